This is an optimization exercise on Yosys and OpenROAD, whose aim is small area, not a production implementation.
At most, simulation tests tie the RTL to the original design; equivalence was not proved.
Runs are listed by start time; runs that overlapped did not see each other's results, and the first one shown may already differ from the original design.
Not every run is shown, and edits may drop behaviour that the tests do not exercise.
Only the layout flow was run in runs 8 and 9; the RTL was not checked for function there.
Power figures rest on the tool's default switching activity, not on a simulated workload.

## constraint.sdc

```tcl
create_clock -name core_clock -period 20.0 [get_ports {clock}]
set_input_delay 4.0000 -clock core_clock [delete_from_list [all_inputs] [get_ports {clock}]]
set_output_delay 4.0000 -clock core_clock [all_outputs]
set_load 0.01 [all_outputs]
```

## config.mk

```make
export PLATFORM = sky130hd
export DESIGN_NAME = FreqMod
export DESIGN_NICKNAME = FreqMod
export VERILOG_FILES = /design/flow/design.v
export SDC_FILE = /design/flow/constraint.sdc
export NUM_CORES = 4
export LEC_CHECK = 0
export ABC_AREA = 1
export CAP_MARGIN = 20
export CORE_MARGIN = 2
export CORE_UTILIZATION = 40
export SLEW_MARGIN = 20
```

## design.v

```verilog
`timescale 1ns / 1ps
module FreqMod(
    input signed [17:0] audio_in,
    input ready,
    input clock,
    input reset,
    input [9:0] controls,
    output wire signed [17:0] audio_out,
    output reg [7:0] freq1,
    output reg [7:0] freq2,
    output reg [7:0] freq3,
    output reg [7:0] freq4,
    output reg [7:0] freq5,
    output reg [7:0] freq6,
    output reg [7:0] freq7,
    output reg [4:0] weight1,
    output reg [4:0] weight2,
    output reg [4:0] weight3,
    output reg [4:0] weight4,
    output reg [4:0] weight5,
    output reg [4:0] weight6,
    output reg [4:0] weight7
    );
    wire [7:0] switches = controls[7:0];
    wire fup = controls[8];
    wire fdown = controls[9];
    reg old_fup, old_fdown, increment, decrement;
    always @(posedge clock) begin
        old_fup <= fup;
        old_fdown <= fdown;
        increment <= fup & ~old_fup;
        decrement <= fdown & ~old_fdown;
        if (reset) begin
            weight1 <= 5'd0; weight2 <= 5'd0; weight3 <= 5'd0; weight4 <= 5'd0;
            weight5 <= 5'd0; weight6 <= 5'd0; weight7 <= 5'd0;
        end else begin
            if (switches[0]) begin
                if (increment & weight1 != 5'd31) weight1 <= weight1 + 1;
                if (decrement & weight1 != 5'd0) weight1 <= weight1 - 1;
            end
            if (switches[1]) begin
                if (increment & weight2 != 5'd31) weight2 <= weight2 + 1;
                if (decrement & weight2 != 5'd0) weight2 <= weight2 - 1;
            end
            if (switches[2]) begin
                if (increment & weight3 != 5'd31) weight3 <= weight3 + 1;
                if (decrement & weight3 != 5'd0) weight3 <= weight3 - 1;
            end
            if (switches[3]) begin
                if (increment & weight4 != 5'd31) weight4 <= weight4 + 1;
                if (decrement & weight4 != 5'd0) weight4 <= weight4 - 1;
            end
            if (switches[4]) begin
                if (increment & weight5 != 5'd31) weight5 <= weight5 + 1;
                if (decrement & weight5 != 5'd0) weight5 <= weight5 - 1;
            end
            if (switches[5]) begin
                if (increment & weight6 != 5'd31) weight6 <= weight6 + 1;
                if (decrement & weight6 != 5'd0) weight6 <= weight6 - 1;
            end
            if (switches[6]) begin
                if (increment & weight7 != 5'd31) weight7 <= weight7 + 1;
                if (decrement & weight7 != 5'd0) weight7 <= weight7 - 1;
            end
        end
    end
    reg [575:0] ring;
    reg [4:0] m1;        
    reg pending;         
    reg [17:0] q;        
    reg [17:0] o;        
    reg [27:0] acc;
    reg [8:0] t;
    wire ins = pending & (m1 == 5'd0);
    wire [17:0] tap1 = ins ? q : ring[575:558];
    wire [17:0] tap2 = ring[287:270];
    always @(posedge clock) begin
        ring <= {ring[557:0], tap1};
        if (reset) m1 <= 5'd0;
        else if (!ready) m1 <= m1 - 5'd1;
        if (reset) pending <= 1'b0;
        else if (ready) pending <= 1'b1;
        else if (m1 == 5'd0) pending <= 1'b0;
        if (reset) t <= 9'd511;
        else if (ready) t <= 9'd1;
        else if (t != 9'd511) t <= t + 9'd1;
    end
    localparam A_HOLD = 2'd0, A_ZERO = 2'd1, A_X4 = 2'd2;
    localparam S_TAP = 2'd0, S_O = 2'd1, S_Q = 2'd2;
    localparam D_NONE = 2'd0, D_ROM = 2'd1, D_CONST = 2'd2, D_BOOTH = 2'd3;
    reg [1:0] amode;
    reg p1_on;
    reg [1:0] p2_dsrc;
    reg [1:0] p2_src;
    reg [2:0] p2_const;
    reg [3:0] pass;
    reg [2:0] wsel;         
    reg [1:0] bstep;        
    reg ld_o_y, ld_o_w, ld_q_y;
    reg [2:0] ld_f;         
    reg [2:0] o_band;       
    wire eqm = !(switches == 8'h01 || switches == 8'h02 || switches == 8'h04 ||
                 switches == 8'h08 || switches == 8'h10 || switches == 8'h20 ||
                 switches == 8'h40);
    task weigh;
        input [8:0] s;
        input [2:0] k;
        input [1:0] src;
        begin
            if (t >= s && t <= s + 9'd2) begin
                amode = (t == s) ? A_ZERO : A_X4;
                p2_dsrc = D_BOOTH; p2_src = src; wsel = k;
                bstep = (t == s) ? 2'd2 : (t == s + 9'd1) ? 2'd1 : 2'd0;
            end
            if (t == s + 9'd3) begin
                ld_f = k;
                if (k == 3'd7) begin
                    ld_o_w = 1'b1; o_band = k;
                end else begin
                    amode = A_HOLD; p2_dsrc = eqm ? D_CONST : D_NONE; p2_src = S_O; p2_const = 3'b001;
                end
            end
            if (t == s + 9'd4 && k != 3'd7) begin
                ld_o_w = 1'b1; o_band = k;
            end
        end
    endtask
    task passes;
        input [8:0] s;
        input [3:0] p0;
        input [3:0] n;
        begin
            if (t >= s && t - s < {n, 4'd0}) begin
                p1_on = 1'b1; p2_dsrc = D_ROM; p2_src = S_TAP;
                pass = p0 + ((t - s) >> 4);
                amode = (t == s) ? A_ZERO : ((t - s) & 9'd15) == 9'd0 ? A_X4 : A_HOLD;
            end
        end
    endtask
    always @(*) begin
        amode = A_HOLD; p1_on = 1'b0; p2_dsrc = D_NONE; p2_src = S_TAP; p2_const = 3'b000;
        pass = 4'd0; wsel = 3'd1; bstep = 2'd0;
        ld_o_y = 1'b0; ld_o_w = 1'b0; ld_q_y = 1'b0; ld_f = 3'd0; o_band = 3'd0;
        if (t == 9'd33) begin amode = A_ZERO; p2_dsrc = D_CONST; p2_src = S_Q; p2_const = 3'b010; end
        if (t >= 9'd34 && t <= 9'd37) amode = A_X4;
        if (t == 9'd38) begin p2_dsrc = D_CONST; p2_src = S_Q; p2_const = 3'b101; end
        if (t == 9'd39) ld_o_y = 1'b1;
        passes(9'd39, 4'd0, 4'd4);
        if (t == 9'd103) ld_q_y = 1'b1;
        weigh(9'd301, 3'd7, S_O);
        weigh(9'd304, 3'd5, S_Q);
        weigh(9'd308, 3'd6, S_Q);
        if (t >= 9'd312 && t < 9'd328) begin passes(9'd312, 4'd4, 4'd1); end
        if (t == 9'd328) amode = A_X4;
        if (t >= 9'd329 && t < 9'd345) begin passes(9'd329, 4'd5, 4'd1); amode = (t == 9'd329) ? A_X4 : A_HOLD; end
        if (t == 9'd345) ld_q_y = 1'b1;
        weigh(9'd346, 3'd1, S_Q);
        passes(9'd350, 4'd6, 4'd3);
        if (t == 9'd398) ld_q_y = 1'b1;
        weigh(9'd399, 3'd2, S_Q);
        passes(9'd403, 4'd9, 4'd2);
        if (t == 9'd435) ld_q_y = 1'b1;
        weigh(9'd436, 3'd3, S_Q);
        passes(9'd440, 4'd11, 4'd1);
        if (t == 9'd456) ld_q_y = 1'b1;
        weigh(9'd457, 3'd4, S_Q);
    end
    wire [5:0] dig;
    eq_digits digits (.pass(pass), .j(m1[3:0]), .dig(dig));
    wire [2:0] d1 = m1[4] ? dig[5:3] : dig[2:0];
    wire [2:0] d2rom = m1[4] ? dig[2:0] : dig[5:3];
    reg [4:0] wt;
    always @(*) begin
        case (wsel)
            3'd1: wt = weight1;
            3'd2: wt = weight2;
            3'd3: wt = weight3;
            3'd4: wt = weight4;
            3'd5: wt = weight5;
            3'd6: wt = weight6;
            default: wt = weight7;
        endcase
    end
    reg [2:0] dbooth;
    always @(*) begin
        case (bstep)
            2'd2: dbooth = {1'b0, wt[4] & wt[3], wt[4] ^ wt[3]};
            2'd1: dbooth = {wt[3] & ~(wt[2] & wt[1]), (wt[3] & ~wt[2] & ~wt[1]) | (~wt[3] & wt[2] & wt[1]), wt[2] ^ wt[1]};
            default: dbooth = {wt[1], wt[1] & ~wt[0], wt[0]};
        endcase
    end
    reg [2:0] d2;
    always @(*) begin
        case (p2_dsrc)
            D_ROM: d2 = d2rom;
            D_CONST: d2 = p2_const;
            D_BOOTH: d2 = dbooth;
            default: d2 = 3'b000;
        endcase
    end
    wire [2:0] d1g = p1_on ? d1 : 3'b000;
    reg [17:0] v2;
    always @(*) begin
        case (p2_src)
            S_O: v2 = o;
            S_Q: v2 = q;
            default: v2 = tap2;
        endcase
    end
    function [27:0] term;
        input [17:0] v;
        input [2:0] d;
        reg [27:0] m;
        begin
            m = d[0] ? {{10{v[17]}}, v} : d[1] ? {{9{v[17]}}, v, 1'b0} : 28'd0;
            term = d[2] ? ~m : m;
        end
    endfunction
    wire [27:0] abase = (amode == A_ZERO) ? 28'd0 : (amode == A_X4) ? {acc[25:0], 2'b00} : acc;
    wire [27:0] acc_next = abase + term(tap1, d1g) + term(v2, d2) + d1g[2] + d2[2];
    always @(posedge clock) begin
        acc <= acc_next;
        if (ready) q <= audio_in;
        else if (ld_q_y) q <= acc[27:10];
        if (ld_o_y) o <= acc[27:10];
        else if (ld_o_w && (o_band == 3'd7 ? switches == 8'h40 :
                            (eqm || switches == (8'd1 << (o_band - 3'd1))))) o <= acc[17:0];
        if (ld_f == 3'd1) freq1 <= acc[17:10];
        if (ld_f == 3'd2) freq2 <= acc[17:10];
        if (ld_f == 3'd3) freq3 <= acc[17:10];
        if (ld_f == 3'd4) freq4 <= acc[17:10];
        if (ld_f == 3'd5) freq5 <= acc[17:10];
        if (ld_f == 3'd6) freq6 <= acc[17:10];
        if (ld_f == 3'd7) freq7 <= acc[17:10];
    end
    assign audio_out = o;
endmodule
module eq_digits(input wire [3:0] pass, input wire [3:0] j, output reg [5:0] dig);
  always @(*)
    case ({pass, j})
      8'd0: dig = 6'b000000;
      8'd1: dig = 6'b000000;
      8'd2: dig = 6'b000000;
      8'd3: dig = 6'b000101;
      8'd4: dig = 6'b000101;
      8'd5: dig = 6'b000110;
      8'd6: dig = 6'b000110;
      8'd7: dig = 6'b000110;
      8'd8: dig = 6'b000110;
      8'd9: dig = 6'b000110;
      8'd10: dig = 6'b000110;
      8'd11: dig = 6'b000110;
      8'd12: dig = 6'b000101;
      8'd13: dig = 6'b000101;
      8'd14: dig = 6'b000000;
      8'd15: dig = 6'b000000;
      8'd16: dig = 6'b010010;
      8'd17: dig = 6'b010001;
      8'd18: dig = 6'b010000;
      8'd19: dig = 6'b010001;
      8'd20: dig = 6'b001101;
      8'd21: dig = 6'b000001;
      8'd22: dig = 6'b101000;
      8'd23: dig = 6'b110101;
      8'd24: dig = 6'b110110;
      8'd25: dig = 6'b110101;
      8'd26: dig = 6'b101000;
      8'd27: dig = 6'b000001;
      8'd28: dig = 6'b001101;
      8'd29: dig = 6'b010001;
      8'd30: dig = 6'b010000;
      8'd31: dig = 6'b010001;
      8'd32: dig = 6'b000000;
      8'd33: dig = 6'b010000;
      8'd34: dig = 6'b001110;
      8'd35: dig = 6'b101001;
      8'd36: dig = 6'b000000;
      8'd37: dig = 6'b101001;
      8'd38: dig = 6'b101110;
      8'd39: dig = 6'b001110;
      8'd40: dig = 6'b000000;
      8'd41: dig = 6'b001110;
      8'd42: dig = 6'b101110;
      8'd43: dig = 6'b101001;
      8'd44: dig = 6'b000000;
      8'd45: dig = 6'b101001;
      8'd46: dig = 6'b001110;
      8'd47: dig = 6'b010000;
      8'd48: dig = 6'b001001;
      8'd49: dig = 6'b101000;
      8'd50: dig = 6'b010110;
      8'd51: dig = 6'b001001;
      8'd52: dig = 6'b110010;
      8'd53: dig = 6'b000101;
      8'd54: dig = 6'b001101;
      8'd55: dig = 6'b000110;
      8'd56: dig = 6'b010000;
      8'd57: dig = 6'b000110;
      8'd58: dig = 6'b001101;
      8'd59: dig = 6'b000101;
      8'd60: dig = 6'b110010;
      8'd61: dig = 6'b001001;
      8'd62: dig = 6'b010110;
      8'd63: dig = 6'b101000;
      8'd64: dig = 6'b010010;
      8'd65: dig = 6'b010010;
      8'd66: dig = 6'b010010;
      8'd67: dig = 6'b010010;
      8'd68: dig = 6'b010010;
      8'd69: dig = 6'b010010;
      8'd70: dig = 6'b010010;
      8'd71: dig = 6'b010010;
      8'd72: dig = 6'b010010;
      8'd73: dig = 6'b010010;
      8'd74: dig = 6'b010010;
      8'd75: dig = 6'b010010;
      8'd76: dig = 6'b010010;
      8'd77: dig = 6'b010010;
      8'd78: dig = 6'b010010;
      8'd79: dig = 6'b010010;
      8'd80: dig = 6'b101101;
      8'd81: dig = 6'b001101;
      8'd82: dig = 6'b001101;
      8'd83: dig = 6'b001101;
      8'd84: dig = 6'b001101;
      8'd85: dig = 6'b000101;
      8'd86: dig = 6'b000000;
      8'd87: dig = 6'b000101;
      8'd88: dig = 6'b000000;
      8'd89: dig = 6'b000101;
      8'd90: dig = 6'b000000;
      8'd91: dig = 6'b000101;
      8'd92: dig = 6'b001101;
      8'd93: dig = 6'b001101;
      8'd94: dig = 6'b001101;
      8'd95: dig = 6'b001101;
      8'd96: dig = 6'b001001;
      8'd97: dig = 6'b001001;
      8'd98: dig = 6'b001001;
      8'd99: dig = 6'b001001;
      8'd100: dig = 6'b001001;
      8'd101: dig = 6'b001001;
      8'd102: dig = 6'b001001;
      8'd103: dig = 6'b001001;
      8'd104: dig = 6'b001001;
      8'd105: dig = 6'b001001;
      8'd106: dig = 6'b001001;
      8'd107: dig = 6'b001001;
      8'd108: dig = 6'b001001;
      8'd109: dig = 6'b001001;
      8'd110: dig = 6'b001001;
      8'd111: dig = 6'b001001;
      8'd112: dig = 6'b010010;
      8'd113: dig = 6'b010010;
      8'd114: dig = 6'b010010;
      8'd115: dig = 6'b010010;
      8'd116: dig = 6'b010010;
      8'd117: dig = 6'b010010;
      8'd118: dig = 6'b010010;
      8'd119: dig = 6'b010010;
      8'd120: dig = 6'b010010;
      8'd121: dig = 6'b010010;
      8'd122: dig = 6'b010010;
      8'd123: dig = 6'b010010;
      8'd124: dig = 6'b010010;
      8'd125: dig = 6'b010010;
      8'd126: dig = 6'b010010;
      8'd127: dig = 6'b010010;
      8'd128: dig = 6'b101101;
      8'd129: dig = 6'b000000;
      8'd130: dig = 6'b101000;
      8'd131: dig = 6'b101000;
      8'd132: dig = 6'b000000;
      8'd133: dig = 6'b001101;
      8'd134: dig = 6'b000101;
      8'd135: dig = 6'b000000;
      8'd136: dig = 6'b010000;
      8'd137: dig = 6'b000000;
      8'd138: dig = 6'b000101;
      8'd139: dig = 6'b001101;
      8'd140: dig = 6'b000000;
      8'd141: dig = 6'b101000;
      8'd142: dig = 6'b101000;
      8'd143: dig = 6'b000000;
      8'd144: dig = 6'b000000;
      8'd145: dig = 6'b000000;
      8'd146: dig = 6'b000000;
      8'd147: dig = 6'b000000;
      8'd148: dig = 6'b000000;
      8'd149: dig = 6'b000000;
      8'd150: dig = 6'b001000;
      8'd151: dig = 6'b000000;
      8'd152: dig = 6'b000000;
      8'd153: dig = 6'b000000;
      8'd154: dig = 6'b001000;
      8'd155: dig = 6'b000000;
      8'd156: dig = 6'b000000;
      8'd157: dig = 6'b000000;
      8'd158: dig = 6'b000000;
      8'd159: dig = 6'b000000;
      8'd160: dig = 6'b001001;
      8'd161: dig = 6'b001000;
      8'd162: dig = 6'b000001;
      8'd163: dig = 6'b001001;
      8'd164: dig = 6'b010000;
      8'd165: dig = 6'b010001;
      8'd166: dig = 6'b101000;
      8'd167: dig = 6'b000000;
      8'd168: dig = 6'b000010;
      8'd169: dig = 6'b000000;
      8'd170: dig = 6'b101000;
      8'd171: dig = 6'b010001;
      8'd172: dig = 6'b010000;
      8'd173: dig = 6'b001001;
      8'd174: dig = 6'b000001;
      8'd175: dig = 6'b001000;
      8'd176: dig = 6'b101101;
      8'd177: dig = 6'b101110;
      8'd178: dig = 6'b000101;
      8'd179: dig = 6'b101101;
      8'd180: dig = 6'b101101;
      8'd181: dig = 6'b000101;
      8'd182: dig = 6'b101101;
      8'd183: dig = 6'b110010;
      8'd184: dig = 6'b000000;
      8'd185: dig = 6'b110010;
      8'd186: dig = 6'b101101;
      8'd187: dig = 6'b000101;
      8'd188: dig = 6'b101101;
      8'd189: dig = 6'b101101;
      8'd190: dig = 6'b000101;
      8'd191: dig = 6'b101110;
      default: dig = 6'b000000;
    endcase
endmodule
```

## run.sh

```bash
#!/bin/bash
# synth_recipe.tcl (not shown) runs the flow's synth.tcl, then flattens the netlist and writes it again
# the make line also repeats each setting of config.mk as NAME=value (left out here)
make -C /OpenROAD-flow-scripts/flow DESIGN_CONFIG=/design/flow/config.mk WORK_HOME=/design/flow/orfs CLKGATE_MAP_FILE= SYNTH_SCRIPT=/design/flow/synth_recipe.tcl finish
```

==> results of run 1 <==
state kept, by name, summed over array words and instances, names as in the netlist, 8 cells and up:
| signal | flops |
|---|---|
| ring | 576 |
| acc | 28 |
| o | 18 |
| q | 18 |
| t | 9 |
| freq1 | 8 |
| freq2 | 8 |
| freq3 | 8 |
| freq4 | 8 |
| freq5 | 8 |
| freq6 | 8 |
| freq7 | 8 |
cells in the mapped netlist, drive strengths merged, types with 2 or more instances:
cell type and count:
a211oi 2, buf 28, o21bai 7, nor4 5, nand3b 2, fa 35
o221ai 3, ha 82, nor3 18, clkbuf 37, clkinv 2, o211ai 10
xnor2 21, nand3 118, inv 311, a21oi 153, xor2 71, a221o 22
a2111oi 2, nand2 526, o22ai 6, dfxtp 658, o21ai 268, nor2 167
a21boi 7, o31ai 7, nand4 40, edfxtp 92, a31oi 5, o2111ai 4
where the power goes:
part / internal (mW) / switching (mW) / total [mW] / leakage [nW]
clock: 0.818 / 0.582 / 1.40 / 1.25
combinational: 0.742 / 1.24 / 1.98 / 6.28
sequential: 1.73 / 0.101 / 1.83 / 6.24
worst paths after layout:
kind | from | to | cells past startpoint
setup reg to reg | t[4]$_SDFFE_PP1P_ | acc[26]$_DFF_P_ | 41
setup / recovery | controls[0] | acc[26]$_DFF_P_ | 41
hold / removal | ring[413]$_DFF_P_ | ring[431]$_DFF_P_ | 0
hold reg to reg | ring[413]$_DFF_P_ | ring[431]$_DFF_P_ | 0
layout make-up:
cell class	count	area share [%]
clock inverter	27	0.981
inverter	313	3.75
timing repair buffer	160	4.92
clock buffer	109	7.07
sequential	750	50.8
tap	864	3.45
multi-input combinational	1589	29.0
worst max-delay path, delay by kind of cell:
family	cells	cell delay, ns
simple gates	14	1.70
fa+ha+maj	2	0.96
xor+xnor	2	0.24
buf+inv	6	1.04
compound gates	17	3.51
per-layer routing:
metal	track usage [%]	share of wire [%]
met1	29.3	47
met2	32.5	44
met3	3.65	6.4
met4	6.80	2.4
met5	0	0
kinds of logic (layout without fill, tap and decap cells):
family / count (synthesis) / after routing / share of synthesized area (%)
xor+xnor: 92 / 92 / 3.10
simple gates: 878 / 878 / 14.2
fa+ha+maj: 117 / 117 / 6.51
compound gates: 501 / 501 / 10.5
buf+inv: 378 / 609 / 5.61
flops: 750 / 750 / 60.1
mux: 1 / 1 / 0.0378
per-stage QoR:
step / std cells / util (%)
floorplan: 2717 / -
global placement: 3676 / 43.9
detailed placement: 3676 / 43.9
CTS: 3812 / 47.8
global route: 3812 / 47.8
finish: 3812 / 47.8
==> run summary, run 1 <==
run status=timing/DRC/antenna clean; total via count after detailed routing=19100; netlist area before placement=26500 um2; TritonCTS clock tree=done; diode insertion count for antenna repair=0; footprint of the flip-flops and latches=15900 um2; data arrival time of the critical path=11.49 ns; total cell area at the placement stage=28800 um2; Tightest Hold Check Type=flip-flop to flip-flop; horizontal die dimension=261 um; Port Buffer Count=139; unrepaired setup endpoints after global routing=false; via count of the first global-routing pass=18600; setup TNS=0 ns; sort of element at the end of the critical path=flip-flop; leading post-synthesis cells by cell area=dfxtp_1, edfxtp_1, nand2_1; count of TritonRoute iterations in the first routing pass=6; Lkg Pwr=13.8 nW; most frequent cell on the critical path=nand2_1; RD Place Congestion=0.977; flops & latches, synth=750; number of cell rows=94; worst-case headroom to the max-slew limit=27.2%; floorplan die height=261 um; post-CTS setup-driven buffer insertion count=0; sequential cell area fraction in the yosys report=60.1%; time the worst path needs with I/O delays and setup=10.95 ns; highest achievable clock rate=91.3 MHz; setup slack on the worst flop-to-flop path=10.03 ns; Post-synth EDFFs=92; share of post-route cells with drive strength above 1=6.92%; CTS max path bufs=3; Clk Latency, worst-skew pair=0.64 ns; Final Cycle Share=54.8%; Crit Path Class=input port to flip-flop; global route overflow=0; Setup crit start kind=input port; Final Hold Violating Endpoints=0; cell count after synthesis=2717; area of the die=68300 um2; worst voltage drop across the vdd grid=0.000137 V; min setup slack post-route=9.05 ns; Slowest cell on crit path=clkdlybuf4s50_1; Core ar.=65600 um2; first-pass GRT wire length=109000 um; biggest fanout along the worst timing path=36; number of buffers added by the clock tree synthesis step=74; number of setup violations in the final report=0; final design instance area without fill=31400 um2; most frequent cells in the layout=dfxtp_1, nand2_1, inv_1; number of different library cells in the post-synthesis netlist=55; mean cell area of the mapped netlist=9.76 um2; WL/cell=18.7 um; worst slew pin tran=1.09 ns; count of antenna-violating nets left after detailed routing=0; prevailing post-synth register cell=dfxtp_1; largest stage delay on the critical path=0.62 ns; routed wire length=71100 um; number of fill cells in the layout=6140; area share of the largest cell type after synthesis=49.7%; leading cell type in the layout, fill and taps excluded=dfxtp_1; Worst Path Required=20.53 ns; power density normalized to cell area=166 nW/um2; number of antenna violations at the first check in global routing=2; area used by multi-input combinational logic=9100 um2; MaxCap Viol Count=0; dpl hpwl=52000 um; CTS-repair resized insts=0; net count after synthesis=2865; detailed router's first-iteration violation count=1533; Worst Hold Slack=0.309 ns; initial core utilization=40.4%; final net count=3036; overall power consumption=5.21 mW; largest area contributor in the netlist=dfxtp_1; asr flop ratio synth=0%; # clock sinks=750; YS warnings=2; number of remaining DRC errors=0; vias per std cell=5.01; max-slew violation count=0; clock slew at the register clock pins of the worst setup and hold paths=0.07 ns; pin count of the biggest net entering global routing=48; Post-CTS Hold Fix Bufs=0; setup slack after placement=8.47 ns; post-route clock skew=0.0400 ns; Area growth, synth to finish=18.3%; total I/O pin count=140; count of H-tree levels built during CTS=3; buffer type at the clock tree root=clkbuf_16; All-Layer GR Usage=20.8%
==> run 2: changes to the inputs <==
--- a/config.mk
+++ b/config.mk
@@ -9,4 +9,5 @@
 export CAP_MARGIN = 20
 export CORE_MARGIN = 2
 export CORE_UTILIZATION = 40
+export CTS_BUF_LIST = sky130_fd_sc_hd__clkbuf_4
 export SLEW_MARGIN = 20
==> run 2 against run 1 <==
Count of clock-buffer cells in the layout up 148. Final cell count up 4.7%. Worst hold slack worse by 0.025 ns. Critical endpoint unchanged. Critical path type unchanged. Highest routed layer unchanged.
==> run summary, run 2 <==
worst-case headroom to the max-slew limit=44.6%; number of cell rows=94; total via count after detailed routing=19700; floorplan die height=261 um; net count after synthesis=2865; Comb power frac=39.2%; CTS max path bufs=3; Internal Pwr Total=3.11 mW; number of setup violations in the final report=0; initial core utilization=40.4%; run status=timing/DRC/antenna clean; YS warnings=2; power density normalized to cell area=162 nW/um2; most common cell in the synthesized netlist=dfxtp_1; count of antenna-violating nets left after detailed routing=0; Lkg Pwr=13.9 nW; first-pass GRT wire length=111000 um; leading cell type in the layout, fill and taps excluded=dfxtp_1; Area growth, synth to finish=17.6%; CTS-repair resized insts=0; largest register by flop count=ring; worst voltage drop across the vdd grid=0.000135 V; MaxCap Viol Count=0; Post-CTS Hold Fix Bufs=0; unrepaired setup endpoints after global routing=false; mean cell area of the mapped netlist=9.76 um2; count of TritonRoute iterations in the first routing pass=6; sequential fraction of design power=36.2%; routed wire length=72000 um; buffer type at the clock tree root=clkbuf_4; max-slew violation count=0; switch share=38.4%; top flop regs=ring (576), acc (28); Post-synth EDFFs=92; pin count of the biggest net entering global routing=48; dpl hpwl=52000 um; asr flop ratio synth=0%; Tightest Hold Check Type=flip-flop to flip-flop; highest achievable clock rate=94.1 MHz; number of remaining DRC errors=0; prevailing post-synth register cell=dfxtp_1; top cells by count, synth=dfxtp_1, nand2_1, inv_1, o21ai_0, nor2_1; worst slew pin tran=0.830 ns; Final Cycle Share=53.1%; Port Buffer Count=139; cell count after synthesis=2717; Core ar.=65600 um2; share of total power in the clock network=24.6%; vias per std cell=4.94; Worst Path Required=20.91 ns; netlist area before placement=26500 um2; area of the die=68300 um2; clock slew at the register clock pins of the worst setup and hold paths=0.07 ns; leading post-synthesis cells by cell area=dfxtp_1, edfxtp_1, nand2_1; post-CTS setup-driven buffer insertion count=0; flops & latches, synth=750; WL/cell=18.0 um; Slowest cell on crit path=clkdlybuf4s50_1; horizontal die dimension=261 um; Crit path max-delay family=compound AO/OA/AOI/OAI gates; count of buffering cells on the critical path with inverters included=6; overall power consumption=5.05 mW; Final Util=47.5%; Crit Path Class=input port to flip-flop; detailed router's first-iteration violation count=1393; number of different library cells in the post-synthesis netlist=55; sort of element at the end of the critical path=flip-flop; largest stage delay on the critical path=0.62 ns; setup TNS=0 ns; # clock sinks=750; global route overflow=0; post-route clock skew=0.115 ns; largest area contributor in the netlist=dfxtp_1; most frequent cells in the layout=dfxtp_1, nand2_1, inv_1; Switch Pwr=1.94 mW; data arrival time of the critical path=11.54 ns; RD Place Congestion=0.977; Final Hold Violating Endpoints=0; time the worst path needs with I/O delays and setup=10.63 ns; sequential cell area fraction in the yosys report=60.1%; All-Layer GR Usage=21.4%; final net count=3145; share of post-route cells with drive strength above 1=11.6%; number of antenna violations at the first check in global routing=4; number of buffers added by the clock tree synthesis step=182; total I/O pin count=140; max reg flops=576; biggest fanout along the worst timing path=36; most frequent cell on the critical path=nand2_1; Setup crit start kind=input port; TritonCTS clock tree=done; area share of the largest cell type after synthesis=49.7%; count of H-tree levels built during CTS=4; via count of the first global-routing pass=19700; Clk Latency, worst-skew pair=1.09 ns
-- run 2: cell families after synthesis --
kind of cell / after synthesis / synth area share, %
simple gates: 878 / 14.2
flops: 750 / 60.1
compound gates: 501 / 10.5
buf+inv: 378 / 5.61
fa+ha+maj: 117 / 6.51
xor+xnor: 92 / 3.10
mux: 1 / 0.0378
-- run 2: power by group through the flow --
stage	Combinational (mW)	Sequential (mW)	Clock (mW)
finish	1.98	1.83	1.24
global route	2.24	1.84	1.37
CTS	1.97	1.83	1.29
detailed placement	1.95	1.86	0
global placement	1.93	1.86	0
floorplan	1.51	1.81	0
-- run 2: metrics by stage --
stage          instances  hold slack, ns  setup slack [ns]  cell area (um2)
3_5_place_dp        3676           0.312              8.47            28800
6_report            3992           0.284              9.37            31200
2_1_floorplan       2717           0.310             10.52            26500
4_1_cts             3988           0.278              9.59            31200
5_1_grt             3991           0.292              8.74            31200
3_3_place_gp        3676           0.310              8.61            28800
-- run 2: worst register-to-register path, delay by kind of cell, from the launching register on --
family                     cells  cell delay [ns]
AOI/OAI and AO/OA             18             4.22
and+or+nand+nor               15             2.33
adders and majority gates      4             1.70
DFF                            1             0.81
buffers and inverters          2             0.62
xor gates and xnor gates       2             0.24
-- run 2: final timing paths --
| check | start | to | slack (ns) | cells past startpoint |
|---|---|---|---|---|
| min | ring[519]$_DFF_P_ | ring[537]$_DFF_P_ | 0.28 | 0 |
| max reg2reg | t[4]$_SDFFE_PP1P_ | acc[26]$_DFF_P_ | 9.92 | 41 |
| min reg2reg | ring[519]$_DFF_P_ | ring[537]$_DFF_P_ | 0.28 | 0 |
| max | controls[0] | acc[26]$_DFF_P_ | 9.37 | 41 |
-- run 2: layout make-up --
cell class,instances,area [um2]
well taps,864,1080
flip-flops and latches,750,15900
diodes,3,7.51
fillers,6227,34400
repair buffers,161,1560
clock buffers,257,1930
multi-input cells,1589,9100
clock inverters,55,395
inverters,313,1180
-- run 2: per-layer routing --
layer | GRT usage, % | wire length, um
met5 | 0 | 0
met1 | 29.1 | 33600
met2 | 33.1 | 32400
met3 | 4.65 | 4090
met4 | 8.30 | 1880
==> run 3: changes to the inputs <==
--- a/config.mk
+++ b/config.mk
@@ -8,6 +8,6 @@
 export ABC_AREA = 1
 export CAP_MARGIN = 20
 export CORE_MARGIN = 2
-export CORE_UTILIZATION = 40
-export CTS_BUF_LIST = sky130_fd_sc_hd__clkbuf_4
+export CORE_UTILIZATION = 60
+export CTS_BUF_LIST = sky130_fd_sc_hd__clkbuf_8
 export SLEW_MARGIN = 20
==> run 3 against run 2 <==
Cell area fell by 1.1%. Routed wire length fell by 2.1%. Worst setup slack worse by 0.12 ns. Synthesized area is the same. Sequential power about the same. Critical path type unchanged. Register-to-register slack hardly changed. Synthesized cell count unchanged. Highest routed layer unchanged. Critical endpoint unchanged. Still clean on timing, DRC and antenna. Via count barely moved. Final cell count shrank 9.8%.
==> run summary, run 3 <==
largest area contributor in the netlist=dfxtp_1; via count of the first global-routing pass=19400; setup TNS=0 ns; area share of the largest cell type after synthesis=49.7%; sort of element at the end of the critical path=flip-flop; most frequent cells in the layout=dfxtp_1, nand2_1, inv_1; worst-case headroom to the max-slew limit=32.0%; All-Layer GR Usage=30.6%; CTS-repair resized insts=0; WL/cell=19.6 um; Tightest Hold Check Type=flip-flop to flip-flop; net count after synthesis=2865; area of the die=45900 um2; worst hold stages=0; biggest fanout along the worst timing path=36; YS warnings=2; max-slew violation count=0; endpoint of the worst-slack reg-to-reg timing path=acc[26]$_DFF_P_; count of antenna-violating nets left after detailed routing=0; top cells by count, synth=dfxtp_1, nand2_1, inv_1, o21ai_0, nor2_1; Port Buffer Count=139; Post-CTS Hold Fix Bufs=0; area used by multi-input combinational logic=9100 um2; RD Place Congestion=0.998; power density normalized to cell area=165 nW/um2; leading cell type in the layout, fill and taps excluded=dfxtp_1; number of fill cells in the layout=3270; TritonCTS clock tree=done; largest register by flop count=ring; footprint of the flip-flops and latches=15900 um2; count of buffering cells on the critical path with inverters included=4; Crit path max-delay family=compound AO/OA/AOI/OAI gates; Slowest cell on crit path=nor2_4; highest achievable clock rate=93.1 MHz; post-CTS setup-driven buffer insertion count=0; Clk Latency, worst-skew pair=0.70 ns; time the worst path needs with I/O delays and setup=10.74 ns; largest stage delay on the critical path=0.58 ns; Lkg Pwr=13.8 nW; sequential cell area fraction in the yosys report=60.1%; most frequent cell on the critical path=nand2_1; max reg flops=576; setup slack after placement=8.69 ns; count of TritonRoute iterations in the first routing pass=7; floorplan die height=214 um; mean cell area of the mapped netlist=9.76 um2; worst slew pin tran=1.01 ns; number of antenna violations at the first check in global routing=1; cell count after synthesis=2717; initial core utilization=60.3%; number of cell rows=77; first-pass GRT wire length=109000 um; Post-synth EDFFs=92; Worst Hold Slack=0.305 ns; most common cell in the synthesized netlist=dfxtp_1; post-route clock skew=0.0409 ns; # clock sinks=750; CTS max path bufs=3; number of different library cells in the post-synthesis netlist=55; final net count=3061; leading post-synthesis cells by cell area=dfxtp_1, edfxtp_1, nand2_1; unrepaired setup endpoints after global routing=false; Final Cycle Share=53.7%; number of buffers added by the clock tree synthesis step=105; global route overflow=0; top flop regs=ring (576), acc (28); worst voltage drop across the vdd grid=0.000136 V; total cell area at the placement stage=28500 um2; final design instance area without fill=30800 um2; horizontal die dimension=214 um; prevailing post-synth register cell=dfxtp_1; capture endpoint of the worst hold path=ring[149]$_DFF_P_; pin count of the biggest net entering global routing=48; MaxCap Viol Count=0; netlist area before placement=26500 um2; data arrival time of the critical path=11.36 ns; number of remaining DRC errors=0; asr flop ratio synth=0%; r2r startpoint=t[6]$_SDFFE_PP1P_; Worst Path Required=20.61 ns; total via count after detailed routing=19700; overall power consumption=5.10 mW; detailed router's first-iteration violation count=1796; clock slew at the register clock pins of the worst setup and hold paths=0.07 ns; min setup slack post-route=9.26 ns; vias per std cell=5.47; routed wire length=70500 um; flops & latches, synth=750; Crit Path Class=input port to flip-flop; Final Hold Violating Endpoints=0; Core ar.=43900 um2; Setup crit start kind=input port; startpoint of the lowest-slack hold path=ring[131]$_DFF_P_; depth of the worst register-to-register path=35; share of post-route cells with drive strength above 1=8.32%; total I/O pin count=140; number of setup violations in the final report=0; buffer type at the clock tree root=clkbuf_8; count of H-tree levels built during CTS=3; setup slack on the worst flop-to-flop path=9.92 ns; dpl hpwl=49700 um; Area growth, synth to finish=16.4%; run status=timing/DRC/antenna clean
-- run 3: cell count changes in the layout (fill, tap and decap cells not counted), moves of 6 or more --
cell / previous run / this run
clkinv_1: 35 / 2
buf_4: 21 / 15
clkinv_2: 4 / 15
clkbuf_4: 257 / 0
inv_1: 297 / 325
clkbuf_8: 0 / 142
-- run 3: where the power goes --
part | total, mW | switching [mW] | internal, mW
sequential | 1.83 | 0.106 | 1.73
clock | 1.28 | 0.569 | 0.706
combinational | 1.99 | 1.25 | 0.742
-- run 3: layer usage --
layer / up-vias / wire length (um) / global-route usage (%)
met1: 9264 / 29900 / 41.9
met3: 157 / 6280 / 6.17
li1: 9311 / - / -
met5: - / 0 / 0
met2: 962 / 32200 / 48.9
met4: 0 / 2120 / 10.5
-- run 3: worst max-delay path by stage --
stage,from,endpoint,slack (ns),depth (start not counted)
after floorplan,controls[0],acc[26]$_DFF_P_,10.52,41
after CTS,controls[0],acc[26]$_DFF_P_,9.40,40
after global placement,controls[0],acc[26]$_DFF_P_,8.96,41
after detailed placement,controls[0],acc[26]$_DFF_P_,8.69,40
after global routing,controls[0],acc[26]$_DFF_P_,8.66,40
final,controls[0],acc[26]$_DFF_P_,9.26,42
-- run 3: logic make-up (layout without fill, tap and decap cells) --
logic type | Yosys count | after routing | share of synthesized area [%]
muxes | 1 | 1 | 0.0378
adders and majority gates | 117 | 117 | 6.51
DFF | 750 | 750 | 60.1
buffers and inverters | 378 | 667 | 5.61
and+or+nand+nor | 878 | 878 | 14.2
other | 0 | 1 | 0
AOI/OAI and AO/OA | 501 | 501 | 10.5
xor gates and xnor gates | 92 | 92 | 3.10
-- run 3: area by class of cell --
type / count / area share [%]
Sequential cell: 750 / 51.7
Multi-Input combinational cell: 1589 / 29.5
Clock buffer: 142 / 6.34
Timing Repair Buffer: 154 / 4.86
Inverter: 313 / 3.82
Tap cell: 592 / 2.40
Clock inverter: 58 / 1.42
Antenna cell: 1 / 0.00811
-- run 3: per-stage QoR --
| stage | utilization [%] | std cells |
|---|---|---|
| after global placement | 64.8 | 3398 |
| after detailed placement | 64.8 | 3398 |
| after floorplan | - | 2717 |
| after CTS | 70.2 | 3598 |
| final | 70.2 | 3599 |
| after global routing | 70.2 | 3598 |
==> run 4: changes to the inputs <==
--- a/design.v
+++ b/design.v
@@ -30,40 +30,27 @@
         old_fdown <= fdown;
         increment <= fup & ~old_fup;
         decrement <= fdown & ~old_fdown;
-        if (reset) begin
-            weight1 <= 5'd0; weight2 <= 5'd0; weight3 <= 5'd0; weight4 <= 5'd0;
-            weight5 <= 5'd0; weight6 <= 5'd0; weight7 <= 5'd0;
-        end else begin
-            if (switches[0]) begin
-                if (increment & weight1 != 5'd31) weight1 <= weight1 + 1;
-                if (decrement & weight1 != 5'd0) weight1 <= weight1 - 1;
-            end
-            if (switches[1]) begin
-                if (increment & weight2 != 5'd31) weight2 <= weight2 + 1;
-                if (decrement & weight2 != 5'd0) weight2 <= weight2 - 1;
-            end
-            if (switches[2]) begin
-                if (increment & weight3 != 5'd31) weight3 <= weight3 + 1;
-                if (decrement & weight3 != 5'd0) weight3 <= weight3 - 1;
-            end
-            if (switches[3]) begin
-                if (increment & weight4 != 5'd31) weight4 <= weight4 + 1;
-                if (decrement & weight4 != 5'd0) weight4 <= weight4 - 1;
-            end
-            if (switches[4]) begin
-                if (increment & weight5 != 5'd31) weight5 <= weight5 + 1;
-                if (decrement & weight5 != 5'd0) weight5 <= weight5 - 1;
-            end
-            if (switches[5]) begin
-                if (increment & weight6 != 5'd31) weight6 <= weight6 + 1;
-                if (decrement & weight6 != 5'd0) weight6 <= weight6 - 1;
-            end
-            if (switches[6]) begin
-                if (increment & weight7 != 5'd31) weight7 <= weight7 + 1;
-                if (decrement & weight7 != 5'd0) weight7 <= weight7 - 1;
-            end
+    end
+    wire [34:0] wts = {weight7, weight6, weight5, weight4, weight3, weight2, weight1};
+    reg [34:0] wts_next;
+    integer k;
+    reg [4:0] w, tg;
+    reg dn, up;
+    always @(*) begin
+        for (k = 0; k < 7; k = k + 1) begin
+            w = wts[5*k +: 5];
+            dn = switches[k] & decrement & (w != 5'd0);
+            up = switches[k] & increment & (w != 5'd31) & ~dn;
+            tg[0] = up | dn;
+            tg[1] = (up & w[0]) | (dn & ~w[0]);
+            tg[2] = (up & (&w[1:0])) | (dn & ~(|w[1:0]));
+            tg[3] = (up & (&w[2:0])) | (dn & ~(|w[2:0]));
+            tg[4] = (up & (&w[3:0])) | (dn & ~(|w[3:0]));
+            wts_next[5*k +: 5] = reset ? 5'd0 : (w ^ tg);
         end
     end
+    always @(posedge clock)
+        {weight7, weight6, weight5, weight4, weight3, weight2, weight1} <= wts_next;
     reg [575:0] ring;
     reg [4:0] m1;        
     reg pending;         
@@ -85,9 +72,11 @@
         else if (ready) t <= 9'd1;
         else if (t != 9'd511) t <= t + 9'd1;
     end
-    localparam A_HOLD = 2'd0, A_ZERO = 2'd1, A_X4 = 2'd2;
+    localparam A_HOLD = 2'd0, A_ZERO = 2'd1, A_X4 = 2'd2, A_X16 = 2'd3;
     localparam S_TAP = 2'd0, S_O = 2'd1, S_Q = 2'd2;
     localparam D_NONE = 2'd0, D_ROM = 2'd1, D_CONST = 2'd2, D_BOOTH = 2'd3;
+    wire [4:0] blk = t[8:4];
+    wire [3:0] c = t[3:0];
     reg [1:0] amode;
     reg p1_on;
     reg [1:0] p2_dsrc;
@@ -102,68 +91,75 @@
     wire eqm = !(switches == 8'h01 || switches == 8'h02 || switches == 8'h04 ||
                  switches == 8'h08 || switches == 8'h10 || switches == 8'h20 ||
                  switches == 8'h40);
-    task weigh;
-        input [8:0] s;
-        input [2:0] k;
-        input [1:0] src;
-        begin
-            if (t >= s && t <= s + 9'd2) begin
-                amode = (t == s) ? A_ZERO : A_X4;
-                p2_dsrc = D_BOOTH; p2_src = src; wsel = k;
-                bstep = (t == s) ? 2'd2 : (t == s + 9'd1) ? 2'd1 : 2'd0;
-            end
-            if (t == s + 9'd3) begin
-                ld_f = k;
-                if (k == 3'd7) begin
-                    ld_o_w = 1'b1; o_band = k;
-                end else begin
-                    amode = A_HOLD; p2_dsrc = eqm ? D_CONST : D_NONE; p2_src = S_O; p2_const = 3'b001;
-                end
+    reg is_pass, first_zero, first_x16, is_w;
+    reg [2:0] wk;
+    always @(*) begin
+        is_pass = 1'b0; first_zero = 1'b0; first_x16 = 1'b0; is_w = 1'b0; wk = 3'd1; pass = 4'd0;
+        case (blk)
+            5'd3:  begin is_pass = 1'b1; pass = 4'd0; first_zero = 1'b1; end    
+            5'd4:  begin is_pass = 1'b1; pass = 4'd1; end
+            5'd5:  begin is_pass = 1'b1; pass = 4'd2; end
+            5'd6:  begin is_pass = 1'b1; pass = 4'd3; end
+            5'd20: begin is_pass = 1'b1; pass = 4'd4; first_zero = 1'b1; end   
+            5'd21: begin is_pass = 1'b1; pass = 4'd5; first_x16 = 1'b1; end
+            5'd22: begin is_w = 1'b1; wk = 3'd1; end
+            5'd23: begin is_pass = 1'b1; pass = 4'd6; first_zero = 1'b1; end   
+            5'd24: begin is_pass = 1'b1; pass = 4'd7; end
+            5'd25: begin is_pass = 1'b1; pass = 4'd8; end
+            5'd26: begin is_w = 1'b1; wk = 3'd2; end
+            5'd27: begin is_pass = 1'b1; pass = 4'd9; first_zero = 1'b1; end   
+            5'd28: begin is_pass = 1'b1; pass = 4'd10; end
+            5'd29: begin is_w = 1'b1; wk = 3'd3; end
+            5'd30: begin is_pass = 1'b1; pass = 4'd11; first_zero = 1'b1; end  
+            5'd31: begin is_w = 1'b1; wk = 3'd4; end
+            default: ;
+        endcase
+    end
+    always @(*) begin
+        amode = A_HOLD; p1_on = 1'b0; p2_dsrc = D_NONE; p2_src = S_TAP; p2_const = 3'b000;
+        wsel = wk; bstep = 2'd0;
+        ld_o_y = 1'b0; ld_o_w = 1'b0; ld_q_y = 1'b0; ld_f = 3'd0; o_band = wk;
+        if (is_pass) begin
+            p1_on = 1'b1; p2_dsrc = D_ROM;
+            if (c == 4'd0) amode = first_zero ? A_ZERO : first_x16 ? A_X16 : A_X4;
+        end
+        if (blk == 5'd2) begin
+            if (c == 4'd1) begin amode = A_ZERO; p2_dsrc = D_CONST; p2_src = S_Q; p2_const = 3'b010; end
+            if (c == 4'd2 || c == 4'd3) amode = A_X16;
+            if (c == 4'd4) begin p2_dsrc = D_CONST; p2_src = S_Q; p2_const = 3'b101; end
+        end
+        if (blk == 5'd3 && c == 4'd0) ld_o_y = 1'b1;
+        if (blk == 5'd7 && c == 4'd0) ld_q_y = 1'b1;
+        if (is_w) begin
+            if (c == 4'd0) ld_q_y = 1'b1;
+            if (c >= 4'd1 && c <= 4'd3) begin
+                amode = (c == 4'd1) ? A_ZERO : A_X4;
+                p2_dsrc = D_BOOTH; p2_src = S_Q;
+                bstep = (c == 4'd1) ? 2'd2 : (c == 4'd2) ? 2'd1 : 2'd0;
             end
-            if (t == s + 9'd4 && k != 3'd7) begin
-                ld_o_w = 1'b1; o_band = k;
+            if (c == 4'd4) begin
+                ld_f = wk; p2_dsrc = eqm ? D_CONST : D_NONE; p2_src = S_O; p2_const = 3'b001;
             end
+            if (c == 4'd5) ld_o_w = 1'b1;
         end
-    endtask
-    task passes;
-        input [8:0] s;
-        input [3:0] p0;
-        input [3:0] n;
-        begin
-            if (t >= s && t - s < {n, 4'd0}) begin
-                p1_on = 1'b1; p2_dsrc = D_ROM; p2_src = S_TAP;
-                pass = p0 + ((t - s) >> 4);
-                amode = (t == s) ? A_ZERO : ((t - s) & 9'd15) == 9'd0 ? A_X4 : A_HOLD;
+        if (blk == 5'd19) begin
+            if (c <= 4'd2) begin
+                amode = (c == 4'd0) ? A_ZERO : A_X4;
+                p2_dsrc = D_BOOTH; p2_src = S_O; wsel = 3'd7;
+                bstep = (c == 4'd0) ? 2'd2 : (c == 4'd1) ? 2'd1 : 2'd0;
+            end
+            if (c == 4'd3) begin ld_f = 3'd7; ld_o_w = 1'b1; o_band = 3'd7; end
+            if ((c >= 4'd3 && c <= 4'd5) || (c >= 4'd7 && c <= 4'd9)) begin
+                amode = (c == 4'd3 || c == 4'd7) ? A_ZERO : A_X4;
+                p2_dsrc = D_BOOTH; p2_src = S_Q; wsel = (c <= 4'd5) ? 3'd5 : 3'd6;
+                bstep = (c == 4'd3 || c == 4'd7) ? 2'd2 : (c == 4'd4 || c == 4'd8) ? 2'd1 : 2'd0;
+            end
+            if (c == 4'd6 || c == 4'd10) begin
+                ld_f = (c == 4'd6) ? 3'd5 : 3'd6;
+                p2_dsrc = eqm ? D_CONST : D_NONE; p2_src = S_O; p2_const = 3'b001;
             end
+            if (c == 4'd7 || c == 4'd11) begin ld_o_w = 1'b1; o_band = (c == 4'd7) ? 3'd5 : 3'd6; end
         end
-    endtask
-    always @(*) begin
-        amode = A_HOLD; p1_on = 1'b0; p2_dsrc = D_NONE; p2_src = S_TAP; p2_const = 3'b000;
-        pass = 4'd0; wsel = 3'd1; bstep = 2'd0;
-        ld_o_y = 1'b0; ld_o_w = 1'b0; ld_q_y = 1'b0; ld_f = 3'd0; o_band = 3'd0;
-        if (t == 9'd33) begin amode = A_ZERO; p2_dsrc = D_CONST; p2_src = S_Q; p2_const = 3'b010; end
-        if (t >= 9'd34 && t <= 9'd37) amode = A_X4;
-        if (t == 9'd38) begin p2_dsrc = D_CONST; p2_src = S_Q; p2_const = 3'b101; end
-        if (t == 9'd39) ld_o_y = 1'b1;
-        passes(9'd39, 4'd0, 4'd4);
-        if (t == 9'd103) ld_q_y = 1'b1;
-        weigh(9'd301, 3'd7, S_O);
-        weigh(9'd304, 3'd5, S_Q);
-        weigh(9'd308, 3'd6, S_Q);
-        if (t >= 9'd312 && t < 9'd328) begin passes(9'd312, 4'd4, 4'd1); end
-        if (t == 9'd328) amode = A_X4;
-        if (t >= 9'd329 && t < 9'd345) begin passes(9'd329, 4'd5, 4'd1); amode = (t == 9'd329) ? A_X4 : A_HOLD; end
-        if (t == 9'd345) ld_q_y = 1'b1;
-        weigh(9'd346, 3'd1, S_Q);
-        passes(9'd350, 4'd6, 4'd3);
-        if (t == 9'd398) ld_q_y = 1'b1;
-        weigh(9'd399, 3'd2, S_Q);
-        passes(9'd403, 4'd9, 4'd2);
-        if (t == 9'd435) ld_q_y = 1'b1;
-        weigh(9'd436, 3'd3, S_Q);
-        passes(9'd440, 4'd11, 4'd1);
-        if (t == 9'd456) ld_q_y = 1'b1;
-        weigh(9'd457, 3'd4, S_Q);
     end
     wire [5:0] dig;
     eq_digits digits (.pass(pass), .j(m1[3:0]), .dig(dig));
@@ -216,8 +212,20 @@
             term = d[2] ? ~m : m;
         end
     endfunction
-    wire [27:0] abase = (amode == A_ZERO) ? 28'd0 : (amode == A_X4) ? {acc[25:0], 2'b00} : acc;
-    wire [27:0] acc_next = abase + term(tap1, d1g) + term(v2, d2) + d1g[2] + d2[2];
+    wire [27:0] abase = (amode == A_ZERO) ? 28'd0 : (amode == A_X4) ? {acc[25:0], 2'b00} :
+                        (amode == A_X16) ? {acc[23:0], 4'b0000} : acc;
+    wire [27:0] t1 = term(tap1, d1g);
+    wire [27:0] t2 = term(v2, d2);
+    wire [27:0] cs_s = abase ^ t1 ^ t2;
+    wire [27:0] cs_c = {(abase[26:0] & t1[26:0]) | (abase[26:0] & t2[26:0]) | (t1[26:0] & t2[26:0]), d1g[2]};
+    wire [28:0] rc;
+    wire [27:0] acc_next;
+    assign rc[0] = d2[2];
+    genvar gi;
+    generate for (gi = 0; gi < 28; gi = gi + 1) begin : ripple
+        assign acc_next[gi] = cs_s[gi] ^ cs_c[gi] ^ rc[gi];
+        assign rc[gi+1] = (cs_s[gi] & cs_c[gi]) | (cs_s[gi] & rc[gi]) | (cs_c[gi] & rc[gi]);
+    end endgenerate
     always @(posedge clock) begin
         acc <= acc_next;
         if (ready) q <= audio_in;
--- a/config.mk
+++ b/config.mk
@@ -8,6 +8,7 @@
 export ABC_AREA = 1
 export CAP_MARGIN = 20
 export CORE_MARGIN = 2
-export CORE_UTILIZATION = 60
-export CTS_BUF_LIST = sky130_fd_sc_hd__clkbuf_8
+export CORE_UTILIZATION = 40
+export CTS_CLUSTER_DIAMETER = 150
+export CTS_CLUSTER_SIZE = 24
 export SLEW_MARGIN = 20
==> run 4 against run 3 <==
Clock power decreased by 37%. Sequential power increased by 2%. Worst hold slack improved by 0.0070 ns. Sequential share of layout area increased by 6.9 points. Fmax decreased by 41%. Synthesized area decreased by 8.2%. Die area increased by 37%. Critical path type unchanged. Critical endpoint is now acc[27]$_DFF_P_. Largest power group is now sequential cells. Highest routed layer unchanged.
==> run summary, run 4 <==
count of H-tree levels built during CTS=2; power density normalized to cell area=119 nW/um2; Crit Path Class=input port to flip-flop; first-pass GRT wire length=85800 um; Port Buffer Count=139; count of TritonRoute iterations in the first routing pass=5; leading post-synthesis cells by cell area=dfxtp_1, edfxtp_1, nand2_1; number of remaining DRC errors=0; highest achievable clock rate=54.8 MHz; horizontal die dimension=251 um; Post-CTS Hold Fix Bufs=0; number of setup violations in the final report=0; # clock sinks=761; data arrival time of the critical path=18.76 ns; r2r startpoint=t[1]$_SDFFE_PP1N_; number of different library cells in the post-synthesis netlist=57; floorplan die height=251 um; global route overflow=0; final design instance area without fill=27600 um2; total I/O pin count=140; All-Layer GR Usage=17.5%; setup slack on the worst flop-to-flop path=4.00 ns; area share of the largest cell type after synthesis=55.0%; biggest fanout along the worst timing path=18; buffer type at the clock tree root=clkbuf_16; largest family of logic cells by synthesized area=simple AND/OR/NAND/NOR gates; post-CTS setup-driven buffer insertion count=0; asr flop ratio synth=0%; run status=timing/DRC/antenna clean; diode insertion count for antenna repair=0; vias per std cell=4.96; Slowest cell on crit path=fa_1; TritonCTS clock tree=done; YS warnings=2; capture endpoint of the worst hold path=ring[23]$_DFF_P_; most common cell in the synthesized netlist=dfxtp_1; max-slew violation count=0; Core ar.=60200 um2; sort of element at the end of the critical path=flip-flop; clock slew at the register clock pins of the worst setup and hold paths=0.10 ns; post-synthesis share of cell area spent on full adders, half adders and majority gates=5.73%; total cell area at the placement stage=26500 um2; Lkg Pwr=11.7 nW; worst voltage drop across the vdd grid=0.0000654 V; MaxCap Viol Count=0; prevailing post-synth register cell=dfxtp_1; most frequent cells in the layout=dfxtp_1, nand2_1, inv_1; Clk Latency, worst-skew pair=0.60 ns; net count after synthesis=2361; share of post-route cells with drive strength above 1=5.32%; routed wire length=55600 um; WL/cell=17.4 um; most frequent cell on the critical path=fa_1; total via count after detailed routing=15800; dpl hpwl=40400 um; count of antenna-violating nets left after detailed routing=0; Worst Path Required=20.50 ns; mean cell area of the mapped netlist=10.8 um2; largest stage delay on the critical path=0.60 ns; overall power consumption=3.27 mW; cell count after synthesis=2251; largest register by flop count=ring; worst hold stages=0; Final Hold Violating Endpoints=0; top cells by count, synth=dfxtp_1, nand2_1, inv_1, o21ai_0, nor2_1; Tightest Hold Check Type=flip-flop to flip-flop; endpoint of the worst-slack reg-to-reg timing path=acc[27]$_DFF_P_; final cell count without fillers=3188; number of antenna violations at the first check in global routing=0; CTS max path bufs=3; number of buffers added by the clock tree synthesis step=37; Setup crit start kind=input port; time the worst path needs with I/O delays and setup=18.26 ns; Inst Count DP=3134; final net count=2501; unrepaired setup endpoints after global routing=false; worst-case headroom to the max-slew limit=26.0%; multiplexer share of the synthesized area=0.0411%; flops & latches, synth=761; post-route clock skew=0.0423 ns; max reg flops=576; Synth Area in XOR/XNOR=0.936%; via count of the first global-routing pass=15000; CTS-repair resized insts=0; Final Cycle Share=91.3%; startpoint of the lowest-slack hold path=ring[5]$_DFF_P_; pin count of the biggest net entering global routing=41; area of the die=62800 um2; top flop regs=ring (576), acc (28); Compound-Gate Fraction of Synth Area=9.39%; Post-synth EDFFs=92; depth of the worst register-to-register path=59; Area growth, synth to finish=13.4%; RD Place Congestion=0.921; sequential cell area fraction in the yosys report=66.4%; worst slew pin tran=1.11 ns; Post-Synth Simple-Gate Area=12.6%; detailed router's first-iteration violation count=1234; leading cell type in the layout, fill and taps excluded=dfxtp_1; number of cell rows=90; initial core utilization=40.4%; netlist area before placement=24300 um2; setup TNS=0 ns; largest area contributor in the netlist=dfxtp_1
## run 4: final cells by class
type,instances,area [um2]
tap,782,978
clock buffer,51,1000
timing repair buffer,154,1500
inverter,245,920
fill,5511,32600
multi-input combinational,1192,6990
sequential,761,16200
clock inverter,3,45.0
## run 4: per-layer routing
| layer | up-vias | routed length, um | GRT usage [%] |
|---|---|---|---|
| met4 | 0 | 917 | 4.35 |
| li1 | 7622 | - | - |
| met5 | - | 0 | 0 |
| met1 | 7589 | 26100 | 25.6 |
| met2 | 534 | 24800 | 26.9 |
| met3 | 69 | 3780 | 2.81 |
## run 4: kinds of logic after synthesis
kind of cell    count (synthesis)
simple gates                  702
fa+ha+maj                      79
mux                             1
buf+inv                       298
compound gates                384
xor+xnor                       26
flops                         761
## run 4: report_power, final
group,switching (mW),internal [mW],total (mW),leakage (nW)
combinational,0.368,0.226,0.594,4.84
clock,0.450,0.356,0.806,0.505
sequential,0.120,1.75,1.87,6.34
## run 4: critical path: cells and delay by family
family	cells	cell delay (ns)
simple gates	14	1.30
xor+xnor	2	0.37
compound gates	4	0.80
fa+ha+maj	28	11.13
buf+inv	7	1.12
## run 4: worst max-delay path by stage
stage,startpoint,end,slack [ns],cells after the start
6_report,controls[3],acc[27]$_DFF_P_,1.74,55
5_1_grt,controls[3],acc[27]$_DFF_P_,1.12,54
4_1_cts,controls[3],acc[27]$_DFF_P_,1.78,55
3_5_place_dp,controls[3],acc[27]$_DFF_P_,1.14,55
3_3_place_gp,controls[3],acc[27]$_DFF_P_,1.29,52
2_1_floorplan,controls[1],acc[27]$_DFF_P_,2.77,56
## run 4: metrics by stage
stage | hold slack (ns) | util (%) | setup WS, ns
final | 0.312 | 45.8 | 1.74
after global routing | 0.310 | 45.8 | 1.12
after CTS | 0.312 | 45.8 | 1.78
after detailed placement | 0.312 | 44.1 | 1.14
after global placement | 0.310 | 44.1 | 1.29
after floorplan | 0.310 | - | 2.77
==> run 5: changes to the inputs <==
--- a/config.mk
+++ b/config.mk
@@ -9,6 +9,6 @@
 export CAP_MARGIN = 20
 export CORE_MARGIN = 2
 export CORE_UTILIZATION = 40
-export CTS_CLUSTER_DIAMETER = 150
-export CTS_CLUSTER_SIZE = 24
+export CTS_CLUSTER_DIAMETER = 100
+export CTS_CLUSTER_SIZE = 30
 export SLEW_MARGIN = 20
==> run 5 against run 4 <==
Register-to-register slack about the same. Synthesized area unchanged. Sequential power is essentially flat. Synthesized cell count did not move. Combinational power about the same. Count of clock-buffer cells in the layout fell by 12. Largest power group unchanged. Die area is the same. Sequential share of layout area rose by 0.36 points. Highest routed layer unchanged. Still clean. Non-clock buffer count stayed put.
==> run summary, run 5 <==
post-route clock skew=0.0331 ns; max-slew violation count=0; largest register by flop count=ring; overall power consumption=3.20 mW; number of cell rows=90; Final Cycle Share=91.0%; setup TNS=0 ns; worst-case headroom to the max-slew limit=26.6%; diode insertion count for antenna repair=0; setup slack on the worst flop-to-flop path=3.99 ns; unrepaired setup endpoints after global routing=false; Worst setup startpoint=controls[3]; TritonCTS clock tree=done; WL/cell=17.4 um; All-Layer GR Usage=17.3%; sequential cell area fraction in the yosys report=66.4%; Crit Path Class=input port to flip-flop; biggest fanout along the worst timing path=18; MaxCap Viol Count=0; floorplan die height=251 um; dpl hpwl=40400 um; clock slew at the register clock pins of the worst setup and hold paths=0.12 ns; count of TritonRoute iterations in the first routing pass=6; top cells by count, synth=dfxtp_1, nand2_1, inv_1, o21ai_0, nor2_1; vias per std cell=4.93; Lkg Pwr=11.6 nW; Setup crit start kind=input port; worst slew pin tran=1.10 ns; number of setup violations in the final report=0; flops & latches, synth=761; highest achievable clock rate=55.0 MHz; worst voltage drop across the vdd grid=0.0000801 V; via count of the first global-routing pass=15000; Slowest cell on crit path=fa_1; startpoint of the lowest-slack hold path=ring[65]$_DFF_P_; largest stage delay on the critical path=0.60 ns; top flop regs=ring (576), acc (28); cell count after synthesis=2251; max reg flops=576; leading cell type in the layout, fill and taps excluded=dfxtp_1; most frequent cells in the layout=dfxtp_1, nand2_1, inv_1; pin count of the biggest net entering global routing=41; count of H-tree levels built during CTS=1; netlist area before placement=24300 um2; count of antenna-violating nets left after detailed routing=0; run status=timing/DRC/antenna clean; time the worst path needs with I/O delays and setup=18.19 ns; number of buffers added by the clock tree synthesis step=30; horizontal die dimension=251 um; Area growth, synth to finish=12.7%; Worst Path Required=20.53 ns; most common cell in the synthesized netlist=dfxtp_1; area of the die=62800 um2; CTS max path bufs=3; asr flop ratio synth=0%; net count after synthesis=2361; final net count=2494; endpoint of the worst-slack reg-to-reg timing path=acc[27]$_DFF_P_; initial core utilization=40.4%; leading post-synthesis cells by cell area=dfxtp_1, edfxtp_1, nand2_1; # clock sinks=761; r2r startpoint=t[1]$_SDFFE_PP1N_; number of antenna violations at the first check in global routing=0; routed wire length=55300 um; Port Buffer Count=139; RD Place Congestion=0.921; buffer type at the clock tree root=clkbuf_16; Clk Latency, worst-skew pair=0.65 ns; mean cell area of the mapped netlist=10.8 um2; number of remaining DRC errors=0; sort of element at the end of the critical path=flip-flop; post-CTS setup-driven buffer insertion count=0; global route overflow=0; YS warnings=2; power density normalized to cell area=117 nW/um2; largest area contributor in the netlist=dfxtp_1; data arrival time of the critical path=18.73 ns; Post-synth EDFFs=92; number of different library cells in the post-synthesis netlist=57; first-pass GRT wire length=85800 um; CTS-repair resized insts=0; Tightest Hold Check Type=flip-flop to flip-flop; area used by multi-input combinational logic=6990 um2; share of post-route cells with drive strength above 1=5.05%; depth of the worst register-to-register path=59; Post-CTS Hold Fix Bufs=0; Final Hold Violating Endpoints=0; area share of the largest cell type after synthesis=55.0%; footprint of the flip-flops and latches=16200 um2; total via count after detailed routing=15700; number of fill cells in the layout=5526; worst setup path end=acc[27]$_DFF_P_; detailed router's first-iteration violation count=1247; most frequent cell on the critical path=fa_1; prevailing post-synth register cell=dfxtp_1; Core ar.=60200 um2; total I/O pin count=140; worst hold stages=0
## run 5: critical path: cells and delay by family
family | cells | cell delay (ns)
fa+ha+maj | 28 | 11.10
simple gates | 14 | 1.30
buf+inv | 7 | 1.11
compound gates | 4 | 0.80
xor+xnor | 2 | 0.36
## run 5: metal layers
layer	track usage (%)	vias to the layer above	part of all wire, %
li1	-	7597	-
met1	25.5	7530	48
met2	27.0	481	44
met3	2.99	68	6.3
met4	3.23	0	1.6
met5	0	-	0
## run 5: how the worst min path moves through the flow
stage / end / slack (ns)
floorplan: ring[100]$_DFF_P_ / 0.31
global placement: ring[269]$_DFF_P_ / 0.31
detailed placement: ring[144]$_DFF_P_ / 0.31
CTS: ring[49]$_DFF_P_ / 0.32
global route: ring[49]$_DFF_P_ / 0.33
finish: ring[83]$_DFF_P_ / 0.32
## run 5: power by group
part / internal [mW] / switching [mW]
Combinational: 0.226 / 0.369
Clock: 0.286 / 0.446
Sequential: 1.75 / 0.120
## run 5: area by class of cell
cell class,instances,area share (%)
clock inverter,4,0.338
tap,782,3.57
inverter,245,3.35
timing repair buffer,154,5.48
clock buffer,39,2.86
sequential,761,58.9
multi-input combinational,1192,25.5
## run 5: cell families after synthesis
kind of cell / Yosys count / share of synthesized area, %
and+or+nand+nor: 702 / 12.6
buffers and inverters: 298 / 4.91
DFF: 761 / 66.4
AOI/OAI and AO/OA: 384 / 9.39
adders and majority gates: 79 / 5.73
xor gates and xnor gates: 26 / 0.936
muxes: 1 / 0.0411
## run 5: metrics by stage
stage          utilization (%)  area [um2]  std cells  hold slack (ns)  setup slack (ns)
2_1_floorplan                -       24300       2251            0.310              2.77
3_3_place_gp              44.1       26500       3134            0.310              1.29
3_5_place_dp              44.1       26500       3134            0.312              1.14
4_1_cts                   45.5       27400       3177            0.320              1.82
5_1_grt                   45.5       27400       3177            0.330              1.17
6_report                  45.5       27400       3177            0.320              1.81
==> run 6: changes to the inputs <==
==> flow/run.sh (new file) <==
#!/bin/bash
# The standard layout (standard.sh), except that the input and output port
# buffers use the smallest buffer cell (buf_1) instead of the default choice.
set -euo pipefail
export BUFFER_PORTS_ARGS="-buffer_cell sky130_fd_sc_hd__buf_1"
bash standard.sh > standard.log 2>&1
==> standard.sh (new file) <==
#!/bin/bash
# synth_recipe.tcl (not shown) runs the flow's synth.tcl, then flattens the netlist and writes it again
# the make line also repeats each setting of config.mk as NAME=value (left out here)
make -C /OpenROAD-flow-scripts/flow DESIGN_CONFIG=/design/flow/config.mk WORK_HOME=/design/flow/orfs CLKGATE_MAP_FILE= SYNTH_SCRIPT=/design/flow/synth_recipe.tcl "${@:-finish}"
--- a/config.mk
+++ b/config.mk
@@ -9,6 +9,6 @@
 export CAP_MARGIN = 20
 export CORE_MARGIN = 2
 export CORE_UTILIZATION = 40
-export CTS_CLUSTER_DIAMETER = 100
-export CTS_CLUSTER_SIZE = 30
+export CTS_CLUSTER_DIAMETER = 150
+export CTS_CLUSTER_SIZE = 24
 export SLEW_MARGIN = 20
removed: run.sh
==> run 6 against run 5 <==
Fmax fell by 0.43%. Critical path depth is 4 lower. Worst setup slack lost 0.078 ns. Worst hold slack lost 0.020 ns. Cell area decreased by 2.6%. Largest power group unchanged. Die area stayed put. Final cell count is 0.31% higher. Critical endpoint unchanged. Sequential share of layout area grew 1.5 points.
==> run summary, run 6 <==
floorplan die height=251 um; horizontal die dimension=251 um; Final Hold Violating Endpoints=0; post-route clock skew=0.0516 ns; Most Used Layer, Global Route=met2; top flop regs=ring (576), acc (28); TritonCTS clock tree=done; most frequent cells in the layout=dfxtp_1, nand2_1, inv_1; detailed router's first-iteration violation count=1130; Post-Synth Simple-Gate Area=12.6%; All-Layer GR Usage=17.7%; WL/cell=17.6 um; most frequent cell on the critical path=fa_1; setup TNS=0 ns; number of remaining DRC errors=0; time the worst path needs with I/O delays and setup=18.27 ns; number of buffers added by the clock tree synthesis step=37; final net count=2502; prevailing post-synth register cell=dfxtp_1; total cell area at the placement stage=25700 um2; worst-case headroom to the max-slew limit=33.3%; Clk Latency, worst-skew pair=0.61 ns; area share of the largest cell type after synthesis=55.0%; number of cell rows=90; depth of the worst register-to-register path=60; mean cell area of the mapped netlist=10.8 um2; unrepaired setup endpoints after global routing=false; first-pass GRT wire length=86600 um; clock slew at the register clock pins of the worst setup and hold paths=0.10 ns; # clock sinks=761; endpoint of the worst-slack reg-to-reg timing path=acc[27]$_DFF_P_; Compound-Gate Fraction of Synth Area=9.39%; largest family of logic cells by synthesized area=simple AND/OR/NAND/NOR gates; Post-synth EDFFs=92; CTS max path bufs=3; number of different library cells in the post-synthesis netlist=57; largest area contributor in the netlist=dfxtp_1; buffer type at the clock tree root=clkbuf_16; leading post-synthesis cells by cell area=dfxtp_1, edfxtp_1, nand2_1; leading cell type in the layout, fill and taps excluded=dfxtp_1; flops & latches, synth=761; number of antenna violations at the first check in global routing=0; initial core utilization=40.4%; biggest fanout along the worst timing path=20; netlist area before placement=24300 um2; post-CTS setup-driven buffer insertion count=0; total via count after detailed routing=15800; cell count after synthesis=2251; dpl hpwl=40500 um; Slowest cell on crit path=o21ai_2; run status=timing/DRC/antenna clean; highest achievable clock rate=54.7 MHz; Synth Area in XOR/XNOR=0.936%; area of the die=62800 um2; Inst Count DP=3135; Setup crit start kind=input port; Tightest Hold Check Type=flip-flop to flip-flop; via count of the first global-routing pass=15200; CTS-repair resized insts=0; vias per std cell=4.95; routed wire length=56200 um; net count after synthesis=2361; sort of element at the end of the critical path=flip-flop; most common cell in the synthesized netlist=dfxtp_1; pin count of the biggest net entering global routing=41; global route overflow=0; top cells by count, synth=dfxtp_1, nand2_1, inv_1, o21ai_0, nor2_1; worst voltage drop across the vdd grid=0.0000574 V; share of post-route cells with drive strength above 1=5.41%; largest register by flop count=ring; final cell count without fillers=3187; MaxCap Viol Count=0; asr flop ratio synth=0%; capture endpoint of the worst hold path=ring[395]$_DFF_P_; Core ar.=60200 um2; sequential cell area fraction in the yosys report=66.4%; post-synthesis share of cell area spent on full adders, half adders and majority gates=5.73%; Final Util=44.4%; final design instance area without fill=26700 um2; largest stage delay on the critical path=0.76 ns; Crit Path Class=input port to flip-flop; power density normalized to cell area=122 nW/um2; Final Cycle Share=91.4%; worst slew pin tran=0.998 ns; data arrival time of the critical path=18.77 ns; Post-CTS Hold Fix Bufs=0; YS warnings=2; max reg flops=576; met2 capacity usage during global routing=27.3%; Area growth, synth to finish=9.84%; max-slew violation count=0; setup slack on the worst flop-to-flop path=3.86 ns; total I/O pin count=140; Lkg Pwr=11.3 nW; number of setup violations in the final report=0; multiplexer share of the synthesized area=0.0411%; startpoint of the lowest-slack hold path=ring[377]$_DFF_P_; count of antenna-violating nets left after detailed routing=0; worst hold stages=0; Worst Path Required=20.50 ns; met3 usage in global routing=2.97%; r2r startpoint=t[0]$_SDFFE_PP1N_; RD Place Congestion=0.885; count of H-tree levels built during CTS=2; count of TritonRoute iterations in the first routing pass=5; Port Buffer Count=139; met1 usage in global routing=25.7%
[run 6: cell counts after synthesis]
No cell type changed its count.
[run 6: metal layers]
| layer | up-vias | wire length, um |
|---|---|---|
| met5 | - | 0 |
| met4 | 0 | 996 |
| met3 | 68 | 3590 |
| met2 | 477 | 24800 |
| met1 | 7608 | 26800 |
| li1 | 7625 | - |
[run 6: cells by family (layout without fill, tap and decap cells)]
| family | after synthesis | in the layout |
|---|---|---|
| flops | 761 | 761 |
| simple gates | 702 | 702 |
| compound gates | 384 | 384 |
| buf+inv | 298 | 451 |
| fa+ha+maj | 79 | 79 |
| xor+xnor | 26 | 26 |
| mux | 1 | 1 |
| other cells | 0 | 1 |
[run 6: where the power goes]
group	leakage [nW]	switching (mW)	total, mW	internal, mW
sequential	6.34	0.115	1.87	1.75
clock	0.501	0.455	0.808	0.354
combinational	4.48	0.376	0.593	0.217
total	11.3	0.946	3.27	2.32
[run 6: worst max-delay path: cells and delay by family]
| kind | cells | cell delay [ns] |
|---|---|---|
| AND/OR/NAND/NOR | 10 | 1.01 |
| adder cells (fa/ha/maj) | 27 | 10.89 |
| XOR/XNOR | 2 | 0.47 |
| AO/OA/AOI/OAI | 5 | 1.55 |
| buffers and inverters | 7 | 0.87 |
[run 6: area by class of cell]
type	count	area, um2
inverter	245	920
clock buffer	48	988
sequential	761	16200
multi-input combinational	1192	6990
tap	782	978
fill	5612	33500
clock inverter	3	45.0
antenna	1	2.50
timing repair buffer	155	643
[run 6: worst max path at each step]
stage                      endpoint         from  cells after the start  slack [ns]
floorplan           acc[27]$_DFF_P_  controls[1]                     56        2.77
global placement    acc[27]$_DFF_P_  controls[3]                     51        1.30
detailed placement  acc[27]$_DFF_P_  controls[3]                     51        1.13
CTS                 acc[27]$_DFF_P_  controls[3]                     51        1.77
global route        acc[27]$_DFF_P_  controls[0]                     53        1.06
finish              acc[27]$_DFF_P_  controls[3]                     51        1.73
[run 6: stage by stage]
| step | hold WS (ns) | setup slack, ns | total power, mW |
|---|---|---|---|
| floorplan | 0.310 | 2.77 | 2.27 |
| global placement | 0.310 | 1.30 | 2.48 |
| detailed placement | 0.312 | 1.13 | 2.49 |
| CTS | 0.303 | 1.77 | 3.30 |
| global route | 0.319 | 1.06 | 3.44 |
| finish | 0.301 | 1.73 | 3.27 |
==> run 7: changes to the inputs <==
--- a/config.mk
+++ b/config.mk
@@ -9,6 +9,6 @@
 export CAP_MARGIN = 20
 export CORE_MARGIN = 2
 export CORE_UTILIZATION = 40
-export CTS_CLUSTER_DIAMETER = 150
-export CTS_CLUSTER_SIZE = 24
+export CTS_CLUSTER_DIAMETER = 100
+export CTS_CLUSTER_SIZE = 28
 export SLEW_MARGIN = 20
==> run 7 against run 6 <==
Sequential power is essentially flat. Worst hold slack gained 0.025 ns. Synthesized area is the same. First-iteration DRC count grew 0.97%. Global-route usage shrank 0.16 points. Clock skew shrank 0.025 ns. Sequential cell count is the same. Critical endpoint unchanged. Cell area shrank 0.62%. Combinational power is essentially flat. Largest power group unchanged.
==> run summary, run 7 <==
setup TNS=0 ns; overall power consumption=3.20 mW; post-CTS setup-driven buffer insertion count=0; most common cell in the synthesized netlist=dfxtp_1; most frequent cell on the critical path=fa_1; horizontal die dimension=251 um; count of H-tree levels built during CTS=1; Crit Path Class=input port to flip-flop; unrepaired setup endpoints after global routing=false; pin count of the biggest net entering global routing=41; Switch Pwr=0.933 mW; floorplan die height=251 um; TritonCTS clock tree=done; Final Cycle Share=91.0%; number of buffers added by the clock tree synthesis step=31; switch share=29.2%; worst voltage drop across the vdd grid=0.0000899 V; mean cell area of the mapped netlist=10.8 um2; sort of element at the end of the critical path=flip-flop; worst hold stages=0; post-route clock skew=0.0261 ns; number of cell rows=90; asr flop ratio synth=0%; depth of the worst register-to-register path=60; number of setup violations in the final report=0; most frequent cells in the layout=dfxtp_1, nand2_1, inv_1; worst slew pin tran=1.03 ns; netlist area before placement=24300 um2; worst-case headroom to the max-slew limit=31.4%; top cells by count, synth=dfxtp_1, nand2_1, inv_1, o21ai_0, nor2_1; biggest fanout along the worst timing path=20; Post-CTS Hold Fix Bufs=0; highest achievable clock rate=54.9 MHz; MaxCap Viol Count=0; Clk Latency, worst-skew pair=0.65 ns; final design instance area without fill=26600 um2; sequential fraction of design power=58.4%; setup slack on the worst flop-to-flop path=3.86 ns; Worst Path Required=20.55 ns; first-pass GRT wire length=86400 um; CTS-repair resized insts=0; Tightest Hold Check Type=flip-flop to flip-flop; area of the die=62800 um2; CTS max path bufs=3; Core ar.=60200 um2; share of total power in the clock network=23.0%; WL/cell=17.6 um; # clock sinks=761; total I/O pin count=140; Final Hold Violating Endpoints=0; startpoint of the lowest-slack hold path=ring[176]$_DFF_P_; largest stage delay on the critical path=0.75 ns; YS warnings=2; total via count after detailed routing=15800; Slowest cell on crit path=o21ai_2; leading post-synthesis cells by cell area=dfxtp_1, edfxtp_1, nand2_1; Lkg Pwr=11.2 nW; total cell area at the placement stage=25700 um2; net count after synthesis=2361; Internal Pwr Total=2.26 mW; sequential cell area fraction in the yosys report=66.4%; global route overflow=0; count of antenna-violating nets left after detailed routing=0; detailed router's first-iteration violation count=1141; Port Buffer Count=139; vias per std cell=4.95; Post-synth EDFFs=92; All-Layer GR Usage=17.5%; routed wire length=56100 um; area share of the largest cell type after synthesis=55.0%; flops & latches, synth=761; data arrival time of the critical path=18.76 ns; share of post-route cells with drive strength above 1=5.21%; top flop regs=ring (576), acc (28); diode insertion count for antenna repair=0; run status=timing/DRC/antenna clean; time the worst path needs with I/O delays and setup=18.21 ns; buffer type at the clock tree root=clkbuf_16; capture endpoint of the worst hold path=ring[194]$_DFF_P_; number of different library cells in the post-synthesis netlist=57; clock slew at the register clock pins of the worst setup and hold paths=0.11 ns; dpl hpwl=40500 um; Area growth, synth to finish=9.15%; r2r startpoint=t[0]$_SDFFE_PP1N_; max reg flops=576; leading cell type in the layout, fill and taps excluded=dfxtp_1; Comb power frac=18.6%; max-slew violation count=0; power density normalized to cell area=120 nW/um2; count of TritonRoute iterations in the first routing pass=5; largest register by flop count=ring; cell count after synthesis=2251; largest area contributor in the netlist=dfxtp_1; number of antenna violations at the first check in global routing=0; RD Place Congestion=0.885; Setup crit start kind=input port; Worst setup startpoint=controls[3]; number of remaining DRC errors=0; initial core utilization=40.4%; via count of the first global-routing pass=15100; prevailing post-synth register cell=dfxtp_1; final net count=2496; endpoint of the worst-slack reg-to-reg timing path=acc[27]$_DFF_P_
[run 7: cell count changes in the layout (fill, tap and decap cells not counted)]
| cell | delta |
|---|---|
| clkbuf_16 | -7 |
| diode_2 | -1 |
| clkbuf_1 | -1 |
| inv_6 | -1 |
| clkbuf_8 | +1 |
| clkinv_8 | -1 |
| inv_8 | +1 |
| clkinv_4 | +1 |
| inv_4 | +1 |
[run 7: power by group through the flow]
stage                     clock network [mW]  logic (mW)  registers, mW
after floorplan                            0       0.427           1.84
final                                  0.734       0.596           1.87
after CTS                              0.759       0.595           1.87
after global placement                     0       0.577           1.90
after detailed placement                   0       0.589           1.90
after global routing                   0.810       0.675           1.89
[run 7: area by class of cell]
class | instances | area (um2)
flip-flops and latches | 761 | 16200
multi-input cells | 1192 | 6990
fillers | 5627 | 33700
clock buffers | 41 | 823
repair buffers | 155 | 643
clock inverters | 4 | 46.3
well taps | 782 | 978
inverters | 245 | 920
[run 7: how the worst max path moves through the flow]
stage | end | cells after the start | slack (ns)
after floorplan | acc[27]$_DFF_P_ | 56 | 2.77
after global placement | acc[27]$_DFF_P_ | 51 | 1.30
after detailed placement | acc[27]$_DFF_P_ | 51 | 1.13
after CTS | acc[27]$_DFF_P_ | 51 | 1.79
after global routing | acc[27]$_DFF_P_ | 53 | 1.10
final | acc[27]$_DFF_P_ | 51 | 1.79
[run 7: routing by layer]
layer	up-vias	track usage (%)	wire [um]
met5	-	0	0
met4	0	3.56	852
met3	58	3.20	3700
met2	494	27.2	24800
met1	7595	25.6	26700
li1	7605	-	-
[run 7: per-stage QoR]
| stage | cells | util, % | setup WS (ns) | hold WS [ns] |
|---|---|---|---|---|
| after floorplan | 2251 | - | 2.77 | 0.310 |
| after global placement | 3135 | 42.6 | 1.30 | 0.310 |
| after detailed placement | 3135 | 42.6 | 1.13 | 0.312 |
| after CTS | 3180 | 44.1 | 1.79 | 0.329 |
| after global routing | 3180 | 44.1 | 1.10 | 0.332 |
| final | 3180 | 44.1 | 1.79 | 0.326 |
[run 7: cell families (layout without fill, tap and decap cells)]
family | after synthesis | in the layout | synth area share, %
DFF | 761 | 761 | 66.4
and+or+nand+nor | 702 | 702 | 12.6
AOI/OAI and AO/OA | 384 | 384 | 9.39
buffers and inverters | 298 | 445 | 4.91
adders and majority gates | 79 | 79 | 5.73
xor gates and xnor gates | 26 | 26 | 0.936
muxes | 1 | 1 | 0.0411
[run 7: worst max-delay path, delay by kind of cell]
family	cells	cell delay, ns
simple gates	10	1.01
compound gates	5	1.52
fa+ha+maj	27	10.89
xor+xnor	2	0.47
buf+inv	7	0.87
==> run 8: changes to the inputs <==
--- a/design.v
+++ b/design.v
@@ -195,25 +195,19 @@
         endcase
     end
     wire [2:0] d1g = p1_on ? d1 : 3'b000;
-    reg [17:0] v2;
-    always @(*) begin
-        case (p2_src)
-            S_O: v2 = o;
-            S_Q: v2 = q;
-            default: v2 = tap2;
-        endcase
-    end
+    wire s_o = (p2_src == S_O), s_q = (p2_src == S_Q), s_t = (p2_src == S_TAP);
+    wire [17:0] v2 = ({18{s_o}} & o) | ({18{s_q}} & q) | ({18{s_t}} & tap2);
     function [27:0] term;
         input [17:0] v;
         input [2:0] d;
-        reg [27:0] m;
+        reg [18:0] m;
         begin
-            m = d[0] ? {{10{v[17]}}, v} : d[1] ? {{9{v[17]}}, v, 1'b0} : 28'd0;
-            term = d[2] ? ~m : m;
+            m = ({19{d[0]}} & {v[17], v}) | ({19{d[1]}} & {v, 1'b0});
+            term = {{9{m[18] ^ d[2]}}, m ^ {19{d[2]}}};
         end
     endfunction
-    wire [27:0] abase = (amode == A_ZERO) ? 28'd0 : (amode == A_X4) ? {acc[25:0], 2'b00} :
-                        (amode == A_X16) ? {acc[23:0], 4'b0000} : acc;
+    wire a_h = (amode == A_HOLD), a_4 = (amode == A_X4), a_16 = (amode == A_X16);
+    wire [27:0] abase = ({28{a_h}} & acc) | ({28{a_4}} & {acc[25:0], 2'b00}) | ({28{a_16}} & {acc[23:0], 4'b0000});
     wire [27:0] t1 = term(tap1, d1g);
     wire [27:0] t2 = term(v2, d2);
     wire [27:0] cs_s = abase ^ t1 ^ t2;
@@ -255,7 +249,7 @@
       8'd6: dig = 6'b000110;
       8'd7: dig = 6'b000110;
       8'd8: dig = 6'b000110;
-      8'd9: dig = 6'b000110;
+      8'd9: dig = 6'b101110;
       8'd10: dig = 6'b000110;
       8'd11: dig = 6'b000110;
       8'd12: dig = 6'b000101;
@@ -271,7 +265,7 @@
       8'd22: dig = 6'b101000;
       8'd23: dig = 6'b110101;
       8'd24: dig = 6'b110110;
-      8'd25: dig = 6'b110101;
+      8'd25: dig = 6'b010101;
       8'd26: dig = 6'b101000;
       8'd27: dig = 6'b000001;
       8'd28: dig = 6'b001101;
@@ -349,7 +343,7 @@
       8'd100: dig = 6'b001001;
       8'd101: dig = 6'b001001;
       8'd102: dig = 6'b001001;
-      8'd103: dig = 6'b001001;
+      8'd103: dig = 6'b010001;
       8'd104: dig = 6'b001001;
       8'd105: dig = 6'b001001;
       8'd106: dig = 6'b001001;
@@ -365,7 +359,7 @@
       8'd116: dig = 6'b010010;
       8'd117: dig = 6'b010010;
       8'd118: dig = 6'b010010;
-      8'd119: dig = 6'b010010;
+      8'd119: dig = 6'b110010;
       8'd120: dig = 6'b010010;
       8'd121: dig = 6'b010010;
       8'd122: dig = 6'b010010;
@@ -395,7 +389,7 @@
       8'd146: dig = 6'b000000;
       8'd147: dig = 6'b000000;
       8'd148: dig = 6'b000000;
-      8'd149: dig = 6'b000000;
+      8'd149: dig = 6'b001000;
       8'd150: dig = 6'b001000;
       8'd151: dig = 6'b000000;
       8'd152: dig = 6'b000000;
@@ -411,7 +405,7 @@
       8'd162: dig = 6'b000001;
       8'd163: dig = 6'b001001;
       8'd164: dig = 6'b010000;
-      8'd165: dig = 6'b010001;
+      8'd165: dig = 6'b110001;
       8'd166: dig = 6'b101000;
       8'd167: dig = 6'b000000;
       8'd168: dig = 6'b000010;
==> flow/run.sh (replaced) <==
#!/bin/bash
# The standard layout (standard.sh), except that the input and output port
# buffers use the smallest buffer cell (buf_1) instead of the default choice, and
# clock tree synthesis inserts no dummy loads.
set -euo pipefail
export BUFFER_PORTS_ARGS="-buffer_cell sky130_fd_sc_hd__buf_1"
export CTS_ARGS="-sink_clustering_enable -repair_clock_nets -sink_clustering_size 28 -sink_clustering_max_diameter 100 -dont_use_dummy_load"
bash standard.sh > standard.log 2>&1
==> run 8 against run 7 <==
Critical path type unchanged. Critical endpoint unchanged. Utilization rose by 0.30 points. Sequential share of layout area rose by 0.73 points. Fmax fell by 0.14%. Combinational power fell by 7.4%.
==> run summary, run 8 <==
run status=timing/DRC/antenna clean; cell count after synthesis=2199; count of H-tree levels built during CTS=2; RD Place Congestion=0.880; pin count of the biggest net entering global routing=45; CTS-repair resized insts=0; worst voltage drop across the vdd grid=0.0000707 V; count of TritonRoute iterations in the first routing pass=23; WL/cell=17.4 um; most frequent cell on the critical path=fa_1; unrepaired setup endpoints after global routing=false; M1 WL=25700 um; horizontal die dimension=249 um; Final Hold Violating Endpoints=0; final cell count without fillers=3122; net count after synthesis=2307; Clk Latency, worst-skew pair=0.58 ns; DR WL met2=23700 um; number of fill cells in the layout=5555; area of the die=61800 um2; number of cell rows=89; YS warnings=2; Final Cycle Share=91.2%; global route overflow=0; post-CTS setup-driven buffer insertion count=0; sort of element at the end of the critical path=flip-flop; count of antenna-violating nets left after detailed routing=0; Port Buffer Count=139; floorplan die height=249 um; All-Layer GR Usage=17.3%; Post-CTS Hold Fix Bufs=0; via count of the first global-routing pass=14900; total cell area at the placement stage=25400 um2; footprint of the flip-flops and latches=16200 um2; worst hold stages=0; Worst Hold Slack=0.306 ns; number of different library cells in the post-synthesis netlist=53; total I/O pin count=140; most common cell in the synthesized netlist=dfxtp_1; asr flop ratio synth=0%; number of setup violations in the final report=0; most frequent cells in the layout=dfxtp_1, nand2_1, inv_1; # clock sinks=761; final net count=2459; CTS max path bufs=3; TritonCTS clock tree=done; share of post-route cells with drive strength above 1=4.00%; total via count after detailed routing=15300; buffer type at the clock tree root=clkbuf_16; final design instance area without fill=26200 um2; Setup crit start kind=input port; area used by multi-input combinational logic=6640 um2; number of antenna violations at the first check in global routing=0; biggest fanout along the worst timing path=7; data arrival time of the critical path=18.65 ns; number of buffers added by the clock tree synthesis step=34; prevailing post-synth register cell=dfxtp_1; Worst Path Required=20.42 ns; top flop regs=ring (576), acc (28); r2r startpoint=t[0]$_SDFFE_PP1N_; overall power consumption=3.10 mW; setup slack on the worst flop-to-flop path=3.45 ns; initial core utilization=40.5%; largest stage delay on the critical path=0.57 ns; netlist area before placement=23900 um2; Lkg Pwr=10.9 nW; area share of the largest cell type after synthesis=55.9%; startpoint of the lowest-slack hold path=ring[123]$_DFF_P_; depth of the worst register-to-register path=63; Tightest Hold Check Type=flip-flop to flip-flop; max reg flops=576; max-slew violation count=0; routed wire length=54300 um; capture endpoint of the worst hold path=ring[141]$_DFF_P_; setup TNS=0 ns; clock slew at the register clock pins of the worst setup and hold paths=0.10 ns; power density normalized to cell area=118 nW/um2; leading post-synthesis cells by cell area=dfxtp_1, edfxtp_1, nand2_1; met3 layer wire length in the routed design=3590 um; worst slew pin tran=0.923 ns; dpl hpwl=39000 um; Area growth, synth to finish=9.61%; Core ar.=59100 um2; worst-case headroom to the max-slew limit=38.2%; Slowest cell on crit path=fa_1; highest achievable clock rate=54.8 MHz; endpoint of the worst-slack reg-to-reg timing path=acc[27]$_DFF_P_; MaxCap Viol Count=0; number of remaining DRC errors=0; sequential cell area fraction in the yosys report=67.5%; leading cell type in the layout, fill and taps excluded=dfxtp_1; largest register by flop count=ring; Crit Path Class=input port to flip-flop; Inst Count DP=3087; mean cell area of the mapped netlist=10.9 um2; largest area contributor in the netlist=dfxtp_1; vias per std cell=4.91; Post-synth EDFFs=92; first-pass GRT wire length=84600 um; Max Used Layer=met4; detailed router's first-iteration violation count=1174; flops & latches, synth=761; post-route clock skew=0.0681 ns; time the worst path needs with I/O delays and setup=18.24 ns; diode insertion count for antenna repair=0; top cells by count, synth=dfxtp_1, nand2_1, inv_1, o21ai_0, nor2_1
[run 8: cell types whose count changed in the layout (fill, tap and decap cells not counted), sizes merged, moves of 5 or more]
cell,change
or2,-14
o22ai,+7
a31oi,-5
o21ai,-26
a221o,-18
nor2,+9
a21oi,-18
a221oi,-16
nand3,-29
inv,+6
clkbuf,-7
a22oi,+37
xor2,+15
o221ai,+13
[run 8: logic make-up after synthesis]
group	after synthesis	synth area share [%]
adder cells (fa/ha/maj)	77	5.72
XOR/XNOR	41	1.50
buffers and inverters	296	4.83
AND/OR/NAND/NOR	671	11.8
AO/OA/AOI/OAI	353	8.72
flip-flops	761	67.5
[run 8: final cells by class]
| cell class | instances | area share, % |
|---|---|---|
| Clock buffer | 34 | 3.24 |
| Sequential cell | 761 | 61.6 |
| Inverter | 255 | 3.68 |
| Tap cell | 773 | 3.68 |
| Timing Repair Buffer | 157 | 2.54 |
| Multi-Input combinational cell | 1142 | 25.3 |
[run 8: power breakdown]
part | internal, mW | switching [mW]
Clock | 0.307 | 0.431
Combinational | 0.197 | 0.355
Sequential | 1.72 | 0.0998
Total | 2.22 | 0.886
[run 8: worst max path at each step]
stage | start | to | slack (ns) | cells past startpoint
after floorplan | controls[3] | acc[27]$_DFF_P_ | 2.25 | 54
after global placement | controls[3] | acc[27]$_DFF_P_ | 1.36 | 52
after detailed placement | controls[3] | acc[27]$_DFF_P_ | 1.22 | 52
after CTS | controls[3] | acc[27]$_DFF_P_ | 1.77 | 52
after global routing | controls[3] | acc[27]$_DFF_P_ | 1.06 | 54
final | controls[3] | acc[27]$_DFF_P_ | 1.76 | 54
[run 8: layer usage]
metal,up-vias,GRT usage (%)
met5,-,0
met4,0,5.26
met3,73,3.25
met2,511,26.5
met1,7314,25.0
li1,7417,-
[run 8: worst max-delay path: cells and delay by family]
kind                       cells  cell delay, ns
AOI/OAI and AO/OA              2            0.32
adders and majority gates     28           11.58
and+or+nand+nor               12            1.54
buffers and inverters          9            0.66
xor gates and xnor gates       3            0.55
[run 8: per-stage QoR]
| stage | util (%) | worst slack (ns) |
|---|---|---|
| 3_5_place_dp | 42.9 | 1.22 |
| 4_1_cts | 44.4 | 1.77 |
| 2_1_floorplan | - | 2.25 |
| 5_1_grt | 44.4 | 1.06 |
| 6_report | 44.4 | 1.76 |
| 3_3_place_gp | 42.9 | 1.36 |
==> run 9: changes to the inputs <==
==> flow/run.sh (replaced) <==
#!/bin/bash
# The standard layout (standard.sh), except that the input and output port
# buffers use the smallest buffer cell (buf_1) instead of the default choice.
set -euo pipefail
export BUFFER_PORTS_ARGS="-buffer_cell sky130_fd_sc_hd__buf_1"
bash standard.sh > standard.log 2>&1
==> run 9 against run 8 <==
Non-clock buffer count unchanged. Global-route usage barely moved. Clock power rose by 8.7%. Still clean on timing, DRC and antenna. Sequential share of layout area is 0.38 points lower. Routed wire length up 0.27%. Worst hold slack lost 0.0019 ns. Via count hardly changed. Sequential power hardly changed. Count of clock-buffer cells in the layout is 12 higher. Register-to-register slack got worse by 0.02 ns. Combinational power about the same. Cell area increased by 0.61%. Largest power group unchanged.
==> run summary, run 9 <==
asr flop ratio synth=0%; leading cell type in the layout, fill and taps excluded=dfxtp_1; setup slack on the worst flop-to-flop path=3.43 ns; total cell area at the placement stage=25400 um2; most common cell in the synthesized netlist=dfxtp_1; horizontal die dimension=249 um; initial core utilization=40.5%; global route overflow=0; r2r startpoint=t[0]$_SDFFE_PP1N_; first-pass GRT wire length=84700 um; footprint of the flip-flops and latches=16200 um2; number of setup violations in the final report=0; largest area contributor in the netlist=dfxtp_1; RD Place Congestion=0.880; depth of the worst register-to-register path=63; floorplan die height=249 um; CTS-repair resized insts=0; Worst Path Required=20.50 ns; biggest fanout along the worst timing path=7; sequential cell area fraction in the yosys report=67.5%; cell count after synthesis=2199; detailed router's first-iteration violation count=1140; final net count=2459; total I/O pin count=140; diode insertion count for antenna repair=0; Core ar.=59100 um2; pin count of the biggest net entering global routing=45; post-CTS setup-driven buffer insertion count=0; worst slew pin tran=0.949 ns; number of different library cells in the post-synthesis netlist=53; endpoint of the worst-slack reg-to-reg timing path=acc[27]$_DFF_P_; Setup crit start kind=input port; Port Buffer Count=139; worst setup path end=acc[27]$_DFF_P_; most frequent cells in the layout=dfxtp_1, nand2_1, inv_1; routed wire length=54400 um; dpl hpwl=39000 um; count of antenna-violating nets left after detailed routing=0; buffer type at the clock tree root=clkbuf_16; final design instance area without fill=26400 um2; run status=timing/DRC/antenna clean; leading post-synthesis cells by cell area=dfxtp_1, edfxtp_1, nand2_1; Post-CTS Hold Fix Bufs=0; number of fill cells in the layout=5549; count of H-tree levels built during CTS=2; All-Layer GR Usage=17.4%; Slowest cell on crit path=fa_1; TritonCTS clock tree=done; sort of element at the end of the critical path=flip-flop; largest register by flop count=ring; Final Hold Violating Endpoints=0; share of post-route cells with drive strength above 1=4.35%; total via count after detailed routing=15300; prevailing post-synth register cell=dfxtp_1; time the worst path needs with I/O delays and setup=18.13 ns; highest achievable clock rate=55.1 MHz; netlist area before placement=23900 um2; Clk Latency, worst-skew pair=0.59 ns; number of buffers added by the clock tree synthesis step=34; worst voltage drop across the vdd grid=0.0000747 V; net count after synthesis=2307; clock slew at the register clock pins of the worst setup and hold paths=0.10 ns; largest stage delay on the critical path=0.57 ns; mean cell area of the mapped netlist=10.9 um2; CTS max path bufs=3; area of the die=61800 um2; worst-case headroom to the max-slew limit=36.5%; power density normalized to cell area=120 nW/um2; data arrival time of the critical path=18.63 ns; Post-synth EDFFs=92; number of remaining DRC errors=0; number of cell rows=89; via count of the first global-routing pass=14900; setup TNS=0 ns; Lkg Pwr=11.0 nW; top flop regs=ring (576), acc (28); YS warnings=2; # clock sinks=761; area share of the largest cell type after synthesis=55.9%; count of TritonRoute iterations in the first routing pass=24; Worst setup startpoint=controls[3]; max reg flops=576; Crit Path Class=input port to flip-flop; WL/cell=17.3 um; most frequent cell on the critical path=fa_1; top cells by count, synth=dfxtp_1, nand2_1, inv_1, o21ai_0, nor2_1; unrepaired setup endpoints after global routing=false; flops & latches, synth=761; MaxCap Viol Count=0; area used by multi-input combinational logic=6640 um2; max-slew violation count=0; post-route clock skew=0.0335 ns; Final Cycle Share=90.7%; Area growth, synth to finish=10.3%; vias per std cell=4.87; number of antenna violations at the first check in global routing=0; Tightest Hold Check Type=flip-flop to flip-flop
[run 9: final cells by class]
cell class              instances  share of cell area (%)
clock buffers                  46                    3.51
clock inverters                 7                   0.322
inverters                     255                    3.65
multi-input cells            1142                    25.2
flip-flops and latches        761                    61.2
well taps                     773                    3.66
repair buffers                157                    2.52
[run 9: cells by family after synthesis]
family,synth area share (%)
fa+ha+maj,5.72
buf+inv,4.83
flops,67.5
compound gates,8.72
xor+xnor,1.50
simple gates,11.8
[run 9: stage by stage]
step | power (mW) | util, % | hold WS (ns) | setup slack [ns] | instances
2_1_floorplan | 2.18 | - | 0.310 | 2.25 | 2199
3_3_place_gp | 2.39 | 42.9 | 0.310 | 1.36 | 3087
3_5_place_dp | 2.40 | 42.9 | 0.312 | 1.22 | 3087
4_1_cts | 3.20 | 44.6 | 0.310 | 1.85 | 3140
5_1_grt | 3.34 | 44.7 | 0.322 | 1.14 | 3141
6_report | 3.17 | 44.7 | 0.304 | 1.87 | 3141
[run 9: power by group]
group	switching (mW)	total, mW	internal, mW
Clock	0.464	0.802	0.338
Combinational	0.354	0.550	0.197
Sequential	0.0996	1.81	1.72
Total	0.917	3.17	2.25
[run 9: worst min path at each step]
stage	startpoint	endpoint	slack [ns]	cells past startpoint
CTS	ring[521]$_DFF_P_	ring[539]$_DFF_P_	0.31	0
finish	ring[160]$_DFF_P_	ring[178]$_DFF_P_	0.30	0
global route	ring[521]$_DFF_P_	ring[539]$_DFF_P_	0.32	0
global placement	ring[207]$_DFF_P_	ring[225]$_DFF_P_	0.31	0
detailed placement	ring[89]$_DFF_P_	ring[107]$_DFF_P_	0.31	0
floorplan	ring[82]$_DFF_P_	ring[100]$_DFF_P_	0.31	0
[run 9: worst max-delay path: cells and delay by family]
kind / cells / cell delay, ns
AOI/OAI and AO/OA: 2 / 0.32
adders and majority gates: 28 / 11.58
and+or+nand+nor: 12 / 1.52
xor gates and xnor gates: 3 / 0.55
buffers and inverters: 9 / 0.65
[run 9: routing by layer]
metal	global-route usage (%)	wire length [um]
met3	3.16	3440
met2	26.5	23800
met1	25.0	25900
met5	0	0
met4	5.51	1380
==> run 10: changes to the inputs <==
--- a/design.v
+++ b/design.v
@@ -225,8 +225,8 @@
         if (ready) q <= audio_in;
         else if (ld_q_y) q <= acc[27:10];
         if (ld_o_y) o <= acc[27:10];
-        else if (ld_o_w && (o_band == 3'd7 ? switches == 8'h40 :
-                            (eqm || switches == (8'd1 << (o_band - 3'd1))))) o <= acc[17:0];
+        else if (ld_o_w && (o_band == 3'd7 ? (!eqm && switches[6]) :
+                            (eqm || switches[o_band - 3'd1]))) o <= acc[17:0];
         if (ld_f == 3'd1) freq1 <= acc[17:10];
         if (ld_f == 3'd2) freq2 <= acc[17:10];
         if (ld_f == 3'd3) freq3 <= acc[17:10];
==> flow/run.sh (replaced) <==
#!/bin/bash
# The standard layout (standard.sh), except that the input and output port
# buffers use the smallest buffer cell (buf_1) instead of the default choice, and
# clock tree synthesis inserts no dummy loads.
set -euo pipefail
export BUFFER_PORTS_ARGS="-buffer_cell sky130_fd_sc_hd__buf_1"
export CTS_ARGS="-sink_clustering_enable -repair_clock_nets -sink_clustering_size 28 -sink_clustering_max_diameter 100 -dont_use_dummy_load"
bash standard.sh > standard.log 2>&1
--- a/config.mk
+++ b/config.mk
@@ -9,6 +9,4 @@
 export CAP_MARGIN = 20
 export CORE_MARGIN = 2
 export CORE_UTILIZATION = 40
-export CTS_CLUSTER_DIAMETER = 100
-export CTS_CLUSTER_SIZE = 28
 export SLEW_MARGIN = 20
==> run 10 against run 9 <==
Non-clock buffer count down 3. First-iteration DRC count is 2.3% higher. Total power down 3.7%. Largest cell class unchanged. Synthesized area is 0.21% lower.
==> run summary, run 10 <==
run status=timing/DRC/antenna clean; count of antenna-violating nets left after detailed routing=0; Setup crit start kind=input port; Crit path max-delay family=adder cells; power density normalized to cell area=117 nW/um2; sequential cell area fraction in the yosys report=67.6%; largest stage delay on the critical path=0.58 ns; buffer type at the clock tree root=clkbuf_16; Worst Hold Slack=0.306 ns; net count after synthesis=2287; Final Cycle Share=90.9%; area share of the largest cell type after synthesis=56.1%; Area growth, synth to finish=9.28%; time the worst path needs with I/O delays and setup=18.17 ns; number of remaining DRC errors=0; netlist area before placement=23900 um2; final net count=2431; largest register by flop count=ring; MaxCap Viol Count=0; Crit Path Class=input port to flip-flop; data arrival time of the critical path=18.67 ns; Clk Latency, worst-skew pair=0.62 ns; Post-synth EDFFs=92; total I/O pin count=140; vias per std cell=4.90; # clock sinks=761; Post-CTS Hold Fix Bufs=0; highest achievable clock rate=55.0 MHz; number of buffers added by the clock tree synthesis step=31; worst voltage drop across the vdd grid=0.000117 V; share of post-route cells with drive strength above 1=3.88%; top cells by count, synth=dfxtp_1, nand2_1, inv_1, o21ai_0, nor2_1; sort of element at the end of the critical path=flip-flop; count of H-tree levels built during CTS=1; max reg flops=576; largest area contributor in the netlist=dfxtp_1; count of TritonRoute iterations in the first routing pass=7; post-route clock skew=0.0474 ns; RD Place Congestion=0.873; initial core utilization=40.5%; CTS-repair resized insts=0; routed wire length=53900 um; Final Hold Violating Endpoints=0; area used by multi-input combinational logic=6650 um2; number of different library cells in the post-synthesis netlist=53; number of fill cells in the layout=5566; post-CTS setup-driven buffer insertion count=0; detailed router's first-iteration violation count=1166; leading cell type in the layout, fill and taps excluded=dfxtp_1; leading post-synthesis cells by cell area=dfxtp_1, edfxtp_1, nand2_1; Core ar.=59000 um2; clock slew at the register clock pins of the worst setup and hold paths=0.09 ns; pin count of the biggest net entering global routing=47; most common cell in the synthesized netlist=dfxtp_1; count of buffering cells on the critical path with inverters included=10; global route overflow=0; TritonCTS clock tree=done; Port Buffer Count=139; Slowest cell on crit path=fa_1; most frequent cell on the critical path=fa_1; biggest fanout along the worst timing path=4; top flop regs=ring (576), acc (28); Lkg Pwr=10.9 nW; YS warnings=2; max-slew violation count=0; cell count after synthesis=2177; All-Layer GR Usage=17.1%; first-pass GRT wire length=84000 um; asr flop ratio synth=0%; horizontal die dimension=248 um; flops & latches, synth=761; total via count after detailed routing=15200; area of the die=61700 um2; dpl hpwl=39100 um; number of antenna violations at the first check in global routing=0; WL/cell=17.4 um; CTS max path bufs=3; setup TNS=0 ns; via count of the first global-routing pass=14800; prevailing post-synth register cell=dfxtp_1; Tightest Hold Check Type=flip-flop to flip-flop; number of setup violations in the final report=0; mean cell area of the mapped netlist=11.0 um2; number of cell rows=89; worst-case headroom to the max-slew limit=33.7%; worst slew pin tran=0.992 ns; Worst Path Required=20.49 ns; most frequent cells in the layout=dfxtp_1, nand2_1, inv_1; floorplan die height=248 um; overall power consumption=3.05 mW; footprint of the flip-flops and latches=16200 um2; unrepaired setup endpoints after global routing=false; diode insertion count for antenna repair=0
[run 10: cell count changes in the layout (fill, tap and decap cells not counted), sizes merged, moves of 12 or more]
cell | before | now
a21oi | 66 | 83
o21ai | 167 | 152
clkbuf | 47 | 32
inv | 255 | 231
nor2 | 139 | 127
nand3 | 81 | 65
[run 10: final cells by class]
cell class                 instances  share of cell area [%]
inverter                         239                    3.45
clock buffer                      31                    2.97
sequential                       761                    61.9
timing repair buffer             154                    2.54
multi-input combinational       1134                    25.5
tap                              773                    3.70
[run 10: path summary, 6_finish.rpt]
check | to | cells after the start | start | slack (ns)
worst max register to register | acc[27]$_DFF_P_ | 65 | t[1]$_SDFFE_PP1N_ | 3.93
worst min-delay path | ring[426]$_DFF_P_ | 0 | ring[408]$_DFF_P_ | 0.31
worst max-delay path | acc[27]$_DFF_P_ | 54 | controls[6] | 1.83
worst min register to register | ring[426]$_DFF_P_ | 0 | ring[408]$_DFF_P_ | 0.31
[run 10: logic make-up after synthesis]
kind of cell | share of synthesized area (%)
AO/OA/AOI/OAI | 8.86
XOR/XNOR | 1.43
adder cells (fa/ha/maj) | 5.83
buffers and inverters | 4.58
flip-flops | 67.6
AND/OR/NAND/NOR | 11.7
[run 10: worst register-to-register path: cells and delay by family, from the launching register on]
family	cells	cell delay (ns)
xor gates and xnor gates	3	0.57
AOI/OAI and AO/OA	4	0.65
buffers and inverters	11	1.01
adders and majority gates	29	11.73
and+or+nand+nor	18	1.59
DFF	1	0.43
[run 10: metal layers]
layer  part of all wire [%]  GRT usage (%)  vias to the layer above
met5                      0              0                        -
met4                    2.8           4.77                        0
met3                    6.0           3.13                       98
met2                     45           27.1                      437
met1                     46           23.9                     7292
li1                       -              -                     7334
[run 10: metrics by stage]
step | instances | util, % | area (um2) | setup WS, ns
after global routing | 3092 | 44.2 | 26100 | 1.07
after floorplan | 2177 | - | 23900 | 2.19
final | 3092 | 44.2 | 26100 | 1.83
after global placement | 3059 | 42.8 | 25300 | 1.49
after detailed placement | 3059 | 42.8 | 25300 | 1.26
after CTS | 3090 | 44.2 | 26100 | 1.89
[run 10: where the power goes]
group	switching [mW]	internal (mW)
clock network	0.422	0.277
registers	0.0962	1.72
logic	0.347	0.192
==> run 11: changes to the inputs <==
--- a/config.mk
+++ b/config.mk
@@ -6,7 +6,7 @@
 export NUM_CORES = 4
 export LEC_CHECK = 0
 export ABC_AREA = 1
-export CAP_MARGIN = 20
+export CAP_MARGIN = 0
 export CORE_MARGIN = 2
 export CORE_UTILIZATION = 40
-export SLEW_MARGIN = 20
+export SLEW_MARGIN = 0
==> run 11 against run 10 <==
Synthesized cell count did not move. Die area did not move. Via count fell by 0.15%. Clock power barely moved. Still clean on timing, DRC and antenna. Non-clock buffer count fell by 2.
==> run summary, run 11 <==
Area growth, synth to finish=9.08%; CTS max path bufs=3; power density normalized to cell area=117 nW/um2; post-route clock skew=0.0494 ns; largest family of logic cells by synthesized area=simple AND/OR/NAND/NOR gates; post-synthesis share of cell area spent on full adders, half adders and majority gates=5.83%; asr flop ratio synth=0%; # clock sinks=761; most frequent cell on the critical path=fa_1; Final Cycle Share=90.6%; leading post-synthesis cells by cell area=dfxtp_1, edfxtp_1, nand2_1; Worst Hold Slack=0.306 ns; vias per std cell=4.90; area of the die=61700 um2; via count of the first global-routing pass=14800; first-pass GRT wire length=84000 um; MaxCap Viol Count=0; Clk Latency, worst-skew pair=0.63 ns; Post-CTS Hold Fix Bufs=0; max reg flops=576; run status=timing/DRC/antenna clean; worst-case headroom to the max-slew limit=19.5%; Tightest Hold Check Type=flip-flop to flip-flop; Core ar.=59000 um2; final design instance area without fill=26100 um2; worst voltage drop across the vdd grid=0.000118 V; final cell count without fillers=3090; floorplan die height=248 um; Inst Count DP=3059; final net count=2429; number of antenna violations at the first check in global routing=0; diode insertion count for antenna repair=0; WL/cell=17.4 um; netlist area before placement=23900 um2; setup TNS=0 ns; total cell area at the placement stage=25300 um2; most common cell in the synthesized netlist=dfxtp_1; post-CTS setup-driven buffer insertion count=0; routed wire length=53900 um; unrepaired setup endpoints after global routing=false; CTS-repair resized insts=0; Post-Synth Simple-Gate Area=11.7%; highest achievable clock rate=55.2 MHz; biggest fanout along the worst timing path=7; TritonCTS clock tree=done; top flop regs=ring (576), acc (28); sort of element at the end of the critical path=flip-flop; number of different library cells in the post-synthesis netlist=53; Worst Path Required=20.49 ns; time the worst path needs with I/O delays and setup=18.12 ns; prevailing post-synth register cell=dfxtp_1; clock slew at the register clock pins of the worst setup and hold paths=0.09 ns; RD Place Congestion=0.873; flops & latches, synth=761; number of cell rows=89; Lkg Pwr=10.9 nW; sequential cell area fraction in the yosys report=67.6%; most frequent cells in the layout=dfxtp_1, nand2_1, inv_1; dpl hpwl=39100 um; number of buffers added by the clock tree synthesis step=31; number of setup violations in the final report=0; Post-synth EDFFs=92; All-Layer GR Usage=17.1%; Final Hold Violating Endpoints=0; worst slew pin tran=1.20 ns; data arrival time of the critical path=18.61 ns; number of remaining DRC errors=0; number of fill cells in the layout=5572; count of antenna-violating nets left after detailed routing=0; buffer type at the clock tree root=clkbuf_16; Setup crit start kind=input port; Crit Path Class=input port to flip-flop; net count after synthesis=2287; YS warnings=2; cell count after synthesis=2177; global route overflow=0; Port Buffer Count=139; largest area contributor in the netlist=dfxtp_1; count of TritonRoute iterations in the first routing pass=8; total I/O pin count=140; largest register by flop count=ring; max-slew violation count=0; total via count after detailed routing=15100; Slowest cell on crit path=fa_1; multiplexer share of the synthesized area=0%; area share of the largest cell type after synthesis=56.1%; pin count of the biggest net entering global routing=47; Compound-Gate Fraction of Synth Area=8.86%; initial core utilization=40.5%; Final Util=44.2%; largest stage delay on the critical path=0.58 ns; mean cell area of the mapped netlist=11.0 um2; count of H-tree levels built during CTS=1; detailed router's first-iteration violation count=1130; top cells by count, synth=dfxtp_1, nand2_1, inv_1, o21ai_0, nor2_1; Synth Area in XOR/XNOR=1.43%; share of post-route cells with drive strength above 1=3.75%; leading cell type in the layout, fill and taps excluded=dfxtp_1; horizontal die dimension=248 um
## run 11: cell count changes in the layout (fill, tap and decap cells not counted), sizes merged
cell / previous run / this run
buf: 153 / 151
## run 11: power by group
group	switching (mW)	internal, mW
Combinational	0.347	0.192
Clock	0.423	0.277
Sequential	0.0961	1.72
Total	0.867	2.19
## run 11: worst paths after layout
| kind | from | endpoint | slack [ns] | cells after the start |
|---|---|---|---|---|
| worst max-delay path | controls[6] | acc[27]$_DFF_P_ | 1.88 | 52 |
| worst min-delay path | ring[408]$_DFF_P_ | ring[426]$_DFF_P_ | 0.31 | 0 |
| worst max register to register | t[1]$_SDFFE_PP1N_ | acc[27]$_DFF_P_ | 3.96 | 65 |
| worst min register to register | ring[408]$_DFF_P_ | ring[426]$_DFF_P_ | 0.31 | 0 |
## run 11: final cells by class
cell class / count / area [um2] / share of cell area, %
Sequential cell: 761 / 16200 / 62.0
Multi-Input combinational cell: 1134 / 6640 / 25.5
Tap cell: 773 / 967 / 3.71
Inverter: 239 / 900 / 3.45
Clock buffer: 31 / 776 / 2.98
Timing Repair Buffer: 152 / 621 / 2.38
## run 11: logic make-up after synthesis
kind of cell	count (synthesis)
buffers and inverters	282
xor gates and xnor gates	39
adders and majority gates	79
DFF	761
AOI/OAI and AO/OA	354
and+or+nand+nor	662
## run 11: worst max-delay path: cells and delay by family
family / cells / cell delay (ns)
and+or+nand+nor: 8 / 0.84
xor gates and xnor gates: 3 / 0.57
buffers and inverters: 9 / 0.78
adders and majority gates: 28 / 11.42
AOI/OAI and AO/OA: 4 / 1.00
## run 11: through the flow
stage          worst slack, ns  power, mW
2_1_floorplan             2.19       2.18
3_5_place_dp              1.26       2.39
4_1_cts                   1.89       3.09
3_3_place_gp              1.49       2.38
5_1_grt                   1.07       3.22
6_report                  1.88       3.05
## run 11: per-layer routing
layer,share of wire (%),track usage (%)
met4,2.9,4.77
met2,45,27.1
met5,0,0
met3,6.1,3.13
met1,46,23.9
==> run 12: changes to the inputs <==
--- a/design.v
+++ b/design.v
@@ -91,30 +91,18 @@
     wire eqm = !(switches == 8'h01 || switches == 8'h02 || switches == 8'h04 ||
                  switches == 8'h08 || switches == 8'h10 || switches == 8'h20 ||
                  switches == 8'h40);
-    reg is_pass, first_zero, first_x16, is_w;
-    reg [2:0] wk;
-    always @(*) begin
-        is_pass = 1'b0; first_zero = 1'b0; first_x16 = 1'b0; is_w = 1'b0; wk = 3'd1; pass = 4'd0;
-        case (blk)
-            5'd3:  begin is_pass = 1'b1; pass = 4'd0; first_zero = 1'b1; end    
-            5'd4:  begin is_pass = 1'b1; pass = 4'd1; end
-            5'd5:  begin is_pass = 1'b1; pass = 4'd2; end
-            5'd6:  begin is_pass = 1'b1; pass = 4'd3; end
-            5'd20: begin is_pass = 1'b1; pass = 4'd4; first_zero = 1'b1; end   
-            5'd21: begin is_pass = 1'b1; pass = 4'd5; first_x16 = 1'b1; end
-            5'd22: begin is_w = 1'b1; wk = 3'd1; end
-            5'd23: begin is_pass = 1'b1; pass = 4'd6; first_zero = 1'b1; end   
-            5'd24: begin is_pass = 1'b1; pass = 4'd7; end
-            5'd25: begin is_pass = 1'b1; pass = 4'd8; end
-            5'd26: begin is_w = 1'b1; wk = 3'd2; end
-            5'd27: begin is_pass = 1'b1; pass = 4'd9; first_zero = 1'b1; end   
-            5'd28: begin is_pass = 1'b1; pass = 4'd10; end
-            5'd29: begin is_w = 1'b1; wk = 3'd3; end
-            5'd30: begin is_pass = 1'b1; pass = 4'd11; first_zero = 1'b1; end  
-            5'd31: begin is_w = 1'b1; wk = 3'd4; end
-            default: ;
-        endcase
-    end
+    wire b3 = blk == 5'd3, b4 = blk == 5'd4, b5 = blk == 5'd5, b6 = blk == 5'd6;
+    wire b20 = blk == 5'd20, b21 = blk == 5'd21, b22 = blk == 5'd22, b23 = blk == 5'd23;
+    wire b24 = blk == 5'd24, b25 = blk == 5'd25, b26 = blk == 5'd26, b27 = blk == 5'd27;
+    wire b28 = blk == 5'd28, b29 = blk == 5'd29, b30 = blk == 5'd30, b31 = blk == 5'd31;
+    wire is_pass = b3 | b4 | b5 | b6 | b20 | b21 | b23 | b24 | b25 | b27 | b28 | b30;
+    wire first_zero = b3 | b20 | b23 | b27 | b30;
+    wire first_x16 = b21;
+    wire is_w = b22 | b26 | b29 | b31;
+    wire [2:0] wk = {b31, b26 | b29, b22 | b29};
+    always @(*)
+        pass = {b25 | b27 | b28 | b30, b20 | b21 | b23 | b24,
+                b5 | b6 | b23 | b24 | b28 | b30, b4 | b6 | b21 | b24 | b27 | b30};
     always @(*) begin
         amode = A_HOLD; p1_on = 1'b0; p2_dsrc = D_NONE; p2_src = S_TAP; p2_const = 3'b000;
         wsel = wk; bstep = 2'd0;
==> flow/run.sh (replaced) <==
#!/bin/bash
# The standard layout (standard.sh) with three changes:
#  - synthesis maps logic with an area-oriented ABC script (flow/abc_area.script,
#    used in place of ORFS's scripts/abc_area.script; every other script is ORFS's own);
#  - the input and output port buffers use the smallest buffer cell (buf_1);
#  - clock tree synthesis clusters up to 28 sinks and inserts no dummy loads.
set -euo pipefail
here=$(pwd)
rm -rf "$here/orfs_scripts"
cp -r "$FLOW_HOME/scripts" "$here/orfs_scripts"
cp "$here/flow/abc_area.script" "$here/orfs_scripts/abc_area.script"
export SCRIPTS_DIR="$here/orfs_scripts"
export BUFFER_PORTS_ARGS="-buffer_cell sky130_fd_sc_hd__buf_1"
export CTS_ARGS="-sink_clustering_enable -repair_clock_nets -sink_clustering_size 28 -sink_clustering_max_diameter 100 -dont_use_dummy_load"
bash standard.sh > standard.log 2>&1
==> flow/abc_area.script (new file) <==
strash
dc2
dch -f
map -a
strash
dch -f
amap
topo
dnsize -c
==> run 12 against run 11 <==
Global-route usage rose by 0.37 points. Still clean. Count of clock-buffer cells in the layout rose by 4. Highest routed layer unchanged. Worst setup slack got worse by 0.26 ns. Routed wire length fell by 7.0%. First-iteration DRC count rose by 14%. Cell area fell by 4.4%. Register-to-register slack got worse by 2.3 ns. Worst hold slack got worse by 0.0039 ns. Synthesized area fell by 6.4%. Die area fell by 6.3%. Total power rose by 3.9%. Clock power rose by 5.7%. Largest cell class unchanged.
==> run summary, run 12 <==
area share of the largest cell type after synthesis=58.9%; RD Place Congestion=0.893; worst voltage drop across the vdd grid=0.0000645 V; max reg flops=576; total cell area at the placement stage=24000 um2; final cell count without fillers=2760; depth of the worst register-to-register path=61; post-CTS setup-driven buffer insertion count=0; prevailing post-synth register cell=dfxtp_1; via count of the first global-routing pass=13500; sort of element at the end of the critical path=flip-flop; Inst Count DP=2725; share of post-route cells with drive strength above 1=3.13%; Crit Path Class=flip-flop to flip-flop; WL/cell=18.2 um; Setup crit start kind=flip-flop; total via count after detailed routing=13900; mean cell area of the mapped netlist=12.3 um2; final design instance area without fill=24900 um2; clock slew at the register clock pins of the worst setup and hold paths=0.10 ns; diode insertion count for antenna repair=0; Tightest Hold Check Type=flip-flop to flip-flop; setup slack after placement=1.56 ns; total I/O pin count=140; pin count of the biggest net entering global routing=51; Max Used Layer=met4; Post-CTS Hold Fix Bufs=0; top flop regs=ring (576), acc (28); TritonCTS clock tree=done; count of H-tree levels built during CTS=2; Final Cycle Share=91.9%; most common cell in the synthesized netlist=dfxtp_1; top cells by count, synth=dfxtp_1, nor2_1, clkinv_1, o21ai_0, o22ai_1; run status=timing/DRC/antenna clean; number of setup violations in the final report=0; netlist area before placement=22400 um2; count of TritonRoute iterations in the first routing pass=6; setup TNS=0 ns; DR WL met2=23300 um; biggest fanout along the worst timing path=19; unrepaired setup endpoints after global routing=false; most frequent cells in the layout=dfxtp_1, nor2_1, clkinv_1; final net count=2119; highest achievable clock rate=54.4 MHz; max-slew violation count=0; number of cell rows=86; vias per std cell=5.04; met3 layer wire length in the routed design=2520 um; largest stage delay on the critical path=0.83 ns; sequential cell area fraction in the yosys report=71.2%; detailed router's first-iteration violation count=1286; buffer type at the clock tree root=clkbuf_16; Final Hold Violating Endpoints=0; flops & latches, synth=750; routed wire length=50100 um; horizontal die dimension=241 um; worst slew pin tran=1.20 ns; worst hold stages=0; first-pass GRT wire length=77600 um; min setup slack post-route=1.62 ns; area of the die=57800 um2; Clk Latency, worst-skew pair=0.58 ns; setup slack on the worst flop-to-flop path=1.62 ns; YS warnings=2; Slowest cell on crit path=nor3_2; CTS-repair resized insts=0; Lkg Pwr=8.94 nW; dpl hpwl=35400 um; M1 WL=23200 um; count of antenna-violating nets left after detailed routing=0; initial core utilization=40.5%; most frequent cell on the critical path=fa_1; CTS max path bufs=3; leading post-synthesis cells by cell area=dfxtp_1, edfxtp_1, fa_1; data arrival time of the critical path=18.87 ns; time the worst path needs with I/O delays and setup=18.38 ns; All-Layer GR Usage=17.4%; floorplan die height=241 um; worst-case headroom to the max-slew limit=19.8%; post-route clock skew=0.0876 ns; Area growth, synth to finish=11.4%; asr flop ratio synth=0%; global route overflow=0; number of different library cells in the post-synthesis netlist=41; number of remaining DRC errors=0; Core ar.=55200 um2; power density normalized to cell area=127 nW/um2; Port Buffer Count=139; Worst Path Required=20.49 ns; # clock sinks=750; Post-synth EDFFs=92; number of buffers added by the clock tree synthesis step=35; largest register by flop count=ring; net count after synthesis=1920; leading cell type in the layout, fill and taps excluded=dfxtp_1; number of antenna violations at the first check in global routing=0; MaxCap Viol Count=0; largest area contributor in the netlist=dfxtp_1; Worst Hold Slack=0.302 ns; cell count after synthesis=1815
-- run 12: worst paths after layout --
kind,to,start
min,ring[539]$_DFF_P_,ring[521]$_DFF_P_
max,acc[27]$_DFF_P_,t[4]$_SDFFE_PP1P_
max reg2reg,acc[27]$_DFF_P_,t[4]$_SDFFE_PP1P_
min reg2reg,ring[539]$_DFF_P_,ring[521]$_DFF_P_
-- run 12: per-stage QoR --
step	util, %	total power, mW
after global routing	45.1	3.36
final	45.1	3.17
after global placement	43.5	2.45
after CTS	45.1	3.21
after detailed placement	43.5	2.48
after floorplan	-	2.23
-- run 12: layout make-up --
type                            count  area, um2
Fill cell                        5058      30300
Sequential cell                   750      15900
Multi-Input combinational cell    882       5780
Tap cell                          748        936
Clock buffer                       35        876
Timing Repair Buffer              162        696
Inverter                          183        687
-- run 12: layer usage --
metal	up-vias	global-route usage, %
met3	73	3.00
met5	-	0
met2	395	28.1
met1	6713	24.1
met4	0	4.99
li1	6716	-
-- run 12: power breakdown --
group          switching [mW]  internal, mW  leakage [nW]
logic                   0.383         0.230          2.26
registers              0.0863          1.73          6.25
clock network           0.425         0.315         0.431
-- run 12: kinds of logic after synthesis --
family | share of synthesized area [%]
flip-flops | 71.2
AO/OA/AOI/OAI | 12.5
buffers and inverters | 3.07
adder cells (fa/ha/maj) | 5.95
AND/OR/NAND/NOR | 7.30
-- run 12: worst max-delay path, delay by kind of cell, from the launching register on --
kind	cells	cell delay [ns]
flops	1	0.42
fa+ha+maj	29	11.74
buf+inv	9	1.64
simple gates	12	2.50
compound gates	11	2.03
==> run 13: changes to the inputs <==
--- a/flow/run.sh
+++ b/flow/run.sh
@@ -11,5 +11,5 @@
 cp "$here/flow/abc_area.script" "$here/orfs_scripts/abc_area.script"
 export SCRIPTS_DIR="$here/orfs_scripts"
 export BUFFER_PORTS_ARGS="-buffer_cell sky130_fd_sc_hd__buf_1"
-export CTS_ARGS="-sink_clustering_enable -repair_clock_nets -sink_clustering_size 28 -sink_clustering_max_diameter 100 -dont_use_dummy_load"
+export CTS_ARGS="-sink_clustering_enable -repair_clock_nets -sink_clustering_size 32 -sink_clustering_max_diameter 80 -dont_use_dummy_load"
 bash standard.sh > standard.log 2>&1
==> run 13 against run 12 <==
Via count rose by 0.45%. Worst setup slack improved by 0.021 ns. Synthesized area did not move. Combinational power barely moved. Critical path depth did not move. Cell area rose by 0.20%. Sequential power barely moved. First-iteration DRC count fell by 1.7%. Clock skew fell by 0.0032 ns. Global-route usage rose by 0.073 points. Sequential share of layout area fell by 0.13 points. Critical endpoint unchanged. Largest cell class unchanged. Largest power group unchanged.
==> run summary, run 13 <==
run status=timing/DRC/antenna clean; largest family of logic cells by synthesized area=compound AO/OA/AOI/OAI gates; post-synthesis share of cell area spent on full adders, half adders and majority gates=5.95%; leading post-synthesis cells by cell area=dfxtp_1, edfxtp_1, fa_1; number of different library cells in the post-synthesis netlist=41; MaxCap Viol Count=0; clock slew at the register clock pins of the worst setup and hold paths=0.11 ns; routed wire length=50300 um; setup slack after placement=1.56 ns; unrepaired setup endpoints after global routing=false; max reg flops=576; Switch Pwr=0.904 mW; largest area contributor in the netlist=dfxtp_1; share of total power in the clock network=24.0%; area of the die=57800 um2; Core ar.=55200 um2; total cell area at the placement stage=24000 um2; initial core utilization=40.5%; worst slew pin tran=1.20 ns; most common cell in the synthesized netlist=dfxtp_1; top flop regs=ring (576), acc (28); sequential fraction of design power=56.9%; WL/cell=18.2 um; TritonCTS clock tree=done; diode insertion count for antenna repair=0; Inst Count DP=2725; worst-case headroom to the max-slew limit=19.7%; most frequent cell on the critical path=fa_1; switch share=28.2%; highest achievable clock rate=54.5 MHz; number of buffers added by the clock tree synthesis step=37; Post-synth EDFFs=92; flops & latches, synth=750; post-CTS setup-driven buffer insertion count=0; buffer type at the clock tree root=clkbuf_16; most frequent cells in the layout=dfxtp_1, nor2_1, clkinv_1; multiplexer share of the synthesized area=0%; leading cell type in the layout, fill and taps excluded=dfxtp_1; asr flop ratio synth=0%; via count of the first global-routing pass=13500; netlist area before placement=22400 um2; power density normalized to cell area=128 nW/um2; biggest fanout along the worst timing path=19; Tightest Hold Check Type=flip-flop to flip-flop; startpoint of the lowest-slack hold path=ring[208]$_DFF_P_; CTS-repair resized insts=0; detailed router's first-iteration violation count=1264; Post-Synth Simple-Gate Area=7.30%; Internal Pwr Total=2.29 mW; dpl hpwl=35400 um; floorplan die height=241 um; Port Buffer Count=139; Synth Area in XOR/XNOR=0%; prevailing post-synth register cell=dfxtp_1; number of cell rows=86; total via count after detailed routing=14000; worst voltage drop across the vdd grid=0.0000614 V; total I/O pin count=140; Setup crit start kind=flip-flop; pin count of the biggest net entering global routing=51; final design instance area without fill=25000 um2; number of antenna violations at the first check in global routing=0; Compound-Gate Fraction of Synth Area=12.5%; worst hold stages=0; count of TritonRoute iterations in the first routing pass=8; number of setup violations in the final report=0; Final Hold Violating Endpoints=0; Slowest cell on crit path=nor3_2; Clk Latency, worst-skew pair=0.59 ns; Comb power frac=19.1%; Crit Path Class=flip-flop to flip-flop; mean cell area of the mapped netlist=12.3 um2; final net count=2121; number of fill cells in the layout=5041; overall power consumption=3.20 mW; Lkg Pwr=8.97 nW; sort of element at the end of the critical path=flip-flop; post-route clock skew=0.0844 ns; depth of the worst register-to-register path=61; vias per std cell=5.05; r2r startpoint=t[4]$_SDFFE_PP1P_; YS warnings=2; sequential cell area fraction in the yosys report=71.2%; time the worst path needs with I/O delays and setup=18.36 ns; min setup slack post-route=1.64 ns; Final Util=45.2%; count of antenna-violating nets left after detailed routing=0; final cell count without fillers=2762; cell count after synthesis=1815; Final Cycle Share=91.8%; area share of the largest cell type after synthesis=58.9%; share of post-route cells with drive strength above 1=3.23%; net count after synthesis=1920; number of remaining DRC errors=0; max-slew violation count=0; largest register by flop count=ring; RD Place Congestion=0.893; CTS max path bufs=3; Post-CTS Hold Fix Bufs=0; Area growth, synth to finish=11.6%; Worst Path Required=20.52 ns; Worst setup startpoint=t[4]$_SDFFE_PP1P_; top cells by count, synth=dfxtp_1, nor2_1, clkinv_1, o21ai_0, o22ai_1; largest stage delay on the critical path=0.82 ns; horizontal die dimension=241 um; count of H-tree levels built during CTS=2; setup TNS=0 ns; first-pass GRT wire length=77800 um; data arrival time of the critical path=18.88 ns; # clock sinks=750; All-Layer GR Usage=17.5%; Worst Hold Slack=0.276 ns; global route overflow=0
[run 13: cell types whose count changed in the layout (fill, tap and decap cells not counted), sizes merged]
| cell | delta |
|---|---|
| clkbuf | +2 |
[run 13: power groups by stage]
stage	Clock (mW)	Combinational, mW	Sequential, mW
global placement	0	0.601	1.85
finish	0.766	0.612	1.82
CTS	0.795	0.620	1.82
floorplan	0	0.416	1.81
global route	0.848	0.701	1.84
detailed placement	0	0.619	1.86
[run 13: cell type report]
| cell class | count | area [um2] | area share, % |
|---|---|---|---|
| Tap cell | 748 | 936 | 3.75 |
| Inverter | 183 | 687 | 2.75 |
| Sequential cell | 750 | 15900 | 63.8 |
| Timing Repair Buffer | 162 | 696 | 2.79 |
| Multi-Input combinational cell | 882 | 5780 | 23.2 |
| Clock buffer | 37 | 926 | 3.71 |
[run 13: kinds of logic after synthesis]
family / Yosys count
compound gates: 419
fa+ha+maj: 74
buf+inv: 183
flops: 750
simple gates: 389
[run 13: path summary, 6_finish.rpt]
kind,end,slack [ns]
worst max-delay path,acc[27]$_DFF_P_,1.64
worst min-delay path,ring[226]$_DFF_P_,0.28
worst max register to register,acc[27]$_DFF_P_,1.64
worst min register to register,ring[226]$_DFF_P_,0.28
[run 13: worst max-delay path, delay by kind of cell, from the launching register on]
family          cells  cell delay (ns)
simple gates       12             2.48
flops               1             0.42
buf+inv             9             1.64
fa+ha+maj          29            11.76
compound gates     11             2.02
[run 13: metal layers]
metal | share of wire [%] | GRT usage (%)
met2 | 46 | 28.2
met1 | 46 | 23.9
met3 | 5.8 | 3.23
met4 | 2.5 | 5.44
met5 | 0 | 0
==> run 14: changes to the inputs <==
--- a/flow/run.sh
+++ b/flow/run.sh
@@ -11,5 +11,5 @@
 cp "$here/flow/abc_area.script" "$here/orfs_scripts/abc_area.script"
 export SCRIPTS_DIR="$here/orfs_scripts"
 export BUFFER_PORTS_ARGS="-buffer_cell sky130_fd_sc_hd__buf_1"
-export CTS_ARGS="-sink_clustering_enable -repair_clock_nets -sink_clustering_size 32 -sink_clustering_max_diameter 80 -dont_use_dummy_load"
+export CTS_ARGS="-sink_clustering_enable -repair_clock_nets -sink_clustering_size 16 -sink_clustering_max_diameter 100 -dont_use_dummy_load -buf_list sky130_fd_sc_hd__clkbuf_8"
 bash standard.sh > standard.log 2>&1
==> run 14 against run 13 <==
Clock skew down 0.0092 ns. Count of clock-buffer cells in the layout up 16. First-iteration DRC count down 11%. Routed wire length grew 0.31%. Utilization fell by 0.35 points. Final cell count increased by 0.62%. Total power is 3.2% lower. Synthesized area stayed put. Non-clock buffer count unchanged. Critical path type unchanged. Critical endpoint unchanged.
==> run summary, run 14 <==
run status=timing/DRC/antenna clean; Tightest Hold Check Type=flip-flop to flip-flop; setup slack after placement=1.56 ns; Worst Path Required=20.58 ns; depth of the worst register-to-register path=61; Slowest cell on crit path=nor3_2; YS warnings=2; min setup slack post-route=1.62 ns; Clk Latency, worst-skew pair=0.66 ns; vias per std cell=5.03; power density normalized to cell area=125 nW/um2; count of H-tree levels built during CTS=2; worst slew pin tran=1.20 ns; Core ar.=55200 um2; post-route clock skew=0.0752 ns; via count of the first global-routing pass=13700; Port Buffer Count=139; sort of element at the end of the critical path=flip-flop; total via count after detailed routing=14000; WL/cell=18.1 um; largest register by flop count=ring; worst hold stages=0; MaxCap Viol Count=0; clock slew at the register clock pins of the worst setup and hold paths=0.09 ns; RD Place Congestion=0.893; biggest fanout along the worst timing path=19; cell count after synthesis=1815; Final Cycle Share=91.9%; capture endpoint of the worst hold path=ring[431]$_DFF_P_; share of post-route cells with drive strength above 1=3.99%; sequential cell area fraction in the yosys report=71.2%; unrepaired setup endpoints after global routing=false; Crit Path Class=flip-flop to flip-flop; Post-synth EDFFs=92; count of buffering cells on the critical path with inverters included=9; endpoint of the worst-slack reg-to-reg timing path=acc[27]$_DFF_P_; total I/O pin count=140; setup TNS=0 ns; buffer type at the clock tree root=clkbuf_8; Worst Hold Slack=0.296 ns; max-slew violation count=0; most frequent cells in the layout=dfxtp_1, nor2_1, clkinv_1; post-CTS setup-driven buffer insertion count=0; count of TritonRoute iterations in the first routing pass=6; top flop regs=ring (576), acc (28); pin count of the biggest net entering global routing=51; worst-case headroom to the max-slew limit=20.2%; leading cell type in the layout, fill and taps excluded=dfxtp_1; time the worst path needs with I/O delays and setup=18.38 ns; final net count=2137; first-pass GRT wire length=78000 um; Setup crit start kind=flip-flop; mean cell area of the mapped netlist=12.3 um2; # clock sinks=750; largest stage delay on the critical path=0.82 ns; CTS-repair resized insts=0; leading post-synthesis cells by cell area=dfxtp_1, edfxtp_1, fa_1; number of antenna violations at the first check in global routing=1; highest achievable clock rate=54.4 MHz; asr flop ratio synth=0%; top cells by count, synth=dfxtp_1, nor2_1, clkinv_1, o21ai_0, o22ai_1; number of setup violations in the final report=0; setup slack on the worst flop-to-flop path=1.62 ns; Area growth, synth to finish=10.7%; largest area contributor in the netlist=dfxtp_1; count of antenna-violating nets left after detailed routing=0; Final Hold Violating Endpoints=0; CTS max path bufs=3; number of fill cells in the layout=5090; initial core utilization=40.5%; global route overflow=0; max reg flops=576; floorplan die height=241 um; r2r startpoint=t[4]$_SDFFE_PP1P_; footprint of the flip-flops and latches=15900 um2; routed wire length=50400 um; flops & latches, synth=750; data arrival time of the critical path=18.96 ns; number of different library cells in the post-synthesis netlist=41; number of remaining DRC errors=0; horizontal die dimension=241 um; worst voltage drop across the vdd grid=0.0000526 V; Post-CTS Hold Fix Bufs=0; netlist area before placement=22400 um2; area used by multi-input combinational logic=5780 um2; number of cell rows=86; most common cell in the synthesized netlist=dfxtp_1; prevailing post-synth register cell=dfxtp_1; number of buffers added by the clock tree synthesis step=53; Crit path max-delay family=adder cells; TritonCTS clock tree=done; net count after synthesis=1920; overall power consumption=3.09 mW; dpl hpwl=35400 um; most frequent cell on the critical path=fa_1; area share of the largest cell type after synthesis=58.9%; area of the die=57800 um2; All-Layer GR Usage=17.6%; detailed router's first-iteration violation count=1127; Lkg Pwr=8.89 nW; startpoint of the lowest-slack hold path=ring[413]$_DFF_P_
-- run 14: changes by cell type in the layout (fill, tap and decap cells not counted), sizes merged --
cell | before | now
clkbuf | 38 | 54
diode | 0 | 1
-- run 14: cell families (layout without fill, tap and decap cells) --
kind of cell,Yosys count,after routing,synth area share (%)
other,0,1,0
AND/OR/NAND/NOR,389,389,7.30
buffers and inverters,183,398,3.07
AO/OA/AOI/OAI,419,419,12.5
adder cells (fa/ha/maj),74,74,5.95
flip-flops,750,750,71.2
-- run 14: worst max-delay path by stage --
stage,startpoint,endpoint,slack (ns),cells after the start
after global routing,t[4]$_SDFFE_PP1P_,acc[27]$_DFF_P_,0.54,59
after CTS,t[4]$_SDFFE_PP1P_,acc[27]$_DFF_P_,1.64,61
after floorplan,t[4]$_SDFFE_PP1P_,acc[27]$_DFF_P_,1.47,60
after global placement,controls[0],acc[27]$_DFF_P_,1.85,50
after detailed placement,controls[6],acc[27]$_DFF_P_,1.56,49
final,t[4]$_SDFFE_PP1P_,acc[27]$_DFF_P_,1.62,61
-- run 14: where the power goes --
part / switching [mW] / internal [mW] / leakage [nW]
Sequential: 0.0860 / 1.73 / 6.25
Combinational: 0.383 / 0.229 / 2.26
Clock: 0.427 / 0.237 / 0.381
Total: 0.895 / 2.20 / 8.89
-- run 14: per-stage QoR --
| step | instance area (um2) | cells | utilization, % |
|---|---|---|---|
| 2_1_floorplan | 22400 | 1815 | - |
| 3_3_place_gp | 24000 | 2725 | 43.5 |
| 3_5_place_dp | 24000 | 2725 | 43.5 |
| 4_1_cts | 24800 | 2778 | 44.9 |
| 5_1_grt | 24800 | 2779 | 44.9 |
| 6_report | 24800 | 2779 | 44.9 |
-- run 14: layer usage --
| metal | wire [um] | up-vias | part of all wire [%] | track usage, % |
|---|---|---|---|---|
| met5 | 0 | - | 0 | 0 |
| met4 | 1490 | 0 | 3.0 | 6.47 |
| met1 | 23100 | 6737 | 46 | 24.1 |
| li1 | - | 6749 | - | - |
| met2 | 23000 | 400 | 46 | 27.9 |
| met3 | 2850 | 98 | 5.6 | 2.99 |
-- run 14: area by class of cell --
class | count | area share [%]
clock buffers | 53 | 2.94
inverters | 183 | 2.77
multi-input cells | 882 | 23.4
flip-flops and latches | 750 | 64.3
diodes | 1 | 0.0101
well taps | 748 | 3.78
repair buffers | 162 | 2.81
==> run 15: changes to the inputs <==
--- a/design.v
+++ b/design.v
@@ -57,7 +57,7 @@
     reg [17:0] q;        
     reg [17:0] o;        
     reg [27:0] acc;
-    reg [8:0] t;
+    reg [5:0] blk;       
     wire ins = pending & (m1 == 5'd0);
     wire [17:0] tap1 = ins ? q : ring[575:558];
     wire [17:0] tap2 = ring[287:270];
@@ -68,15 +68,14 @@
         if (reset) pending <= 1'b0;
         else if (ready) pending <= 1'b1;
         else if (m1 == 5'd0) pending <= 1'b0;
-        if (reset) t <= 9'd511;
-        else if (ready) t <= 9'd1;
-        else if (t != 9'd511) t <= t + 9'd1;
+        if (reset) blk <= 6'd63;
+        else if (ready) blk <= 6'd0;
+        else if (m1[3:0] == 4'd0 && blk != 6'd63) blk <= blk + 6'd1;
     end
     localparam A_HOLD = 2'd0, A_ZERO = 2'd1, A_X4 = 2'd2, A_X16 = 2'd3;
     localparam S_TAP = 2'd0, S_O = 2'd1, S_Q = 2'd2;
     localparam D_NONE = 2'd0, D_ROM = 2'd1, D_CONST = 2'd2, D_BOOTH = 2'd3;
-    wire [4:0] blk = t[8:4];
-    wire [3:0] c = t[3:0];
+    wire [3:0] c = ~m1[3:0];
     reg [1:0] amode;
     reg p1_on;
     reg [1:0] p2_dsrc;
@@ -91,18 +90,18 @@
     wire eqm = !(switches == 8'h01 || switches == 8'h02 || switches == 8'h04 ||
                  switches == 8'h08 || switches == 8'h10 || switches == 8'h20 ||
                  switches == 8'h40);
-    wire b3 = blk == 5'd3, b4 = blk == 5'd4, b5 = blk == 5'd5, b6 = blk == 5'd6;
-    wire b20 = blk == 5'd20, b21 = blk == 5'd21, b22 = blk == 5'd22, b23 = blk == 5'd23;
-    wire b24 = blk == 5'd24, b25 = blk == 5'd25, b26 = blk == 5'd26, b27 = blk == 5'd27;
-    wire b28 = blk == 5'd28, b29 = blk == 5'd29, b30 = blk == 5'd30, b31 = blk == 5'd31;
-    wire is_pass = b3 | b4 | b5 | b6 | b20 | b21 | b23 | b24 | b25 | b27 | b28 | b30;
-    wire first_zero = b3 | b20 | b23 | b27 | b30;
-    wire first_x16 = b21;
-    wire is_w = b22 | b26 | b29 | b31;
-    wire [2:0] wk = {b31, b26 | b29, b22 | b29};
+    wire b3 = blk == 6'd3, b4 = blk == 6'd4, b5 = blk == 6'd5, b6 = blk == 6'd6;
+    wire b21 = blk == 6'd21, b22 = blk == 6'd22, b23 = blk == 6'd23, b24 = blk == 6'd24;
+    wire b25 = blk == 6'd25, b26 = blk == 6'd26, b27 = blk == 6'd27, b28 = blk == 6'd28;
+    wire b29 = blk == 6'd29, b30 = blk == 6'd30, b31 = blk == 6'd31, b32 = blk == 6'd32;
+    wire is_pass = b3 | b4 | b5 | b6 | b21 | b22 | b24 | b25 | b26 | b28 | b29 | b31;
+    wire first_zero = b3 | b21 | b24 | b28 | b31;
+    wire first_x16 = b22;
+    wire is_w = b23 | b27 | b30 | b32;
+    wire [2:0] wk = {b32, b27 | b30, b23 | b30};
     always @(*)
-        pass = {b25 | b27 | b28 | b30, b20 | b21 | b23 | b24,
-                b5 | b6 | b23 | b24 | b28 | b30, b4 | b6 | b21 | b24 | b27 | b30};
+        pass = {b26 | b28 | b29 | b31, b21 | b22 | b24 | b25,
+                b5 | b6 | b24 | b25 | b29 | b31, b4 | b6 | b22 | b25 | b28 | b31};
     always @(*) begin
         amode = A_HOLD; p1_on = 1'b0; p2_dsrc = D_NONE; p2_src = S_TAP; p2_const = 3'b000;
         wsel = wk; bstep = 2'd0;
@@ -111,13 +110,13 @@
             p1_on = 1'b1; p2_dsrc = D_ROM;
             if (c == 4'd0) amode = first_zero ? A_ZERO : first_x16 ? A_X16 : A_X4;
         end
-        if (blk == 5'd2) begin
+        if (blk == 6'd2) begin
             if (c == 4'd1) begin amode = A_ZERO; p2_dsrc = D_CONST; p2_src = S_Q; p2_const = 3'b010; end
             if (c == 4'd2 || c == 4'd3) amode = A_X16;
             if (c == 4'd4) begin p2_dsrc = D_CONST; p2_src = S_Q; p2_const = 3'b101; end
         end
-        if (blk == 5'd3 && c == 4'd0) ld_o_y = 1'b1;
-        if (blk == 5'd7 && c == 4'd0) ld_q_y = 1'b1;
+        if (blk == 6'd3 && c == 4'd0) ld_o_y = 1'b1;
+        if (blk == 6'd7 && c == 4'd0) ld_q_y = 1'b1;
         if (is_w) begin
             if (c == 4'd0) ld_q_y = 1'b1;
             if (c >= 4'd1 && c <= 4'd3) begin
@@ -130,7 +129,7 @@
             end
             if (c == 4'd5) ld_o_w = 1'b1;
         end
-        if (blk == 5'd19) begin
+        if (blk == 6'd20) begin
             if (c <= 4'd2) begin
                 amode = (c == 4'd0) ? A_ZERO : A_X4;
                 p2_dsrc = D_BOOTH; p2_src = S_O; wsel = 3'd7;
--- a/flow/run.sh
+++ b/flow/run.sh
@@ -11,5 +11,5 @@
 cp "$here/flow/abc_area.script" "$here/orfs_scripts/abc_area.script"
 export SCRIPTS_DIR="$here/orfs_scripts"
 export BUFFER_PORTS_ARGS="-buffer_cell sky130_fd_sc_hd__buf_1"
-export CTS_ARGS="-sink_clustering_enable -repair_clock_nets -sink_clustering_size 16 -sink_clustering_max_diameter 100 -dont_use_dummy_load -buf_list sky130_fd_sc_hd__clkbuf_8"
+export CTS_ARGS="-sink_clustering_enable -repair_clock_nets -sink_clustering_size 28 -sink_clustering_max_diameter 100 -dont_use_dummy_load"
 bash standard.sh > standard.log 2>&1
==> run 15 against run 14 <==
Routed wire length is 0.56% lower. Global-route usage is 0.15 points lower. Sequential power hardly changed. Synthesized area is 0.53% lower. Sequential share of layout area is 0.35 points lower. Fmax is 1.6% lower. Critical path depth is 12 lower. Via count is 0.32% lower. Clock power is about 10% higher. Synthesized cell count hardly changed. First-iteration DRC count is 15% higher. Clock skew is 0.021 ns higher.
==> run summary, run 15 <==
final design instance area without fill=24800 um2; share of post-route cells with drive strength above 1=3.33%; number of remaining DRC errors=0; Port Buffer Count=139; leading post-synthesis cells by cell area=dfxtp_1, edfxtp_1, fa_1; number of fill cells in the layout=5196; number of antenna violations at the first check in global routing=0; YS warnings=2; Core ar.=55100 um2; most frequent cell on the critical path=fa_1; largest area contributor in the netlist=dfxtp_1; area used by multi-input combinational logic=5750 um2; prevailing post-synth register cell=dfxtp_1; via count of the first global-routing pass=13600; biggest fanout along the worst timing path=4; global route overflow=0; buffer type at the clock tree root=clkbuf_16; count of buffering cells on the critical path with inverters included=3; footprint of the flip-flops and latches=15900 um2; post-CTS setup-driven buffer insertion count=0; largest stage delay on the critical path=0.59 ns; Crit path max-delay family=adder cells; horizontal die dimension=240 um; asr flop ratio synth=0%; max reg flops=576; RD Place Congestion=0.903; vias per std cell=5.05; # clock sinks=747; sort of element at the end of the critical path=flip-flop; net count after synthesis=1919; first-pass GRT wire length=77200 um; number of cell rows=86; total cell area at the placement stage=23900 um2; pin count of the biggest net entering global routing=42; leading cell type in the layout, fill and taps excluded=dfxtp_1; setup TNS=0 ns; top flop regs=ring (576), acc (28); time the worst path needs with I/O delays and setup=18.68 ns; WL/cell=18.2 um; All-Layer GR Usage=17.4%; largest register by flop count=ring; cell count after synthesis=1816; Tightest Hold Check Type=flip-flop to flip-flop; flops & latches, synth=747; Setup crit start kind=input port; Final Cycle Share=93.4%; max-slew violation count=0; Clk Latency, worst-skew pair=0.57 ns; routed wire length=50100 um; MaxCap Viol Count=0; sequential cell area fraction in the yosys report=71.3%; data arrival time of the critical path=19.18 ns; CTS-repair resized insts=0; Area growth, synth to finish=11.5%; power density normalized to cell area=119 nW/um2; run status=timing/DRC/antenna clean; area share of the largest cell type after synthesis=58.9%; worst voltage drop across the vdd grid=0.0000763 V; dpl hpwl=35900 um; worst slew pin tran=1.27 ns; most frequent cells in the layout=dfxtp_1, nor2_1, clkinv_1; Worst Path Required=20.50 ns; Final Hold Violating Endpoints=0; TritonCTS clock tree=done; netlist area before placement=22300 um2; unrepaired setup endpoints after global routing=false; count of TritonRoute iterations in the first routing pass=5; Post-synth EDFFs=92; clock slew at the register clock pins of the worst setup and hold paths=0.09 ns; post-route clock skew=0.0960 ns; worst-case headroom to the max-slew limit=14.6%; final net count=2119; number of different library cells in the post-synthesis netlist=45; Slowest cell on crit path=fa_1; Lkg Pwr=8.97 nW; CTS max path bufs=3; most common cell in the synthesized netlist=dfxtp_1; top cells by count, synth=dfxtp_1, nor2_1, clkinv_1, o21ai_0, o22ai_1; number of buffers added by the clock tree synthesis step=35; diode insertion count for antenna repair=0; area of the die=57500 um2; highest achievable clock rate=53.5 MHz; initial core utilization=40.4%; count of H-tree levels built during CTS=2; Final Util=45.0%; Worst Hold Slack=0.267 ns; Crit Path Class=input port to flip-flop; count of antenna-violating nets left after detailed routing=0; mean cell area of the mapped netlist=12.3 um2; Post-CTS Hold Fix Bufs=0; detailed router's first-iteration violation count=1291; total via count after detailed routing=13900; number of setup violations in the final report=0; floorplan die height=240 um; total I/O pin count=140
run 15: cell families (layout without fill, tap and decap cells):
kind of cell,count (synthesis),count (layout),synth area share [%]
adders and majority gates,72,72,5.87
AOI/OAI and AO/OA,408,408,12.2
and+or+nand+nor,409,409,7.56
buffers and inverters,180,378,3.04
DFF,747,747,71.3
run 15: routing by layer:
layer	wire length [um]	track usage (%)	up-vias
met5	0	0	-
met4	1740	6.78	0
met3	2650	2.85	109
met2	22700	27.0	424
met1	23100	24.4	6733
li1	-	-	6673
run 15: worst paths after layout:
path	slack (ns)	to	cells after the start	from
max reg2reg	1.66	acc[27]$_DFF_P_	56	m1[2]$_SDFFE_PP0N_
max	1.32	acc[27]$_DFF_P_	49	controls[4]
min reg2reg	0.27	ring[49]$_DFF_P_	0	ring[31]$_DFF_P_
min	0.27	ring[49]$_DFF_P_	0	ring[31]$_DFF_P_
run 15: final cells by class:
class | instances | area share, %
clock buffer | 35 | 3.53
multi-input combinational | 889 | 23.2
sequential | 747 | 64.0
inverter | 180 | 2.72
timing repair buffer | 163 | 2.83
tap | 748 | 3.77
run 15: where the power goes:
group	leakage (nW)	total, mW	internal, mW	switching, mW
Clock	0.431	0.733	0.315	0.418
Combinational	2.31	0.412	0.141	0.270
Sequential	6.22	1.80	1.72	0.0814
run 15: worst reg2reg max path, delay by kind of cell (launching register included):
family	cells	cell delay [ns]
buffers and inverters	6	1.56
adders and majority gates	28	11.97
DFF	1	0.73
and+or+nand+nor	10	1.56
AOI/OAI and AO/OA	12	2.50
run 15: stage by stage:
step,total power [mW],std cells,setup slack [ns]
global route,3.09,2762,0.592
global placement,2.23,2727,0.963
finish,2.94,2762,1.32
CTS,2.98,2762,1.31
floorplan,2.07,1816,0.687
detailed placement,2.25,2727,0.707
==> run 16: changes to the inputs <==
==> flow/run.sh (replaced) <==
#!/bin/bash
# The standard layout (standard.sh) with three changes:
#  - synthesis maps logic with an area-oriented ABC script (flow/abc_area.script,
#    used in place of ORFS's scripts/abc_area.script; every other script is ORFS's own);
#  - the input and output port buffers use the smallest buffer cell (buf_1);
#  - clock tree synthesis uses clkbuf_8, clusters up to 16 sinks, inserts no dummy loads.
set -euo pipefail
here=$(pwd)
rm -rf "$here/orfs_scripts"
cp -r "$FLOW_HOME/scripts" "$here/orfs_scripts"
cp "$here/flow/abc_area.script" "$here/orfs_scripts/abc_area.script"
export SCRIPTS_DIR="$here/orfs_scripts"
export BUFFER_PORTS_ARGS="-buffer_cell sky130_fd_sc_hd__buf_1"
export CTS_ARGS="-sink_clustering_enable -repair_clock_nets -sink_clustering_size 16 -sink_clustering_max_diameter 100 -dont_use_dummy_load -buf_list sky130_fd_sc_hd__clkbuf_8"
bash standard.sh > standard.log 2>&1
==> run 16 against run 15 <==
Register-to-register slack gained 0.03 ns. Clock skew down 0.022 ns. Combinational power about the same. Final cell count grew 0.69%. Synthesized area unchanged. Largest cell class unchanged. Synthesized cell count did not move. Non-clock buffer count is the same. Critical path depth unchanged. Utilization down 0.26 points.
==> run summary, run 16 <==
data arrival time of the critical path=19.16 ns; final net count=2137; unrepaired setup endpoints after global routing=false; most frequent cell on the critical path=fa_1; Setup crit start kind=input port; worst slew pin tran=1.37 ns; RD Place Congestion=0.903; area share of the largest cell type after synthesis=58.9%; floorplan die height=240 um; Port Buffer Count=139; # clock sinks=747; worst voltage drop across the vdd grid=0.0000442 V; most frequent cells in the layout=dfxtp_1, nor2_1, clkinv_1; worst-case headroom to the max-slew limit=8.19%; Inst Count DP=2727; first-pass GRT wire length=78000 um; number of antenna violations at the first check in global routing=1; post-CTS setup-driven buffer insertion count=0; Tightest Hold Check Type=flip-flop to flip-flop; Post-CTS Hold Fix Bufs=0; largest area contributor in the netlist=dfxtp_1; Clk Latency, worst-skew pair=0.68 ns; run status=timing/DRC/antenna clean; worst hold stages=0; CTS-repair resized insts=0; area of the die=57500 um2; Lkg Pwr=8.92 nW; buffer type at the clock tree root=clkbuf_8; MaxCap Viol Count=0; share of post-route cells with drive strength above 1=4.18%; post-route clock skew=0.0745 ns; largest register by flop count=ring; net count after synthesis=1919; pin count of the biggest net entering global routing=42; setup TNS=0 ns; clock slew at the register clock pins of the worst setup and hold paths=0.10 ns; Final Cycle Share=92.8%; Worst Path Required=20.59 ns; Crit Path Class=input port to flip-flop; count of TritonRoute iterations in the first routing pass=6; Area growth, synth to finish=10.8%; Post-synth EDFFs=92; All-Layer GR Usage=17.6%; sort of element at the end of the critical path=flip-flop; sequential cell area fraction in the yosys report=71.3%; Core ar.=55100 um2; time the worst path needs with I/O delays and setup=18.57 ns; max reg flops=576; asr flop ratio synth=0%; global route overflow=0; total I/O pin count=140; top cells by count, synth=dfxtp_1, nor2_1, clkinv_1, o21ai_0, o22ai_1; detailed router's first-iteration violation count=1110; horizontal die dimension=240 um; TritonCTS clock tree=done; number of buffers added by the clock tree synthesis step=53; count of buffering cells on the critical path with inverters included=3; number of setup violations in the final report=0; largest stage delay on the critical path=0.58 ns; cell count after synthesis=1816; WL/cell=18.2 um; depth of the worst register-to-register path=56; leading cell type in the layout, fill and taps excluded=dfxtp_1; Crit path max-delay family=adder cells; flops & latches, synth=747; total via count after detailed routing=14000; setup slack after placement=0.707 ns; footprint of the flip-flops and latches=15900 um2; count of antenna-violating nets left after detailed routing=0; most common cell in the synthesized netlist=dfxtp_1; final cell count without fillers=2781; Slowest cell on crit path=fa_1; initial core utilization=40.4%; routed wire length=50600 um; power density normalized to cell area=116 nW/um2; leading post-synthesis cells by cell area=dfxtp_1, edfxtp_1, fa_1; netlist area before placement=22300 um2; vias per std cell=5.05; highest achievable clock rate=53.9 MHz; biggest fanout along the worst timing path=4; CTS max path bufs=3; number of different library cells in the post-synthesis netlist=45; count of H-tree levels built during CTS=2; r2r startpoint=m1[2]$_SDFFE_PP0N_; YS warnings=2; area used by multi-input combinational logic=5750 um2; prevailing post-synth register cell=dfxtp_1; endpoint of the worst-slack reg-to-reg timing path=acc[27]$_DFF_P_; startpoint of the lowest-slack hold path=ring[453]$_DFF_P_; dpl hpwl=35900 um; number of fill cells in the layout=5215; number of remaining DRC errors=0; min setup slack post-route=1.43 ns; mean cell area of the mapped netlist=12.3 um2; overall power consumption=2.87 mW; top flop regs=ring (576), acc (28); Final Hold Violating Endpoints=0; number of cell rows=86; setup slack on the worst flop-to-flop path=1.69 ns; capture endpoint of the worst hold path=ring[471]$_DFF_P_; via count of the first global-routing pass=13800; max-slew violation count=0
[run 16: logic make-up (layout without fill, tap and decap cells)]
| kind of cell | count (synthesis) | in the layout | synth area share (%) |
|---|---|---|---|
| flip-flops | 747 | 747 | 71.3 |
| AND/OR/NAND/NOR | 409 | 409 | 7.56 |
| AO/OA/AOI/OAI | 408 | 408 | 12.2 |
| buffers and inverters | 180 | 396 | 3.04 |
| adder cells (fa/ha/maj) | 72 | 72 | 5.87 |
| other | 0 | 1 | 0 |
[run 16: routing by layer]
| metal | track usage (%) | vias up | part of all wire [%] |
|---|---|---|---|
| met2 | 27.2 | 439 | 45 |
| met5 | 0 | - | 0 |
| met3 | 3.07 | 114 | 5.5 |
| li1 | - | 6717 | - |
| met4 | 7.19 | 0 | 3.6 |
| met1 | 24.5 | 6768 | 46 |
[run 16: report_power, final]
group | internal [mW] | leakage [nW] | switching (mW)
Sequential | 1.72 | 6.22 | 0.0818
Clock | 0.237 | 0.381 | 0.420
Combinational | 0.142 | 2.31 | 0.271
Total | 2.10 | 8.92 | 0.773
[run 16: worst max path at each step]
stage	startpoint	end	depth (start not counted)
floorplan	controls[4]	acc[27]$_DFF_P_	48
global placement	controls[4]	acc[27]$_DFF_P_	49
detailed placement	controls[4]	acc[27]$_DFF_P_	49
CTS	controls[4]	acc[27]$_DFF_P_	49
global route	m1[2]$_SDFFE_PP0N_	acc[27]$_DFF_P_	56
finish	controls[4]	acc[27]$_DFF_P_	49
[run 16: final cells by class]
class	count	share of cell area, %
flip-flops and latches	747	64.4
well taps	748	3.79
repair buffers	163	2.85
multi-input cells	889	23.3
diodes	1	0.0101
inverters	180	2.74
clock buffers	53	2.96
[run 16: through the flow]
step,utilization [%],cell area (um2),hold slack [ns]
final,44.8,24700,0.311
after global routing,44.8,24700,0.308
after CTS,44.8,24700,0.303
after detailed placement,43.4,23900,0.312
after global placement,43.4,23900,0.310
after floorplan,-,22300,0.310
==> run 17: changes to the inputs <==
--- a/flow/run.sh
+++ b/flow/run.sh
@@ -11,5 +11,5 @@
 cp "$here/flow/abc_area.script" "$here/orfs_scripts/abc_area.script"
 export SCRIPTS_DIR="$here/orfs_scripts"
 export BUFFER_PORTS_ARGS="-buffer_cell sky130_fd_sc_hd__buf_1"
-export CTS_ARGS="-sink_clustering_enable -repair_clock_nets -sink_clustering_size 16 -sink_clustering_max_diameter 100 -dont_use_dummy_load -buf_list sky130_fd_sc_hd__clkbuf_8"
+export CTS_ARGS="-sink_clustering_enable -repair_clock_nets -sink_clustering_size 18 -sink_clustering_max_diameter 100 -dont_use_dummy_load -buf_list sky130_fd_sc_hd__clkbuf_8"
 bash standard.sh > standard.log 2>&1
==> run 17 against run 16 <==
Routed wire length up 0.20%. Critical path type unchanged. Still clean. Sequential cell count unchanged. First-iteration DRC count up 8.5%. Worst hold slack worse by 0.019 ns.
==> run summary, run 17 <==
run status=timing/DRC/antenna clean; first-pass GRT wire length=77800 um; share of post-route cells with drive strength above 1=3.95%; dpl hpwl=35900 um; CTS max path bufs=3; time the worst path needs with I/O delays and setup=18.61 ns; most frequent cell on the critical path=fa_1; Post-synth EDFFs=92; setup slack on the worst flop-to-flop path=1.72 ns; number of cell rows=86; Inst Count DP=2727; asr flop ratio synth=0%; number of buffers added by the clock tree synthesis step=48; Worst Path Required=20.57 ns; unrepaired setup endpoints after global routing=false; worst setup path end=acc[27]$_DFF_P_; worst slew pin tran=1.29 ns; detailed router's first-iteration violation count=1204; buffer type at the clock tree root=clkbuf_8; post-CTS setup-driven buffer insertion count=0; mean cell area of the mapped netlist=12.3 um2; number of antenna violations at the first check in global routing=1; overall power consumption=2.85 mW; count of H-tree levels built during CTS=2; total cell area at the placement stage=23900 um2; # clock sinks=747; max-slew violation count=0; post-route clock skew=0.0470 ns; largest stage delay on the critical path=0.59 ns; CTS-repair resized insts=0; clock slew at the register clock pins of the worst setup and hold paths=0.11 ns; worst hold stages=0; WL/cell=18.2 um; depth of the worst register-to-register path=56; data arrival time of the critical path=19.18 ns; area of the die=57500 um2; leading cell type in the layout, fill and taps excluded=dfxtp_1; floorplan die height=240 um; worst-case headroom to the max-slew limit=13.6%; biggest fanout along the worst timing path=4; Port Buffer Count=139; number of fill cells in the layout=5215; final cell count without fillers=2776; sort of element at the end of the critical path=flip-flop; Final Hold Violating Endpoints=0; Clk Latency, worst-skew pair=0.65 ns; top cells by count, synth=dfxtp_1, nor2_1, clkinv_1, o21ai_0, o22ai_1; largest register by flop count=ring; min setup slack post-route=1.39 ns; routed wire length=50700 um; MaxCap Viol Count=0; sequential cell area fraction in the yosys report=71.3%; final net count=2132; Crit Path Class=input port to flip-flop; cell count after synthesis=1816; pin count of the biggest net entering global routing=42; count of TritonRoute iterations in the first routing pass=6; Setup crit start kind=input port; Final Cycle Share=93.0%; flops & latches, synth=747; r2r startpoint=m1[2]$_SDFFE_PP0N_; most frequent cells in the layout=dfxtp_1, nor2_1, clkinv_1; All-Layer GR Usage=17.5%; Core ar.=55100 um2; final design instance area without fill=24600 um2; Tightest Hold Check Type=flip-flop to flip-flop; highest achievable clock rate=53.7 MHz; via count of the first global-routing pass=13700; horizontal die dimension=240 um; initial core utilization=40.4%; number of different library cells in the post-synthesis netlist=45; area share of the largest cell type after synthesis=58.9%; YS warnings=2; largest area contributor in the netlist=dfxtp_1; TritonCTS clock tree=done; most common cell in the synthesized netlist=dfxtp_1; Post-CTS Hold Fix Bufs=0; top flop regs=ring (576), acc (28); power density normalized to cell area=116 nW/um2; setup TNS=0 ns; number of remaining DRC errors=0; leading post-synthesis cells by cell area=dfxtp_1, edfxtp_1, fa_1; total via count after detailed routing=14000; net count after synthesis=1919; Lkg Pwr=8.88 nW; Worst setup startpoint=controls[4]; endpoint of the worst-slack reg-to-reg timing path=acc[27]$_DFF_P_; max reg flops=576; worst voltage drop across the vdd grid=0.0000428 V; Slowest cell on crit path=fa_1; RD Place Congestion=0.903; vias per std cell=5.05; netlist area before placement=22300 um2; total I/O pin count=140; setup slack after placement=0.707 ns; prevailing post-synth register cell=dfxtp_1; number of setup violations in the final report=0; global route overflow=0; Final Util=44.6%; Area growth, synth to finish=10.5%; count of antenna-violating nets left after detailed routing=0; Worst Hold Slack=0.292 ns
==> run 17: worst max-delay path: cells and delay by family <==
family	cells	cell delay, ns
simple gates	9	0.95
buf+inv	3	0.34
fa+ha+maj	28	11.96
compound gates	9	1.97
==> run 17: power breakdown <==
part / internal (mW) / switching (mW)
clock network: 0.216 / 0.418
registers: 1.72 / 0.0826
logic: 0.141 / 0.271
total: 2.08 / 0.772
==> run 17: layout make-up <==
type                    instances  area [um2]  share of cell area, %
inverters                     180         676                   2.75
diodes                          1        2.50                 0.0102
repair buffers                163         703                   2.86
clock buffers                  48         661                   2.69
multi-input cells             889        5750                   23.4
flip-flops and latches        747       15900                   64.5
well taps                     748         936                   3.80
==> run 17: logic make-up (layout without fill, tap and decap cells) <==
family          after synthesis  in the layout  share of synthesized area [%]
flops                       747            747                           71.3
simple gates                409            409                           7.56
compound gates              408            408                           12.2
buf+inv                     180            391                           3.04
fa+ha+maj                    72             72                           5.87
other cells                   0              1                              0
==> run 17: worst min path at each step <==
| stage | slack (ns) | end | from |
|---|---|---|---|
| after CTS | 0.30 | ring[66]$_DFF_P_ | ring[48]$_DFF_P_ |
| after detailed placement | 0.31 | ring[137]$_DFF_P_ | ring[119]$_DFF_P_ |
| after floorplan | 0.31 | ring[100]$_DFF_P_ | ring[82]$_DFF_P_ |
| final | 0.29 | ring[66]$_DFF_P_ | ring[48]$_DFF_P_ |
| after global routing | 0.29 | ring[67]$_DFF_P_ | ring[49]$_DFF_P_ |
| after global placement | 0.31 | ring[154]$_DFF_P_ | ring[136]$_DFF_P_ |
==> run 17: per-layer routing <==
metal | GRT usage (%) | vias to the layer above | routed length (um)
li1 | - | 6705 | -
met1 | 24.6 | 6784 | 23100
met2 | 27.3 | 425 | 22900
met3 | 2.79 | 114 | 2860
met4 | 6.91 | 0 | 1770
met5 | 0 | - | 0
==> run 18: changes to the inputs <==
--- a/flow/run.sh
+++ b/flow/run.sh
@@ -11,5 +11,5 @@
 cp "$here/flow/abc_area.script" "$here/orfs_scripts/abc_area.script"
 export SCRIPTS_DIR="$here/orfs_scripts"
 export BUFFER_PORTS_ARGS="-buffer_cell sky130_fd_sc_hd__buf_1"
-export CTS_ARGS="-sink_clustering_enable -repair_clock_nets -sink_clustering_size 18 -sink_clustering_max_diameter 100 -dont_use_dummy_load -buf_list sky130_fd_sc_hd__clkbuf_8"
+export CTS_ARGS="-sink_clustering_enable -repair_clock_nets -sink_clustering_size 14 -sink_clustering_max_diameter 80 -dont_use_dummy_load -buf_list sky130_fd_sc_hd__clkbuf_8"
 bash standard.sh > standard.log 2>&1
==> run 18 against run 17 <==
Sequential share of layout area decreased by 0.47 points. Synthesized area unchanged. Critical endpoint unchanged. Register-to-register slack got worse by 0.07 ns.
==> run summary, run 18 <==
CTS max path bufs=3; run status=timing/DRC/antenna clean; total I/O pin count=140; routed wire length=50900 um; area share of the largest cell type after synthesis=58.9%; Core ar.=55100 um2; net count after synthesis=1919; most frequent cell on the critical path=fa_1; max-slew violation count=0; highest achievable clock rate=53.9 MHz; prevailing post-synth register cell=dfxtp_1; data arrival time of the critical path=19.16 ns; share of total power in the clock network=24.0%; worst voltage drop across the vdd grid=0.0000558 V; multiplexer share of the synthesized area=0%; startpoint of the lowest-slack hold path=ring[204]$_DFF_P_; buffer type at the clock tree root=clkbuf_8; MaxCap Viol Count=0; Area growth, synth to finish=11.3%; global route overflow=0; pin count of the biggest net entering global routing=42; asr flop ratio synth=0%; switch share=26.9%; post-synthesis share of cell area spent on full adders, half adders and majority gates=5.87%; Compound-Gate Fraction of Synth Area=12.2%; number of different library cells in the post-synthesis netlist=45; number of cell rows=86; count of TritonRoute iterations in the first routing pass=6; top cells by count, synth=dfxtp_1, nor2_1, clkinv_1, o21ai_0, o22ai_1; Post-Synth Simple-Gate Area=7.56%; power density normalized to cell area=118 nW/um2; Final Hold Violating Endpoints=0; time the worst path needs with I/O delays and setup=18.55 ns; Post-synth EDFFs=92; CTS-repair resized insts=0; Lkg Pwr=8.97 nW; unrepaired setup endpoints after global routing=false; clock slew at the register clock pins of the worst setup and hold paths=0.08 ns; Final Cycle Share=92.7%; largest area contributor in the netlist=dfxtp_1; YS warnings=2; number of antenna violations at the first check in global routing=1; Post-CTS Hold Fix Bufs=0; Worst setup startpoint=controls[4]; count of antenna-violating nets left after detailed routing=0; biggest fanout along the worst timing path=4; leading post-synthesis cells by cell area=dfxtp_1, edfxtp_1, fa_1; vias per std cell=5.08; Switch Pwr=0.783 mW; number of fill cells in the layout=5193; RD Place Congestion=0.903; setup TNS=0 ns; flops & latches, synth=747; sequential fraction of design power=61.8%; count of H-tree levels built during CTS=2; post-route clock skew=0.0822 ns; number of setup violations in the final report=0; final cell count without fillers=2789; mean cell area of the mapped netlist=12.3 um2; Clk Latency, worst-skew pair=0.70 ns; Port Buffer Count=139; sort of element at the end of the critical path=flip-flop; total via count after detailed routing=14200; most common cell in the synthesized netlist=dfxtp_1; largest stage delay on the critical path=0.58 ns; sequential cell area fraction in the yosys report=71.3%; final design instance area without fill=24800 um2; first-pass GRT wire length=78600 um; horizontal die dimension=240 um; Comb power frac=14.2%; Setup crit start kind=input port; area of the die=57500 um2; cell count after synthesis=1816; largest family of logic cells by synthesized area=compound AO/OA/AOI/OAI gates; largest register by flop count=ring; Worst Path Required=20.61 ns; overall power consumption=2.91 mW; TritonCTS clock tree=done; top flop regs=ring (576), acc (28); post-CTS setup-driven buffer insertion count=0; final net count=2145; total cell area at the placement stage=23900 um2; Tightest Hold Check Type=flip-flop to flip-flop; worst-case headroom to the max-slew limit=11.9%; initial core utilization=40.4%; dpl hpwl=35900 um; WL/cell=18.3 um; number of remaining DRC errors=0; number of buffers added by the clock tree synthesis step=61; All-Layer GR Usage=17.7%; max reg flops=576; floorplan die height=240 um; leading cell type in the layout, fill and taps excluded=dfxtp_1; Internal Pwr Total=2.13 mW; most frequent cells in the layout=dfxtp_1, nor2_1, clkinv_1; via count of the first global-routing pass=14000; Slowest cell on crit path=fa_1; Inst Count DP=2727; detailed router's first-iteration violation count=1180; worst slew pin tran=1.31 ns; Synth Area in XOR/XNOR=0%; Crit Path Class=input port to flip-flop; share of post-route cells with drive strength above 1=4.56%; r2r startpoint=m1[2]$_SDFFE_PP0N_; # clock sinks=747; netlist area before placement=22300 um2
## run 18: cell counts after synthesis
Identical to the previous run, type by type.
## run 18: kinds of logic (layout without fill, tap and decap cells)
logic type | after synthesis | count (layout)
AO/OA/AOI/OAI | 408 | 408
buffers and inverters | 180 | 404
AND/OR/NAND/NOR | 409 | 409
adder cells (fa/ha/maj) | 72 | 72
flip-flops | 747 | 747
other | 0 | 1
## run 18: routing by layer
metal  global-route usage (%)  vias up  share of wire, %
li1                         -     6729                 -
met1                     24.4     6852                45
met2                     27.7      458                46
met3                     2.94      139               5.5
met4                     7.42        0               3.7
met5                        0        -                 0
## run 18: final cells by class
| class | instances | area (um2) | share of cell area [%] |
|---|---|---|---|
| well taps | 748 | 936 | 3.78 |
| repair buffers | 163 | 703 | 2.84 |
| flip-flops and latches | 747 | 15900 | 64.1 |
| inverters | 180 | 676 | 2.73 |
| diodes | 1 | 2.50 | 0.0101 |
| clock buffers | 61 | 840 | 3.39 |
| multi-input cells | 889 | 5750 | 23.2 |
## run 18: path summary, 6_finish.rpt
check / end / slack (ns) / cells past startpoint
max: acc[27]$_DFF_P_ / 1.45 / 49
min: ring[222]$_DFF_P_ / 0.31 / 0
max reg2reg: acc[27]$_DFF_P_ / 1.65 / 56
min reg2reg: ring[222]$_DFF_P_ / 0.31 / 0
## run 18: worst max-delay path: cells and delay by family
family / cells / cell delay, ns
buffers and inverters: 3 / 0.33
AOI/OAI and AO/OA: 9 / 1.95
adders and majority gates: 28 / 11.96
and+or+nand+nor: 9 / 0.95
## run 18: power by group through the flow
stage	registers, mW	logic [mW]	clock network, mW
final	1.80	0.413	0.700
after detailed placement	1.84	0.411	0
after floorplan	1.79	0.273	0
after global placement	1.83	0.401	0
after CTS	1.81	0.412	0.732
after global routing	1.82	0.460	0.783
## run 18: stage by stage
step | util [%] | hold WS [ns] | setup WS, ns
after detailed placement | 43.4 | 0.312 | 0.707
after CTS | 45.0 | 0.309 | 1.46
after global routing | 45.0 | 0.312 | 0.615
final | 45.0 | 0.309 | 1.45
after global placement | 43.4 | 0.310 | 0.963
after floorplan | - | 0.310 | 0.687
==> run 19: changes to the inputs <==
--- a/flow/run.sh
+++ b/flow/run.sh
@@ -11,5 +11,5 @@
 cp "$here/flow/abc_area.script" "$here/orfs_scripts/abc_area.script"
 export SCRIPTS_DIR="$here/orfs_scripts"
 export BUFFER_PORTS_ARGS="-buffer_cell sky130_fd_sc_hd__buf_1"
-export CTS_ARGS="-sink_clustering_enable -repair_clock_nets -sink_clustering_size 14 -sink_clustering_max_diameter 80 -dont_use_dummy_load -buf_list sky130_fd_sc_hd__clkbuf_8"
+export CTS_ARGS="-sink_clustering_enable -repair_clock_nets -sink_clustering_size 16 -sink_clustering_max_diameter 100 -dont_use_dummy_load -buf_list \"sky130_fd_sc_hd__clkbuf_8 sky130_fd_sc_hd__clkbuf_16\""
 bash standard.sh > standard.log 2>&1
==> run 19 against run 18 <==
Critical path depth unchanged. Utilization rose by 0.88 points. Clock power rose by 32%. Largest cell class unchanged. Critical path type unchanged. Critical endpoint unchanged. Still clean. Non-clock buffer count unchanged. Largest power group unchanged. Worst hold slack lost 0.0085 ns. Sequential cell count unchanged.
==> run summary, run 19 <==
Slowest cell on crit path=fa_1; vias per std cell=5.06; post-route clock skew=0.0618 ns; Area growth, synth to finish=13.5%; Tightest Hold Check Type=flip-flop to flip-flop; Worst setup startpoint=controls[4]; Post-synth EDFFs=92; unrepaired setup endpoints after global routing=false; Lkg Pwr=9.19 nW; startpoint of the lowest-slack hold path=ring[453]$_DFF_P_; top flop regs=ring (576), acc (28); number of antenna violations at the first check in global routing=0; buffer type at the clock tree root=clkbuf_16; worst voltage drop across the vdd grid=0.0000587 V; RD Place Congestion=0.903; mean cell area of the mapped netlist=12.3 um2; most common cell in the synthesized netlist=dfxtp_1; most frequent cell on the critical path=fa_1; via count of the first global-routing pass=13900; leading post-synthesis cells by cell area=dfxtp_1, edfxtp_1, fa_1; net count after synthesis=1919; top cells by count, synth=dfxtp_1, nor2_1, clkinv_1, o21ai_0, o22ai_1; biggest fanout along the worst timing path=4; prevailing post-synth register cell=dfxtp_1; footprint of the flip-flops and latches=15900 um2; time the worst path needs with I/O delays and setup=18.63 ns; sort of element at the end of the critical path=flip-flop; most frequent cells in the layout=dfxtp_1, nor2_1, clkinv_1; run status=timing/DRC/antenna clean; Setup crit start kind=input port; overall power consumption=3.13 mW; Core ar.=55100 um2; # clock sinks=747; count of antenna-violating nets left after detailed routing=0; Port Buffer Count=139; number of buffers added by the clock tree synthesis step=53; All-Layer GR Usage=17.7%; area share of the largest cell type after synthesis=58.9%; area of the die=57500 um2; Final Cycle Share=93.2%; routed wire length=50900 um; TritonCTS clock tree=done; CTS max path bufs=3; clock slew at the register clock pins of the worst setup and hold paths=0.07 ns; setup TNS=0 ns; share of post-route cells with drive strength above 1=4.18%; number of cell rows=86; MaxCap Viol Count=0; leading cell type in the layout, fill and taps excluded=dfxtp_1; flops & latches, synth=747; number of remaining DRC errors=0; horizontal die dimension=240 um; Crit Path Class=input port to flip-flop; number of different library cells in the post-synthesis netlist=45; max reg flops=576; post-CTS setup-driven buffer insertion count=0; max-slew violation count=0; count of H-tree levels built during CTS=2; sequential cell area fraction in the yosys report=71.3%; largest stage delay on the critical path=0.59 ns; dpl hpwl=35900 um; data arrival time of the critical path=19.17 ns; cell count after synthesis=1816; diode insertion count for antenna repair=0; asr flop ratio synth=0%; number of setup violations in the final report=0; total via count after detailed routing=14100; global route overflow=0; initial core utilization=40.4%; pin count of the biggest net entering global routing=42; CTS-repair resized insts=0; highest achievable clock rate=53.7 MHz; WL/cell=18.3 um; total I/O pin count=140; worst slew pin tran=1.32 ns; Worst Path Required=20.53 ns; largest area contributor in the netlist=dfxtp_1; count of TritonRoute iterations in the first routing pass=6; detailed router's first-iteration violation count=1196; YS warnings=2; power density normalized to cell area=124 nW/um2; Clk Latency, worst-skew pair=0.62 ns; number of fill cells in the layout=5146; final net count=2137; largest register by flop count=ring; Post-CTS Hold Fix Bufs=0; area used by multi-input combinational logic=5750 um2; floorplan die height=240 um; r2r startpoint=m1[2]$_SDFFE_PP0N_; worst-case headroom to the max-slew limit=11.5%; netlist area before placement=22300 um2; Final Hold Violating Endpoints=0; first-pass GRT wire length=78500 um
run 19: kinds of logic after synthesis:
kind of cell / Yosys count / synth area share [%]
AOI/OAI and AO/OA: 408 / 12.2
adders and majority gates: 72 / 5.87
buffers and inverters: 180 / 3.04
DFF: 747 / 71.3
and+or+nand+nor: 409 / 7.56
run 19: cell type report:
class | instances | area share (%)
Sequential cell | 747 | 62.8
Multi-Input combinational cell | 889 | 22.7
Timing Repair Buffer | 163 | 2.78
Clock buffer | 53 | 5.25
Tap cell | 748 | 3.70
Inverter | 180 | 2.67
run 19: final timing paths:
path	endpoint	slack, ns	depth (start not counted)
worst max-delay path	acc[27]$_DFF_P_	1.37	49
worst min-delay path	ring[471]$_DFF_P_	0.30	0
worst max register to register	acc[27]$_DFF_P_	1.70	56
worst min register to register	ring[471]$_DFF_P_	0.30	0
run 19: critical path, delay by kind of cell:
family                   cells  cell delay [ns]
adder cells (fa/ha/maj)     28            11.96
AO/OA/AOI/OAI                9             1.97
AND/OR/NAND/NOR              9             0.94
buffers and inverters        3             0.34
run 19: through the flow:
step	util, %	cell area (um2)	setup WS [ns]	hold WS (ns)	instances
after floorplan	-	22300	0.687	0.310	1816
after global placement	43.4	23900	0.963	0.310	2727
after detailed placement	43.4	23900	0.707	0.312	2727
after CTS	45.9	25300	1.36	0.297	2780
after global routing	45.9	25300	0.619	0.306	2780
final	45.9	25300	1.37	0.301	2780
run 19: layer usage:
metal	track usage (%)	up-vias	wire length, um
li1	-	6721	-
met1	24.6	6814	23400
met2	27.5	427	23000
met3	3.00	117	2680
met4	7.28	0	1830
met5	0	-	0
run 19: power breakdown:
part,total [mW],switching [mW],internal [mW]
Sequential,1.80,0.0823,1.72
Clock,0.921,0.455,0.466
Combinational,0.412,0.270,0.141
==> run 20: changes to the inputs <==
--- a/flow/run.sh
+++ b/flow/run.sh
@@ -11,5 +11,5 @@
 cp "$here/flow/abc_area.script" "$here/orfs_scripts/abc_area.script"
 export SCRIPTS_DIR="$here/orfs_scripts"
 export BUFFER_PORTS_ARGS="-buffer_cell sky130_fd_sc_hd__buf_1"
-export CTS_ARGS="-sink_clustering_enable -repair_clock_nets -sink_clustering_size 16 -sink_clustering_max_diameter 100 -dont_use_dummy_load -buf_list \"sky130_fd_sc_hd__clkbuf_8 sky130_fd_sc_hd__clkbuf_16\""
+export CTS_ARGS="-sink_clustering_enable -repair_clock_nets -sink_clustering_size 14 -sink_clustering_max_diameter 80 -dont_use_dummy_load -buf_list sky130_fd_sc_hd__clkbuf_8"
 bash standard.sh > standard.log 2>&1
--- a/config.mk
+++ b/config.mk
@@ -8,5 +8,5 @@
 export ABC_AREA = 1
 export CAP_MARGIN = 0
 export CORE_MARGIN = 2
-export CORE_UTILIZATION = 40
+export CORE_UTILIZATION = 60
 export SLEW_MARGIN = 0
==> run 20 against run 19 <==
Highest routed layer unchanged. Synthesized cell count stayed put. Critical path depth stayed put. Fmax is 0.19% lower. Sequential cell count stayed put. Worst setup slack worse by 0.036 ns. Total power is 7.6% lower. Still clean on timing, DRC and antenna. Global-route usage is 7.4 points higher. Count of clock-buffer cells in the layout is 7 higher. Via count is 0.75% lower.
==> run summary, run 20 <==
run status=timing/DRC/antenna clean; total cell area at the placement stage=23600 um2; depth of the worst register-to-register path=57; power density normalized to cell area=119 nW/um2; area of the die=38600 um2; time the worst path needs with I/O delays and setup=18.67 ns; total via count after detailed routing=14000; number of different library cells in the post-synthesis netlist=45; number of remaining DRC errors=0; initial core utilization=60.8%; capture endpoint of the worst hold path=ring[503]$_DFF_P_; highest achievable clock rate=53.6 MHz; worst voltage drop across the vdd grid=0.0000868 V; largest register by flop count=ring; sequential cell area fraction in the yosys report=71.3%; area share of the largest cell type after synthesis=58.9%; cell count after synthesis=1816; Worst Hold Slack=0.296 ns; final design instance area without fill=24400 um2; count of antenna-violating nets left after detailed routing=0; min setup slack post-route=1.33 ns; YS warnings=2; number of setup violations in the final report=0; max reg flops=576; most common cell in the synthesized netlist=dfxtp_1; TritonCTS clock tree=done; most frequent cell on the critical path=fa_1; top cells by count, synth=dfxtp_1, nor2_1, clkinv_1, o21ai_0, o22ai_1; Area growth, synth to finish=9.71%; worst hold stages=0; sort of element at the end of the critical path=flip-flop; Final Cycle Share=93.3%; Slowest cell on crit path=fa_1; clock slew at the register clock pins of the worst setup and hold paths=0.09 ns; MaxCap Viol Count=0; Final Hold Violating Endpoints=0; buffer type at the clock tree root=clkbuf_8; via count of the first global-routing pass=13400; data arrival time of the critical path=19.23 ns; Clk Latency, worst-skew pair=0.67 ns; leading post-synthesis cells by cell area=dfxtp_1, edfxtp_1, fa_1; Post-CTS Hold Fix Bufs=0; post-route clock skew=0.0560 ns; unrepaired setup endpoints after global routing=false; top flop regs=ring (576), acc (28); overall power consumption=2.90 mW; count of TritonRoute iterations in the first routing pass=8; Final Util=66.7%; netlist area before placement=22300 um2; pin count of the biggest net entering global routing=42; largest area contributor in the netlist=dfxtp_1; final cell count without fillers=2510; biggest fanout along the worst timing path=19; r2r startpoint=m1[2]$_SDFFE_PP0N_; count of H-tree levels built during CTS=2; RD Place Congestion=0.890; Inst Count DP=2448; largest stage delay on the critical path=0.59 ns; Worst Path Required=20.57 ns; CTS max path bufs=3; Lkg Pwr=8.97 nW; worst-case headroom to the max-slew limit=24.4%; All-Layer GR Usage=25.1%; flops & latches, synth=747; Port Buffer Count=139; max-slew violation count=0; floorplan die height=197 um; Post-synth EDFFs=92; asr flop ratio synth=0%; Crit Path Class=input port to flip-flop; total I/O pin count=140; Setup crit start kind=input port; setup TNS=0 ns; startpoint of the lowest-slack hold path=ring[485]$_DFF_P_; routed wire length=48100 um; first-pass GRT wire length=74500 um; setup slack on the worst flop-to-flop path=1.63 ns; dpl hpwl=33900 um; mean cell area of the mapped netlist=12.3 um2; leading cell type in the layout, fill and taps excluded=dfxtp_1; Core ar.=36600 um2; number of cell rows=70; setup slack after placement=0.682 ns; share of post-route cells with drive strength above 1=4.51%; Tightest Hold Check Type=flip-flop to flip-flop; CTS-repair resized insts=0; number of buffers added by the clock tree synthesis step=60; prevailing post-synth register cell=dfxtp_1; global route overflow=0; horizontal die dimension=197 um; WL/cell=19.1 um; number of antenna violations at the first check in global routing=1; most frequent cells in the layout=dfxtp_1, nor2_1, clkinv_1; detailed router's first-iteration violation count=1233; worst slew pin tran=1.13 ns; final net count=2145; post-CTS setup-driven buffer insertion count=0; net count after synthesis=1919; vias per std cell=5.57; # clock sinks=747; endpoint of the worst-slack reg-to-reg timing path=acc[27]$_DFF_P_
-- run 20: cells by family (layout without fill, tap and decap cells) --
group                      Yosys count  in the layout  synth area share (%)
adders and majority gates           72             72                  5.87
and+or+nand+nor                    409            409                  7.56
AOI/OAI and AO/OA                  408            408                  12.2
other                                0              2                     0
buffers and inverters              180            404                  3.04
DFF                                747            747                  71.3
-- run 20: worst max-delay path: cells and delay by family --
kind,cells,cell delay (ns)
AND/OR/NAND/NOR,9,0.81
adder cells (fa/ha/maj),28,11.91
buffers and inverters,3,0.49
AO/OA/AOI/OAI,9,2.02
-- run 20: how the worst max path moves through the flow --
stage / end / cells past startpoint / from / slack (ns)
after floorplan: acc[27]$_DFF_P_ / 48 / controls[4] / 0.69
after global placement: acc[27]$_DFF_P_ / 49 / controls[4] / 0.97
after detailed placement: acc[27]$_DFF_P_ / 49 / controls[4] / 0.68
after CTS: acc[27]$_DFF_P_ / 49 / controls[4] / 1.36
after global routing: acc[27]$_DFF_P_ / 57 / m1[2]$_SDFFE_PP0N_ / 0.49
final: acc[27]$_DFF_P_ / 49 / controls[4] / 1.33
-- run 20: per-layer routing --
layer,up-vias,track usage (%),routed length (um)
met5,-,0,0
met4,0,9.25,1370
li1,6746,-,-
met3,100,4.50,2780
met1,6663,33.9,21200
met2,465,41.0,22800
-- run 20: area by class of cell --
type / instances / area, um2
Clock buffer: 60 / 826
Inverter: 180 / 676
Tap cell: 468 / 586
Antenna cell: 2 / 5.00
Fill cell: 2768 / 12200
Timing Repair Buffer: 164 / 711
Multi-Input combinational cell: 889 / 5740
Sequential cell: 747 / 15900
-- run 20: power by group --
group          leakage [nW]  internal, mW  switching [mW]  total, mW
Sequential             6.22          1.72          0.0795       1.80
Clock                 0.431         0.267           0.424      0.690
Combinational          2.31         0.141           0.267      0.408
==> run 21: changes to the inputs <==
--- a/flow/run.sh
+++ b/flow/run.sh
@@ -11,5 +11,5 @@
 cp "$here/flow/abc_area.script" "$here/orfs_scripts/abc_area.script"
 export SCRIPTS_DIR="$here/orfs_scripts"
 export BUFFER_PORTS_ARGS="-buffer_cell sky130_fd_sc_hd__buf_1"
-export CTS_ARGS="-sink_clustering_enable -repair_clock_nets -sink_clustering_size 14 -sink_clustering_max_diameter 80 -dont_use_dummy_load -buf_list sky130_fd_sc_hd__clkbuf_8"
+export CTS_ARGS="-sink_clustering_enable -repair_clock_nets -sink_clustering_size 16 -sink_clustering_max_diameter 100 -dont_use_dummy_load -buf_list sky130_fd_sc_hd__clkbuf_8"
 bash standard.sh > standard.log 2>&1
--- a/config.mk
+++ b/config.mk
@@ -8,5 +8,5 @@
 export ABC_AREA = 1
 export CAP_MARGIN = 0
 export CORE_MARGIN = 2
-export CORE_UTILIZATION = 60
+export CORE_UTILIZATION = 70
 export SLEW_MARGIN = 0
==> run 21 against run 20 <==
Sequential power about the same. Register-to-register slack worse by 0.47 ns. Sequential share of layout area increased by 0.52 points. Combinational power rose by 8.3%. Critical path depth is the same. First-iteration DRC count up 54%. Largest power group unchanged.
==> run summary, run 21 <==
Switch Pwr=0.806 mW; largest area contributor in the netlist=dfxtp_1; final design instance area without fill=24200 um2; Comb power frac=15.2%; Final Cycle Share=95.1%; MaxCap Viol Count=0; vias per std cell=6.14; count of buffering cells on the critical path with inverters included=3; Setup crit start kind=input port; time the worst path needs with I/O delays and setup=19.02 ns; area share of the largest cell type after synthesis=58.9%; largest stage delay on the critical path=0.61 ns; CTS-repair resized insts=0; Final Util=77.2%; worst-case headroom to the max-slew limit=26.7%; run status=timing/DRC/antenna clean; Post-synth EDFFs=92; multiplexer share of the synthesized area=0%; Final Hold Violating Endpoints=0; clock slew at the register clock pins of the worst setup and hold paths=0.10 ns; Port Buffer Count=139; All-Layer GR Usage=33.0%; dpl hpwl=37100 um; area used by multi-input combinational logic=5740 um2; DR WL met2=26800 um; YS warnings=2; floorplan die height=182 um; share of post-route cells with drive strength above 1=4.13%; Compound-Gate Fraction of Synth Area=12.2%; setup TNS=0 ns; worst voltage drop across the vdd grid=0.0000823 V; flops & latches, synth=747; leading cell type in the layout, fill and taps excluded=dfxtp_1; RD Place Congestion=0.961; first-pass GRT wire length=83800 um; sequential cell area fraction in the yosys report=71.3%; overall power consumption=2.91 mW; count of antenna-violating nets left after detailed routing=0; WL/cell=22.4 um; final net count=2137; detailed router's first-iteration violation count=1898; sequential fraction of design power=62.1%; switch share=27.7%; initial core utilization=70.9%; total I/O pin count=140; Crit path max-delay family=adder cells; count of TritonRoute iterations in the first routing pass=7; Core ar.=31400 um2; biggest fanout along the worst timing path=4; count of H-tree levels built during CTS=2; Internal Pwr Total=2.10 mW; unrepaired setup endpoints after global routing=false; Lkg Pwr=8.91 nW; netlist area before placement=22300 um2; share of total power in the clock network=22.7%; horizontal die dimension=182 um; Post-Synth Simple-Gate Area=7.56%; sort of element at the end of the critical path=flip-flop; buffer type at the clock tree root=clkbuf_8; post-CTS setup-driven buffer insertion count=0; post-route clock skew=0.0675 ns; via count of the first global-routing pass=14900; leading post-synthesis cells by cell area=dfxtp_1, edfxtp_1, fa_1; power density normalized to cell area=120 nW/um2; top cells by count, synth=dfxtp_1, nor2_1, clkinv_1, o21ai_0, o22ai_1; Clk Latency, worst-skew pair=0.63 ns; pin count of the biggest net entering global routing=42; data arrival time of the critical path=19.54 ns; CTS max path bufs=3; max-slew violation count=0; Synth Area in XOR/XNOR=0%; number of antenna violations at the first check in global routing=2; Max Used Layer=met4; most frequent cell on the critical path=fa_1; number of setup violations in the final report=0; area of the die=33200 um2; asr flop ratio synth=0%; Area growth, synth to finish=8.83%; global route overflow=0; prevailing post-synth register cell=dfxtp_1; routed wire length=54500 um; mean cell area of the mapped netlist=12.3 um2; Post-CTS Hold Fix Bufs=0; largest family of logic cells by synthesized area=compound AO/OA/AOI/OAI gates; largest register by flop count=ring; Crit Path Class=input port to flip-flop; number of remaining DRC errors=0; highest achievable clock rate=52.6 MHz; met3 layer wire length in the routed design=4450 um; Tightest Hold Check Type=flip-flop to flip-flop; most common cell in the synthesized netlist=dfxtp_1; Worst Path Required=20.52 ns; max reg flops=576; number of cell rows=65; worst slew pin tran=1.09 ns; # clock sinks=747; TritonCTS clock tree=done; post-synthesis share of cell area spent on full adders, half adders and majority gates=5.87%; top flop regs=ring (576), acc (28); total via count after detailed routing=15000; Slowest cell on crit path=fa_1; most frequent cells in the layout=dfxtp_1, nor2_1, clkinv_1; footprint of the flip-flops and latches=15900 um2; net count after synthesis=1919; M1 WL=20400 um; number of buffers added by the clock tree synthesis step=52; cell count after synthesis=1816; number of fill cells in the layout=1855; number of different library cells in the post-synthesis netlist=45; total cell area at the placement stage=23500 um2
-- run 21: final timing paths --
kind | from | to | slack (ns) | cells past startpoint
hold / removal | ring[374]$_DFF_P_ | ring[392]$_DFF_P_ | 0.28 | 0
setup / recovery | controls[4] | acc[27]$_DFF_P_ | 0.98 | 49
hold reg to reg | ring[374]$_DFF_P_ | ring[392]$_DFF_P_ | 0.28 | 0
setup reg to reg | m1[1]$_SDFFE_PP0N_ | acc[27]$_DFF_P_ | 1.16 | 56
-- run 21: per-stage QoR --
| stage | std cells | hold WS (ns) | setup WS, ns |
|---|---|---|---|
| 2_1_floorplan | 1816 | 0.310 | 0.687 |
| 3_3_place_gp | 2382 | 0.309 | 1.12 |
| 3_5_place_dp | 2382 | 0.312 | 0.628 |
| 4_1_cts | 2434 | 0.276 | 1.13 |
| 5_1_grt | 2435 | 0.292 | 0.236 |
| 6_report | 2435 | 0.278 | 0.980 |
-- run 21: power by group through the flow --
stage	combinational (mW)	sequential [mW]	clock, mW
3_3_place_gp	0.395	1.82	0
4_1_cts	0.427	1.81	0.667
5_1_grt	0.476	1.82	0.721
3_5_place_dp	0.418	1.84	0
6_report	0.442	1.81	0.659
2_1_floorplan	0.273	1.79	0
-- run 21: cells by family after synthesis --
| group | after synthesis |
|---|---|
| flip-flops | 747 |
| AO/OA/AOI/OAI | 408 |
| buffers and inverters | 180 |
| AND/OR/NAND/NOR | 409 |
| adder cells (fa/ha/maj) | 72 |
-- run 21: area by class of cell --
cell class / count / area share (%)
diodes: 1 / 0.0103
multi-input cells: 889 / 23.7
clock buffers: 52 / 2.95
repair buffers: 164 / 2.93
well taps: 402 / 2.08
flip-flops and latches: 747 / 65.5
inverters: 180 / 2.79
-- run 21: routing by layer --
| layer | GRT usage, % | up-vias |
|---|---|---|
| met5 | 0 | - |
| met4 | 14.0 | 0 |
| met3 | 5.53 | 252 |
| met2 | 56.8 | 922 |
| met1 | 41.6 | 7065 |
| li1 | - | 6720 |
==> run 22: changes to the inputs <==
--- a/config.mk
+++ b/config.mk
@@ -8,5 +8,7 @@
 export ABC_AREA = 1
 export CAP_MARGIN = 0
 export CORE_MARGIN = 2
-export CORE_UTILIZATION = 70
+export CORE_UTILIZATION = 60
+export GPL_ROUTABILITY_DRIVEN = 0
+export GPL_TIMING_DRIVEN = 0
 export SLEW_MARGIN = 0
==> run 22 against run 21 <==
Critical path depth is 1 higher. First-iteration DRC count is 31% lower. Synthesized area stayed put. Global-route usage is 9.3 points lower. Final cell count is 2.1% higher. Count of clock-buffer cells in the layout stayed put. Total power is 2.3% lower. Critical endpoint unchanged. Via count is 6.9% lower. Critical path type unchanged. Utilization is 11 points lower. Sequential cell count stayed put. Sequential power hardly changed. Die area is 16% higher.
==> run summary, run 22 <==
post-route clock skew=0.0563 ns; global route overflow=0; netlist area before placement=22300 um2; power density normalized to cell area=117 nW/um2; area share of the largest cell type after synthesis=58.9%; asr flop ratio synth=0%; Final Util=66.3%; MaxCap Viol Count=0; depth of the worst register-to-register path=57; Clk Latency, worst-skew pair=0.66 ns; total via count after detailed routing=13900; cell count after synthesis=1816; most frequent cell on the critical path=fa_1; sort of element at the end of the critical path=flip-flop; WL/cell=18.4 um; total I/O pin count=140; share of post-route cells with drive strength above 1=3.92%; Final Cycle Share=96.0%; post-CTS setup-driven buffer insertion count=0; area of the die=38600 um2; YS warnings=2; top cells by count, synth=dfxtp_1, nor2_1, clkinv_1, o21ai_0, o22ai_1; via count of the first global-routing pass=13300; count of H-tree levels built during CTS=2; worst hold stages=0; Tightest Hold Check Type=flip-flop to flip-flop; setup slack on the worst flop-to-flop path=0.97 ns; biggest fanout along the worst timing path=25; floorplan die height=197 um; met2 capacity usage during global routing=37.8%; most frequent cells in the layout=dfxtp_1, nor2_1, clkinv_1; leading cell type in the layout, fill and taps excluded=dfxtp_1; clock slew at the register clock pins of the worst setup and hold paths=0.10 ns; CTS-repair resized insts=0; worst slew pin tran=1.25 ns; leading post-synthesis cells by cell area=dfxtp_1, edfxtp_1, fa_1; prevailing post-synth register cell=dfxtp_1; most common cell in the synthesized netlist=dfxtp_1; Post-CTS Hold Fix Bufs=0; run status=timing/DRC/antenna clean; sequential cell area fraction in the yosys report=71.3%; Area growth, synth to finish=9.13%; met3 usage in global routing=3.83%; number of antenna violations at the first check in global routing=2; flops & latches, synth=747; Port Buffer Count=139; pin count of the biggest net entering global routing=45; final net count=2120; All-Layer GR Usage=23.7%; horizontal die dimension=197 um; mean cell area of the mapped netlist=12.3 um2; worst voltage drop across the vdd grid=0.0000839 V; data arrival time of the critical path=19.78 ns; CTS max path bufs=3; worst-case headroom to the max-slew limit=16.8%; Crit Path Class=input port to flip-flop; number of remaining DRC errors=0; Setup crit start kind=input port; Most Used Layer, Global Route=met2; buffer type at the clock tree root=clkbuf_8; Slowest cell on crit path=fa_1; highest achievable clock rate=52.1 MHz; Final Hold Violating Endpoints=0; # clock sinks=747; first-pass GRT wire length=71400 um; max-slew violation count=0; vias per std cell=5.60; Core ar.=36600 um2; overall power consumption=2.84 mW; count of TritonRoute iterations in the first routing pass=7; met1 usage in global routing=33.0%; count of antenna-violating nets left after detailed routing=0; number of buffers added by the clock tree synthesis step=52; largest register by flop count=ring; net count after synthesis=1919; unrepaired setup endpoints after global routing=false; number of setup violations in the final report=0; detailed router's first-iteration violation count=1301; TritonCTS clock tree=done; Post-synth EDFFs=92; dpl hpwl=31900 um; largest stage delay on the critical path=0.59 ns; number of different library cells in the post-synthesis netlist=45; Worst Path Required=20.58 ns; number of cell rows=70; time the worst path needs with I/O delays and setup=19.20 ns; top flop regs=ring (576), acc (28); Lkg Pwr=8.87 nW; max reg flops=576; largest area contributor in the netlist=dfxtp_1; routed wire length=45700 um; initial core utilization=60.8%
==> run 22: cell types whose count changed in the layout (fill, tap and decap cells not counted), sizes merged <==
cell,delta
buf,-16
clkbuf,-1
clkinv,-3
clkinvlp,+2
diode,+1
inv,+1
==> run 22: logic make-up (layout without fill, tap and decap cells) <==
family / Yosys count / after routing / synth area share, %
AND/OR/NAND/NOR: 409 / 409 / 7.56
AO/OA/AOI/OAI: 408 / 408 / 12.2
adder cells (fa/ha/maj): 72 / 72 / 5.87
flip-flops: 747 / 747 / 71.3
buffers and inverters: 180 / 379 / 3.04
other: 0 / 2 / 0
==> run 22: worst max-delay path, delay by kind of cell <==
family	cells	cell delay (ns)
compound gates	9	1.91
fa+ha+maj	28	12.07
buf+inv	4	0.55
simple gates	9	1.25
==> run 22: per-stage QoR <==
step / TNS [ns] / hold slack (ns) / instance area, um2 / instances / setup slack (ns)
2_1_floorplan: 0 / 0.310 / 22300 / 1816 / 0.687
3_5_place_dp: 0 / 0.312 / 23500 / 2431 / 0.0764
5_1_grt: 0 / 0.305 / 24300 / 2485 / 0.0363
4_1_cts: 0 / 0.303 / 24300 / 2483 / 0.410
6_report: 0 / 0.295 / 24300 / 2485 / 0.799
3_3_place_gp: -1.21 / 0.310 / 23400 / 2423 / -0.980
==> run 22: per-layer routing <==
layer | share of wire, % | vias to the layer above
li1 | - | 6678
met2 | 46 | 508
met5 | 0 | -
met1 | 45 | 6648
met3 | 6.5 | 88
met4 | 2.7 | 0
==> run 22: area by class of cell <==
| cell class | instances | area [um2] |
|---|---|---|
| antenna | 2 | 5.00 |
| clock buffer | 52 | 716 |
| fill | 2800 | 12300 |
| inverter | 180 | 683 |
| multi-input combinational | 889 | 5780 |
| sequential | 747 | 15900 |
| tap | 468 | 586 |
| timing repair buffer | 147 | 646 |
==> run 22: worst paths after layout <==
check	from	end
worst max-delay path	controls[4]	acc[27]$_DFF_P_
worst min-delay path	ring[310]$_DFF_P_	ring[328]$_DFF_P_
worst max register to register	m1[2]$_SDFFE_PP0N_	acc[27]$_DFF_P_
worst min register to register	ring[310]$_DFF_P_	ring[328]$_DFF_P_
==> run 22: power by group <==
part	leakage (nW)	total (mW)	internal (mW)	switching [mW]
Clock	0.374	0.644	0.233	0.410
Sequential	6.22	1.80	1.72	0.0798
Combinational	2.28	0.398	0.138	0.260
Total	8.87	2.84	2.09	0.750
==> run 23: changes to the inputs <==
==> flow/abc_area.script (replaced) <==
strash
dc2
dch -f
map -a
strash
dch -f
amap
topo
stime -c
buffer -c
dnsize -c
--- a/config.mk
+++ b/config.mk
@@ -8,7 +8,5 @@
 export ABC_AREA = 1
 export CAP_MARGIN = 0
 export CORE_MARGIN = 2
-export CORE_UTILIZATION = 60
-export GPL_ROUTABILITY_DRIVEN = 0
-export GPL_TIMING_DRIVEN = 0
+export CORE_UTILIZATION = 40
 export SLEW_MARGIN = 0
==> run 23 against run 22 <==
Fmax is 2.6% higher. Register-to-register slack better by 0.89 ns. Final cell count increased by 12%. Largest power group unchanged. Critical endpoint unchanged. Total power grew 1.1%. Sequential power hardly changed. Via count is 1.2% higher. Clock power up 2%. Sequential share of layout area down 0.97 points. Clock skew fell by 0.0099 ns. Sequential cell count stayed put. Worst hold slack better by 0.013 ns. Largest cell class unchanged.
==> run summary, run 23 <==
run status=timing/DRC/antenna clean; setup TNS=0 ns; RD Place Congestion=0.930; area of the die=58100 um2; data arrival time of the critical path=19.29 ns; CTS max path bufs=3; WL/cell=18.3 um; post-CTS setup-driven buffer insertion count=0; dpl hpwl=35700 um; Setup crit start kind=input port; sequential cell area fraction in the yosys report=70.7%; area share of the largest cell type after synthesis=58.4%; Crit Path Class=input port to flip-flop; max-slew violation count=0; Worst Path Required=20.59 ns; startpoint of the lowest-slack hold path=ring[550]$_DFF_P_; via count of the first global-routing pass=13600; total via count after detailed routing=14100; number of different library cells in the post-synthesis netlist=53; post-route clock skew=0.0464 ns; number of buffers added by the clock tree synthesis step=52; Worst Hold Slack=0.308 ns; leading post-synthesis cells by cell area=dfxtp_1, edfxtp_1, fa_1; detailed router's first-iteration violation count=1344; max reg flops=576; Post-synth EDFFs=92; Clk Latency, worst-skew pair=0.66 ns; Port Buffer Count=139; vias per std cell=5.07; flops & latches, synth=747; net count after synthesis=1970; routed wire length=51000 um; number of fill cells in the layout=5141; # clock sinks=747; count of H-tree levels built during CTS=2; total I/O pin count=140; number of setup violations in the final report=0; worst hold stages=0; Post-CTS Hold Fix Bufs=0; unrepaired setup endpoints after global routing=false; worst-case headroom to the max-slew limit=33.2%; Lkg Pwr=9.53 nW; power density normalized to cell area=116 nW/um2; TritonCTS clock tree=done; final net count=2137; mean cell area of the mapped netlist=12.0 um2; number of cell rows=86; YS warnings=2; most common cell in the synthesized netlist=dfxtp_1; count of antenna-violating nets left after detailed routing=0; buffer type at the clock tree root=clkbuf_8; All-Layer GR Usage=17.7%; worst slew pin tran=0.995 ns; number of remaining DRC errors=0; CTS-repair resized insts=0; capture endpoint of the worst hold path=ring[568]$_DFF_P_; netlist area before placement=22500 um2; highest achievable clock rate=53.5 MHz; Inst Count DP=2728; initial core utilization=40.6%; largest register by flop count=ring; share of post-route cells with drive strength above 1=4.72%; largest area contributor in the netlist=dfxtp_1; worst voltage drop across the vdd grid=0.0000819 V; asr flop ratio synth=0%; number of antenna violations at the first check in global routing=2; time the worst path needs with I/O delays and setup=18.71 ns; pin count of the biggest net entering global routing=42; top cells by count, synth=dfxtp_1, nor2_1, inv_1, o21ai_0, o22ai_1; leading cell type in the layout, fill and taps excluded=dfxtp_1; biggest fanout along the worst timing path=19; final cell count without fillers=2781; Final Cycle Share=93.5%; r2r startpoint=m1[2]$_SDFFE_PP0N_; Final Hold Violating Endpoints=0; most frequent cells in the layout=dfxtp_1, nor2_1, inv_1; count of TritonRoute iterations in the first routing pass=9; prevailing post-synth register cell=dfxtp_1; global route overflow=0; clock slew at the register clock pins of the worst setup and hold paths=0.11 ns; Core ar.=55300 um2; Area growth, synth to finish=9.77%; most frequent cell on the critical path=fa_1; largest stage delay on the critical path=0.60 ns; sort of element at the end of the critical path=flip-flop; top flop regs=ring (576), acc (28); endpoint of the worst-slack reg-to-reg timing path=acc[27]$_DFF_P_; floorplan die height=241 um; setup slack on the worst flop-to-flop path=1.86 ns; MaxCap Viol Count=0; horizontal die dimension=241 um; cell count after synthesis=1867; Tightest Hold Check Type=flip-flop to flip-flop; first-pass GRT wire length=78900 um; depth of the worst register-to-register path=57; Slowest cell on crit path=fa_1
run 23: worst max path at each step:
stage                      startpoint              end
after floorplan           controls[4]  acc[27]$_DFF_P_
after global placement    controls[4]  acc[27]$_DFF_P_
after detailed placement  controls[4]  acc[27]$_DFF_P_
after CTS                 controls[4]  acc[27]$_DFF_P_
after global routing      controls[4]  acc[27]$_DFF_P_
final                     controls[4]  acc[27]$_DFF_P_
run 23: stage by stage:
step	setup slack (ns)	cell area [um2]	utilization, %	total power [mW]
2_1_floorplan	1.32	22500	-	2.06
3_3_place_gp	1.02	23900	43.3	2.23
3_5_place_dp	0.659	23900	43.3	2.25
4_1_cts	1.38	24700	44.6	2.90
5_1_grt	0.432	24700	44.6	3.02
6_report	1.29	24700	44.6	2.87
run 23: cell type report:
cell class | count | area, um2 | area share (%)
Sequential cell | 747 | 15900 | 64.4
Multi-Input combinational cell | 889 | 5740 | 23.3
Tap cell | 748 | 936 | 3.80
Clock buffer | 52 | 716 | 2.90
Timing Repair Buffer | 164 | 709 | 2.88
Inverter | 180 | 676 | 2.74
Antenna cell | 1 | 2.50 | 0.0102
run 23: worst max-delay path: cells and delay by family:
kind                     cells  cell delay [ns]
adder cells (fa/ha/maj)     28            11.77
AO/OA/AOI/OAI                9             2.15
buffers and inverters        3             0.44
AND/OR/NAND/NOR              9             0.90
run 23: kinds of logic (layout without fill, tap and decap cells):
| kind of cell | Yosys count | in the layout | synth area share, % |
|---|---|---|---|
| AO/OA/AOI/OAI | 408 | 408 | 12.1 |
| AND/OR/NAND/NOR | 409 | 409 | 7.52 |
| other | 0 | 1 | 0 |
| buffers and inverters | 231 | 396 | 3.87 |
| flip-flops | 747 | 747 | 70.7 |
| adder cells (fa/ha/maj) | 72 | 72 | 5.82 |
run 23: power breakdown:
part / internal [mW] / switching [mW] / total [mW]
logic: 0.141 / 0.270 / 0.411
clock network: 0.233 / 0.423 / 0.656
registers: 1.72 / 0.0853 / 1.80
run 23: layer usage:
layer	up-vias	GRT usage (%)	part of all wire, %
met5	-	0	0
met1	6805	24.8	46
met3	109	3.66	6.9
met2	494	26.8	44
met4	0	6.90	3.4
li1	6681	-	-
==> run 24: changes to the inputs <==
==> flow/abc_area.script (replaced) <==
strash
dc2
dch -f
map -a
strash
dch -f
amap
topo
dnsize -c
--- a/config.mk
+++ b/config.mk
@@ -8,5 +8,5 @@
 export ABC_AREA = 1
 export CAP_MARGIN = 0
 export CORE_MARGIN = 2
-export CORE_UTILIZATION = 40
+export CORE_UTILIZATION = 60
 export SLEW_MARGIN = 0
==> run 24 against run 23 <==
Still clean on timing, DRC and antenna. Clock skew decreased by 0.0013 ns. Sequential power about the same. Worst setup slack got worse by 0.013 ns. Critical path depth unchanged. Highest routed layer unchanged.
==> run summary, run 24 <==
Lkg Pwr=8.91 nW; top cells by count, synth=dfxtp_1, nor2_1, clkinv_1, o21ai_0, o22ai_1; post-route clock skew=0.0451 ns; buffer type at the clock tree root=clkbuf_8; most common cell in the synthesized netlist=dfxtp_1; largest area contributor in the netlist=dfxtp_1; r2r startpoint=m1[2]$_SDFFE_PP0N_; Final Hold Violating Endpoints=0; net count after synthesis=1919; mean cell area of the mapped netlist=12.3 um2; dpl hpwl=33900 um; Slowest cell on crit path=fa_1; worst setup path end=acc[27]$_DFF_P_; horizontal die dimension=197 um; Final Cycle Share=93.6%; YS warnings=2; Worst Path Required=20.56 ns; clock slew at the register clock pins of the worst setup and hold paths=0.09 ns; CTS max path bufs=3; run status=timing/DRC/antenna clean; netlist area before placement=22300 um2; TritonCTS clock tree=done; highest achievable clock rate=53.4 MHz; DR WL met2=22500 um; power density normalized to cell area=117 nW/um2; Clk Latency, worst-skew pair=0.66 ns; number of setup violations in the final report=0; M1 WL=21000 um; setup slack after placement=0.682 ns; most frequent cells in the layout=dfxtp_1, nor2_1, clkinv_1; asr flop ratio synth=0%; initial core utilization=60.8%; worst-case headroom to the max-slew limit=21.0%; Max Used Layer=met4; data arrival time of the critical path=19.28 ns; leading post-synthesis cells by cell area=dfxtp_1, edfxtp_1, fa_1; routed wire length=48000 um; Worst setup startpoint=controls[4]; area share of the largest cell type after synthesis=58.9%; max-slew violation count=0; final net count=2137; detailed router's first-iteration violation count=1117; CTS-repair resized insts=0; endpoint of the worst-slack reg-to-reg timing path=acc[27]$_DFF_P_; sort of element at the end of the critical path=flip-flop; largest stage delay on the critical path=0.60 ns; number of different library cells in the post-synthesis netlist=45; Final Util=66.4%; Core ar.=36600 um2; share of post-route cells with drive strength above 1=4.13%; Post-synth EDFFs=92; sequential cell area fraction in the yosys report=71.3%; depth of the worst register-to-register path=57; worst slew pin tran=1.17 ns; total via count after detailed routing=14000; top flop regs=ring (576), acc (28); pin count of the biggest net entering global routing=42; MaxCap Viol Count=0; Worst Hold Slack=0.308 ns; largest register by flop count=ring; min setup slack post-route=1.28 ns; WL/cell=19.2 um; max reg flops=576; startpoint of the lowest-slack hold path=ring[260]$_DFF_P_; number of remaining DRC errors=0; overall power consumption=2.85 mW; number of cell rows=70; time the worst path needs with I/O delays and setup=18.72 ns; count of antenna-violating nets left after detailed routing=0; Post-CTS Hold Fix Bufs=0; area of the die=38600 um2; floorplan die height=197 um; count of H-tree levels built during CTS=2; via count of the first global-routing pass=13200; total I/O pin count=140; Area growth, synth to finish=9.20%; Port Buffer Count=139; Tightest Hold Check Type=flip-flop to flip-flop; biggest fanout along the worst timing path=19; leading cell type in the layout, fill and taps excluded=dfxtp_1; flops & latches, synth=747; post-CTS setup-driven buffer insertion count=0; worst voltage drop across the vdd grid=0.000111 V; prevailing post-synth register cell=dfxtp_1; Crit Path Class=input port to flip-flop; number of antenna violations at the first check in global routing=2; Setup crit start kind=input port; global route overflow=0; count of TritonRoute iterations in the first routing pass=6; RD Place Congestion=0.890; cell count after synthesis=1816; number of buffers added by the clock tree synthesis step=52; vias per std cell=5.59; # clock sinks=747; most frequent cell on the critical path=fa_1; met3 layer wire length in the routed design=3000 um; first-pass GRT wire length=74000 um; unrepaired setup endpoints after global routing=false; All-Layer GR Usage=24.9%; setup slack on the worst flop-to-flop path=1.55 ns; setup TNS=0 ns
run 24: changes by cell type after synthesis, sizes merged:
cell / change
buf: -3
clkbuf: -48
clkinv: +175
inv: -175
run 24: routing by layer:
layer	GRT usage, %	up-vias
li1	-	6714
met1	33.7	6662
met2	40.6	504
met3	4.47	104
met4	9.38	0
met5	0	-
run 24: through the flow:
step           instance area (um2)  std cells
2_1_floorplan                22300       1816
3_3_place_gp                 23600       2448
3_5_place_dp                 23600       2448
4_1_cts                      24300       2500
5_1_grt                      24300       2501
6_report                     24300       2501
run 24: logic make-up after synthesis:
| family | Yosys count | share of synthesized area [%] |
|---|---|---|
| DFF | 747 | 71.3 |
| and+or+nand+nor | 409 | 7.56 |
| AOI/OAI and AO/OA | 408 | 12.2 |
| buffers and inverters | 180 | 3.04 |
| adders and majority gates | 72 | 5.87 |
run 24: worst min path at each step:
stage / endpoint / slack, ns / cells past startpoint
finish: ring[278]$_DFF_P_ / 0.31 / 0
global route: ring[231]$_DFF_P_ / 0.31 / 0
CTS: ring[278]$_DFF_P_ / 0.30 / 0
detailed placement: ring[251]$_DFF_P_ / 0.31 / 0
global placement: ring[116]$_DFF_P_ / 0.31 / 0
floorplan: ring[100]$_DFF_P_ / 0.31 / 0
run 24: cell type report:
class                   instances  area [um2]
flip-flops and latches        747       15900
multi-input cells             889        5740
repair buffers                164         711
fillers                      2777       12300
well taps                     468         586
diodes                          1        2.50
inverters                     180         676
clock buffers                  52         716
run 24: report_power, final:
| part | internal, mW | leakage [nW] | switching, mW |
|---|---|---|---|
| clock | 0.233 | 0.374 | 0.416 |
| combinational | 0.141 | 2.31 | 0.266 |
| sequential | 1.72 | 6.22 | 0.0796 |
| total | 2.09 | 8.91 | 0.762 |
run 24: critical path, delay by kind of cell:
| kind | cells | cell delay (ns) |
|---|---|---|
| compound gates | 9 | 2.06 |
| simple gates | 9 | 0.81 |
| buf+inv | 3 | 0.50 |
| fa+ha+maj | 28 | 11.94 |

## port drivers added, routing unchanged
The flow's constraints put no driver on any port. The routed layouts listed below were extracted and timed again, unchanged, in two steps. Step 1 sets driving cells, clkbuf_16 on the clock port and buf_2 on the other inputs (assumed; they add their load-dependent delay and slew). Step 2 also shifts input and output timing later by t, the mid clock arrival at the registers, as if the neighbouring blocks saw the same clock. Slacks: ideal / step 1 / step 2; pairs: ideal / step 1.
| run | t, ns | slack for setup (ns) | worst setup path after step 2 |
|---|---|---|---|
| run 1 | 0.682 | 9.047 / 9.086 / 8.404 | input to register |
| run 2 | 1.084 | 9.373 / 9.409 / 8.325 | input to register |
| run 3 | 0.738 | 9.258 / 9.295 / 8.556 | input to register |
| run 4 | 0.635 | 1.741 / 1.779 / 1.144 | input to register |
| run 5 | 0.689 | 1.807 / 1.843 / 1.154 | input to register |
| run 6 | 0.639 | 1.728 / 1.768 / 1.129 | input to register |
| run 7 | 0.692 | 1.790 / 1.830 / 1.138 | input to register |
| run 8 | 0.612 | 1.764 / 1.809 / 1.197 | input to register |
| run 9 | 0.641 | 1.865 / 1.909 / 1.268 | input to register |
| run 10 | 0.659 | 1.827 / 1.858 / 1.199 | input to register |
| run 11 | 0.659 | 1.880 / 1.910 / 1.251 | input to register |
| run 12 | 0.602 | 1.620 / 1.620 / 1.615 | input to register |
| run 13 | 0.604 | 1.641 / 1.641 / 1.601 | input to register |
| run 14 | 0.680 | 1.623 / 1.623 / 1.616 | input to register |
| run 15 | 0.578 | 1.324 / 1.357 / 0.779 | input to register |
| run 16 | 0.693 | 1.431 / 1.465 / 0.772 | input to register |
| run 17 | 0.686 | 1.392 / 1.430 / 0.744 | input to register |
| run 18 | 0.708 | 1.450 / 1.483 / 0.775 | input to register |
| run 19 | 0.644 | 1.369 / 1.406 / 0.762 | input to register |
| run 20 | 0.690 | 1.333 / 1.363 / 0.673 | input to register |
| run 21 | 0.646 | 0.980 / 1.010 / 0.364 | input to register |
| run 22 | 0.684 | 0.799 / 0.830 / 0.146 | input to register |
| run 23 | 0.691 | 1.293 / 1.312 / 0.621 | input to register |
| run 24 | 0.684 | 1.280 / 1.310 / 0.626 | input to register |
After both steps setup and hold are still met in every run listed. For run 2, which loses most, drivers alone change the setup slack by +0.036 ns; drivers and shift together by -1.048 ns.
